Source: an optimization exercise on an open RTL-to-GDS flow (aim: small area, a short achievable clock period and few clock cycles per item). Production flows keep margins and buffers that such runs may drop. In this exercise RTL edits were held to simulation tests only and were not proved equivalent to the original. Runs are listed by start time; runs that overlapped did not see each other's results, and the first one shown may already differ from the original design. Some runs may be left out. An edit can pass the tests and still lose a function that they never use.

## flow/config.mk

```make
export PLATFORM = sky130hd
export DESIGN_NAME = systolic_matmul
export DESIGN_NICKNAME = systolic_matmul
export VERILOG_FILES = /design/flow/design.v
export SDC_FILE = /design/flow/constraint.sdc
export NUM_CORES = 4
export LEC_CHECK = 0
export CAP_MARGIN = 20
export CORE_MARGIN = 2
export CORE_UTILIZATION = 40
export PLACE_DENSITY = 0.6
export SLEW_MARGIN = 20
```

## flow/constraint.sdc

```tcl
create_clock -name core_clock -period 8.0 [get_ports {clk}]
set_input_delay 1.6000 -clock core_clock [delete_from_list [all_inputs] [get_ports {clk}]]
set_output_delay 1.6000 -clock core_clock [all_outputs]
set_load 0.01 [all_outputs]
```

## flow/design.v

```verilog
`timescale 1ns / 1ps
module block #(parameter DATA_WIDTH = 32) (inp_north, inp_west, clk, rst, outp_south, outp_east, result);
    input [DATA_WIDTH-1:0] inp_north, inp_west;
    input clk, rst;
    output reg [DATA_WIDTH-1:0] outp_south, outp_east;
    output reg [2*DATA_WIDTH-1:0] result;
    wire [2*DATA_WIDTH-1:0] multi;
    always @(posedge clk or posedge rst) begin
        if(rst) begin
            result <= 0;
            outp_east <= 0;
            outp_south <= 0;
        end
        else begin
            result <= result + multi;
            outp_east <= inp_west;
            outp_south <= inp_north;
        end
    end
    assign multi = inp_north * inp_west;
endmodule
`timescale 1ns / 1ps
module systolic_array #(parameter DATA_WIDTH = 32) (inp_west0, inp_west4, inp_west8, inp_west12, inp_north0, inp_north1, inp_north2, inp_north3,
                      clk, rst, done,
                      result0, result1, result2, result3, result4, result5, result6, result7,
                      result8, result9, result10, result11, result12, result13, result14, result15);
    input [DATA_WIDTH-1:0] inp_west0, inp_west4, inp_west8, inp_west12, inp_north0, inp_north1, inp_north2, inp_north3;
    output reg done;
    input clk, rst;
    reg [31:0] count;   
    wire [DATA_WIDTH-1:0] outp_south0, outp_south1, outp_south2, outp_south3, outp_south4, outp_south5, outp_south6, outp_south7, outp_south8, outp_south9, outp_south10, outp_south11, outp_south12, outp_south13, outp_south14, outp_south15;
    wire [DATA_WIDTH-1:0] outp_east0, outp_east1, outp_east2, outp_east3, outp_east4, outp_east5, outp_east6, outp_east7, outp_east8, outp_east9, outp_east10, outp_east11, outp_east12, outp_east13, outp_east14, outp_east15;
    output [2*DATA_WIDTH-1:0] result0, result1, result2, result3, result4, result5, result6, result7, result8, result9, result10, result11, result12, result13, result14, result15;
    block #(DATA_WIDTH) P0 (inp_north0, inp_west0, clk, rst, outp_south0, outp_east0, result0);
    block #(DATA_WIDTH) P1 (inp_north1, outp_east0, clk, rst, outp_south1, outp_east1, result1);
    block #(DATA_WIDTH) P2 (inp_north2, outp_east1, clk, rst, outp_south2, outp_east2, result2);
    block #(DATA_WIDTH) P3 (inp_north3, outp_east2, clk, rst, outp_south3, outp_east3, result3);
    block #(DATA_WIDTH) P4 (outp_south0, inp_west4, clk, rst, outp_south4, outp_east4, result4);
    block #(DATA_WIDTH) P5 (outp_south1, outp_east4, clk, rst, outp_south5, outp_east5, result5);
    block #(DATA_WIDTH) P6 (outp_south2, outp_east5, clk, rst, outp_south6, outp_east6, result6);
    block #(DATA_WIDTH) P7 (outp_south3, outp_east6, clk, rst, outp_south7, outp_east7, result7);
    block #(DATA_WIDTH) P8 (outp_south4, inp_west8, clk, rst, outp_south8, outp_east8, result8);
    block #(DATA_WIDTH) P9 (outp_south5, outp_east8, clk, rst, outp_south9, outp_east9, result9);
    block #(DATA_WIDTH) P10 (outp_south6, outp_east9, clk, rst, outp_south10, outp_east10, result10);
    block #(DATA_WIDTH) P11 (outp_south7, outp_east10, clk, rst, outp_south11, outp_east11, result11);
    block #(DATA_WIDTH) P12 (outp_south8, inp_west12, clk, rst, outp_south12, outp_east12, result12);
    block #(DATA_WIDTH) P13 (outp_south9, outp_east12, clk, rst, outp_south13, outp_east13, result13);
    block #(DATA_WIDTH) P14 (outp_south10, outp_east13, clk, rst, outp_south14, outp_east14, result14);
    block #(DATA_WIDTH) P15 (outp_south11, outp_east14, clk, rst, outp_south15, outp_east15, result15);
    always @(posedge clk or posedge rst) begin
        if(rst) begin
            done <= 0;
            count <= 0;
        end
        else begin
            if(count == 11) begin
                done <= 1;
                count <= 0;
            end
            else begin
                done <= 0;
                count <= count + 1;
            end
        end    
    end
endmodule
module systolic_scheduler#(
  parameter DELAY = 10,
  parameter DATA_WIDTH = 32
) (
  input clk,
  input rst,
  input start,
  input [DATA_WIDTH-1:0] mat_a_00, mat_a_01, mat_a_02, mat_a_03,
  input [DATA_WIDTH-1:0] mat_a_10, mat_a_11, mat_a_12, mat_a_13,
  input [DATA_WIDTH-1:0] mat_a_20, mat_a_21, mat_a_22, mat_a_23,
  input [DATA_WIDTH-1:0] mat_a_30, mat_a_31, mat_a_32, mat_a_33,
  input [DATA_WIDTH-1:0] mat_b_00, mat_b_01, mat_b_02, mat_b_03,
  input [DATA_WIDTH-1:0] mat_b_10, mat_b_11, mat_b_12, mat_b_13,
  input [DATA_WIDTH-1:0] mat_b_20, mat_b_21, mat_b_22, mat_b_23,
  input [DATA_WIDTH-1:0] mat_b_30, mat_b_31, mat_b_32, mat_b_33,
  output reg [DATA_WIDTH-1:0] a_out0, a_out1, a_out2, a_out3,
  output reg [DATA_WIDTH-1:0] b_out0, b_out1, b_out2, b_out3,
  output reg valid,
  output reg done
);
  reg [3:0] step;  
  reg [$clog2(DELAY+1)-1:0] delay_counter;  
  reg feeding;  
  wire [DATA_WIDTH-1:0] mat_a [0:3][0:3];
  wire [DATA_WIDTH-1:0] mat_b [0:3][0:3];
  assign mat_a[0][0] = mat_a_00; assign mat_a[0][1] = mat_a_01; assign mat_a[0][2] = mat_a_02; assign mat_a[0][3] = mat_a_03;
  assign mat_a[1][0] = mat_a_10; assign mat_a[1][1] = mat_a_11; assign mat_a[1][2] = mat_a_12; assign mat_a[1][3] = mat_a_13;
  assign mat_a[2][0] = mat_a_20; assign mat_a[2][1] = mat_a_21; assign mat_a[2][2] = mat_a_22; assign mat_a[2][3] = mat_a_23;
  assign mat_a[3][0] = mat_a_30; assign mat_a[3][1] = mat_a_31; assign mat_a[3][2] = mat_a_32; assign mat_a[3][3] = mat_a_33;
  assign mat_b[0][0] = mat_b_00; assign mat_b[0][1] = mat_b_01; assign mat_b[0][2] = mat_b_02; assign mat_b[0][3] = mat_b_03;
  assign mat_b[1][0] = mat_b_10; assign mat_b[1][1] = mat_b_11; assign mat_b[1][2] = mat_b_12; assign mat_b[1][3] = mat_b_13;
  assign mat_b[2][0] = mat_b_20; assign mat_b[2][1] = mat_b_21; assign mat_b[2][2] = mat_b_22; assign mat_b[2][3] = mat_b_23;
  assign mat_b[3][0] = mat_b_30; assign mat_b[3][1] = mat_b_31; assign mat_b[3][2] = mat_b_32; assign mat_b[3][3] = mat_b_33;
  always @(posedge clk or posedge rst) begin
    if (rst) begin
      step <= 0;
      delay_counter <= 0;
      valid <= 0;
      done <= 0;
      feeding <= 0;
      a_out0 <= 0; a_out1 <= 0; a_out2 <= 0; a_out3 <= 0;
      b_out0 <= 0; b_out1 <= 0; b_out2 <= 0; b_out3 <= 0;
    end else begin
    if (start && !feeding) begin
        feeding <= 1;
        step <= 0;
        delay_counter <= 0;
        done <= 0;
        valid <= 0;
      end
      if (feeding) begin
        if (delay_counter == DELAY-1) begin
            delay_counter <= 0;
            valid <= 1;
            if (step <= 3) begin
              a_out0 <= mat_a[0][step];
              b_out0 <= mat_b[step][0];
            end else begin
              a_out0 <= 0;
              b_out0 <= 0;
            end
            if (step >= 1 && step <= 4) begin
              a_out1 <= mat_a[1][step-1];
              b_out1 <= mat_b[step-1][1];
            end else begin
              a_out1 <= 0;
              b_out1 <= 0;
            end
            if (step >= 2 && step <= 5) begin
              a_out2 <= mat_a[2][step-2];
              b_out2 <= mat_b[step-2][2];
            end else begin
              a_out2 <= 0;  
              b_out2 <= 0;
            end
            if (step >= 3 && step <= 6) begin
              a_out3 <= mat_a[3][step-3];
              b_out3 <= mat_b[step-3][3];
            end else begin
              a_out3 <= 0;
              b_out3 <= 0;
            end
            if (step == 7) begin
              feeding <= 0;
              done <= 1;
              valid <= 0;
            end else begin
              step <= step + 1;
            end
        end else begin
          delay_counter <= delay_counter + 1;
          valid <= 0;
        end
      end else if (done) begin
          valid <= 0;
          if (start) begin
              done <= 0;  
          end
      end else begin
        valid <= 0;
      end
    end
  end
endmodule
module systolic_matmul #(
  parameter DATA_WIDTH = 16
) (
  input clk,
  input rst,
  input start,
  input [DATA_WIDTH-1:0] mat_a_00, mat_a_01, mat_a_02, mat_a_03, mat_a_10, mat_a_11, mat_a_12, mat_a_13, mat_a_20, mat_a_21, mat_a_22, mat_a_23, mat_a_30, mat_a_31, mat_a_32, mat_a_33,
  input [DATA_WIDTH-1:0] mat_b_00, mat_b_01, mat_b_02, mat_b_03, mat_b_10, mat_b_11, mat_b_12, mat_b_13, mat_b_20, mat_b_21, mat_b_22, mat_b_23, mat_b_30, mat_b_31, mat_b_32, mat_b_33,
  output [2*DATA_WIDTH-1:0] c_00, c_01, c_02, c_03, c_10, c_11, c_12, c_13, c_20, c_21, c_22, c_23, c_30, c_31, c_32, c_33,
  output reg busy,
  output reg done
);
  localparam LAST = 11;
  wire [DATA_WIDTH-1:0] a_out0, a_out1, a_out2, a_out3;
  wire [DATA_WIDTH-1:0] b_out0, b_out1, b_out2, b_out3;
  wire sched_valid, sched_done, array_done;
  reg [3:0] cnt;
  wire go = start && !busy;
  always @(posedge clk or posedge rst) begin
    if (rst) begin
      busy <= 0;
      done <= 0;
      cnt <= 0;
    end else begin
      done <= 0;
      if (go) begin
        busy <= 1;
        cnt <= 1;
      end else if (busy) begin
        if (cnt == LAST) begin
          busy <= 0;
          done <= 1;
          cnt <= 0;
        end else begin
          cnt <= cnt + 1;
        end
      end
    end
  end
  systolic_scheduler #(
    .DELAY(1),
    .DATA_WIDTH(DATA_WIDTH)
  ) scheduler (
    .clk(clk),
    .rst(rst),
    .start(go),
    .mat_a_00(mat_a_00),
    .mat_a_01(mat_a_01),
    .mat_a_02(mat_a_02),
    .mat_a_03(mat_a_03),
    .mat_a_10(mat_a_10),
    .mat_a_11(mat_a_11),
    .mat_a_12(mat_a_12),
    .mat_a_13(mat_a_13),
    .mat_a_20(mat_a_20),
    .mat_a_21(mat_a_21),
    .mat_a_22(mat_a_22),
    .mat_a_23(mat_a_23),
    .mat_a_30(mat_a_30),
    .mat_a_31(mat_a_31),
    .mat_a_32(mat_a_32),
    .mat_a_33(mat_a_33),
    .mat_b_00(mat_b_00),
    .mat_b_01(mat_b_01),
    .mat_b_02(mat_b_02),
    .mat_b_03(mat_b_03),
    .mat_b_10(mat_b_10),
    .mat_b_11(mat_b_11),
    .mat_b_12(mat_b_12),
    .mat_b_13(mat_b_13),
    .mat_b_20(mat_b_20),
    .mat_b_21(mat_b_21),
    .mat_b_22(mat_b_22),
    .mat_b_23(mat_b_23),
    .mat_b_30(mat_b_30),
    .mat_b_31(mat_b_31),
    .mat_b_32(mat_b_32),
    .mat_b_33(mat_b_33),
    .a_out0(a_out0), .a_out1(a_out1), .a_out2(a_out2), .a_out3(a_out3),
    .b_out0(b_out0), .b_out1(b_out1), .b_out2(b_out2), .b_out3(b_out3),
    .valid(sched_valid),
    .done(sched_done)
  );
  systolic_array #(
    .DATA_WIDTH(DATA_WIDTH)
  ) array (
    .inp_west0(a_out0), .inp_west4(a_out1), .inp_west8(a_out2), .inp_west12(a_out3),
    .inp_north0(b_out0), .inp_north1(b_out1), .inp_north2(b_out2), .inp_north3(b_out3),
    .clk(clk),
    .rst(rst),
    .done(array_done),
    .result0(c_00),
    .result1(c_01),
    .result2(c_02),
    .result3(c_03),
    .result4(c_10),
    .result5(c_11),
    .result6(c_12),
    .result7(c_13),
    .result8(c_20),
    .result9(c_21),
    .result10(c_22),
    .result11(c_23),
    .result12(c_30),
    .result13(c_31),
    .result14(c_32),
    .result15(c_33)
  );
endmodule
```

## flow/run.sh

```bash
#!/bin/bash
# synth_recipe.tcl (not shown) runs the flow's synth.tcl, then flattens the netlist and writes it again
# the make line also repeats each setting of config.mk as NAME=value (left out here)
make -C /OpenROAD-flow-scripts/flow DESIGN_CONFIG=/design/flow/config.mk WORK_HOME=/design/flow/orfs CLKGATE_MAP_FILE= SYNTH_SCRIPT=/design/flow/synth_recipe.tcl finish
```

==> impl_metrics.ini, run 1 <==
[run_status]
status = timing/DRC/antenna clean

[timing]
fmax_mhz = 137
hold_viol_final = 0
maxSlewHeadroom_pct = 13.4
slew_viol_final = 0
rsz0062_at_grt = false
finalSetupViolations = 0
min_period_ns = 7.31
skew_ns = 0.0697
worst_slack_ns = 0.690
worstMarginPinSlew_ns = 1.29
period_share_pct = 91.4

[floorplan]
die-area_mm2 = 0.466
die_w_um = 683
row_count = 249
io_pins = 1029
die_h_um = 683
initial_core_util_pct = 40.1
core_area_mm2 = 0.459

[clocking]
cts_max_level = 4
cts_setup_buffers = 0
clk_path_buf_depth = 4
cts-root-buf = clkbuf_16
clock_latency_ns = 0.94
cts_tree = yes
numCtsBuffers = 156
cts.sinks = 1035
post_cts_resized = 0
path_clk_slew_ns = 0.06
cts_hold_buffers = 0

[worst_setup_path]
crit_buf_inv = 5
crit_start = array.P9.outp_east[7]
endpoint = array.P10.result[28]
path_common_cell = fa_1
critPathKind = register to register
reg2reg_from = array.P9.outp_east[7]
start_kind = register
slowest_delay_ns = 1.02
critPathMaxFanout = 17
crit_chain = nand2_1 > fa_1 > inv_1 > fa_1 > inv_1 > fa_1 > inv_1 > fa_1 > fa_1 > inv_1 > fa_1 > inv_1 > ha_1 > a21oi_1 > o21ai_0 > a21oi_1 > o21ai_0 > o41ai_1 > o21ai_1 > o41a_1 > a21o_1 > a21oi_1 > xnor2_1
worstPathRequired_ns = 8.81
rr_endpoint = array.P10.result[28]
cpMaxStageDelayCell = dfrtp_1
cp.arrival_ns = 8.12
path_depth = 23
rrSetupSlack_ns = 0.69
cpLargestDelayFamily = adder cells
reg2regPathDepth = 23
cp-end-kind = register

[layout]
area_delta_synth_final_pct = 13.1
final_common_cell = inv_1
finish.utilization_pct = 45.4
layout-drive-gt1-share_pct = 3.63
mostFrequentLayoutCells = 5509 x inv_1, 3600 x fa_1, 2565 x nand2_1, 1829 x and2_1, 1588 x ha_1
final_nets = 26673

[grt]
grt_pass1_wl_um = 1010000
grt_util_all_layers_pct = 29.7
antenna_found_initial = 213
grt_start_max_net_pins = 132
grt_overflow = 0
grt_pass1_vias = 151846

[synth]
synth_cells = 20125
synth_cell_types = 94
synthesis.nets = 25836
synthTopCellsByArea = fa_1 39%, dfrtp_1 14%, inv_1 11%
synth_seq_area_share_pct = 14.1
synth-edff-count = 0
synth-async-reset-ratio_pct = 100
postSynthAreaPerCell_um2 = 9.16
synth_top_cell_area_share_pct = 39.1
synthesis.area_mm2 = 0.184
yosys_register_bits = 1035
synth_top_area_cell = fa_1
synthFlopType = dfrtp_1
ys_warn_count = 4

[route]
top_layer = met5
final_antenna_net_count = 0
wl_um = 681000
met1Wirelength_um = 250000
route.detailed.drc = 0
wl_per_cell_um = 24.9
dr.first_iter.drc_count = 10775
vias_per_cell = 5.18
drtPass1Iterations = 9
num_vias = 141713
routed-wl-met2_um = 317000
met3_length_um = 54400

[placed_design]
io_buffers = 1028
gp_congestion = 1.02
dp_slack_ns = 0.640
dpl.hpwl_um = 557000

[hold_path]
whs_path_depth = 0
min-delay-start = scheduler.a_out0[4]
hp-class = register to register

[run]
drv_cap = 0
==> per-stage QoR <==
stage / TNS (ns) / instances / hold slack [ns] / instance area (µm²)
CTS: 0 / 27233 / 0.436 / 208000
floorplan: -8143.17 / 20125 / 0.352 / 184000
global route: 0 / 27298 / 0.455 / 208000
detailed placement: 0 / 26953 / 0.428 / 203000
finish: 0 / 27339 / 0.435 / 208000
global placement: 0 / 26950 / 0.399 / 203000
==> cells in the mapped netlist, types with 18 or more instances <==
cell	number
nand2_1	2566
a211o_1	18
xor2_1	110
ha_1	1596
a21oi_1	492
fa_1	3600
inv_1	5510
nor2b_1	74
and3_1	44
a222oi_1	56
or3_1	19
o31ai_1	20
nand4_1	57
o21a_1	61
a211oi_1	46
xnor2_1	355
clkbuf_1	696
a22oi_1	129
nor2_1	357
o21bai_1	54
o21ai_1	22
buf_1	40
a21o_1	158
o21ai_0	208
mux2i_1	19
a31oi_1	47
nor3_1	59
a221oi_1	148
a22o_1	111
dfrtp_1	1035
o22ai_1	123
nand3_1	142
nand2b_1	58
and2_1	1829
==> layout make-up <==
class	instances	area, µm²
antenna	106	265
inverter	5518	20700
fill	44776	251000
clock inverter	84	972
tap	6149	7690
multi-input combinational	12835	135000
sequential	1035	25900
clock buffer	196	4320
timing repair buffer	1416	13400
==> worst reg2reg max path: stages, from the launching register on <==
cell and delay (ns):
dfrtp_1 1.02, nand2_1 0.20, fa_1 0.59, inv_1 0.06, fa_1 0.51, inv_1 0.06, fa_1 0.52, inv_1 0.05
fa_1 0.39, fa_1 0.51, inv_1 0.05, fa_1 0.47, inv_1 0.04, ha_1 0.35, a21oi_1 0.19, o21ai_0 0.12
a21oi_1 0.22, o21ai_0 0.23, o41ai_1 0.60, o21ai_1 0.22, o41a_1 0.37, a21o_1 0.19, a21oi_1 0.17, xnor2_1 0.13
==> worst min path at each step <==
stage | to | slack (ns)
2_1_floorplan | array.P0.outp_east[1] | 0.35
3_3_place_gp | array.P0.outp_east[4] | 0.40
3_5_place_dp | array.P0.outp_east[4] | 0.43
4_1_cts | array.P0.outp_east[4] | 0.44
5_1_grt | array.P0.outp_east[4] | 0.46
6_report | array.P0.outp_east[4] | 0.44
==> routing by layer <==
layer | vias to the layer above | track usage [%]
li1 | 61605 | -
met1 | 72722 | 34.7
met2 | 5579 | 48.5
met3 | 1677 | 6.88
met4 | 130 | 20.5
met5 | - | 0
==> cells by family after synthesis <==
family	synth area share, %
adder cells (fa/ha/maj)	49.9
XOR/XNOR	2.21
AO/OA/AOI/OAI	6.94
buffers and inverters	12.7
AND/OR/NAND/NOR	13.8
multiplexers	0.274
flip-flops	14.1
Testbench counts, summed over its fixed seeds: cycles 4,608, items 384.
Power of run 1 is not shown: the default activity estimate is doubtful for this run.
==> run 2, diff against run 1 <==
==> flow/design.v (replaced) <==
module systolic_matmul #(
  parameter DATA_WIDTH = 16
) (
  input clk,
  input rst,
  input start,
  input [DATA_WIDTH-1:0] mat_a_00, mat_a_01, mat_a_02, mat_a_03, mat_a_10, mat_a_11, mat_a_12, mat_a_13, mat_a_20, mat_a_21, mat_a_22, mat_a_23, mat_a_30, mat_a_31, mat_a_32, mat_a_33,
  input [DATA_WIDTH-1:0] mat_b_00, mat_b_01, mat_b_02, mat_b_03, mat_b_10, mat_b_11, mat_b_12, mat_b_13, mat_b_20, mat_b_21, mat_b_22, mat_b_23, mat_b_30, mat_b_31, mat_b_32, mat_b_33,
  output [2*DATA_WIDTH-1:0] c_00, c_01, c_02, c_03, c_10, c_11, c_12, c_13, c_20, c_21, c_22, c_23, c_30, c_31, c_32, c_33,
  output reg busy,
  output reg done
);
  wire [15:0] a [0:3][0:3];
  wire [15:0] b [0:3][0:3];
  assign a[0][0] = mat_a_00; assign a[0][1] = mat_a_01; assign a[0][2] = mat_a_02; assign a[0][3] = mat_a_03;
  assign a[1][0] = mat_a_10; assign a[1][1] = mat_a_11; assign a[1][2] = mat_a_12; assign a[1][3] = mat_a_13;
  assign a[2][0] = mat_a_20; assign a[2][1] = mat_a_21; assign a[2][2] = mat_a_22; assign a[2][3] = mat_a_23;
  assign a[3][0] = mat_a_30; assign a[3][1] = mat_a_31; assign a[3][2] = mat_a_32; assign a[3][3] = mat_a_33;
  assign b[0][0] = mat_b_00; assign b[0][1] = mat_b_01; assign b[0][2] = mat_b_02; assign b[0][3] = mat_b_03;
  assign b[1][0] = mat_b_10; assign b[1][1] = mat_b_11; assign b[1][2] = mat_b_12; assign b[1][3] = mat_b_13;
  assign b[2][0] = mat_b_20; assign b[2][1] = mat_b_21; assign b[2][2] = mat_b_22; assign b[2][3] = mat_b_23;
  assign b[3][0] = mat_b_30; assign b[3][1] = mat_b_31; assign b[3][2] = mat_b_32; assign b[3][3] = mat_b_33;
  reg [0:0] k;
  wire go = start && !busy;
  always @(posedge clk or posedge rst)
    if (rst) begin
      busy <= 1'b0; done <= 1'b0; k <= 0;
    end else begin
      done <= 1'b0;
      if (go) begin
        busy <= 1'b1; k <= 1;
      end else if (busy) begin
        if (k == 1) begin
          busy <= 1'b0; done <= 1'b1; k <= 0;
        end else
          k <= k + 1'b1;
      end
    end
  wire en = go || busy;
  wire [15:0] na_0_0 = ~((k ? a[0][2] : a[0][0]) & {16{en}});
  wire [15:0] nb_0_0 = ~(k ? b[2][0] : b[0][0]);
  wire [15:0] na_0_1 = ~((k ? a[0][3] : a[0][1]) & {16{en}});
  wire [15:0] nb_1_0 = ~(k ? b[3][0] : b[1][0]);
  wire [15:0] na_1_0 = ~((k ? a[1][2] : a[1][0]) & {16{en}});
  wire [15:0] nb_0_1 = ~(k ? b[2][1] : b[0][1]);
  wire [15:0] na_1_1 = ~((k ? a[1][3] : a[1][1]) & {16{en}});
  wire [15:0] nb_1_1 = ~(k ? b[3][1] : b[1][1]);
  wire [15:0] na_2_0 = ~((k ? a[2][2] : a[2][0]) & {16{en}});
  wire [15:0] nb_0_2 = ~(k ? b[2][2] : b[0][2]);
  wire [15:0] na_2_1 = ~((k ? a[2][3] : a[2][1]) & {16{en}});
  wire [15:0] nb_1_2 = ~(k ? b[3][2] : b[1][2]);
  wire [15:0] na_3_0 = ~((k ? a[3][2] : a[3][0]) & {16{en}});
  wire [15:0] nb_0_3 = ~(k ? b[2][3] : b[0][3]);
  wire [15:0] na_3_1 = ~((k ? a[3][3] : a[3][1]) & {16{en}});
  wire [15:0] nb_1_3 = ~(k ? b[3][3] : b[1][3]);
  reg [31:0] cs [0:3][0:3];
  reg [31:0] cc [0:3][0:3];
  wire [31:0] ns [0:3][0:3];
  wire [31:0] nc [0:3][0:3];
  mac m00 (na_0_0, nb_0_0, na_0_1, nb_1_0, cs[0][0], cc[0][0], ns[0][0], nc[0][0]);
  assign c_00 = cs[0][0] + cc[0][0];
  mac m01 (na_0_0, nb_0_1, na_0_1, nb_1_1, cs[0][1], cc[0][1], ns[0][1], nc[0][1]);
  assign c_01 = cs[0][1] + cc[0][1];
  mac m02 (na_0_0, nb_0_2, na_0_1, nb_1_2, cs[0][2], cc[0][2], ns[0][2], nc[0][2]);
  assign c_02 = cs[0][2] + cc[0][2];
  mac m03 (na_0_0, nb_0_3, na_0_1, nb_1_3, cs[0][3], cc[0][3], ns[0][3], nc[0][3]);
  assign c_03 = cs[0][3] + cc[0][3];
  mac m10 (na_1_0, nb_0_0, na_1_1, nb_1_0, cs[1][0], cc[1][0], ns[1][0], nc[1][0]);
  assign c_10 = cs[1][0] + cc[1][0];
  mac m11 (na_1_0, nb_0_1, na_1_1, nb_1_1, cs[1][1], cc[1][1], ns[1][1], nc[1][1]);
  assign c_11 = cs[1][1] + cc[1][1];
  mac m12 (na_1_0, nb_0_2, na_1_1, nb_1_2, cs[1][2], cc[1][2], ns[1][2], nc[1][2]);
  assign c_12 = cs[1][2] + cc[1][2];
  mac m13 (na_1_0, nb_0_3, na_1_1, nb_1_3, cs[1][3], cc[1][3], ns[1][3], nc[1][3]);
  assign c_13 = cs[1][3] + cc[1][3];
  mac m20 (na_2_0, nb_0_0, na_2_1, nb_1_0, cs[2][0], cc[2][0], ns[2][0], nc[2][0]);
  assign c_20 = cs[2][0] + cc[2][0];
  mac m21 (na_2_0, nb_0_1, na_2_1, nb_1_1, cs[2][1], cc[2][1], ns[2][1], nc[2][1]);
  assign c_21 = cs[2][1] + cc[2][1];
  mac m22 (na_2_0, nb_0_2, na_2_1, nb_1_2, cs[2][2], cc[2][2], ns[2][2], nc[2][2]);
  assign c_22 = cs[2][2] + cc[2][2];
  mac m23 (na_2_0, nb_0_3, na_2_1, nb_1_3, cs[2][3], cc[2][3], ns[2][3], nc[2][3]);
  assign c_23 = cs[2][3] + cc[2][3];
  mac m30 (na_3_0, nb_0_0, na_3_1, nb_1_0, cs[3][0], cc[3][0], ns[3][0], nc[3][0]);
  assign c_30 = cs[3][0] + cc[3][0];
  mac m31 (na_3_0, nb_0_1, na_3_1, nb_1_1, cs[3][1], cc[3][1], ns[3][1], nc[3][1]);
  assign c_31 = cs[3][1] + cc[3][1];
  mac m32 (na_3_0, nb_0_2, na_3_1, nb_1_2, cs[3][2], cc[3][2], ns[3][2], nc[3][2]);
  assign c_32 = cs[3][2] + cc[3][2];
  mac m33 (na_3_0, nb_0_3, na_3_1, nb_1_3, cs[3][3], cc[3][3], ns[3][3], nc[3][3]);
  assign c_33 = cs[3][3] + cc[3][3];
  always @(posedge clk or posedge rst)
    if (rst) begin
      cs[0][0] <= 32'd0; cc[0][0] <= 32'd0;
      cs[0][1] <= 32'd0; cc[0][1] <= 32'd0;
      cs[0][2] <= 32'd0; cc[0][2] <= 32'd0;
      cs[0][3] <= 32'd0; cc[0][3] <= 32'd0;
      cs[1][0] <= 32'd0; cc[1][0] <= 32'd0;
      cs[1][1] <= 32'd0; cc[1][1] <= 32'd0;
      cs[1][2] <= 32'd0; cc[1][2] <= 32'd0;
      cs[1][3] <= 32'd0; cc[1][3] <= 32'd0;
      cs[2][0] <= 32'd0; cc[2][0] <= 32'd0;
      cs[2][1] <= 32'd0; cc[2][1] <= 32'd0;
      cs[2][2] <= 32'd0; cc[2][2] <= 32'd0;
      cs[2][3] <= 32'd0; cc[2][3] <= 32'd0;
      cs[3][0] <= 32'd0; cc[3][0] <= 32'd0;
      cs[3][1] <= 32'd0; cc[3][1] <= 32'd0;
      cs[3][2] <= 32'd0; cc[3][2] <= 32'd0;
      cs[3][3] <= 32'd0; cc[3][3] <= 32'd0;
    end else begin
      cs[0][0] <= ns[0][0]; cc[0][0] <= nc[0][0];
      cs[0][1] <= ns[0][1]; cc[0][1] <= nc[0][1];
      cs[0][2] <= ns[0][2]; cc[0][2] <= nc[0][2];
      cs[0][3] <= ns[0][3]; cc[0][3] <= nc[0][3];
      cs[1][0] <= ns[1][0]; cc[1][0] <= nc[1][0];
      cs[1][1] <= ns[1][1]; cc[1][1] <= nc[1][1];
      cs[1][2] <= ns[1][2]; cc[1][2] <= nc[1][2];
      cs[1][3] <= ns[1][3]; cc[1][3] <= nc[1][3];
      cs[2][0] <= ns[2][0]; cc[2][0] <= nc[2][0];
      cs[2][1] <= ns[2][1]; cc[2][1] <= nc[2][1];
      cs[2][2] <= ns[2][2]; cc[2][2] <= nc[2][2];
      cs[2][3] <= ns[2][3]; cc[2][3] <= nc[2][3];
      cs[3][0] <= ns[3][0]; cc[3][0] <= nc[3][0];
      cs[3][1] <= ns[3][1]; cc[3][1] <= nc[3][1];
      cs[3][2] <= ns[3][2]; cc[3][2] <= nc[3][2];
      cs[3][3] <= ns[3][3]; cc[3][3] <= nc[3][3];
    end
endmodule
module mac (input [15:0] na0, input [15:0] nb0, input [15:0] na1, input [15:0] nb1, input [31:0] r0, input [31:0] r1, output [31:0] s, output [31:0] c);
  wire [255:0] pp0;
  pp_cell p0_0_0 (na0[0], nb0[0], pp0[0]);
  pp_cell p0_0_1 (na0[1], nb0[0], pp0[1]);
  pp_cell p0_0_2 (na0[2], nb0[0], pp0[2]);
  pp_cell p0_0_3 (na0[3], nb0[0], pp0[3]);
  pp_cell p0_0_4 (na0[4], nb0[0], pp0[4]);
  pp_cell p0_0_5 (na0[5], nb0[0], pp0[5]);
  pp_cell p0_0_6 (na0[6], nb0[0], pp0[6]);
  pp_cell p0_0_7 (na0[7], nb0[0], pp0[7]);
  pp_cell p0_0_8 (na0[8], nb0[0], pp0[8]);
  pp_cell p0_0_9 (na0[9], nb0[0], pp0[9]);
  pp_cell p0_0_10 (na0[10], nb0[0], pp0[10]);
  pp_cell p0_0_11 (na0[11], nb0[0], pp0[11]);
  pp_cell p0_0_12 (na0[12], nb0[0], pp0[12]);
  pp_cell p0_0_13 (na0[13], nb0[0], pp0[13]);
  pp_cell p0_0_14 (na0[14], nb0[0], pp0[14]);
  pp_cell p0_0_15 (na0[15], nb0[0], pp0[15]);
  pp_cell p0_1_0 (na0[0], nb0[1], pp0[16]);
  pp_cell p0_1_1 (na0[1], nb0[1], pp0[17]);
  pp_cell p0_1_2 (na0[2], nb0[1], pp0[18]);
  pp_cell p0_1_3 (na0[3], nb0[1], pp0[19]);
  pp_cell p0_1_4 (na0[4], nb0[1], pp0[20]);
  pp_cell p0_1_5 (na0[5], nb0[1], pp0[21]);
  pp_cell p0_1_6 (na0[6], nb0[1], pp0[22]);
  pp_cell p0_1_7 (na0[7], nb0[1], pp0[23]);
  pp_cell p0_1_8 (na0[8], nb0[1], pp0[24]);
  pp_cell p0_1_9 (na0[9], nb0[1], pp0[25]);
  pp_cell p0_1_10 (na0[10], nb0[1], pp0[26]);
  pp_cell p0_1_11 (na0[11], nb0[1], pp0[27]);
  pp_cell p0_1_12 (na0[12], nb0[1], pp0[28]);
  pp_cell p0_1_13 (na0[13], nb0[1], pp0[29]);
  pp_cell p0_1_14 (na0[14], nb0[1], pp0[30]);
  pp_cell p0_1_15 (na0[15], nb0[1], pp0[31]);
  pp_cell p0_2_0 (na0[0], nb0[2], pp0[32]);
  pp_cell p0_2_1 (na0[1], nb0[2], pp0[33]);
  pp_cell p0_2_2 (na0[2], nb0[2], pp0[34]);
  pp_cell p0_2_3 (na0[3], nb0[2], pp0[35]);
  pp_cell p0_2_4 (na0[4], nb0[2], pp0[36]);
  pp_cell p0_2_5 (na0[5], nb0[2], pp0[37]);
  pp_cell p0_2_6 (na0[6], nb0[2], pp0[38]);
  pp_cell p0_2_7 (na0[7], nb0[2], pp0[39]);
  pp_cell p0_2_8 (na0[8], nb0[2], pp0[40]);
  pp_cell p0_2_9 (na0[9], nb0[2], pp0[41]);
  pp_cell p0_2_10 (na0[10], nb0[2], pp0[42]);
  pp_cell p0_2_11 (na0[11], nb0[2], pp0[43]);
  pp_cell p0_2_12 (na0[12], nb0[2], pp0[44]);
  pp_cell p0_2_13 (na0[13], nb0[2], pp0[45]);
  pp_cell p0_2_14 (na0[14], nb0[2], pp0[46]);
  pp_cell p0_2_15 (na0[15], nb0[2], pp0[47]);
  pp_cell p0_3_0 (na0[0], nb0[3], pp0[48]);
  pp_cell p0_3_1 (na0[1], nb0[3], pp0[49]);
  pp_cell p0_3_2 (na0[2], nb0[3], pp0[50]);
  pp_cell p0_3_3 (na0[3], nb0[3], pp0[51]);
  pp_cell p0_3_4 (na0[4], nb0[3], pp0[52]);
  pp_cell p0_3_5 (na0[5], nb0[3], pp0[53]);
  pp_cell p0_3_6 (na0[6], nb0[3], pp0[54]);
  pp_cell p0_3_7 (na0[7], nb0[3], pp0[55]);
  pp_cell p0_3_8 (na0[8], nb0[3], pp0[56]);
  pp_cell p0_3_9 (na0[9], nb0[3], pp0[57]);
  pp_cell p0_3_10 (na0[10], nb0[3], pp0[58]);
  pp_cell p0_3_11 (na0[11], nb0[3], pp0[59]);
  pp_cell p0_3_12 (na0[12], nb0[3], pp0[60]);
  pp_cell p0_3_13 (na0[13], nb0[3], pp0[61]);
  pp_cell p0_3_14 (na0[14], nb0[3], pp0[62]);
  pp_cell p0_3_15 (na0[15], nb0[3], pp0[63]);
  pp_cell p0_4_0 (na0[0], nb0[4], pp0[64]);
  pp_cell p0_4_1 (na0[1], nb0[4], pp0[65]);
  pp_cell p0_4_2 (na0[2], nb0[4], pp0[66]);
  pp_cell p0_4_3 (na0[3], nb0[4], pp0[67]);
  pp_cell p0_4_4 (na0[4], nb0[4], pp0[68]);
  pp_cell p0_4_5 (na0[5], nb0[4], pp0[69]);
  pp_cell p0_4_6 (na0[6], nb0[4], pp0[70]);
  pp_cell p0_4_7 (na0[7], nb0[4], pp0[71]);
  pp_cell p0_4_8 (na0[8], nb0[4], pp0[72]);
  pp_cell p0_4_9 (na0[9], nb0[4], pp0[73]);
  pp_cell p0_4_10 (na0[10], nb0[4], pp0[74]);
  pp_cell p0_4_11 (na0[11], nb0[4], pp0[75]);
  pp_cell p0_4_12 (na0[12], nb0[4], pp0[76]);
  pp_cell p0_4_13 (na0[13], nb0[4], pp0[77]);
  pp_cell p0_4_14 (na0[14], nb0[4], pp0[78]);
  pp_cell p0_4_15 (na0[15], nb0[4], pp0[79]);
  pp_cell p0_5_0 (na0[0], nb0[5], pp0[80]);
  pp_cell p0_5_1 (na0[1], nb0[5], pp0[81]);
  pp_cell p0_5_2 (na0[2], nb0[5], pp0[82]);
  pp_cell p0_5_3 (na0[3], nb0[5], pp0[83]);
  pp_cell p0_5_4 (na0[4], nb0[5], pp0[84]);
  pp_cell p0_5_5 (na0[5], nb0[5], pp0[85]);
  pp_cell p0_5_6 (na0[6], nb0[5], pp0[86]);
  pp_cell p0_5_7 (na0[7], nb0[5], pp0[87]);
  pp_cell p0_5_8 (na0[8], nb0[5], pp0[88]);
  pp_cell p0_5_9 (na0[9], nb0[5], pp0[89]);
  pp_cell p0_5_10 (na0[10], nb0[5], pp0[90]);
  pp_cell p0_5_11 (na0[11], nb0[5], pp0[91]);
  pp_cell p0_5_12 (na0[12], nb0[5], pp0[92]);
  pp_cell p0_5_13 (na0[13], nb0[5], pp0[93]);
  pp_cell p0_5_14 (na0[14], nb0[5], pp0[94]);
  pp_cell p0_5_15 (na0[15], nb0[5], pp0[95]);
  pp_cell p0_6_0 (na0[0], nb0[6], pp0[96]);
  pp_cell p0_6_1 (na0[1], nb0[6], pp0[97]);
  pp_cell p0_6_2 (na0[2], nb0[6], pp0[98]);
  pp_cell p0_6_3 (na0[3], nb0[6], pp0[99]);
  pp_cell p0_6_4 (na0[4], nb0[6], pp0[100]);
  pp_cell p0_6_5 (na0[5], nb0[6], pp0[101]);
  pp_cell p0_6_6 (na0[6], nb0[6], pp0[102]);
  pp_cell p0_6_7 (na0[7], nb0[6], pp0[103]);
  pp_cell p0_6_8 (na0[8], nb0[6], pp0[104]);
  pp_cell p0_6_9 (na0[9], nb0[6], pp0[105]);
  pp_cell p0_6_10 (na0[10], nb0[6], pp0[106]);
  pp_cell p0_6_11 (na0[11], nb0[6], pp0[107]);
  pp_cell p0_6_12 (na0[12], nb0[6], pp0[108]);
  pp_cell p0_6_13 (na0[13], nb0[6], pp0[109]);
  pp_cell p0_6_14 (na0[14], nb0[6], pp0[110]);
  pp_cell p0_6_15 (na0[15], nb0[6], pp0[111]);
  pp_cell p0_7_0 (na0[0], nb0[7], pp0[112]);
  pp_cell p0_7_1 (na0[1], nb0[7], pp0[113]);
  pp_cell p0_7_2 (na0[2], nb0[7], pp0[114]);
  pp_cell p0_7_3 (na0[3], nb0[7], pp0[115]);
  pp_cell p0_7_4 (na0[4], nb0[7], pp0[116]);
  pp_cell p0_7_5 (na0[5], nb0[7], pp0[117]);
  pp_cell p0_7_6 (na0[6], nb0[7], pp0[118]);
  pp_cell p0_7_7 (na0[7], nb0[7], pp0[119]);
  pp_cell p0_7_8 (na0[8], nb0[7], pp0[120]);
  pp_cell p0_7_9 (na0[9], nb0[7], pp0[121]);
  pp_cell p0_7_10 (na0[10], nb0[7], pp0[122]);
  pp_cell p0_7_11 (na0[11], nb0[7], pp0[123]);
  pp_cell p0_7_12 (na0[12], nb0[7], pp0[124]);
  pp_cell p0_7_13 (na0[13], nb0[7], pp0[125]);
  pp_cell p0_7_14 (na0[14], nb0[7], pp0[126]);
  pp_cell p0_7_15 (na0[15], nb0[7], pp0[127]);
  pp_cell p0_8_0 (na0[0], nb0[8], pp0[128]);
  pp_cell p0_8_1 (na0[1], nb0[8], pp0[129]);
  pp_cell p0_8_2 (na0[2], nb0[8], pp0[130]);
  pp_cell p0_8_3 (na0[3], nb0[8], pp0[131]);
  pp_cell p0_8_4 (na0[4], nb0[8], pp0[132]);
  pp_cell p0_8_5 (na0[5], nb0[8], pp0[133]);
  pp_cell p0_8_6 (na0[6], nb0[8], pp0[134]);
  pp_cell p0_8_7 (na0[7], nb0[8], pp0[135]);
  pp_cell p0_8_8 (na0[8], nb0[8], pp0[136]);
  pp_cell p0_8_9 (na0[9], nb0[8], pp0[137]);
  pp_cell p0_8_10 (na0[10], nb0[8], pp0[138]);
  pp_cell p0_8_11 (na0[11], nb0[8], pp0[139]);
  pp_cell p0_8_12 (na0[12], nb0[8], pp0[140]);
  pp_cell p0_8_13 (na0[13], nb0[8], pp0[141]);
  pp_cell p0_8_14 (na0[14], nb0[8], pp0[142]);
  pp_cell p0_8_15 (na0[15], nb0[8], pp0[143]);
  pp_cell p0_9_0 (na0[0], nb0[9], pp0[144]);
  pp_cell p0_9_1 (na0[1], nb0[9], pp0[145]);
  pp_cell p0_9_2 (na0[2], nb0[9], pp0[146]);
  pp_cell p0_9_3 (na0[3], nb0[9], pp0[147]);
  pp_cell p0_9_4 (na0[4], nb0[9], pp0[148]);
  pp_cell p0_9_5 (na0[5], nb0[9], pp0[149]);
  pp_cell p0_9_6 (na0[6], nb0[9], pp0[150]);
  pp_cell p0_9_7 (na0[7], nb0[9], pp0[151]);
  pp_cell p0_9_8 (na0[8], nb0[9], pp0[152]);
  pp_cell p0_9_9 (na0[9], nb0[9], pp0[153]);
  pp_cell p0_9_10 (na0[10], nb0[9], pp0[154]);
  pp_cell p0_9_11 (na0[11], nb0[9], pp0[155]);
  pp_cell p0_9_12 (na0[12], nb0[9], pp0[156]);
  pp_cell p0_9_13 (na0[13], nb0[9], pp0[157]);
  pp_cell p0_9_14 (na0[14], nb0[9], pp0[158]);
  pp_cell p0_9_15 (na0[15], nb0[9], pp0[159]);
  pp_cell p0_10_0 (na0[0], nb0[10], pp0[160]);
  pp_cell p0_10_1 (na0[1], nb0[10], pp0[161]);
  pp_cell p0_10_2 (na0[2], nb0[10], pp0[162]);
  pp_cell p0_10_3 (na0[3], nb0[10], pp0[163]);
  pp_cell p0_10_4 (na0[4], nb0[10], pp0[164]);
  pp_cell p0_10_5 (na0[5], nb0[10], pp0[165]);
  pp_cell p0_10_6 (na0[6], nb0[10], pp0[166]);
  pp_cell p0_10_7 (na0[7], nb0[10], pp0[167]);
  pp_cell p0_10_8 (na0[8], nb0[10], pp0[168]);
  pp_cell p0_10_9 (na0[9], nb0[10], pp0[169]);
  pp_cell p0_10_10 (na0[10], nb0[10], pp0[170]);
  pp_cell p0_10_11 (na0[11], nb0[10], pp0[171]);
  pp_cell p0_10_12 (na0[12], nb0[10], pp0[172]);
  pp_cell p0_10_13 (na0[13], nb0[10], pp0[173]);
  pp_cell p0_10_14 (na0[14], nb0[10], pp0[174]);
  pp_cell p0_10_15 (na0[15], nb0[10], pp0[175]);
  pp_cell p0_11_0 (na0[0], nb0[11], pp0[176]);
  pp_cell p0_11_1 (na0[1], nb0[11], pp0[177]);
  pp_cell p0_11_2 (na0[2], nb0[11], pp0[178]);
  pp_cell p0_11_3 (na0[3], nb0[11], pp0[179]);
  pp_cell p0_11_4 (na0[4], nb0[11], pp0[180]);
  pp_cell p0_11_5 (na0[5], nb0[11], pp0[181]);
  pp_cell p0_11_6 (na0[6], nb0[11], pp0[182]);
  pp_cell p0_11_7 (na0[7], nb0[11], pp0[183]);
  pp_cell p0_11_8 (na0[8], nb0[11], pp0[184]);
  pp_cell p0_11_9 (na0[9], nb0[11], pp0[185]);
  pp_cell p0_11_10 (na0[10], nb0[11], pp0[186]);
  pp_cell p0_11_11 (na0[11], nb0[11], pp0[187]);
  pp_cell p0_11_12 (na0[12], nb0[11], pp0[188]);
  pp_cell p0_11_13 (na0[13], nb0[11], pp0[189]);
  pp_cell p0_11_14 (na0[14], nb0[11], pp0[190]);
  pp_cell p0_11_15 (na0[15], nb0[11], pp0[191]);
  pp_cell p0_12_0 (na0[0], nb0[12], pp0[192]);
  pp_cell p0_12_1 (na0[1], nb0[12], pp0[193]);
  pp_cell p0_12_2 (na0[2], nb0[12], pp0[194]);
  pp_cell p0_12_3 (na0[3], nb0[12], pp0[195]);
  pp_cell p0_12_4 (na0[4], nb0[12], pp0[196]);
  pp_cell p0_12_5 (na0[5], nb0[12], pp0[197]);
  pp_cell p0_12_6 (na0[6], nb0[12], pp0[198]);
  pp_cell p0_12_7 (na0[7], nb0[12], pp0[199]);
  pp_cell p0_12_8 (na0[8], nb0[12], pp0[200]);
  pp_cell p0_12_9 (na0[9], nb0[12], pp0[201]);
  pp_cell p0_12_10 (na0[10], nb0[12], pp0[202]);
  pp_cell p0_12_11 (na0[11], nb0[12], pp0[203]);
  pp_cell p0_12_12 (na0[12], nb0[12], pp0[204]);
  pp_cell p0_12_13 (na0[13], nb0[12], pp0[205]);
  pp_cell p0_12_14 (na0[14], nb0[12], pp0[206]);
  pp_cell p0_12_15 (na0[15], nb0[12], pp0[207]);
  pp_cell p0_13_0 (na0[0], nb0[13], pp0[208]);
  pp_cell p0_13_1 (na0[1], nb0[13], pp0[209]);
  pp_cell p0_13_2 (na0[2], nb0[13], pp0[210]);
  pp_cell p0_13_3 (na0[3], nb0[13], pp0[211]);
  pp_cell p0_13_4 (na0[4], nb0[13], pp0[212]);
  pp_cell p0_13_5 (na0[5], nb0[13], pp0[213]);
  pp_cell p0_13_6 (na0[6], nb0[13], pp0[214]);
  pp_cell p0_13_7 (na0[7], nb0[13], pp0[215]);
  pp_cell p0_13_8 (na0[8], nb0[13], pp0[216]);
  pp_cell p0_13_9 (na0[9], nb0[13], pp0[217]);
  pp_cell p0_13_10 (na0[10], nb0[13], pp0[218]);
  pp_cell p0_13_11 (na0[11], nb0[13], pp0[219]);
  pp_cell p0_13_12 (na0[12], nb0[13], pp0[220]);
  pp_cell p0_13_13 (na0[13], nb0[13], pp0[221]);
  pp_cell p0_13_14 (na0[14], nb0[13], pp0[222]);
  pp_cell p0_13_15 (na0[15], nb0[13], pp0[223]);
  pp_cell p0_14_0 (na0[0], nb0[14], pp0[224]);
  pp_cell p0_14_1 (na0[1], nb0[14], pp0[225]);
  pp_cell p0_14_2 (na0[2], nb0[14], pp0[226]);
  pp_cell p0_14_3 (na0[3], nb0[14], pp0[227]);
  pp_cell p0_14_4 (na0[4], nb0[14], pp0[228]);
  pp_cell p0_14_5 (na0[5], nb0[14], pp0[229]);
  pp_cell p0_14_6 (na0[6], nb0[14], pp0[230]);
  pp_cell p0_14_7 (na0[7], nb0[14], pp0[231]);
  pp_cell p0_14_8 (na0[8], nb0[14], pp0[232]);
  pp_cell p0_14_9 (na0[9], nb0[14], pp0[233]);
  pp_cell p0_14_10 (na0[10], nb0[14], pp0[234]);
  pp_cell p0_14_11 (na0[11], nb0[14], pp0[235]);
  pp_cell p0_14_12 (na0[12], nb0[14], pp0[236]);
  pp_cell p0_14_13 (na0[13], nb0[14], pp0[237]);
  pp_cell p0_14_14 (na0[14], nb0[14], pp0[238]);
  pp_cell p0_14_15 (na0[15], nb0[14], pp0[239]);
  pp_cell p0_15_0 (na0[0], nb0[15], pp0[240]);
  pp_cell p0_15_1 (na0[1], nb0[15], pp0[241]);
  pp_cell p0_15_2 (na0[2], nb0[15], pp0[242]);
  pp_cell p0_15_3 (na0[3], nb0[15], pp0[243]);
  pp_cell p0_15_4 (na0[4], nb0[15], pp0[244]);
  pp_cell p0_15_5 (na0[5], nb0[15], pp0[245]);
  pp_cell p0_15_6 (na0[6], nb0[15], pp0[246]);
  pp_cell p0_15_7 (na0[7], nb0[15], pp0[247]);
  pp_cell p0_15_8 (na0[8], nb0[15], pp0[248]);
  pp_cell p0_15_9 (na0[9], nb0[15], pp0[249]);
  pp_cell p0_15_10 (na0[10], nb0[15], pp0[250]);
  pp_cell p0_15_11 (na0[11], nb0[15], pp0[251]);
  pp_cell p0_15_12 (na0[12], nb0[15], pp0[252]);
  pp_cell p0_15_13 (na0[13], nb0[15], pp0[253]);
  pp_cell p0_15_14 (na0[14], nb0[15], pp0[254]);
  pp_cell p0_15_15 (na0[15], nb0[15], pp0[255]);
  wire [255:0] pp1;
  pp_cell p1_0_0 (na1[0], nb1[0], pp1[0]);
  pp_cell p1_0_1 (na1[1], nb1[0], pp1[1]);
  pp_cell p1_0_2 (na1[2], nb1[0], pp1[2]);
  pp_cell p1_0_3 (na1[3], nb1[0], pp1[3]);
  pp_cell p1_0_4 (na1[4], nb1[0], pp1[4]);
  pp_cell p1_0_5 (na1[5], nb1[0], pp1[5]);
  pp_cell p1_0_6 (na1[6], nb1[0], pp1[6]);
  pp_cell p1_0_7 (na1[7], nb1[0], pp1[7]);
  pp_cell p1_0_8 (na1[8], nb1[0], pp1[8]);
  pp_cell p1_0_9 (na1[9], nb1[0], pp1[9]);
  pp_cell p1_0_10 (na1[10], nb1[0], pp1[10]);
  pp_cell p1_0_11 (na1[11], nb1[0], pp1[11]);
  pp_cell p1_0_12 (na1[12], nb1[0], pp1[12]);
  pp_cell p1_0_13 (na1[13], nb1[0], pp1[13]);
  pp_cell p1_0_14 (na1[14], nb1[0], pp1[14]);
  pp_cell p1_0_15 (na1[15], nb1[0], pp1[15]);
  pp_cell p1_1_0 (na1[0], nb1[1], pp1[16]);
  pp_cell p1_1_1 (na1[1], nb1[1], pp1[17]);
  pp_cell p1_1_2 (na1[2], nb1[1], pp1[18]);
  pp_cell p1_1_3 (na1[3], nb1[1], pp1[19]);
  pp_cell p1_1_4 (na1[4], nb1[1], pp1[20]);
  pp_cell p1_1_5 (na1[5], nb1[1], pp1[21]);
  pp_cell p1_1_6 (na1[6], nb1[1], pp1[22]);
  pp_cell p1_1_7 (na1[7], nb1[1], pp1[23]);
  pp_cell p1_1_8 (na1[8], nb1[1], pp1[24]);
  pp_cell p1_1_9 (na1[9], nb1[1], pp1[25]);
  pp_cell p1_1_10 (na1[10], nb1[1], pp1[26]);
  pp_cell p1_1_11 (na1[11], nb1[1], pp1[27]);
  pp_cell p1_1_12 (na1[12], nb1[1], pp1[28]);
  pp_cell p1_1_13 (na1[13], nb1[1], pp1[29]);
  pp_cell p1_1_14 (na1[14], nb1[1], pp1[30]);
  pp_cell p1_1_15 (na1[15], nb1[1], pp1[31]);
  pp_cell p1_2_0 (na1[0], nb1[2], pp1[32]);
  pp_cell p1_2_1 (na1[1], nb1[2], pp1[33]);
  pp_cell p1_2_2 (na1[2], nb1[2], pp1[34]);
  pp_cell p1_2_3 (na1[3], nb1[2], pp1[35]);
  pp_cell p1_2_4 (na1[4], nb1[2], pp1[36]);
  pp_cell p1_2_5 (na1[5], nb1[2], pp1[37]);
  pp_cell p1_2_6 (na1[6], nb1[2], pp1[38]);
  pp_cell p1_2_7 (na1[7], nb1[2], pp1[39]);
  pp_cell p1_2_8 (na1[8], nb1[2], pp1[40]);
  pp_cell p1_2_9 (na1[9], nb1[2], pp1[41]);
  pp_cell p1_2_10 (na1[10], nb1[2], pp1[42]);
  pp_cell p1_2_11 (na1[11], nb1[2], pp1[43]);
  pp_cell p1_2_12 (na1[12], nb1[2], pp1[44]);
  pp_cell p1_2_13 (na1[13], nb1[2], pp1[45]);
  pp_cell p1_2_14 (na1[14], nb1[2], pp1[46]);
  pp_cell p1_2_15 (na1[15], nb1[2], pp1[47]);
  pp_cell p1_3_0 (na1[0], nb1[3], pp1[48]);
  pp_cell p1_3_1 (na1[1], nb1[3], pp1[49]);
  pp_cell p1_3_2 (na1[2], nb1[3], pp1[50]);
  pp_cell p1_3_3 (na1[3], nb1[3], pp1[51]);
  pp_cell p1_3_4 (na1[4], nb1[3], pp1[52]);
  pp_cell p1_3_5 (na1[5], nb1[3], pp1[53]);
  pp_cell p1_3_6 (na1[6], nb1[3], pp1[54]);
  pp_cell p1_3_7 (na1[7], nb1[3], pp1[55]);
  pp_cell p1_3_8 (na1[8], nb1[3], pp1[56]);
  pp_cell p1_3_9 (na1[9], nb1[3], pp1[57]);
  pp_cell p1_3_10 (na1[10], nb1[3], pp1[58]);
  pp_cell p1_3_11 (na1[11], nb1[3], pp1[59]);
  pp_cell p1_3_12 (na1[12], nb1[3], pp1[60]);
  pp_cell p1_3_13 (na1[13], nb1[3], pp1[61]);
  pp_cell p1_3_14 (na1[14], nb1[3], pp1[62]);
  pp_cell p1_3_15 (na1[15], nb1[3], pp1[63]);
  pp_cell p1_4_0 (na1[0], nb1[4], pp1[64]);
  pp_cell p1_4_1 (na1[1], nb1[4], pp1[65]);
  pp_cell p1_4_2 (na1[2], nb1[4], pp1[66]);
  pp_cell p1_4_3 (na1[3], nb1[4], pp1[67]);
  pp_cell p1_4_4 (na1[4], nb1[4], pp1[68]);
  pp_cell p1_4_5 (na1[5], nb1[4], pp1[69]);
  pp_cell p1_4_6 (na1[6], nb1[4], pp1[70]);
  pp_cell p1_4_7 (na1[7], nb1[4], pp1[71]);
  pp_cell p1_4_8 (na1[8], nb1[4], pp1[72]);
  pp_cell p1_4_9 (na1[9], nb1[4], pp1[73]);
  pp_cell p1_4_10 (na1[10], nb1[4], pp1[74]);
  pp_cell p1_4_11 (na1[11], nb1[4], pp1[75]);
  pp_cell p1_4_12 (na1[12], nb1[4], pp1[76]);
  pp_cell p1_4_13 (na1[13], nb1[4], pp1[77]);
  pp_cell p1_4_14 (na1[14], nb1[4], pp1[78]);
  pp_cell p1_4_15 (na1[15], nb1[4], pp1[79]);
  pp_cell p1_5_0 (na1[0], nb1[5], pp1[80]);
  pp_cell p1_5_1 (na1[1], nb1[5], pp1[81]);
  pp_cell p1_5_2 (na1[2], nb1[5], pp1[82]);
  pp_cell p1_5_3 (na1[3], nb1[5], pp1[83]);
  pp_cell p1_5_4 (na1[4], nb1[5], pp1[84]);
  pp_cell p1_5_5 (na1[5], nb1[5], pp1[85]);
  pp_cell p1_5_6 (na1[6], nb1[5], pp1[86]);
  pp_cell p1_5_7 (na1[7], nb1[5], pp1[87]);
  pp_cell p1_5_8 (na1[8], nb1[5], pp1[88]);
  pp_cell p1_5_9 (na1[9], nb1[5], pp1[89]);
  pp_cell p1_5_10 (na1[10], nb1[5], pp1[90]);
  pp_cell p1_5_11 (na1[11], nb1[5], pp1[91]);
  pp_cell p1_5_12 (na1[12], nb1[5], pp1[92]);
  pp_cell p1_5_13 (na1[13], nb1[5], pp1[93]);
  pp_cell p1_5_14 (na1[14], nb1[5], pp1[94]);
  pp_cell p1_5_15 (na1[15], nb1[5], pp1[95]);
  pp_cell p1_6_0 (na1[0], nb1[6], pp1[96]);
  pp_cell p1_6_1 (na1[1], nb1[6], pp1[97]);
  pp_cell p1_6_2 (na1[2], nb1[6], pp1[98]);
  pp_cell p1_6_3 (na1[3], nb1[6], pp1[99]);
  pp_cell p1_6_4 (na1[4], nb1[6], pp1[100]);
  pp_cell p1_6_5 (na1[5], nb1[6], pp1[101]);
  pp_cell p1_6_6 (na1[6], nb1[6], pp1[102]);
  pp_cell p1_6_7 (na1[7], nb1[6], pp1[103]);
  pp_cell p1_6_8 (na1[8], nb1[6], pp1[104]);
  pp_cell p1_6_9 (na1[9], nb1[6], pp1[105]);
  pp_cell p1_6_10 (na1[10], nb1[6], pp1[106]);
  pp_cell p1_6_11 (na1[11], nb1[6], pp1[107]);
  pp_cell p1_6_12 (na1[12], nb1[6], pp1[108]);
  pp_cell p1_6_13 (na1[13], nb1[6], pp1[109]);
  pp_cell p1_6_14 (na1[14], nb1[6], pp1[110]);
  pp_cell p1_6_15 (na1[15], nb1[6], pp1[111]);
  pp_cell p1_7_0 (na1[0], nb1[7], pp1[112]);
  pp_cell p1_7_1 (na1[1], nb1[7], pp1[113]);
  pp_cell p1_7_2 (na1[2], nb1[7], pp1[114]);
  pp_cell p1_7_3 (na1[3], nb1[7], pp1[115]);
  pp_cell p1_7_4 (na1[4], nb1[7], pp1[116]);
  pp_cell p1_7_5 (na1[5], nb1[7], pp1[117]);
  pp_cell p1_7_6 (na1[6], nb1[7], pp1[118]);
  pp_cell p1_7_7 (na1[7], nb1[7], pp1[119]);
  pp_cell p1_7_8 (na1[8], nb1[7], pp1[120]);
  pp_cell p1_7_9 (na1[9], nb1[7], pp1[121]);
  pp_cell p1_7_10 (na1[10], nb1[7], pp1[122]);
  pp_cell p1_7_11 (na1[11], nb1[7], pp1[123]);
  pp_cell p1_7_12 (na1[12], nb1[7], pp1[124]);
  pp_cell p1_7_13 (na1[13], nb1[7], pp1[125]);
  pp_cell p1_7_14 (na1[14], nb1[7], pp1[126]);
  pp_cell p1_7_15 (na1[15], nb1[7], pp1[127]);
  pp_cell p1_8_0 (na1[0], nb1[8], pp1[128]);
  pp_cell p1_8_1 (na1[1], nb1[8], pp1[129]);
  pp_cell p1_8_2 (na1[2], nb1[8], pp1[130]);
  pp_cell p1_8_3 (na1[3], nb1[8], pp1[131]);
  pp_cell p1_8_4 (na1[4], nb1[8], pp1[132]);
  pp_cell p1_8_5 (na1[5], nb1[8], pp1[133]);
  pp_cell p1_8_6 (na1[6], nb1[8], pp1[134]);
  pp_cell p1_8_7 (na1[7], nb1[8], pp1[135]);
  pp_cell p1_8_8 (na1[8], nb1[8], pp1[136]);
  pp_cell p1_8_9 (na1[9], nb1[8], pp1[137]);
  pp_cell p1_8_10 (na1[10], nb1[8], pp1[138]);
  pp_cell p1_8_11 (na1[11], nb1[8], pp1[139]);
  pp_cell p1_8_12 (na1[12], nb1[8], pp1[140]);
  pp_cell p1_8_13 (na1[13], nb1[8], pp1[141]);
  pp_cell p1_8_14 (na1[14], nb1[8], pp1[142]);
  pp_cell p1_8_15 (na1[15], nb1[8], pp1[143]);
  pp_cell p1_9_0 (na1[0], nb1[9], pp1[144]);
  pp_cell p1_9_1 (na1[1], nb1[9], pp1[145]);
  pp_cell p1_9_2 (na1[2], nb1[9], pp1[146]);
  pp_cell p1_9_3 (na1[3], nb1[9], pp1[147]);
  pp_cell p1_9_4 (na1[4], nb1[9], pp1[148]);
  pp_cell p1_9_5 (na1[5], nb1[9], pp1[149]);
  pp_cell p1_9_6 (na1[6], nb1[9], pp1[150]);
  pp_cell p1_9_7 (na1[7], nb1[9], pp1[151]);
  pp_cell p1_9_8 (na1[8], nb1[9], pp1[152]);
  pp_cell p1_9_9 (na1[9], nb1[9], pp1[153]);
  pp_cell p1_9_10 (na1[10], nb1[9], pp1[154]);
  pp_cell p1_9_11 (na1[11], nb1[9], pp1[155]);
  pp_cell p1_9_12 (na1[12], nb1[9], pp1[156]);
  pp_cell p1_9_13 (na1[13], nb1[9], pp1[157]);
  pp_cell p1_9_14 (na1[14], nb1[9], pp1[158]);
  pp_cell p1_9_15 (na1[15], nb1[9], pp1[159]);
  pp_cell p1_10_0 (na1[0], nb1[10], pp1[160]);
  pp_cell p1_10_1 (na1[1], nb1[10], pp1[161]);
  pp_cell p1_10_2 (na1[2], nb1[10], pp1[162]);
  pp_cell p1_10_3 (na1[3], nb1[10], pp1[163]);
  pp_cell p1_10_4 (na1[4], nb1[10], pp1[164]);
  pp_cell p1_10_5 (na1[5], nb1[10], pp1[165]);
  pp_cell p1_10_6 (na1[6], nb1[10], pp1[166]);
  pp_cell p1_10_7 (na1[7], nb1[10], pp1[167]);
  pp_cell p1_10_8 (na1[8], nb1[10], pp1[168]);
  pp_cell p1_10_9 (na1[9], nb1[10], pp1[169]);
  pp_cell p1_10_10 (na1[10], nb1[10], pp1[170]);
  pp_cell p1_10_11 (na1[11], nb1[10], pp1[171]);
  pp_cell p1_10_12 (na1[12], nb1[10], pp1[172]);
  pp_cell p1_10_13 (na1[13], nb1[10], pp1[173]);
  pp_cell p1_10_14 (na1[14], nb1[10], pp1[174]);
  pp_cell p1_10_15 (na1[15], nb1[10], pp1[175]);
  pp_cell p1_11_0 (na1[0], nb1[11], pp1[176]);
  pp_cell p1_11_1 (na1[1], nb1[11], pp1[177]);
  pp_cell p1_11_2 (na1[2], nb1[11], pp1[178]);
  pp_cell p1_11_3 (na1[3], nb1[11], pp1[179]);
  pp_cell p1_11_4 (na1[4], nb1[11], pp1[180]);
  pp_cell p1_11_5 (na1[5], nb1[11], pp1[181]);
  pp_cell p1_11_6 (na1[6], nb1[11], pp1[182]);
  pp_cell p1_11_7 (na1[7], nb1[11], pp1[183]);
  pp_cell p1_11_8 (na1[8], nb1[11], pp1[184]);
  pp_cell p1_11_9 (na1[9], nb1[11], pp1[185]);
  pp_cell p1_11_10 (na1[10], nb1[11], pp1[186]);
  pp_cell p1_11_11 (na1[11], nb1[11], pp1[187]);
  pp_cell p1_11_12 (na1[12], nb1[11], pp1[188]);
  pp_cell p1_11_13 (na1[13], nb1[11], pp1[189]);
  pp_cell p1_11_14 (na1[14], nb1[11], pp1[190]);
  pp_cell p1_11_15 (na1[15], nb1[11], pp1[191]);
  pp_cell p1_12_0 (na1[0], nb1[12], pp1[192]);
  pp_cell p1_12_1 (na1[1], nb1[12], pp1[193]);
  pp_cell p1_12_2 (na1[2], nb1[12], pp1[194]);
  pp_cell p1_12_3 (na1[3], nb1[12], pp1[195]);
  pp_cell p1_12_4 (na1[4], nb1[12], pp1[196]);
  pp_cell p1_12_5 (na1[5], nb1[12], pp1[197]);
  pp_cell p1_12_6 (na1[6], nb1[12], pp1[198]);
  pp_cell p1_12_7 (na1[7], nb1[12], pp1[199]);
  pp_cell p1_12_8 (na1[8], nb1[12], pp1[200]);
  pp_cell p1_12_9 (na1[9], nb1[12], pp1[201]);
  pp_cell p1_12_10 (na1[10], nb1[12], pp1[202]);
  pp_cell p1_12_11 (na1[11], nb1[12], pp1[203]);
  pp_cell p1_12_12 (na1[12], nb1[12], pp1[204]);
  pp_cell p1_12_13 (na1[13], nb1[12], pp1[205]);
  pp_cell p1_12_14 (na1[14], nb1[12], pp1[206]);
  pp_cell p1_12_15 (na1[15], nb1[12], pp1[207]);
  pp_cell p1_13_0 (na1[0], nb1[13], pp1[208]);
  pp_cell p1_13_1 (na1[1], nb1[13], pp1[209]);
  pp_cell p1_13_2 (na1[2], nb1[13], pp1[210]);
  pp_cell p1_13_3 (na1[3], nb1[13], pp1[211]);
  pp_cell p1_13_4 (na1[4], nb1[13], pp1[212]);
  pp_cell p1_13_5 (na1[5], nb1[13], pp1[213]);
  pp_cell p1_13_6 (na1[6], nb1[13], pp1[214]);
  pp_cell p1_13_7 (na1[7], nb1[13], pp1[215]);
  pp_cell p1_13_8 (na1[8], nb1[13], pp1[216]);
  pp_cell p1_13_9 (na1[9], nb1[13], pp1[217]);
  pp_cell p1_13_10 (na1[10], nb1[13], pp1[218]);
  pp_cell p1_13_11 (na1[11], nb1[13], pp1[219]);
  pp_cell p1_13_12 (na1[12], nb1[13], pp1[220]);
  pp_cell p1_13_13 (na1[13], nb1[13], pp1[221]);
  pp_cell p1_13_14 (na1[14], nb1[13], pp1[222]);
  pp_cell p1_13_15 (na1[15], nb1[13], pp1[223]);
  pp_cell p1_14_0 (na1[0], nb1[14], pp1[224]);
  pp_cell p1_14_1 (na1[1], nb1[14], pp1[225]);
  pp_cell p1_14_2 (na1[2], nb1[14], pp1[226]);
  pp_cell p1_14_3 (na1[3], nb1[14], pp1[227]);
  pp_cell p1_14_4 (na1[4], nb1[14], pp1[228]);
  pp_cell p1_14_5 (na1[5], nb1[14], pp1[229]);
  pp_cell p1_14_6 (na1[6], nb1[14], pp1[230]);
  pp_cell p1_14_7 (na1[7], nb1[14], pp1[231]);
  pp_cell p1_14_8 (na1[8], nb1[14], pp1[232]);
  pp_cell p1_14_9 (na1[9], nb1[14], pp1[233]);
  pp_cell p1_14_10 (na1[10], nb1[14], pp1[234]);
  pp_cell p1_14_11 (na1[11], nb1[14], pp1[235]);
  pp_cell p1_14_12 (na1[12], nb1[14], pp1[236]);
  pp_cell p1_14_13 (na1[13], nb1[14], pp1[237]);
  pp_cell p1_14_14 (na1[14], nb1[14], pp1[238]);
  pp_cell p1_14_15 (na1[15], nb1[14], pp1[239]);
  pp_cell p1_15_0 (na1[0], nb1[15], pp1[240]);
  pp_cell p1_15_1 (na1[1], nb1[15], pp1[241]);
  pp_cell p1_15_2 (na1[2], nb1[15], pp1[242]);
  pp_cell p1_15_3 (na1[3], nb1[15], pp1[243]);
  pp_cell p1_15_4 (na1[4], nb1[15], pp1[244]);
  pp_cell p1_15_5 (na1[5], nb1[15], pp1[245]);
  pp_cell p1_15_6 (na1[6], nb1[15], pp1[246]);
  pp_cell p1_15_7 (na1[7], nb1[15], pp1[247]);
  pp_cell p1_15_8 (na1[8], nb1[15], pp1[248]);
  pp_cell p1_15_9 (na1[9], nb1[15], pp1[249]);
  pp_cell p1_15_10 (na1[10], nb1[15], pp1[250]);
  pp_cell p1_15_11 (na1[11], nb1[15], pp1[251]);
  pp_cell p1_15_12 (na1[12], nb1[15], pp1[252]);
  pp_cell p1_15_13 (na1[13], nb1[15], pp1[253]);
  pp_cell p1_15_14 (na1[14], nb1[15], pp1[254]);
  pp_cell p1_15_15 (na1[15], nb1[15], pp1[255]);
  wire s1, c1;
  fa_cell f1 (r0[13], r1[13], pp0[13], s1, c1);
  wire s2, c2;
  fa_cell f2 (r0[14], r1[14], pp0[14], s2, c2);
  wire s3, c3;
  fa_cell f3 (pp0[29], pp0[44], pp0[59], s3, c3);
  wire s4, c4;
  ha_cell h4 (pp0[74], pp0[89], s4, c4);
  wire s5, c5;
  fa_cell f5 (r0[15], r1[15], pp0[15], s5, c5);
  wire s6, c6;
  fa_cell f6 (pp0[30], pp0[45], pp0[60], s6, c6);
  wire s7, c7;
  fa_cell f7 (pp0[75], pp0[90], pp0[105], s7, c7);
  wire s8, c8;
  fa_cell f8 (pp0[120], pp0[135], pp0[150], s8, c8);
  wire s9, c9;
  ha_cell h9 (pp0[165], pp0[180], s9, c9);
  wire s10, c10;
  fa_cell f10 (r0[16], r1[16], pp0[31], s10, c10);
  wire s11, c11;
  fa_cell f11 (pp0[46], pp0[61], pp0[76], s11, c11);
  wire s12, c12;
  fa_cell f12 (pp0[91], pp0[106], pp0[121], s12, c12);
  wire s13, c13;
  fa_cell f13 (pp0[136], pp0[151], pp0[166], s13, c13);
  wire s14, c14;
  ha_cell h14 (pp0[181], pp0[196], s14, c14);
  wire s15, c15;
  fa_cell f15 (r0[17], r1[17], pp0[47], s15, c15);
  wire s16, c16;
  fa_cell f16 (pp0[62], pp0[77], pp0[92], s16, c16);
  wire s17, c17;
  fa_cell f17 (pp0[107], pp0[122], pp0[137], s17, c17);
  wire s18, c18;
  ha_cell h18 (pp0[152], pp0[167], s18, c18);
  wire s19, c19;
  fa_cell f19 (r0[18], r1[18], pp0[63], s19, c19);
  wire s20, c20;
  fa_cell f20 (pp0[78], pp0[93], pp0[108], s20, c20);
  wire s21, c21;
  ha_cell h21 (r0[8], r1[8], s21, c21);
  wire s22, c22;
  fa_cell f22 (r0[9], r1[9], pp0[9], s22, c22);
  wire s23, c23;
  fa_cell f23 (pp0[24], pp0[39], pp0[54], s23, c23);
  wire s24, c24;
  fa_cell f24 (r0[10], r1[10], pp0[10], s24, c24);
  wire s25, c25;
  fa_cell f25 (pp0[25], pp0[40], pp0[55], s25, c25);
  wire s26, c26;
  fa_cell f26 (pp0[70], pp0[85], pp0[100], s26, c26);
  wire s27, c27;
  ha_cell h27 (pp0[115], pp0[130], s27, c27);
  wire s28, c28;
  fa_cell f28 (r0[11], r1[11], pp0[11], s28, c28);
  wire s29, c29;
  fa_cell f29 (pp0[26], pp0[41], pp0[56], s29, c29);
  wire s30, c30;
  fa_cell f30 (pp0[71], pp0[86], pp0[101], s30, c30);
  wire s31, c31;
  fa_cell f31 (pp0[116], pp0[131], pp0[146], s31, c31);
  wire s32, c32;
  fa_cell f32 (pp0[161], pp0[176], pp1[11], s32, c32);
  wire s33, c33;
  ha_cell h33 (pp1[26], pp1[41], s33, c33);
  wire s34, c34;
  fa_cell f34 (r0[12], r1[12], pp0[12], s34, c34);
  wire s35, c35;
  fa_cell f35 (pp0[27], pp0[42], pp0[57], s35, c35);
  wire s36, c36;
  fa_cell f36 (pp0[72], pp0[87], pp0[102], s36, c36);
  wire s37, c37;
  fa_cell f37 (pp0[117], pp0[132], pp0[147], s37, c37);
  wire s38, c38;
  fa_cell f38 (pp0[162], pp0[177], pp0[192], s38, c38);
  wire s39, c39;
  fa_cell f39 (pp1[12], pp1[27], pp1[42], s39, c39);
  wire s40, c40;
  fa_cell f40 (pp1[57], pp1[72], pp1[87], s40, c40);
  wire s41, c41;
  ha_cell h41 (pp1[102], pp1[117], s41, c41);
  wire s42, c42;
  fa_cell f42 (pp0[28], pp0[43], pp0[58], s42, c42);
  wire s43, c43;
  fa_cell f43 (pp0[73], pp0[88], pp0[103], s43, c43);
  wire s44, c44;
  fa_cell f44 (pp0[118], pp0[133], pp0[148], s44, c44);
  wire s45, c45;
  fa_cell f45 (pp0[163], pp0[178], pp0[193], s45, c45);
  wire s46, c46;
  fa_cell f46 (pp0[208], pp1[13], pp1[28], s46, c46);
  wire s47, c47;
  fa_cell f47 (pp1[43], pp1[58], pp1[73], s47, c47);
  wire s48, c48;
  fa_cell f48 (pp1[88], pp1[103], pp1[118], s48, c48);
  wire s49, c49;
  fa_cell f49 (pp1[133], pp1[148], pp1[163], s49, c49);
  wire s50, c50;
  ha_cell h50 (pp1[178], pp1[193], s50, c50);
  wire s51, c51;
  fa_cell f51 (pp0[104], pp0[119], pp0[134], s51, c51);
  wire s52, c52;
  fa_cell f52 (pp0[149], pp0[164], pp0[179], s52, c52);
  wire s53, c53;
  fa_cell f53 (pp0[194], pp0[209], pp0[224], s53, c53);
  wire s54, c54;
  fa_cell f54 (pp1[14], pp1[29], pp1[44], s54, c54);
  wire s55, c55;
  fa_cell f55 (pp1[59], pp1[74], pp1[89], s55, c55);
  wire s56, c56;
  fa_cell f56 (pp1[104], pp1[119], pp1[134], s56, c56);
  wire s57, c57;
  fa_cell f57 (pp1[149], pp1[164], pp1[179], s57, c57);
  wire s58, c58;
  fa_cell f58 (pp1[194], pp1[209], pp1[224], s58, c58);
  wire s59, c59;
  fa_cell f59 (c1, s2, s3, s59, c59);
  wire s60, c60;
  fa_cell f60 (pp0[195], pp0[210], pp0[225], s60, c60);
  wire s61, c61;
  fa_cell f61 (pp0[240], pp1[15], pp1[30], s61, c61);
  wire s62, c62;
  fa_cell f62 (pp1[45], pp1[60], pp1[75], s62, c62);
  wire s63, c63;
  fa_cell f63 (pp1[90], pp1[105], pp1[120], s63, c63);
  wire s64, c64;
  fa_cell f64 (pp1[135], pp1[150], pp1[165], s64, c64);
  wire s65, c65;
  fa_cell f65 (pp1[180], pp1[195], pp1[210], s65, c65);
  wire s66, c66;
  fa_cell f66 (pp1[225], pp1[240], c2, s66, c66);
  wire s67, c67;
  fa_cell f67 (c3, c4, s5, s67, c67);
  wire s68, c68;
  fa_cell f68 (s6, s7, s8, s68, c68);
  wire s69, c69;
  fa_cell f69 (pp0[211], pp0[226], pp0[241], s69, c69);
  wire s70, c70;
  fa_cell f70 (pp1[31], pp1[46], pp1[61], s70, c70);
  wire s71, c71;
  fa_cell f71 (pp1[76], pp1[91], pp1[106], s71, c71);
  wire s72, c72;
  fa_cell f72 (pp1[121], pp1[136], pp1[151], s72, c72);
  wire s73, c73;
  fa_cell f73 (pp1[166], pp1[181], pp1[196], s73, c73);
  wire s74, c74;
  fa_cell f74 (pp1[211], pp1[226], pp1[241], s74, c74);
  wire s75, c75;
  fa_cell f75 (c5, c6, c7, s75, c75);
  wire s76, c76;
  fa_cell f76 (c8, c9, s10, s76, c76);
  wire s77, c77;
  fa_cell f77 (s11, s12, s13, s77, c77);
  wire s78, c78;
  fa_cell f78 (pp0[182], pp0[197], pp0[212], s78, c78);
  wire s79, c79;
  fa_cell f79 (pp0[227], pp0[242], pp1[47], s79, c79);
  wire s80, c80;
  fa_cell f80 (pp1[62], pp1[77], pp1[92], s80, c80);
  wire s81, c81;
  fa_cell f81 (pp1[107], pp1[122], pp1[137], s81, c81);
  wire s82, c82;
  fa_cell f82 (pp1[152], pp1[167], pp1[182], s82, c82);
  wire s83, c83;
  fa_cell f83 (pp1[197], pp1[212], pp1[227], s83, c83);
  wire s84, c84;
  fa_cell f84 (pp1[242], c10, c11, s84, c84);
  wire s85, c85;
  fa_cell f85 (c12, c13, c14, s85, c85);
  wire s86, c86;
  fa_cell f86 (s15, s16, s17, s86, c86);
  wire s87, c87;
  fa_cell f87 (pp0[123], pp0[138], pp0[153], s87, c87);
  wire s88, c88;
  fa_cell f88 (pp0[168], pp0[183], pp0[198], s88, c88);
  wire s89, c89;
  fa_cell f89 (pp0[213], pp0[228], pp0[243], s89, c89);
  wire s90, c90;
  fa_cell f90 (pp1[63], pp1[78], pp1[93], s90, c90);
  wire s91, c91;
  fa_cell f91 (pp1[108], pp1[123], pp1[138], s91, c91);
  wire s92, c92;
  fa_cell f92 (pp1[153], pp1[168], pp1[183], s92, c92);
  wire s93, c93;
  fa_cell f93 (pp1[198], pp1[213], pp1[228], s93, c93);
  wire s94, c94;
  fa_cell f94 (pp1[243], c15, c16, s94, c94);
  wire s95, c95;
  fa_cell f95 (c17, c18, s19, s95, c95);
  wire s96, c96;
  fa_cell f96 (r0[19], r1[19], pp0[79], s96, c96);
  wire s97, c97;
  fa_cell f97 (pp0[94], pp0[109], pp0[124], s97, c97);
  wire s98, c98;
  fa_cell f98 (pp0[139], pp0[154], pp0[169], s98, c98);
  wire s99, c99;
  fa_cell f99 (pp0[184], pp0[199], pp0[214], s99, c99);
  wire s100, c100;
  fa_cell f100 (pp0[229], pp0[244], pp1[79], s100, c100);
  wire s101, c101;
  fa_cell f101 (pp1[94], pp1[109], pp1[124], s101, c101);
  wire s102, c102;
  fa_cell f102 (pp1[139], pp1[154], pp1[169], s102, c102);
  wire s103, c103;
  fa_cell f103 (pp1[184], pp1[199], pp1[214], s103, c103);
  wire s104, c104;
  fa_cell f104 (pp1[229], pp1[244], c19, s104, c104);
  wire s105, c105;
  fa_cell f105 (r0[20], r1[20], pp0[95], s105, c105);
  wire s106, c106;
  fa_cell f106 (pp0[110], pp0[125], pp0[140], s106, c106);
  wire s107, c107;
  fa_cell f107 (pp0[155], pp0[170], pp0[185], s107, c107);
  wire s108, c108;
  fa_cell f108 (pp0[200], pp0[215], pp0[230], s108, c108);
  wire s109, c109;
  fa_cell f109 (pp0[245], pp1[95], pp1[110], s109, c109);
  wire s110, c110;
  fa_cell f110 (pp1[125], pp1[140], pp1[155], s110, c110);
  wire s111, c111;
  fa_cell f111 (pp1[170], pp1[185], pp1[200], s111, c111);
  wire s112, c112;
  fa_cell f112 (r0[21], r1[21], pp0[111], s112, c112);
  wire s113, c113;
  fa_cell f113 (pp0[126], pp0[141], pp0[156], s113, c113);
  wire s114, c114;
  fa_cell f114 (pp0[171], pp0[186], pp0[201], s114, c114);
  wire s115, c115;
  fa_cell f115 (pp0[216], pp0[231], pp0[246], s115, c115);
  wire s116, c116;
  fa_cell f116 (pp1[111], pp1[126], pp1[141], s116, c116);
  wire s117, c117;
  fa_cell f117 (r0[22], r1[22], pp0[127], s117, c117);
  wire s118, c118;
  fa_cell f118 (pp0[142], pp0[157], pp0[172], s118, c118);
  wire s119, c119;
  fa_cell f119 (pp0[187], pp0[202], pp0[217], s119, c119);
  wire s120, c120;
  fa_cell f120 (r0[23], r1[23], pp0[143], s120, c120);
  wire s121, c121;
  ha_cell h121 (r0[5], r1[5], s121, c121);
  wire s122, c122;
  fa_cell f122 (r0[6], r1[6], pp0[6], s122, c122);
  wire s123, c123;
  fa_cell f123 (pp0[21], pp0[36], pp0[51], s123, c123);
  wire s124, c124;
  fa_cell f124 (r0[7], r1[7], pp0[7], s124, c124);
  wire s125, c125;
  fa_cell f125 (pp0[22], pp0[37], pp0[52], s125, c125);
  wire s126, c126;
  fa_cell f126 (pp0[67], pp0[82], pp0[97], s126, c126);
  wire s127, c127;
  ha_cell h127 (pp0[112], pp1[7], s127, c127);
  wire s128, c128;
  fa_cell f128 (pp0[8], pp0[23], pp0[38], s128, c128);
  wire s129, c129;
  fa_cell f129 (pp0[53], pp0[68], pp0[83], s129, c129);
  wire s130, c130;
  fa_cell f130 (pp0[98], pp0[113], pp0[128], s130, c130);
  wire s131, c131;
  fa_cell f131 (pp1[8], pp1[23], pp1[38], s131, c131);
  wire s132, c132;
  fa_cell f132 (pp1[53], pp1[68], pp1[83], s132, c132);
  wire s133, c133;
  fa_cell f133 (pp0[69], pp0[84], pp0[99], s133, c133);
  wire s134, c134;
  fa_cell f134 (pp0[114], pp0[129], pp0[144], s134, c134);
  wire s135, c135;
  fa_cell f135 (pp1[9], pp1[24], pp1[39], s135, c135);
  wire s136, c136;
  fa_cell f136 (pp1[54], pp1[69], pp1[84], s136, c136);
  wire s137, c137;
  fa_cell f137 (pp1[99], pp1[114], pp1[129], s137, c137);
  wire s138, c138;
  ha_cell h138 (pp1[144], c21, s138, c138);
  wire s139, c139;
  fa_cell f139 (pp0[145], pp0[160], pp1[10], s139, c139);
  wire s140, c140;
  fa_cell f140 (pp1[25], pp1[40], pp1[55], s140, c140);
  wire s141, c141;
  fa_cell f141 (pp1[70], pp1[85], pp1[100], s141, c141);
  wire s142, c142;
  fa_cell f142 (pp1[115], pp1[130], pp1[145], s142, c142);
  wire s143, c143;
  fa_cell f143 (pp1[160], c22, c23, s143, c143);
  wire s144, c144;
  fa_cell f144 (s24, s25, s26, s144, c144);
  wire s145, c145;
  fa_cell f145 (pp1[56], pp1[71], pp1[86], s145, c145);
  wire s146, c146;
  fa_cell f146 (pp1[101], pp1[116], pp1[131], s146, c146);
  wire s147, c147;
  fa_cell f147 (pp1[146], pp1[161], pp1[176], s147, c147);
  wire s148, c148;
  fa_cell f148 (c24, c25, c26, s148, c148);
  wire s149, c149;
  fa_cell f149 (c27, s28, s29, s149, c149);
  wire s150, c150;
  fa_cell f150 (s30, s31, s32, s150, c150);
  wire s151, c151;
  fa_cell f151 (pp1[132], pp1[147], pp1[162], s151, c151);
  wire s152, c152;
  fa_cell f152 (pp1[177], pp1[192], c28, s152, c152);
  wire s153, c153;
  fa_cell f153 (c29, c30, c31, s153, c153);
  wire s154, c154;
  fa_cell f154 (c32, c33, s34, s154, c154);
  wire s155, c155;
  fa_cell f155 (s35, s36, s37, s155, c155);
  wire s156, c156;
  fa_cell f156 (s38, s39, s40, s156, c156);
  wire s157, c157;
  fa_cell f157 (pp1[208], s1, c34, s157, c157);
  wire s158, c158;
  fa_cell f158 (c35, c36, c37, s158, c158);
  wire s159, c159;
  fa_cell f159 (c38, c39, c40, s159, c159);
  wire s160, c160;
  fa_cell f160 (c41, s42, s43, s160, c160);
  wire s161, c161;
  fa_cell f161 (s44, s45, s46, s161, c161);
  wire s162, c162;
  fa_cell f162 (s47, s48, s49, s162, c162);
  wire s163, c163;
  fa_cell f163 (s4, c42, c43, s163, c163);
  wire s164, c164;
  fa_cell f164 (c44, c45, c46, s164, c164);
  wire s165, c165;
  fa_cell f165 (c47, c48, c49, s165, c165);
  wire s166, c166;
  fa_cell f166 (c50, s51, s52, s166, c166);
  wire s167, c167;
  fa_cell f167 (s53, s54, s55, s167, c167);
  wire s168, c168;
  fa_cell f168 (s56, s57, s58, s168, c168);
  wire s169, c169;
  fa_cell f169 (s9, c51, c52, s169, c169);
  wire s170, c170;
  fa_cell f170 (c53, c54, c55, s170, c170);
  wire s171, c171;
  fa_cell f171 (c56, c57, c58, s171, c171);
  wire s172, c172;
  fa_cell f172 (c59, s60, s61, s172, c172);
  wire s173, c173;
  fa_cell f173 (s62, s63, s64, s173, c173);
  wire s174, c174;
  fa_cell f174 (s65, s66, s67, s174, c174);
  wire s175, c175;
  fa_cell f175 (s14, c60, c61, s175, c175);
  wire s176, c176;
  fa_cell f176 (c62, c63, c64, s176, c176);
  wire s177, c177;
  fa_cell f177 (c65, c66, c67, s177, c177);
  wire s178, c178;
  fa_cell f178 (c68, s69, s70, s178, c178);
  wire s179, c179;
  fa_cell f179 (s71, s72, s73, s179, c179);
  wire s180, c180;
  fa_cell f180 (s74, s75, s76, s180, c180);
  wire s181, c181;
  fa_cell f181 (s18, c69, c70, s181, c181);
  wire s182, c182;
  fa_cell f182 (c71, c72, c73, s182, c182);
  wire s183, c183;
  fa_cell f183 (c74, c75, c76, s183, c183);
  wire s184, c184;
  fa_cell f184 (c77, s78, s79, s184, c184);
  wire s185, c185;
  fa_cell f185 (s80, s81, s82, s185, c185);
  wire s186, c186;
  fa_cell f186 (s83, s84, s85, s186, c186);
  wire s187, c187;
  fa_cell f187 (s20, c78, c79, s187, c187);
  wire s188, c188;
  fa_cell f188 (c80, c81, c82, s188, c188);
  wire s189, c189;
  fa_cell f189 (c83, c84, c85, s189, c189);
  wire s190, c190;
  fa_cell f190 (c86, s87, s88, s190, c190);
  wire s191, c191;
  fa_cell f191 (s89, s90, s91, s191, c191);
  wire s192, c192;
  fa_cell f192 (s92, s93, s94, s192, c192);
  wire s193, c193;
  fa_cell f193 (c20, c87, c88, s193, c193);
  wire s194, c194;
  fa_cell f194 (c89, c90, c91, s194, c194);
  wire s195, c195;
  fa_cell f195 (c92, c93, c94, s195, c195);
  wire s196, c196;
  fa_cell f196 (c95, s96, s97, s196, c196);
  wire s197, c197;
  fa_cell f197 (s98, s99, s100, s197, c197);
  wire s198, c198;
  fa_cell f198 (s101, s102, s103, s198, c198);
  wire s199, c199;
  fa_cell f199 (pp1[215], pp1[230], pp1[245], s199, c199);
  wire s200, c200;
  fa_cell f200 (c96, c97, c98, s200, c200);
  wire s201, c201;
  fa_cell f201 (c99, c100, c101, s201, c201);
  wire s202, c202;
  fa_cell f202 (c102, c103, c104, s202, c202);
  wire s203, c203;
  fa_cell f203 (s105, s106, s107, s203, c203);
  wire s204, c204;
  fa_cell f204 (s108, s109, s110, s204, c204);
  wire s205, c205;
  fa_cell f205 (pp1[156], pp1[171], pp1[186], s205, c205);
  wire s206, c206;
  fa_cell f206 (pp1[201], pp1[216], pp1[231], s206, c206);
  wire s207, c207;
  fa_cell f207 (pp1[246], c105, c106, s207, c207);
  wire s208, c208;
  fa_cell f208 (c107, c108, c109, s208, c208);
  wire s209, c209;
  fa_cell f209 (c110, c111, s112, s209, c209);
  wire s210, c210;
  fa_cell f210 (s113, s114, s115, s210, c210);
  wire s211, c211;
  fa_cell f211 (pp0[232], pp0[247], pp1[127], s211, c211);
  wire s212, c212;
  fa_cell f212 (pp1[142], pp1[157], pp1[172], s212, c212);
  wire s213, c213;
  fa_cell f213 (pp1[187], pp1[202], pp1[217], s213, c213);
  wire s214, c214;
  fa_cell f214 (pp1[232], pp1[247], c112, s214, c214);
  wire s215, c215;
  fa_cell f215 (c113, c114, c115, s215, c215);
  wire s216, c216;
  fa_cell f216 (c116, s117, s118, s216, c216);
  wire s217, c217;
  fa_cell f217 (pp0[158], pp0[173], pp0[188], s217, c217);
  wire s218, c218;
  fa_cell f218 (pp0[203], pp0[218], pp0[233], s218, c218);
  wire s219, c219;
  fa_cell f219 (pp0[248], pp1[143], pp1[158], s219, c219);
  wire s220, c220;
  fa_cell f220 (pp1[173], pp1[188], pp1[203], s220, c220);
  wire s221, c221;
  fa_cell f221 (pp1[218], pp1[233], pp1[248], s221, c221);
  wire s222, c222;
  fa_cell f222 (c117, c118, c119, s222, c222);
  wire s223, c223;
  fa_cell f223 (r0[24], r1[24], pp0[159], s223, c223);
  wire s224, c224;
  fa_cell f224 (pp0[174], pp0[189], pp0[204], s224, c224);
  wire s225, c225;
  fa_cell f225 (pp0[219], pp0[234], pp0[249], s225, c225);
  wire s226, c226;
  fa_cell f226 (pp1[159], pp1[174], pp1[189], s226, c226);
  wire s227, c227;
  fa_cell f227 (pp1[204], pp1[219], pp1[234], s227, c227);
  wire s228, c228;
  fa_cell f228 (r0[25], r1[25], pp0[175], s228, c228);
  wire s229, c229;
  fa_cell f229 (pp0[190], pp0[205], pp0[220], s229, c229);
  wire s230, c230;
  fa_cell f230 (pp0[235], pp0[250], pp1[175], s230, c230);
  wire s231, c231;
  fa_cell f231 (r0[26], r1[26], pp0[191], s231, c231);
  wire s232, c232;
  ha_cell h232 (r0[3], r1[3], s232, c232);
  wire s233, c233;
  fa_cell f233 (r0[4], r1[4], pp0[4], s233, c233);
  wire s234, c234;
  fa_cell f234 (pp0[19], pp0[34], pp0[49], s234, c234);
  wire s235, c235;
  fa_cell f235 (pp0[5], pp0[20], pp0[35], s235, c235);
  wire s236, c236;
  fa_cell f236 (pp0[50], pp0[65], pp0[80], s236, c236);
  wire s237, c237;
  fa_cell f237 (pp1[5], pp1[20], pp1[35], s237, c237);
  wire s238, c238;
  fa_cell f238 (pp0[66], pp0[81], pp0[96], s238, c238);
  wire s239, c239;
  fa_cell f239 (pp1[6], pp1[21], pp1[36], s239, c239);
  wire s240, c240;
  fa_cell f240 (pp1[51], pp1[66], pp1[81], s240, c240);
  wire s241, c241;
  ha_cell h241 (pp1[96], c121, s241, c241);
  wire s242, c242;
  fa_cell f242 (pp1[22], pp1[37], pp1[52], s242, c242);
  wire s243, c243;
  fa_cell f243 (pp1[67], pp1[82], pp1[97], s243, c243);
  wire s244, c244;
  fa_cell f244 (pp1[112], c122, c123, s244, c244);
  wire s245, c245;
  fa_cell f245 (s124, s125, s126, s245, c245);
  wire s246, c246;
  fa_cell f246 (pp1[98], pp1[113], pp1[128], s246, c246);
  wire s247, c247;
  fa_cell f247 (s21, c124, c125, s247, c247);
  wire s248, c248;
  fa_cell f248 (c126, c127, s128, s248, c248);
  wire s249, c249;
  fa_cell f249 (s129, s130, s131, s249, c249);
  wire s250, c250;
  fa_cell f250 (s22, s23, c128, s250, c250);
  wire s251, c251;
  fa_cell f251 (c129, c130, c131, s251, c251);
  wire s252, c252;
  fa_cell f252 (c132, s133, s134, s252, c252);
  wire s253, c253;
  fa_cell f253 (s135, s136, s137, s253, c253);
  wire s254, c254;
  fa_cell f254 (s27, c133, c134, s254, c254);
  wire s255, c255;
  fa_cell f255 (c135, c136, c137, s255, c255);
  wire s256, c256;
  fa_cell f256 (c138, s139, s140, s256, c256);
  wire s257, c257;
  fa_cell f257 (s141, s142, s143, s257, c257);
  wire s258, c258;
  fa_cell f258 (s33, c139, c140, s258, c258);
  wire s259, c259;
  fa_cell f259 (c141, c142, c143, s259, c259);
  wire s260, c260;
  fa_cell f260 (c144, s145, s146, s260, c260);
  wire s261, c261;
  fa_cell f261 (s147, s148, s149, s261, c261);
  wire s262, c262;
  fa_cell f262 (s41, c145, c146, s262, c262);
  wire s263, c263;
  fa_cell f263 (c147, c148, c149, s263, c263);
  wire s264, c264;
  fa_cell f264 (c150, s151, s152, s264, c264);
  wire s265, c265;
  fa_cell f265 (s153, s154, s155, s265, c265);
  wire s266, c266;
  fa_cell f266 (s50, c151, c152, s266, c266);
  wire s267, c267;
  fa_cell f267 (c153, c154, c155, s267, c267);
  wire s268, c268;
  fa_cell f268 (c156, s157, s158, s268, c268);
  wire s269, c269;
  fa_cell f269 (s159, s160, s161, s269, c269);
  wire s270, c270;
  fa_cell f270 (s59, c157, c158, s270, c270);
  wire s271, c271;
  fa_cell f271 (c159, c160, c161, s271, c271);
  wire s272, c272;
  fa_cell f272 (c162, s163, s164, s272, c272);
  wire s273, c273;
  fa_cell f273 (s165, s166, s167, s273, c273);
  wire s274, c274;
  fa_cell f274 (s68, c163, c164, s274, c274);
  wire s275, c275;
  fa_cell f275 (c165, c166, c167, s275, c275);
  wire s276, c276;
  fa_cell f276 (c168, s169, s170, s276, c276);
  wire s277, c277;
  fa_cell f277 (s171, s172, s173, s277, c277);
  wire s278, c278;
  fa_cell f278 (s77, c169, c170, s278, c278);
  wire s279, c279;
  fa_cell f279 (c171, c172, c173, s279, c279);
  wire s280, c280;
  fa_cell f280 (c174, s175, s176, s280, c280);
  wire s281, c281;
  fa_cell f281 (s177, s178, s179, s281, c281);
  wire s282, c282;
  fa_cell f282 (s86, c175, c176, s282, c282);
  wire s283, c283;
  fa_cell f283 (c177, c178, c179, s283, c283);
  wire s284, c284;
  fa_cell f284 (c180, s181, s182, s284, c284);
  wire s285, c285;
  fa_cell f285 (s183, s184, s185, s285, c285);
  wire s286, c286;
  fa_cell f286 (s95, c181, c182, s286, c286);
  wire s287, c287;
  fa_cell f287 (c183, c184, c185, s287, c287);
  wire s288, c288;
  fa_cell f288 (c186, s187, s188, s288, c288);
  wire s289, c289;
  fa_cell f289 (s189, s190, s191, s289, c289);
  wire s290, c290;
  fa_cell f290 (s104, c187, c188, s290, c290);
  wire s291, c291;
  fa_cell f291 (c189, c190, c191, s291, c291);
  wire s292, c292;
  fa_cell f292 (c192, s193, s194, s292, c292);
  wire s293, c293;
  fa_cell f293 (s195, s196, s197, s293, c293);
  wire s294, c294;
  fa_cell f294 (s111, c193, c194, s294, c294);
  wire s295, c295;
  fa_cell f295 (c195, c196, c197, s295, c295);
  wire s296, c296;
  fa_cell f296 (c198, s199, s200, s296, c296);
  wire s297, c297;
  fa_cell f297 (s201, s202, s203, s297, c297);
  wire s298, c298;
  fa_cell f298 (s116, c199, c200, s298, c298);
  wire s299, c299;
  fa_cell f299 (c201, c202, c203, s299, c299);
  wire s300, c300;
  fa_cell f300 (c204, s205, s206, s300, c300);
  wire s301, c301;
  fa_cell f301 (s207, s208, s209, s301, c301);
  wire s302, c302;
  fa_cell f302 (s119, c205, c206, s302, c302);
  wire s303, c303;
  fa_cell f303 (c207, c208, c209, s303, c303);
  wire s304, c304;
  fa_cell f304 (c210, s211, s212, s304, c304);
  wire s305, c305;
  fa_cell f305 (s213, s214, s215, s305, c305);
  wire s306, c306;
  fa_cell f306 (s120, c211, c212, s306, c306);
  wire s307, c307;
  fa_cell f307 (c213, c214, c215, s307, c307);
  wire s308, c308;
  fa_cell f308 (c216, s217, s218, s308, c308);
  wire s309, c309;
  fa_cell f309 (s219, s220, s221, s309, c309);
  wire s310, c310;
  fa_cell f310 (pp1[249], c120, c217, s310, c310);
  wire s311, c311;
  fa_cell f311 (c218, c219, c220, s311, c311);
  wire s312, c312;
  fa_cell f312 (c221, c222, s223, s312, c312);
  wire s313, c313;
  fa_cell f313 (s224, s225, s226, s313, c313);
  wire s314, c314;
  fa_cell f314 (pp1[190], pp1[205], pp1[220], s314, c314);
  wire s315, c315;
  fa_cell f315 (pp1[235], pp1[250], c223, s315, c315);
  wire s316, c316;
  fa_cell f316 (c224, c225, c226, s316, c316);
  wire s317, c317;
  fa_cell f317 (c227, s228, s229, s317, c317);
  wire s318, c318;
  fa_cell f318 (pp0[206], pp0[221], pp0[236], s318, c318);
  wire s319, c319;
  fa_cell f319 (pp0[251], pp1[191], pp1[206], s319, c319);
  wire s320, c320;
  fa_cell f320 (pp1[221], pp1[236], pp1[251], s320, c320);
  wire s321, c321;
  fa_cell f321 (c228, c229, c230, s321, c321);
  wire s322, c322;
  fa_cell f322 (r0[27], r1[27], pp0[207], s322, c322);
  wire s323, c323;
  fa_cell f323 (pp0[222], pp0[237], pp0[252], s323, c323);
  wire s324, c324;
  fa_cell f324 (pp1[207], pp1[222], pp1[237], s324, c324);
  wire s325, c325;
  fa_cell f325 (r0[28], r1[28], pp0[223], s325, c325);
  wire s326, c326;
  fa_cell f326 (r0[2], r1[2], pp0[2], s326, c326);
  wire s327, c327;
  fa_cell f327 (pp0[3], pp0[18], pp0[33], s327, c327);
  wire s328, c328;
  fa_cell f328 (pp0[48], pp1[3], pp1[18], s328, c328);
  wire s329, c329;
  fa_cell f329 (pp0[64], pp1[4], pp1[19], s329, c329);
  wire s330, c330;
  fa_cell f330 (pp1[34], pp1[49], pp1[64], s330, c330);
  wire s331, c331;
  ha_cell h331 (c232, s233, s331, c331);
  wire s332, c332;
  fa_cell f332 (pp1[50], pp1[65], pp1[80], s332, c332);
  wire s333, c333;
  fa_cell f333 (s121, c233, c234, s333, c333);
  wire s334, c334;
  fa_cell f334 (s235, s236, s237, s334, c334);
  wire s335, c335;
  fa_cell f335 (s122, s123, c235, s335, c335);
  wire s336, c336;
  fa_cell f336 (c236, c237, s238, s336, c336);
  wire s337, c337;
  fa_cell f337 (s239, s240, s241, s337, c337);
  wire s338, c338;
  fa_cell f338 (s127, c238, c239, s338, c338);
  wire s339, c339;
  fa_cell f339 (c240, c241, s242, s339, c339);
  wire s340, c340;
  fa_cell f340 (s243, s244, s245, s340, c340);
  wire s341, c341;
  fa_cell f341 (s132, c242, c243, s341, c341);
  wire s342, c342;
  fa_cell f342 (c244, c245, s246, s342, c342);
  wire s343, c343;
  fa_cell f343 (s247, s248, s249, s343, c343);
  wire s344, c344;
  fa_cell f344 (s138, c246, c247, s344, c344);
  wire s345, c345;
  fa_cell f345 (c248, c249, s250, s345, c345);
  wire s346, c346;
  fa_cell f346 (s251, s252, s253, s346, c346);
  wire s347, c347;
  fa_cell f347 (s144, c250, c251, s347, c347);
  wire s348, c348;
  fa_cell f348 (c252, c253, s254, s348, c348);
  wire s349, c349;
  fa_cell f349 (s255, s256, s257, s349, c349);
  wire s350, c350;
  fa_cell f350 (s150, c254, c255, s350, c350);
  wire s351, c351;
  fa_cell f351 (c256, c257, s258, s351, c351);
  wire s352, c352;
  fa_cell f352 (s259, s260, s261, s352, c352);
  wire s353, c353;
  fa_cell f353 (s156, c258, c259, s353, c353);
  wire s354, c354;
  fa_cell f354 (c260, c261, s262, s354, c354);
  wire s355, c355;
  fa_cell f355 (s263, s264, s265, s355, c355);
  wire s356, c356;
  fa_cell f356 (s162, c262, c263, s356, c356);
  wire s357, c357;
  fa_cell f357 (c264, c265, s266, s357, c357);
  wire s358, c358;
  fa_cell f358 (s267, s268, s269, s358, c358);
  wire s359, c359;
  fa_cell f359 (s168, c266, c267, s359, c359);
  wire s360, c360;
  fa_cell f360 (c268, c269, s270, s360, c360);
  wire s361, c361;
  fa_cell f361 (s271, s272, s273, s361, c361);
  wire s362, c362;
  fa_cell f362 (s174, c270, c271, s362, c362);
  wire s363, c363;
  fa_cell f363 (c272, c273, s274, s363, c363);
  wire s364, c364;
  fa_cell f364 (s275, s276, s277, s364, c364);
  wire s365, c365;
  fa_cell f365 (s180, c274, c275, s365, c365);
  wire s366, c366;
  fa_cell f366 (c276, c277, s278, s366, c366);
  wire s367, c367;
  fa_cell f367 (s279, s280, s281, s367, c367);
  wire s368, c368;
  fa_cell f368 (s186, c278, c279, s368, c368);
  wire s369, c369;
  fa_cell f369 (c280, c281, s282, s369, c369);
  wire s370, c370;
  fa_cell f370 (s283, s284, s285, s370, c370);
  wire s371, c371;
  fa_cell f371 (s192, c282, c283, s371, c371);
  wire s372, c372;
  fa_cell f372 (c284, c285, s286, s372, c372);
  wire s373, c373;
  fa_cell f373 (s287, s288, s289, s373, c373);
  wire s374, c374;
  fa_cell f374 (s198, c286, c287, s374, c374);
  wire s375, c375;
  fa_cell f375 (c288, c289, s290, s375, c375);
  wire s376, c376;
  fa_cell f376 (s291, s292, s293, s376, c376);
  wire s377, c377;
  fa_cell f377 (s204, c290, c291, s377, c377);
  wire s378, c378;
  fa_cell f378 (c292, c293, s294, s378, c378);
  wire s379, c379;
  fa_cell f379 (s295, s296, s297, s379, c379);
  wire s380, c380;
  fa_cell f380 (s210, c294, c295, s380, c380);
  wire s381, c381;
  fa_cell f381 (c296, c297, s298, s381, c381);
  wire s382, c382;
  fa_cell f382 (s299, s300, s301, s382, c382);
  wire s383, c383;
  fa_cell f383 (s216, c298, c299, s383, c383);
  wire s384, c384;
  fa_cell f384 (c300, c301, s302, s384, c384);
  wire s385, c385;
  fa_cell f385 (s303, s304, s305, s385, c385);
  wire s386, c386;
  fa_cell f386 (s222, c302, c303, s386, c386);
  wire s387, c387;
  fa_cell f387 (c304, c305, s306, s387, c387);
  wire s388, c388;
  fa_cell f388 (s307, s308, s309, s388, c388);
  wire s389, c389;
  fa_cell f389 (s227, c306, c307, s389, c389);
  wire s390, c390;
  fa_cell f390 (c308, c309, s310, s390, c390);
  wire s391, c391;
  fa_cell f391 (s311, s312, s313, s391, c391);
  wire s392, c392;
  fa_cell f392 (s230, c310, c311, s392, c392);
  wire s393, c393;
  fa_cell f393 (c312, c313, s314, s393, c393);
  wire s394, c394;
  fa_cell f394 (s315, s316, s317, s394, c394);
  wire s395, c395;
  fa_cell f395 (s231, c314, c315, s395, c395);
  wire s396, c396;
  fa_cell f396 (c316, c317, s318, s396, c396);
  wire s397, c397;
  fa_cell f397 (s319, s320, s321, s397, c397);
  wire s398, c398;
  fa_cell f398 (pp1[252], c231, c318, s398, c398);
  wire s399, c399;
  fa_cell f399 (c319, c320, c321, s399, c399);
  wire s400, c400;
  fa_cell f400 (s322, s323, s324, s400, c400);
  wire s401, c401;
  fa_cell f401 (pp0[238], pp0[253], pp1[223], s401, c401);
  wire s402, c402;
  fa_cell f402 (pp1[238], pp1[253], c322, s402, c402);
  wire s403, c403;
  fa_cell f403 (c323, c324, s325, s403, c403);
  wire s404, c404;
  fa_cell f404 (r0[29], r1[29], pp0[239], s404, c404);
  wire s405, c405;
  fa_cell f405 (pp0[254], pp1[239], pp1[254], s405, c405);
  wire s406, c406;
  fa_cell f406 (r0[1], r1[1], pp0[1], s406, c406);
  wire s407, c407;
  fa_cell f407 (pp0[17], pp0[32], pp1[2], s407, c407);
  wire s408, c408;
  ha_cell h408 (pp1[17], pp1[32], s408, c408);
  wire s409, c409;
  fa_cell f409 (pp1[33], pp1[48], s232, s409, c409);
  wire s410, c410;
  fa_cell f410 (c326, s327, s328, s410, c410);
  wire s411, c411;
  fa_cell f411 (s234, c327, c328, s411, c411);
  wire s412, c412;
  fa_cell f412 (s329, s330, s331, s412, c412);
  wire s413, c413;
  fa_cell f413 (c329, c330, c331, s413, c413);
  wire s414, c414;
  fa_cell f414 (s332, s333, s334, s414, c414);
  wire s415, c415;
  fa_cell f415 (c332, c333, c334, s415, c415);
  wire s416, c416;
  fa_cell f416 (s335, s336, s337, s416, c416);
  wire s417, c417;
  fa_cell f417 (c335, c336, c337, s417, c417);
  wire s418, c418;
  fa_cell f418 (s338, s339, s340, s418, c418);
  wire s419, c419;
  fa_cell f419 (c338, c339, c340, s419, c419);
  wire s420, c420;
  fa_cell f420 (s341, s342, s343, s420, c420);
  wire s421, c421;
  fa_cell f421 (c341, c342, c343, s421, c421);
  wire s422, c422;
  fa_cell f422 (s344, s345, s346, s422, c422);
  wire s423, c423;
  fa_cell f423 (c344, c345, c346, s423, c423);
  wire s424, c424;
  fa_cell f424 (s347, s348, s349, s424, c424);
  wire s425, c425;
  fa_cell f425 (c347, c348, c349, s425, c425);
  wire s426, c426;
  fa_cell f426 (s350, s351, s352, s426, c426);
  wire s427, c427;
  fa_cell f427 (c350, c351, c352, s427, c427);
  wire s428, c428;
  fa_cell f428 (s353, s354, s355, s428, c428);
  wire s429, c429;
  fa_cell f429 (c353, c354, c355, s429, c429);
  wire s430, c430;
  fa_cell f430 (s356, s357, s358, s430, c430);
  wire s431, c431;
  fa_cell f431 (c356, c357, c358, s431, c431);
  wire s432, c432;
  fa_cell f432 (s359, s360, s361, s432, c432);
  wire s433, c433;
  fa_cell f433 (c359, c360, c361, s433, c433);
  wire s434, c434;
  fa_cell f434 (s362, s363, s364, s434, c434);
  wire s435, c435;
  fa_cell f435 (c362, c363, c364, s435, c435);
  wire s436, c436;
  fa_cell f436 (s365, s366, s367, s436, c436);
  wire s437, c437;
  fa_cell f437 (c365, c366, c367, s437, c437);
  wire s438, c438;
  fa_cell f438 (s368, s369, s370, s438, c438);
  wire s439, c439;
  fa_cell f439 (c368, c369, c370, s439, c439);
  wire s440, c440;
  fa_cell f440 (s371, s372, s373, s440, c440);
  wire s441, c441;
  fa_cell f441 (c371, c372, c373, s441, c441);
  wire s442, c442;
  fa_cell f442 (s374, s375, s376, s442, c442);
  wire s443, c443;
  fa_cell f443 (c374, c375, c376, s443, c443);
  wire s444, c444;
  fa_cell f444 (s377, s378, s379, s444, c444);
  wire s445, c445;
  fa_cell f445 (c377, c378, c379, s445, c445);
  wire s446, c446;
  fa_cell f446 (s380, s381, s382, s446, c446);
  wire s447, c447;
  fa_cell f447 (c380, c381, c382, s447, c447);
  wire s448, c448;
  fa_cell f448 (s383, s384, s385, s448, c448);
  wire s449, c449;
  fa_cell f449 (c383, c384, c385, s449, c449);
  wire s450, c450;
  fa_cell f450 (s386, s387, s388, s450, c450);
  wire s451, c451;
  fa_cell f451 (c386, c387, c388, s451, c451);
  wire s452, c452;
  fa_cell f452 (s389, s390, s391, s452, c452);
  wire s453, c453;
  fa_cell f453 (c389, c390, c391, s453, c453);
  wire s454, c454;
  fa_cell f454 (s392, s393, s394, s454, c454);
  wire s455, c455;
  fa_cell f455 (c392, c393, c394, s455, c455);
  wire s456, c456;
  fa_cell f456 (s395, s396, s397, s456, c456);
  wire s457, c457;
  fa_cell f457 (c395, c396, c397, s457, c457);
  wire s458, c458;
  fa_cell f458 (s398, s399, s400, s458, c458);
  wire s459, c459;
  fa_cell f459 (c398, c399, c400, s459, c459);
  wire s460, c460;
  fa_cell f460 (s401, s402, s403, s460, c460);
  wire s461, c461;
  fa_cell f461 (c325, c401, c402, s461, c461);
  wire s462, c462;
  fa_cell f462 (c403, s404, s405, s462, c462);
  wire s463, c463;
  fa_cell f463 (r0[30], r1[30], pp0[255], s463, c463);
  wire s464, c464;
  fa_cell f464 (pp1[255], c404, c405, s464, c464);
  wire s465, c465;
  ha_cell h465 (r0[0], r1[0], s465, c465);
  wire s466, c466;
  fa_cell f466 (pp0[16], pp1[1], pp1[16], s466, c466);
  wire s467, c467;
  fa_cell f467 (s326, c406, s407, s467, c467);
  wire s468, c468;
  fa_cell f468 (c407, c408, s409, s468, c468);
  wire s469, c469;
  fa_cell f469 (c409, c410, s411, s469, c469);
  wire s470, c470;
  fa_cell f470 (c411, c412, s413, s470, c470);
  wire s471, c471;
  fa_cell f471 (c413, c414, s415, s471, c471);
  wire s472, c472;
  fa_cell f472 (c415, c416, s417, s472, c472);
  wire s473, c473;
  fa_cell f473 (c417, c418, s419, s473, c473);
  wire s474, c474;
  fa_cell f474 (c419, c420, s421, s474, c474);
  wire s475, c475;
  fa_cell f475 (c421, c422, s423, s475, c475);
  wire s476, c476;
  fa_cell f476 (c423, c424, s425, s476, c476);
  wire s477, c477;
  fa_cell f477 (c425, c426, s427, s477, c477);
  wire s478, c478;
  fa_cell f478 (c427, c428, s429, s478, c478);
  wire s479, c479;
  fa_cell f479 (c429, c430, s431, s479, c479);
  wire s480, c480;
  fa_cell f480 (c431, c432, s433, s480, c480);
  wire s481, c481;
  fa_cell f481 (c433, c434, s435, s481, c481);
  wire s482, c482;
  fa_cell f482 (c435, c436, s437, s482, c482);
  wire s483, c483;
  fa_cell f483 (c437, c438, s439, s483, c483);
  wire s484, c484;
  fa_cell f484 (c439, c440, s441, s484, c484);
  wire s485, c485;
  fa_cell f485 (c441, c442, s443, s485, c485);
  wire s486, c486;
  fa_cell f486 (c443, c444, s445, s486, c486);
  wire s487, c487;
  fa_cell f487 (c445, c446, s447, s487, c487);
  wire s488, c488;
  fa_cell f488 (c447, c448, s449, s488, c488);
  wire s489, c489;
  fa_cell f489 (c449, c450, s451, s489, c489);
  wire s490, c490;
  fa_cell f490 (c451, c452, s453, s490, c490);
  wire s491, c491;
  fa_cell f491 (c453, c454, s455, s491, c491);
  wire s492, c492;
  fa_cell f492 (c455, c456, s457, s492, c492);
  wire s493, c493;
  fa_cell f493 (c457, c458, s459, s493, c493);
  wire s494, c494;
  fa_cell f494 (c459, c460, s461, s494, c494);
  wire s495, c495;
  fa_cell f495 (c461, c462, s463, s495, c495);
  wire s496, c496;
  fa_cell f496 (r0[31], r1[31], c463, s496, c496);
  wire s497, c497;
  ha_cell h497 (pp0[0], pp1[0], s497, c497);
  wire s498, c498;
  fa_cell f498 (s406, c465, s466, s498, c498);
  wire s499, c499;
  fa_cell f499 (s408, c466, s467, s499, c499);
  wire s500, c500;
  fa_cell f500 (s410, c467, s468, s500, c500);
  wire s501, c501;
  fa_cell f501 (s412, c468, s469, s501, c501);
  wire s502, c502;
  fa_cell f502 (s414, c469, s470, s502, c502);
  wire s503, c503;
  fa_cell f503 (s416, c470, s471, s503, c503);
  wire s504, c504;
  fa_cell f504 (s418, c471, s472, s504, c504);
  wire s505, c505;
  fa_cell f505 (s420, c472, s473, s505, c505);
  wire s506, c506;
  fa_cell f506 (s422, c473, s474, s506, c506);
  wire s507, c507;
  fa_cell f507 (s424, c474, s475, s507, c507);
  wire s508, c508;
  fa_cell f508 (s426, c475, s476, s508, c508);
  wire s509, c509;
  fa_cell f509 (s428, c476, s477, s509, c509);
  wire s510, c510;
  fa_cell f510 (s430, c477, s478, s510, c510);
  wire s511, c511;
  fa_cell f511 (s432, c478, s479, s511, c511);
  wire s512, c512;
  fa_cell f512 (s434, c479, s480, s512, c512);
  wire s513, c513;
  fa_cell f513 (s436, c480, s481, s513, c513);
  wire s514, c514;
  fa_cell f514 (s438, c481, s482, s514, c514);
  wire s515, c515;
  fa_cell f515 (s440, c482, s483, s515, c515);
  wire s516, c516;
  fa_cell f516 (s442, c483, s484, s516, c516);
  wire s517, c517;
  fa_cell f517 (s444, c484, s485, s517, c517);
  wire s518, c518;
  fa_cell f518 (s446, c485, s486, s518, c518);
  wire s519, c519;
  fa_cell f519 (s448, c486, s487, s519, c519);
  wire s520, c520;
  fa_cell f520 (s450, c487, s488, s520, c520);
  wire s521, c521;
  fa_cell f521 (s452, c488, s489, s521, c521);
  wire s522, c522;
  fa_cell f522 (s454, c489, s490, s522, c522);
  wire s523, c523;
  fa_cell f523 (s456, c490, s491, s523, c523);
  wire s524, c524;
  fa_cell f524 (s458, c491, s492, s524, c524);
  wire s525, c525;
  fa_cell f525 (s460, c492, s493, s525, c525);
  wire s526, c526;
  fa_cell f526 (s462, c493, s494, s526, c526);
  wire s527, c527;
  fa_cell f527 (s464, c494, s495, s527, c527);
  wire s528, c528;
  fa_cell f528 (c464, c495, s496, s528, c528);
  assign s = {c527, c526, c525, c524, c523, c522, c521, c520, c519, c518, c517, c516, c515, c514, c513, c512, c511, c510, c509, c508, c507, c506, c505, c504, c503, c502, c501, c500, c499, c498, c497, s465};
  assign c = {s528, s527, s526, s525, s524, s523, s522, s521, s520, s519, s518, s517, s516, s515, s514, s513, s512, s511, s510, s509, s508, s507, s506, s505, s504, s503, s502, s501, s500, s499, s498, s497};
endmodule
module fa_cell (input a, input b, input ci, output s, output co);
  assign s = a ^ b ^ ci;
  assign co = (a & b) | (ci & (a ^ b));
endmodule
module ha_cell (input a, input b, output s, output co);
  assign s = a ^ b;
  assign co = a & b;
endmodule
module pp_cell (input na, input nb, output p);
  assign p = ~(na | nb);
endmodule
--- a/flow/config.mk
+++ b/flow/config.mk
@@ -12 +12,2 @@
 export SLEW_MARGIN = 20
+export SYNTH_HIERARCHICAL = 1
==> run 2 against run 1 <==
The layout now fails its checks (setup timing); hold slack better by 0.055 ns; non-clock buffer count up 618; setup slack worse by 0.82 ns; sequential share of layout area down 3.6 points; register-to-register slack better by 0.55 ns; critical path depth down 13; first-iteration DRC count up 140%; synthesized cell count up 12%; die area up 40%; global-route usage up 7.7 points; fmax down 10%.
==> impl_metrics.ini, run 2 <==
[run_status]
status = finished with violations
check.faults = setup timing

[route]
wl_um = 1210000
num_vias = 200938
dr.first_iter.drc_count = 25603
drtPass1Iterations = 9
final_antenna_net_count = 0
vias_per_cell = 6.20
route.detailed.drc = 0
wl_per_cell_um = 37.2

[hold_path]
hp-class = register to register

[synth]
synthFlopType = dfrtp_1
yosysMostFrequentCell = nor2_1
synth_seq_area_share_pct = 9.92
synthTopCellsByCount = 8441 x nor2_1, 8176 x fa_1, 1027 x dfrtp_1
synth_cell_types = 103
ys_warn_count = 11
synth_cells = 22538
synthTopCellsByArea = fa_1 63%, nor2_1 12%, dfrtp_1 9.9%
synth_top_area_cell = fa_1
muxShareOfSynthArea_pct = 1.07
synth-compound-area-share_pct = 3.42
yosys_register_bits = 1027
synthesis.nets = 32013
synthesis.area_mm2 = 0.259
synth_fa_ha_area_share_pct = 67.0
synth-async-reset-ratio_pct = 100
synth_top_family_by_area = adder cells
synth_simple_gate_area_share_pct = 13.8
synth-xor-area-share_pct = 1.50
synth-edff-count = 0
synth_top_cell_area_share_pct = 63.2
postSynthAreaPerCell_um2 = 11.5

[placed_design]
gp_congestion = 1.02
dpl.hpwl_um = 901000
io_buffers = 1028
dp_cells = 32056

[layout]
layout-drive-gt1-share_pct = 7.41
reg.largest.list = cc x512, cs x512
final_nets = 33088
final_cells = 32435
final_common_cell = nor2_1
regArea_mm2 = 0.0257
fillers = 59305
multi_input_area_mm2 = 0.227
area_delta_synth_final_pct = 12.7
mostFrequentLayoutCells = 8441 x nor2_1, 8176 x fa_1, 1028 x clkdlybuf4s50_1, 1026 x dfrtp_1, 784 x ha_1

[worst_setup_path]
cp-end-kind = primary output
crit_chain = ha_1 > nand4_1 > a21oi_1 > a211o_1 > and2_1 > nor3b_1 > o31ai_1 > a21oi_1 > xnor2_1 > clkdlybuf4s50_1
path_common_cell = a21oi_1
cpMaxStageDelayCell = a21oi_1
start_kind = register
critPathMaxFanout = 14
slowest_delay_ns = 1.15
critPathKind = register to primary output
worstPathRequired_ns = 6.40
cp.arrival_ns = 6.53

[clocking]
clk_path_buf_depth = 4
cts_hold_buffers = 0
cts_max_level = 4
cts.sinks = 1027
cts_setup_buffers = 0
numCtsBuffers = 167
post_cts_resized = 0
clock_latency_ns = 1.03
path_clk_slew_ns = 0.05
cts_tree = yes
cts-root-buf = clkbuf_16

[floorplan]
die-area_mm2 = 0.654
row_count = 295
core_area_mm2 = 0.645
io_pins = 1029
die_h_um = 809
initial_core_util_pct = 40.2
die_w_um = 809

[run]
drv_cap = 0

[timing]
hold_viol_final = 0
skew_ns = 0.0658
finalSetupViolations = 4
worstMarginPinSlew_ns = 1.32
worst_slack_ns = -0.128
period_share_pct = 102
fmax_mhz = 123
slew_viol_final = 0
maxSlewHeadroom_pct = 11.0
min_period_ns = 8.13
rsz0062_at_grt = false

[grt]
grt_start_max_net_pins = 144
grt_pass1_vias = 219485
grt_util_all_layers_pct = 37.4
grt_pass1_wl_um = 1710000
antenna_found_initial = 50
grt_overflow = 0
run 2: worst paths after layout:
check	slack, ns	cells past startpoint	from	endpoint
worst max-delay path	-0.13	10	cs[11][15]	c_23[31]
max in group asynchronous	4.98	4	rst	cc[12][5]
min in group asynchronous	1.05	2	rst	cs[7][2]
worst min register to register	0.49	1	cc[4][0]	cs[4][0]
worst min-delay path	0.49	1	cc[4][0]	cs[4][0]
worst max register to register	1.24	13	k	cc[3][17]
run 2: worst max-delay path, delay by kind of cell, from the launching register on:
kind	cells	cell delay (ns)
compound gates	4	2.42
flops	1	0.53
buf+inv	1	0.64
fa+ha+maj	1	0.50
simple gates	3	0.97
xor+xnor	1	0.43
run 2: metrics by stage:
step	setup WS, ns	hold WS (ns)	setup TNS (ns)	instance area, µm²	utilization [%]
2_1_floorplan	-7.76	0.556	-7965.31	259000	-
3_3_place_gp	0.297	0.479	0	286000	44.3
3_5_place_dp	0.300	0.485	0	286000	44.3
4_1_cts	0.351	0.496	0	292000	45.2
5_1_grt	0.0548	0.511	0	292000	45.2
6_report	-0.128	0.490	-0.264	292000	45.2
run 2: cells by family (layout without fill, tap and decap cells):
family | Yosys count | count (layout)
XOR/XNOR | 444 | 444
adder cells (fa/ha/maj) | 8960 | 8960
multiplexers | 262 | 262
flip-flops | 1027 | 1027
AO/OA/AOI/OAI | 1338 | 1338
buffers and inverters | 1228 | 2434
AND/OR/NAND/NOR | 9279 | 9279
other | 0 | 78
run 2: per-module statistics from Yosys (local to each module, per instance):
| module | flops+latches | cell area, µm² |
|---|---|---|
| ha_cell | 0 | 12.5 |
| systolic_matmul | 1027 | 53700 |
| fa_cell | 0 | 20.0 |
| pp_cell | 0 | 3.75 |
| mac | 0 | 480 |
run 2: routing by layer:
| layer | share of wire, % | vias to the layer above | track usage (%) |
|---|---|---|---|
| li1 | - | 72258 | - |
| met2 | 36 | 19063 | 45.1 |
| met5 | 0.12 | - | 1.22 |
| met1 | 37 | 106069 | 50.0 |
| met4 | 9.4 | 56 | 25.8 |
| met3 | 18 | 3492 | 20.7 |
run 2: area by class of cell:
cell class	count	share of cell area, %
Inverter	100	0.130
Timing Repair Buffer	2034	7.39
Sequential cell	1027	8.80
Tap cell	8613	3.69
Clock buffer	232	1.66
Multi-Input combinational cell	20283	77.9
Clock inverter	68	0.354
Antenna cell	78	0.0669
Testbench counts for the RTL of run 2, summed over its fixed seeds: cycles 768, items 384.
Power of run 2 is not shown: default switching activity piles up to over one toggle a cycle in this logic, so the estimate is an artifact.
==> run 3, diff against run 2 <==
--- a/flow/design.v
+++ b/flow/design.v
@@ -60,33 +60,33 @@
   mac m00 (na_0_0, nb_0_0, na_0_1, nb_1_0, cs[0][0], cc[0][0], ns[0][0], nc[0][0]);
-  assign c_00 = cs[0][0] + cc[0][0];
+  cpa a00 (cs[0][0], cc[0][0], c_00);
   mac m01 (na_0_0, nb_0_1, na_0_1, nb_1_1, cs[0][1], cc[0][1], ns[0][1], nc[0][1]);
-  assign c_01 = cs[0][1] + cc[0][1];
+  cpa a01 (cs[0][1], cc[0][1], c_01);
   mac m02 (na_0_0, nb_0_2, na_0_1, nb_1_2, cs[0][2], cc[0][2], ns[0][2], nc[0][2]);
-  assign c_02 = cs[0][2] + cc[0][2];
+  cpa a02 (cs[0][2], cc[0][2], c_02);
   mac m03 (na_0_0, nb_0_3, na_0_1, nb_1_3, cs[0][3], cc[0][3], ns[0][3], nc[0][3]);
-  assign c_03 = cs[0][3] + cc[0][3];
+  cpa a03 (cs[0][3], cc[0][3], c_03);
   mac m10 (na_1_0, nb_0_0, na_1_1, nb_1_0, cs[1][0], cc[1][0], ns[1][0], nc[1][0]);
-  assign c_10 = cs[1][0] + cc[1][0];
+  cpa a10 (cs[1][0], cc[1][0], c_10);
   mac m11 (na_1_0, nb_0_1, na_1_1, nb_1_1, cs[1][1], cc[1][1], ns[1][1], nc[1][1]);
-  assign c_11 = cs[1][1] + cc[1][1];
+  cpa a11 (cs[1][1], cc[1][1], c_11);
   mac m12 (na_1_0, nb_0_2, na_1_1, nb_1_2, cs[1][2], cc[1][2], ns[1][2], nc[1][2]);
-  assign c_12 = cs[1][2] + cc[1][2];
+  cpa a12 (cs[1][2], cc[1][2], c_12);
   mac m13 (na_1_0, nb_0_3, na_1_1, nb_1_3, cs[1][3], cc[1][3], ns[1][3], nc[1][3]);
-  assign c_13 = cs[1][3] + cc[1][3];
+  cpa a13 (cs[1][3], cc[1][3], c_13);
   mac m20 (na_2_0, nb_0_0, na_2_1, nb_1_0, cs[2][0], cc[2][0], ns[2][0], nc[2][0]);
-  assign c_20 = cs[2][0] + cc[2][0];
+  cpa a20 (cs[2][0], cc[2][0], c_20);
   mac m21 (na_2_0, nb_0_1, na_2_1, nb_1_1, cs[2][1], cc[2][1], ns[2][1], nc[2][1]);
-  assign c_21 = cs[2][1] + cc[2][1];
+  cpa a21 (cs[2][1], cc[2][1], c_21);
   mac m22 (na_2_0, nb_0_2, na_2_1, nb_1_2, cs[2][2], cc[2][2], ns[2][2], nc[2][2]);
-  assign c_22 = cs[2][2] + cc[2][2];
+  cpa a22 (cs[2][2], cc[2][2], c_22);
   mac m23 (na_2_0, nb_0_3, na_2_1, nb_1_3, cs[2][3], cc[2][3], ns[2][3], nc[2][3]);
-  assign c_23 = cs[2][3] + cc[2][3];
+  cpa a23 (cs[2][3], cc[2][3], c_23);
   mac m30 (na_3_0, nb_0_0, na_3_1, nb_1_0, cs[3][0], cc[3][0], ns[3][0], nc[3][0]);
-  assign c_30 = cs[3][0] + cc[3][0];
+  cpa a30 (cs[3][0], cc[3][0], c_30);
   mac m31 (na_3_0, nb_0_1, na_3_1, nb_1_1, cs[3][1], cc[3][1], ns[3][1], nc[3][1]);
-  assign c_31 = cs[3][1] + cc[3][1];
+  cpa a31 (cs[3][1], cc[3][1], c_31);
   mac m32 (na_3_0, nb_0_2, na_3_1, nb_1_2, cs[3][2], cc[3][2], ns[3][2], nc[3][2]);
-  assign c_32 = cs[3][2] + cc[3][2];
+  cpa a32 (cs[3][2], cc[3][2], c_32);
   mac m33 (na_3_0, nb_0_3, na_3_1, nb_1_3, cs[3][3], cc[3][3], ns[3][3], nc[3][3]);
-  assign c_33 = cs[3][3] + cc[3][3];
+  cpa a33 (cs[3][3], cc[3][3], c_33);
   always @(posedge clk or posedge rst)
@@ -1702,2 +1702,309 @@
 endmodule
+module cpa (input [31:0] x, input [31:0] y, output [31:0] z);
+  wire [31:0] g0, p0;
+  ha_cell pg0 (x[0], y[0], p0[0], g0[0]);
+  ha_cell pg1 (x[1], y[1], p0[1], g0[1]);
+  ha_cell pg2 (x[2], y[2], p0[2], g0[2]);
+  ha_cell pg3 (x[3], y[3], p0[3], g0[3]);
+  ha_cell pg4 (x[4], y[4], p0[4], g0[4]);
+  ha_cell pg5 (x[5], y[5], p0[5], g0[5]);
+  ha_cell pg6 (x[6], y[6], p0[6], g0[6]);
+  ha_cell pg7 (x[7], y[7], p0[7], g0[7]);
+  ha_cell pg8 (x[8], y[8], p0[8], g0[8]);
+  ha_cell pg9 (x[9], y[9], p0[9], g0[9]);
+  ha_cell pg10 (x[10], y[10], p0[10], g0[10]);
+  ha_cell pg11 (x[11], y[11], p0[11], g0[11]);
+  ha_cell pg12 (x[12], y[12], p0[12], g0[12]);
+  ha_cell pg13 (x[13], y[13], p0[13], g0[13]);
+  ha_cell pg14 (x[14], y[14], p0[14], g0[14]);
+  ha_cell pg15 (x[15], y[15], p0[15], g0[15]);
+  ha_cell pg16 (x[16], y[16], p0[16], g0[16]);
+  ha_cell pg17 (x[17], y[17], p0[17], g0[17]);
+  ha_cell pg18 (x[18], y[18], p0[18], g0[18]);
+  ha_cell pg19 (x[19], y[19], p0[19], g0[19]);
+  ha_cell pg20 (x[20], y[20], p0[20], g0[20]);
+  ha_cell pg21 (x[21], y[21], p0[21], g0[21]);
+  ha_cell pg22 (x[22], y[22], p0[22], g0[22]);
+  ha_cell pg23 (x[23], y[23], p0[23], g0[23]);
+  ha_cell pg24 (x[24], y[24], p0[24], g0[24]);
+  ha_cell pg25 (x[25], y[25], p0[25], g0[25]);
+  ha_cell pg26 (x[26], y[26], p0[26], g0[26]);
+  ha_cell pg27 (x[27], y[27], p0[27], g0[27]);
+  ha_cell pg28 (x[28], y[28], p0[28], g0[28]);
+  ha_cell pg29 (x[29], y[29], p0[29], g0[29]);
+  ha_cell pg30 (x[30], y[30], p0[30], g0[30]);
+  ha_cell pg31 (x[31], y[31], p0[31], g0[31]);
+  wire g1_1;
+  ao_cell c1_1 (g0[1], p0[1], g0[0], g1_1);
+  wire g1_3;
+  ao_cell c1_3 (g0[3], p0[3], g0[2], g1_3);
+  wire p1_3;
+  and_cell d1_3 (p0[3], p0[2], p1_3);
+  wire g1_5;
+  ao_cell c1_5 (g0[5], p0[5], g0[4], g1_5);
+  wire p1_5;
+  and_cell d1_5 (p0[5], p0[4], p1_5);
+  wire g1_7;
+  ao_cell c1_7 (g0[7], p0[7], g0[6], g1_7);
+  wire p1_7;
+  and_cell d1_7 (p0[7], p0[6], p1_7);
+  wire g1_9;
+  ao_cell c1_9 (g0[9], p0[9], g0[8], g1_9);
+  wire p1_9;
+  and_cell d1_9 (p0[9], p0[8], p1_9);
+  wire g1_11;
+  ao_cell c1_11 (g0[11], p0[11], g0[10], g1_11);
+  wire p1_11;
+  and_cell d1_11 (p0[11], p0[10], p1_11);
+  wire g1_13;
+  ao_cell c1_13 (g0[13], p0[13], g0[12], g1_13);
+  wire p1_13;
+  and_cell d1_13 (p0[13], p0[12], p1_13);
+  wire g1_15;
+  ao_cell c1_15 (g0[15], p0[15], g0[14], g1_15);
+  wire p1_15;
+  and_cell d1_15 (p0[15], p0[14], p1_15);
+  wire g1_17;
+  ao_cell c1_17 (g0[17], p0[17], g0[16], g1_17);
+  wire p1_17;
+  and_cell d1_17 (p0[17], p0[16], p1_17);
+  wire g1_19;
+  ao_cell c1_19 (g0[19], p0[19], g0[18], g1_19);
+  wire p1_19;
+  and_cell d1_19 (p0[19], p0[18], p1_19);
+  wire g1_21;
+  ao_cell c1_21 (g0[21], p0[21], g0[20], g1_21);
+  wire p1_21;
+  and_cell d1_21 (p0[21], p0[20], p1_21);
+  wire g1_23;
+  ao_cell c1_23 (g0[23], p0[23], g0[22], g1_23);
+  wire p1_23;
+  and_cell d1_23 (p0[23], p0[22], p1_23);
+  wire g1_25;
+  ao_cell c1_25 (g0[25], p0[25], g0[24], g1_25);
+  wire p1_25;
+  and_cell d1_25 (p0[25], p0[24], p1_25);
+  wire g1_27;
+  ao_cell c1_27 (g0[27], p0[27], g0[26], g1_27);
+  wire p1_27;
+  and_cell d1_27 (p0[27], p0[26], p1_27);
+  wire g1_29;
+  ao_cell c1_29 (g0[29], p0[29], g0[28], g1_29);
+  wire p1_29;
+  and_cell d1_29 (p0[29], p0[28], p1_29);
+  wire g2_2;
+  ao_cell c2_2 (g0[2], p0[2], g1_1, g2_2);
+  wire g2_3;
+  ao_cell c2_3 (g1_3, p1_3, g1_1, g2_3);
+  wire g2_6;
+  ao_cell c2_6 (g0[6], p0[6], g1_5, g2_6);
+  wire p2_6;
+  and_cell d2_6 (p0[6], p1_5, p2_6);
+  wire g2_7;
+  ao_cell c2_7 (g1_7, p1_7, g1_5, g2_7);
+  wire p2_7;
+  and_cell d2_7 (p1_7, p1_5, p2_7);
+  wire g2_10;
+  ao_cell c2_10 (g0[10], p0[10], g1_9, g2_10);
+  wire p2_10;
+  and_cell d2_10 (p0[10], p1_9, p2_10);
+  wire g2_11;
+  ao_cell c2_11 (g1_11, p1_11, g1_9, g2_11);
+  wire p2_11;
+  and_cell d2_11 (p1_11, p1_9, p2_11);
+  wire g2_14;
+  ao_cell c2_14 (g0[14], p0[14], g1_13, g2_14);
+  wire p2_14;
+  and_cell d2_14 (p0[14], p1_13, p2_14);
+  wire g2_15;
+  ao_cell c2_15 (g1_15, p1_15, g1_13, g2_15);
+  wire p2_15;
+  and_cell d2_15 (p1_15, p1_13, p2_15);
+  wire g2_18;
+  ao_cell c2_18 (g0[18], p0[18], g1_17, g2_18);
+  wire p2_18;
+  and_cell d2_18 (p0[18], p1_17, p2_18);
+  wire g2_19;
+  ao_cell c2_19 (g1_19, p1_19, g1_17, g2_19);
+  wire p2_19;
+  and_cell d2_19 (p1_19, p1_17, p2_19);
+  wire g2_22;
+  ao_cell c2_22 (g0[22], p0[22], g1_21, g2_22);
+  wire p2_22;
+  and_cell d2_22 (p0[22], p1_21, p2_22);
+  wire g2_23;
+  ao_cell c2_23 (g1_23, p1_23, g1_21, g2_23);
+  wire p2_23;
+  and_cell d2_23 (p1_23, p1_21, p2_23);
+  wire g2_26;
+  ao_cell c2_26 (g0[26], p0[26], g1_25, g2_26);
+  wire p2_26;
+  and_cell d2_26 (p0[26], p1_25, p2_26);
+  wire g2_27;
+  ao_cell c2_27 (g1_27, p1_27, g1_25, g2_27);
+  wire p2_27;
+  and_cell d2_27 (p1_27, p1_25, p2_27);
+  wire g2_30;
+  ao_cell c2_30 (g0[30], p0[30], g1_29, g2_30);
+  wire p2_30;
+  and_cell d2_30 (p0[30], p1_29, p2_30);
+  wire g3_4;
+  ao_cell c3_4 (g0[4], p0[4], g2_3, g3_4);
+  wire g3_5;
+  ao_cell c3_5 (g1_5, p1_5, g2_3, g3_5);
+  wire g3_6;
+  ao_cell c3_6 (g2_6, p2_6, g2_3, g3_6);
+  wire g3_7;
+  ao_cell c3_7 (g2_7, p2_7, g2_3, g3_7);
+  wire g3_12;
+  ao_cell c3_12 (g0[12], p0[12], g2_11, g3_12);
+  wire p3_12;
+  and_cell d3_12 (p0[12], p2_11, p3_12);
+  wire g3_13;
+  ao_cell c3_13 (g1_13, p1_13, g2_11, g3_13);
+  wire p3_13;
+  and_cell d3_13 (p1_13, p2_11, p3_13);
+  wire g3_14;
+  ao_cell c3_14 (g2_14, p2_14, g2_11, g3_14);
+  wire p3_14;
+  and_cell d3_14 (p2_14, p2_11, p3_14);
+  wire g3_15;
+  ao_cell c3_15 (g2_15, p2_15, g2_11, g3_15);
+  wire p3_15;
+  and_cell d3_15 (p2_15, p2_11, p3_15);
+  wire g3_20;
+  ao_cell c3_20 (g0[20], p0[20], g2_19, g3_20);
+  wire p3_20;
+  and_cell d3_20 (p0[20], p2_19, p3_20);
+  wire g3_21;
+  ao_cell c3_21 (g1_21, p1_21, g2_19, g3_21);
+  wire p3_21;
+  and_cell d3_21 (p1_21, p2_19, p3_21);
+  wire g3_22;
+  ao_cell c3_22 (g2_22, p2_22, g2_19, g3_22);
+  wire p3_22;
+  and_cell d3_22 (p2_22, p2_19, p3_22);
+  wire g3_23;
+  ao_cell c3_23 (g2_23, p2_23, g2_19, g3_23);
+  wire p3_23;
+  and_cell d3_23 (p2_23, p2_19, p3_23);
+  wire g3_28;
+  ao_cell c3_28 (g0[28], p0[28], g2_27, g3_28);
+  wire p3_28;
+  and_cell d3_28 (p0[28], p2_27, p3_28);
+  wire g3_29;
+  ao_cell c3_29 (g1_29, p1_29, g2_27, g3_29);
+  wire p3_29;
+  and_cell d3_29 (p1_29, p2_27, p3_29);
+  wire g3_30;
+  ao_cell c3_30 (g2_30, p2_30, g2_27, g3_30);
+  wire p3_30;
+  and_cell d3_30 (p2_30, p2_27, p3_30);
+  wire g4_8;
+  ao_cell c4_8 (g0[8], p0[8], g3_7, g4_8);
+  wire g4_9;
+  ao_cell c4_9 (g1_9, p1_9, g3_7, g4_9);
+  wire g4_10;
+  ao_cell c4_10 (g2_10, p2_10, g3_7, g4_10);
+  wire g4_11;
+  ao_cell c4_11 (g2_11, p2_11, g3_7, g4_11);
+  wire g4_12;
+  ao_cell c4_12 (g3_12, p3_12, g3_7, g4_12);
+  wire g4_13;
+  ao_cell c4_13 (g3_13, p3_13, g3_7, g4_13);
+  wire g4_14;
+  ao_cell c4_14 (g3_14, p3_14, g3_7, g4_14);
+  wire g4_15;
+  ao_cell c4_15 (g3_15, p3_15, g3_7, g4_15);
+  wire g4_24;
+  ao_cell c4_24 (g0[24], p0[24], g3_23, g4_24);
+  wire p4_24;
+  and_cell d4_24 (p0[24], p3_23, p4_24);
+  wire g4_25;
+  ao_cell c4_25 (g1_25, p1_25, g3_23, g4_25);
+  wire p4_25;
+  and_cell d4_25 (p1_25, p3_23, p4_25);
+  wire g4_26;
+  ao_cell c4_26 (g2_26, p2_26, g3_23, g4_26);
+  wire p4_26;
+  and_cell d4_26 (p2_26, p3_23, p4_26);
+  wire g4_27;
+  ao_cell c4_27 (g2_27, p2_27, g3_23, g4_27);
+  wire p4_27;
+  and_cell d4_27 (p2_27, p3_23, p4_27);
+  wire g4_28;
+  ao_cell c4_28 (g3_28, p3_28, g3_23, g4_28);
+  wire p4_28;
+  and_cell d4_28 (p3_28, p3_23, p4_28);
+  wire g4_29;
+  ao_cell c4_29 (g3_29, p3_29, g3_23, g4_29);
+  wire p4_29;
+  and_cell d4_29 (p3_29, p3_23, p4_29);
+  wire g4_30;
+  ao_cell c4_30 (g3_30, p3_30, g3_23, g4_30);
+  wire p4_30;
+  and_cell d4_30 (p3_30, p3_23, p4_30);
+  wire g5_16;
+  ao_cell c5_16 (g0[16], p0[16], g4_15, g5_16);
+  wire g5_17;
+  ao_cell c5_17 (g1_17, p1_17, g4_15, g5_17);
+  wire g5_18;
+  ao_cell c5_18 (g2_18, p2_18, g4_15, g5_18);
+  wire g5_19;
+  ao_cell c5_19 (g2_19, p2_19, g4_15, g5_19);
+  wire g5_20;
+  ao_cell c5_20 (g3_20, p3_20, g4_15, g5_20);
+  wire g5_21;
+  ao_cell c5_21 (g3_21, p3_21, g4_15, g5_21);
+  wire g5_22;
+  ao_cell c5_22 (g3_22, p3_22, g4_15, g5_22);
+  wire g5_23;
+  ao_cell c5_23 (g3_23, p3_23, g4_15, g5_23);
+  wire g5_24;
+  ao_cell c5_24 (g4_24, p4_24, g4_15, g5_24);
+  wire g5_25;
+  ao_cell c5_25 (g4_25, p4_25, g4_15, g5_25);
+  wire g5_26;
+  ao_cell c5_26 (g4_26, p4_26, g4_15, g5_26);
+  wire g5_27;
+  ao_cell c5_27 (g4_27, p4_27, g4_15, g5_27);
+  wire g5_28;
+  ao_cell c5_28 (g4_28, p4_28, g4_15, g5_28);
+  wire g5_29;
+  ao_cell c5_29 (g4_29, p4_29, g4_15, g5_29);
+  wire g5_30;
+  ao_cell c5_30 (g4_30, p4_30, g4_15, g5_30);
+  assign z[0] = p0[0];
+  xor_cell s1 (p0[1], g0[0], z[1]);
+  xor_cell s2 (p0[2], g1_1, z[2]);
+  xor_cell s3 (p0[3], g2_2, z[3]);
+  xor_cell s4 (p0[4], g2_3, z[4]);
+  xor_cell s5 (p0[5], g3_4, z[5]);
+  xor_cell s6 (p0[6], g3_5, z[6]);
+  xor_cell s7 (p0[7], g3_6, z[7]);
+  xor_cell s8 (p0[8], g3_7, z[8]);
+  xor_cell s9 (p0[9], g4_8, z[9]);
+  xor_cell s10 (p0[10], g4_9, z[10]);
+  xor_cell s11 (p0[11], g4_10, z[11]);
+  xor_cell s12 (p0[12], g4_11, z[12]);
+  xor_cell s13 (p0[13], g4_12, z[13]);
+  xor_cell s14 (p0[14], g4_13, z[14]);
+  xor_cell s15 (p0[15], g4_14, z[15]);
+  xor_cell s16 (p0[16], g4_15, z[16]);
+  xor_cell s17 (p0[17], g5_16, z[17]);
+  xor_cell s18 (p0[18], g5_17, z[18]);
+  xor_cell s19 (p0[19], g5_18, z[19]);
+  xor_cell s20 (p0[20], g5_19, z[20]);
+  xor_cell s21 (p0[21], g5_20, z[21]);
+  xor_cell s22 (p0[22], g5_21, z[22]);
+  xor_cell s23 (p0[23], g5_22, z[23]);
+  xor_cell s24 (p0[24], g5_23, z[24]);
+  xor_cell s25 (p0[25], g5_24, z[25]);
+  xor_cell s26 (p0[26], g5_25, z[26]);
+  xor_cell s27 (p0[27], g5_26, z[27]);
+  xor_cell s28 (p0[28], g5_27, z[28]);
+  xor_cell s29 (p0[29], g5_28, z[29]);
+  xor_cell s30 (p0[30], g5_29, z[30]);
+  xor_cell s31 (p0[31], g5_30, z[31]);
+endmodule
 module fa_cell (input a, input b, input ci, output s, output co);
@@ -1710,2 +2017,11 @@
 endmodule
+module ao_cell (input g, input p, input gl, output go);
+  assign go = g | (p & gl);
+endmodule
+module and_cell (input a, input b, output y);
+  assign y = a & b;
+endmodule
+module xor_cell (input a, input b, output y);
+  assign y = a ^ b;
+endmodule
 module pp_cell (input na, input nb, output p);
--- a/flow/config.mk
+++ b/flow/config.mk
@@ -11,2 +11,3 @@
 export PLACE_DENSITY = 0.6
+export SETUP_SLACK_MARGIN = 0.1
 export SLEW_MARGIN = 20
==> run 3 against run 2 <==
The run now finishes clean; utilization fell by 0.28 points; largest cell class unchanged; die area is 0.11% higher; setup slack gained 1.1 ns; fmax increased by 15%; critical path type is now primary input to register.
==> impl_metrics.ini, run 3 <==
[clocking]
clk_path_buf_depth = 4
numCtsBuffers = 161
cts_tree = yes
cts_hold_buffers = 0
post_cts_resized = 0
cts_setup_buffers = 0
cts-root-buf = clkbuf_16
cts_max_level = 4
path_clk_slew_ns = 0.06
cts.sinks = 1027
clock_latency_ns = 1.01

[synth]
synth_cell_types = 18
synth_seq_area_share_pct = 9.91
synth-async-reset-ratio_pct = 100
postSynthAreaPerCell_um2 = 11.8
synth_top_area_cell = fa_1
synth_cells = 22069
synthesis.area_mm2 = 0.259
synthTopCellsByCount = 8193 x nor2_1, 8160 x fa_1, 1200 x a21o_1
synthesis.nets = 31544
synthFlopType = dfrtp_1
ys_warn_count = 11
yosys_register_bits = 1027
synth_top_cell_area_share_pct = 63.0
synth-edff-count = 0
yosysMostFrequentCell = nor2_1
synthTopCellsByArea = fa_1 63%, nor2_1 12%, dfrtp_1 9.9%

[worst_setup_path]
reg2regPathDepth = 12
critPathMaxFanout = 24
worstPathRequired_ns = 8.82
cp.arrival_ns = 7.88
cpLargestDelayFamily = adder cells
rr_endpoint = cc[8][22]
cpMaxStageDelayCell = fa_1
critPathKind = primary input to register
slowest_delay_ns = 0.66
path_common_cell = fa_1
start_kind = primary input
crit_chain = clkdlybuf4s50_1 > or2_4 > buf_12 > buf_12 > nand2_4 > buf_4 > nor2_1 > fa_1 > fa_1 > fa_1 > fa_1 > fa_1 > fa_1 > fa_1
rrSetupSlack_ns = 1.12
crit_buf_inv = 4
reg2reg_from = k
cp-end-kind = register

[timing]
slew_viol_final = 0
min_period_ns = 7.05
maxSlewHeadroom_pct = 17.7
fmax_mhz = 142
worstMarginPinSlew_ns = 1.21
finalSetupViolations = 0
skew_ns = 0.0693
hold_viol_final = 0
rsz0062_at_grt = false
period_share_pct = 88.1

[route]
final_antenna_net_count = 0
route.detailed.drc = 0
vias_per_cell = 6.08
wl_um = 1150000
dr.first_iter.drc_count = 25490
drtPass1Iterations = 9
wl_per_cell_um = 36.2
num_vias = 193625

[run_status]
status = timing/DRC/antenna clean

[layout]
layout-drive-gt1-share_pct = 6.61
area_delta_synth_final_pct = 11.9
final_nets = 32543
fillers = 58814
finish.utilization_pct = 45.0
mostFrequentLayoutCells = 8193 x nor2_1, 8160 x fa_1, 1199 x a21o_1, 1028 x clkdlybuf4s50_1, 1026 x dfrtp_1
final_common_cell = nor2_1
reg.largest.list = cc x512, cs x512

[placed_design]
io_buffers = 1028
dpl.hpwl_um = 846000
gp_congestion = 0.991

[grt]
grt_overflow = 0
grt_util_all_layers_pct = 35.8
antenna_found_initial = 61
grt_pass1_vias = 214696
grt_start_max_net_pins = 137
grt_pass1_wl_um = 1640000

[floorplan]
row_count = 295
core_area_mm2 = 0.646
die_h_um = 809
io_pins = 1029
die_w_um = 809
initial_core_util_pct = 40.2
die-area_mm2 = 0.655

[run]
drv_cap = 0

[hold_path]
whs_endpoint = cs[2][0]
whs_path_depth = 1
hp-class = register to register
min-delay-start = cc[2][0]
## run 3: cell count changes in the layout (fill, tap and decap cells not counted), moves of 250 or more
cell,delta
a21o_1,+973
a21oi_1,-422
nand2_1,-250
xnor2_1,-294
xor2_1,+346
and2_1,+693
## run 3: routing by layer
metal	wire, µm	global-route usage, %
met3	211000	20.2
met1	432000	48.7
met2	417000	43.4
met5	424	0.731
met4	92400	21.2
## run 3: worst max-delay path by stage
stage | start | slack [ns] | depth (start not counted) | end
after global routing | start | 0.90 | 15 | cc[7][20]
after floorplan | rst | -7.76 | 1 | busy
after detailed placement | start | 0.16 | 13 | cc[2][20]
after global placement | start | 0.20 | 14 | cc[4][16]
final | start | 0.95 | 14 | cc[11][24]
after CTS | cs[6][1] | 1.17 | 8 | c_12[17]
## run 3: stage by stage
stage | hold slack [ns] | instance area (µm²) | worst slack, ns | setup TNS [ns] | std cells
2_1_floorplan | 0.558 | 259000 | -7.76 | -7965.31 | 22069
3_3_place_gp | 0.481 | 285000 | 0.198 | 0 | 31516
3_5_place_dp | 0.487 | 285000 | 0.162 | 0 | 31518
4_1_cts | 0.498 | 290000 | 1.17 | 0 | 31801
5_1_grt | 0.520 | 290000 | 0.902 | 0 | 31805
6_report | 0.494 | 290000 | 0.950 | 0 | 31849
## run 3: cells by family (layout without fill, tap and decap cells)
kind of cell | Yosys count | count (layout) | share of synthesized area, %
compound gates | 1200 | 1200 | 3.47
xor+xnor | 496 | 496 | 1.68
fa+ha+maj | 8960 | 8960 | 66.9
buf+inv | 1085 | 2204 | 3.15
flops | 1027 | 1027 | 9.91
mux | 257 | 257 | 1.15
other cells | 0 | 48 | 0
simple gates | 9044 | 9044 | 13.8
## run 3: layout make-up
type	count	area, µm²	share of cell area, %
Antenna cell	48	120	0.0414
Clock buffer	226	4650	1.60
Clock inverter	57	842	0.290
Inverter	2	11.3	0.00388
Multi-Input combinational cell	19957	228000	78.5
Sequential cell	1027	25700	8.85
Tap cell	8613	10800	3.71
Timing Repair Buffer	1919	20200	6.95
## run 3: Yosys stat by module (local to each module, per instance)
module / cell area, µm² / copies in the design
pp_cell: 3.75 / 8192
xor_cell: 8.76 / 496
and_cell: 6.26 / 720
ha_cell: 12.5 / 800
mac: 480 / 16
systolic_matmul: 29500 / 1
fa_cell: 20.0 / 8160
cpa: 7.51 / 16
ao_cell: 7.51 / 1200
Testbench counts for the RTL of run 3, summed over its fixed seeds: cycles 768, items 384.
Power of run 3 is left out for the same reason.
==> run 4, diff against run 3 <==
==> flow/design.v (replaced) <==
module systolic_matmul #(
  parameter DATA_WIDTH = 16
) (
  input clk,
  input rst,
  input start,
  input [DATA_WIDTH-1:0] mat_a_00, mat_a_01, mat_a_02, mat_a_03, mat_a_10, mat_a_11, mat_a_12, mat_a_13, mat_a_20, mat_a_21, mat_a_22, mat_a_23, mat_a_30, mat_a_31, mat_a_32, mat_a_33,
  input [DATA_WIDTH-1:0] mat_b_00, mat_b_01, mat_b_02, mat_b_03, mat_b_10, mat_b_11, mat_b_12, mat_b_13, mat_b_20, mat_b_21, mat_b_22, mat_b_23, mat_b_30, mat_b_31, mat_b_32, mat_b_33,
  output [2*DATA_WIDTH-1:0] c_00, c_01, c_02, c_03, c_10, c_11, c_12, c_13, c_20, c_21, c_22, c_23, c_30, c_31, c_32, c_33,
  output reg busy,
  output reg done
);
  wire [15:0] a [0:3][0:3];
  wire [15:0] b [0:3][0:3];
  assign a[0][0] = mat_a_00; assign a[0][1] = mat_a_01; assign a[0][2] = mat_a_02; assign a[0][3] = mat_a_03;
  assign a[1][0] = mat_a_10; assign a[1][1] = mat_a_11; assign a[1][2] = mat_a_12; assign a[1][3] = mat_a_13;
  assign a[2][0] = mat_a_20; assign a[2][1] = mat_a_21; assign a[2][2] = mat_a_22; assign a[2][3] = mat_a_23;
  assign a[3][0] = mat_a_30; assign a[3][1] = mat_a_31; assign a[3][2] = mat_a_32; assign a[3][3] = mat_a_33;
  assign b[0][0] = mat_b_00; assign b[0][1] = mat_b_01; assign b[0][2] = mat_b_02; assign b[0][3] = mat_b_03;
  assign b[1][0] = mat_b_10; assign b[1][1] = mat_b_11; assign b[1][2] = mat_b_12; assign b[1][3] = mat_b_13;
  assign b[2][0] = mat_b_20; assign b[2][1] = mat_b_21; assign b[2][2] = mat_b_22; assign b[2][3] = mat_b_23;
  assign b[3][0] = mat_b_30; assign b[3][1] = mat_b_31; assign b[3][2] = mat_b_32; assign b[3][3] = mat_b_33;
  reg [0:0] k;
  wire go = start && !busy;
  always @(posedge clk or posedge rst)
    if (rst) begin
      busy <= 1'b0; done <= 1'b0; k <= 0;
    end else begin
      done <= 1'b0;
      if (go) begin
        busy <= 1'b1; k <= 1;
      end else if (busy) begin
        if (k == 1) begin
          busy <= 1'b0; done <= 1'b1; k <= 0;
        end else
          k <= k + 1'b1;
      end
    end
  wire en = go || busy;
  wire [15:0] na_0_0 = ~((k ? a[0][2] : a[0][0]));
  wire [15:0] nb_0_0 = ~(k ? b[2][0] : b[0][0]);
  wire [15:0] na_0_1 = ~((k ? a[0][3] : a[0][1]));
  wire [15:0] nb_1_0 = ~(k ? b[3][0] : b[1][0]);
  wire [15:0] na_1_0 = ~((k ? a[1][2] : a[1][0]));
  wire [15:0] nb_0_1 = ~(k ? b[2][1] : b[0][1]);
  wire [15:0] na_1_1 = ~((k ? a[1][3] : a[1][1]));
  wire [15:0] nb_1_1 = ~(k ? b[3][1] : b[1][1]);
  wire [15:0] na_2_0 = ~((k ? a[2][2] : a[2][0]));
  wire [15:0] nb_0_2 = ~(k ? b[2][2] : b[0][2]);
  wire [15:0] na_2_1 = ~((k ? a[2][3] : a[2][1]));
  wire [15:0] nb_1_2 = ~(k ? b[3][2] : b[1][2]);
  wire [15:0] na_3_0 = ~((k ? a[3][2] : a[3][0]));
  wire [15:0] nb_0_3 = ~(k ? b[2][3] : b[0][3]);
  wire [15:0] na_3_1 = ~((k ? a[3][3] : a[3][1]));
  wire [15:0] nb_1_3 = ~(k ? b[3][3] : b[1][3]);
  reg [31:0] cs [0:3][0:3];
  reg [31:0] cc [0:3][0:3];
  wire [31:0] ns [0:3][0:3];
  wire [31:0] nc [0:3][0:3];
  mac m00 (na_0_0, nb_0_0, na_0_1, nb_1_0, cs[0][0], cc[0][0], ns[0][0], nc[0][0]);
  cpa a00 (cs[0][0], cc[0][0], c_00);
  mac m01 (na_0_0, nb_0_1, na_0_1, nb_1_1, cs[0][1], cc[0][1], ns[0][1], nc[0][1]);
  cpa a01 (cs[0][1], cc[0][1], c_01);
  mac m02 (na_0_0, nb_0_2, na_0_1, nb_1_2, cs[0][2], cc[0][2], ns[0][2], nc[0][2]);
  cpa a02 (cs[0][2], cc[0][2], c_02);
  mac m03 (na_0_0, nb_0_3, na_0_1, nb_1_3, cs[0][3], cc[0][3], ns[0][3], nc[0][3]);
  cpa a03 (cs[0][3], cc[0][3], c_03);
  mac m10 (na_1_0, nb_0_0, na_1_1, nb_1_0, cs[1][0], cc[1][0], ns[1][0], nc[1][0]);
  cpa a10 (cs[1][0], cc[1][0], c_10);
  mac m11 (na_1_0, nb_0_1, na_1_1, nb_1_1, cs[1][1], cc[1][1], ns[1][1], nc[1][1]);
  cpa a11 (cs[1][1], cc[1][1], c_11);
  mac m12 (na_1_0, nb_0_2, na_1_1, nb_1_2, cs[1][2], cc[1][2], ns[1][2], nc[1][2]);
  cpa a12 (cs[1][2], cc[1][2], c_12);
  mac m13 (na_1_0, nb_0_3, na_1_1, nb_1_3, cs[1][3], cc[1][3], ns[1][3], nc[1][3]);
  cpa a13 (cs[1][3], cc[1][3], c_13);
  mac m20 (na_2_0, nb_0_0, na_2_1, nb_1_0, cs[2][0], cc[2][0], ns[2][0], nc[2][0]);
  cpa a20 (cs[2][0], cc[2][0], c_20);
  mac m21 (na_2_0, nb_0_1, na_2_1, nb_1_1, cs[2][1], cc[2][1], ns[2][1], nc[2][1]);
  cpa a21 (cs[2][1], cc[2][1], c_21);
  mac m22 (na_2_0, nb_0_2, na_2_1, nb_1_2, cs[2][2], cc[2][2], ns[2][2], nc[2][2]);
  cpa a22 (cs[2][2], cc[2][2], c_22);
  mac m23 (na_2_0, nb_0_3, na_2_1, nb_1_3, cs[2][3], cc[2][3], ns[2][3], nc[2][3]);
  cpa a23 (cs[2][3], cc[2][3], c_23);
  mac m30 (na_3_0, nb_0_0, na_3_1, nb_1_0, cs[3][0], cc[3][0], ns[3][0], nc[3][0]);
  cpa a30 (cs[3][0], cc[3][0], c_30);
  mac m31 (na_3_0, nb_0_1, na_3_1, nb_1_1, cs[3][1], cc[3][1], ns[3][1], nc[3][1]);
  cpa a31 (cs[3][1], cc[3][1], c_31);
  mac m32 (na_3_0, nb_0_2, na_3_1, nb_1_2, cs[3][2], cc[3][2], ns[3][2], nc[3][2]);
  cpa a32 (cs[3][2], cc[3][2], c_32);
  mac m33 (na_3_0, nb_0_3, na_3_1, nb_1_3, cs[3][3], cc[3][3], ns[3][3], nc[3][3]);
  cpa a33 (cs[3][3], cc[3][3], c_33);
  always @(posedge clk or posedge rst)
    if (rst) begin
      cs[0][0] <= 32'd0; cc[0][0] <= 32'd0;
      cs[0][1] <= 32'd0; cc[0][1] <= 32'd0;
      cs[0][2] <= 32'd0; cc[0][2] <= 32'd0;
      cs[0][3] <= 32'd0; cc[0][3] <= 32'd0;
      cs[1][0] <= 32'd0; cc[1][0] <= 32'd0;
      cs[1][1] <= 32'd0; cc[1][1] <= 32'd0;
      cs[1][2] <= 32'd0; cc[1][2] <= 32'd0;
      cs[1][3] <= 32'd0; cc[1][3] <= 32'd0;
      cs[2][0] <= 32'd0; cc[2][0] <= 32'd0;
      cs[2][1] <= 32'd0; cc[2][1] <= 32'd0;
      cs[2][2] <= 32'd0; cc[2][2] <= 32'd0;
      cs[2][3] <= 32'd0; cc[2][3] <= 32'd0;
      cs[3][0] <= 32'd0; cc[3][0] <= 32'd0;
      cs[3][1] <= 32'd0; cc[3][1] <= 32'd0;
      cs[3][2] <= 32'd0; cc[3][2] <= 32'd0;
      cs[3][3] <= 32'd0; cc[3][3] <= 32'd0;
    end else if (en) begin
      cs[0][0] <= ns[0][0]; cc[0][0] <= nc[0][0];
      cs[0][1] <= ns[0][1]; cc[0][1] <= nc[0][1];
      cs[0][2] <= ns[0][2]; cc[0][2] <= nc[0][2];
      cs[0][3] <= ns[0][3]; cc[0][3] <= nc[0][3];
      cs[1][0] <= ns[1][0]; cc[1][0] <= nc[1][0];
      cs[1][1] <= ns[1][1]; cc[1][1] <= nc[1][1];
      cs[1][2] <= ns[1][2]; cc[1][2] <= nc[1][2];
      cs[1][3] <= ns[1][3]; cc[1][3] <= nc[1][3];
      cs[2][0] <= ns[2][0]; cc[2][0] <= nc[2][0];
      cs[2][1] <= ns[2][1]; cc[2][1] <= nc[2][1];
      cs[2][2] <= ns[2][2]; cc[2][2] <= nc[2][2];
      cs[2][3] <= ns[2][3]; cc[2][3] <= nc[2][3];
      cs[3][0] <= ns[3][0]; cc[3][0] <= nc[3][0];
      cs[3][1] <= ns[3][1]; cc[3][1] <= nc[3][1];
      cs[3][2] <= ns[3][2]; cc[3][2] <= nc[3][2];
      cs[3][3] <= ns[3][3]; cc[3][3] <= nc[3][3];
    end
endmodule
module mac (input [15:0] na0, input [15:0] nb0, input [15:0] na1, input [15:0] nb1, input [31:0] r0, input [31:0] r1, output [31:0] s, output [31:0] c);
  wire [255:0] pp0;
  assign pp0[15:0] = ~(na0 | {16{nb0[0]}});
  assign pp0[31:16] = ~(na0 | {16{nb0[1]}});
  assign pp0[47:32] = ~(na0 | {16{nb0[2]}});
  assign pp0[63:48] = ~(na0 | {16{nb0[3]}});
  assign pp0[79:64] = ~(na0 | {16{nb0[4]}});
  assign pp0[95:80] = ~(na0 | {16{nb0[5]}});
  assign pp0[111:96] = ~(na0 | {16{nb0[6]}});
  assign pp0[127:112] = ~(na0 | {16{nb0[7]}});
  assign pp0[143:128] = ~(na0 | {16{nb0[8]}});
  assign pp0[159:144] = ~(na0 | {16{nb0[9]}});
  assign pp0[175:160] = ~(na0 | {16{nb0[10]}});
  assign pp0[191:176] = ~(na0 | {16{nb0[11]}});
  assign pp0[207:192] = ~(na0 | {16{nb0[12]}});
  assign pp0[223:208] = ~(na0 | {16{nb0[13]}});
  assign pp0[239:224] = ~(na0 | {16{nb0[14]}});
  assign pp0[255:240] = ~(na0 | {16{nb0[15]}});
  wire [255:0] pp1;
  assign pp1[15:0] = ~(na1 | {16{nb1[0]}});
  assign pp1[31:16] = ~(na1 | {16{nb1[1]}});
  assign pp1[47:32] = ~(na1 | {16{nb1[2]}});
  assign pp1[63:48] = ~(na1 | {16{nb1[3]}});
  assign pp1[79:64] = ~(na1 | {16{nb1[4]}});
  assign pp1[95:80] = ~(na1 | {16{nb1[5]}});
  assign pp1[111:96] = ~(na1 | {16{nb1[6]}});
  assign pp1[127:112] = ~(na1 | {16{nb1[7]}});
  assign pp1[143:128] = ~(na1 | {16{nb1[8]}});
  assign pp1[159:144] = ~(na1 | {16{nb1[9]}});
  assign pp1[175:160] = ~(na1 | {16{nb1[10]}});
  assign pp1[191:176] = ~(na1 | {16{nb1[11]}});
  assign pp1[207:192] = ~(na1 | {16{nb1[12]}});
  assign pp1[223:208] = ~(na1 | {16{nb1[13]}});
  assign pp1[239:224] = ~(na1 | {16{nb1[14]}});
  assign pp1[255:240] = ~(na1 | {16{nb1[15]}});
  wire [15:0] fs0, fc0;
  fa_vec #(16) f0 ({pp0[78], r0[18], pp0[107], pp0[62], r0[17], pp0[136], pp0[91], pp0[46], r0[16], pp0[120], pp0[75], pp0[30], r0[15], pp0[29], r0[14], r0[13]}, {pp0[93], r1[18], pp0[122], pp0[77], r1[17], pp0[151], pp0[106], pp0[61], r1[16], pp0[135], pp0[90], pp0[45], r1[15], pp0[44], r1[14], r1[13]}, {pp0[108], pp0[63], pp0[137], pp0[92], pp0[47], pp0[166], pp0[121], pp0[76], pp0[31], pp0[150], pp0[105], pp0[60], pp0[15], pp0[59], pp0[14], pp0[13]}, fs0, fc0);
  wire [3:0] hs0, hc0;
  ha_vec #(4) h0 ({pp0[152], pp0[181], pp0[165], pp0[74]}, {pp0[167], pp0[196], pp0[180], pp0[89]}, hs0, hc0);
  wire [94:0] fs1, fc1;
  fa_vec #(95) f1 ({r0[23], pp0[187], pp0[142], r0[22], pp1[111], pp0[216], pp0[171], pp0[126], r0[21], pp1[170], pp1[125], pp0[245], pp0[200], pp0[155], pp0[110], r0[20], pp1[229], pp1[184], pp1[139], pp1[94], pp0[229], pp0[184], pp0[139], pp0[94], r0[19], fc0[13], pp1[243], pp1[198], pp1[153], pp1[108], pp1[63], pp0[213], pp0[168], pp0[123], fs0[11], fc0[9], pp1[242], pp1[197], pp1[152], pp1[107], pp1[62], pp0[227], pp0[182], fs0[8], fc0[6], fc0[3], pp1[211], pp1[166], pp1[121], pp1[76], pp1[31], pp0[211], fs0[4], fc0[2], pp1[225], pp1[180], pp1[135], pp1[90], pp1[45], pp0[240], pp0[195], fc0[0], pp1[194], pp1[149], pp1[104], pp1[59], pp1[14], pp0[194], pp0[149], pp0[104], pp1[133], pp1[88], pp1[43], pp0[208], pp0[163], pp0[118], pp0[73], pp0[28], pp1[57], pp1[12], pp0[162], pp0[117], pp0[72], pp0[27], r0[12], pp0[161], pp0[116], pp0[71], pp0[26], r0[11], pp0[70], pp0[25], r0[10], pp0[24], r0[9]}, {r1[23], pp0[202], pp0[157], r1[22], pp1[126], pp0[231], pp0[186], pp0[141], r1[21], pp1[185], pp1[140], pp1[95], pp0[215], pp0[170], pp0[125], r1[20], pp1[244], pp1[199], pp1[154], pp1[109], pp0[244], pp0[199], pp0[154], pp0[109], r1[19], hc0[3], fc0[11], pp1[213], pp1[168], pp1[123], pp1[78], pp0[228], pp0[183], pp0[138], fs0[12], fc0[10], fc0[7], pp1[212], pp1[167], pp1[122], pp1[77], pp0[242], pp0[197], fs0[9], hc0[1], fc0[4], pp1[226], pp1[181], pp1[136], pp1[91], pp1[46], pp0[226], fs0[5], hc0[0], pp1[240], pp1[195], pp1[150], pp1[105], pp1[60], pp1[15], pp0[210], fs0[1], pp1[209], pp1[164], pp1[119], pp1[74], pp1[29], pp0[209], pp0[164], pp0[119], pp1[148], pp1[103], pp1[58], pp1[13], pp0[178], pp0[133], pp0[88], pp0[43], pp1[72], pp1[27], pp0[177], pp0[132], pp0[87], pp0[42], r1[12], pp0[176], pp0[131], pp0[86], pp0[41], r1[11], pp0[85], pp0[40], r1[10], pp0[39], r1[9]}, {pp0[143], pp0[217], pp0[172], pp0[127], pp1[141], pp0[246], pp0[201], pp0[156], pp0[111], pp1[200], pp1[155], pp1[110], pp0[230], pp0[185], pp0[140], pp0[95], fc0[14], pp1[214], pp1[169], pp1[124], pp1[79], pp0[214], pp0[169], pp0[124], pp0[79], fs0[14], fc0[12], pp1[228], pp1[183], pp1[138], pp1[93], pp0[243], pp0[198], pp0[153], fs0[13], hc0[2], fc0[8], pp1[227], pp1[182], pp1[137], pp1[92], pp1[47], pp0[212], fs0[10], fs0[7], fc0[5], pp1[241], pp1[196], pp1[151], pp1[106], pp1[61], pp0[241], fs0[6], fs0[3], fc0[1], pp1[210], pp1[165], pp1[120], pp1[75], pp1[30], pp0[225], fs0[2], pp1[224], pp1[179], pp1[134], pp1[89], pp1[44], pp0[224], pp0[179], pp0[134], pp1[163], pp1[118], pp1[73], pp1[28], pp0[193], pp0[148], pp0[103], pp0[58], pp1[87], pp1[42], pp0[192], pp0[147], pp0[102], pp0[57], pp0[12], pp1[11], pp0[146], pp0[101], pp0[56], pp0[11], pp0[100], pp0[55], pp0[10], pp0[54], pp0[9]}, fs1, fc1);
  wire [4:0] hs1, hc1;
  ha_vec #(5) h1 ({pp1[178], pp1[102], pp1[26], pp0[115], r0[8]}, {pp1[193], pp1[117], pp1[41], pp0[130], r1[8]}, hs1, hc1);
  wire [107:0] fs2, fc2;
  fa_vec #(108) f2 ({r0[26], pp0[235], pp0[190], r0[25], pp1[204], pp1[159], pp0[219], pp0[174], r0[24], fc1[91], pp1[218], pp1[173], pp0[248], pp0[203], pp0[158], fc1[90], fc1[87], pp1[232], pp1[187], pp1[142], pp0[232], fs1[87], fc1[84], fc1[81], pp1[246], pp1[201], pp1[156], fs1[82], fs1[79], fc1[76], fc1[73], fc1[70], pp1[215], fs1[75], fs1[72], fc1[69], fc1[66], fc1[63], fc0[15], fs1[66], fs1[63], fc1[60], fc1[57], fc1[54], fs0[15], fs1[57], fs1[54], fc1[51], fc1[48], fc1[45], hs0[3], fs1[48], fs1[45], fc1[42], fc1[39], fc1[36], hs0[2], fs1[39], fs1[36], fc1[33], fc1[30], fc1[27], hs0[1], fs1[30], fs1[27], hc1[4], fc1[22], fc1[19], hs0[0], fs1[22], fs1[19], hc1[3], fc1[14], fc1[11], pp1[208], fs1[14], fs1[11], fc1[9], fc1[6], pp1[177], pp1[132], fs1[7], hc1[1], fc1[2], pp1[146], pp1[101], pp1[56], fs1[2], pp1[160], pp1[115], pp1[70], pp1[25], pp0[145], pp1[99], pp1[54], pp1[9], pp0[114], pp0[69], pp1[53], pp1[8], pp0[98], pp0[53], pp0[8], pp0[67], pp0[22], r0[7], pp0[21], r0[6]}, {r1[26], pp0[250], pp0[205], r1[25], pp1[219], pp1[174], pp0[234], pp0[189], r1[24], fc1[92], pp1[233], pp1[188], pp1[143], pp0[218], pp0[173], fs1[91], fc1[88], pp1[247], pp1[202], pp1[157], pp0[247], fs1[88], fc1[85], fc1[82], fc1[79], pp1[216], pp1[171], fs1[83], fs1[80], fc1[77], fc1[74], fc1[71], pp1[230], fs1[76], fs1[73], fs1[70], fc1[67], fc1[64], fc1[61], fs1[67], fs1[64], fs1[61], fc1[58], fc1[55], fc1[52], fs1[58], fs1[55], fs1[52], fc1[49], fc1[46], fc1[43], fs1[49], fs1[46], fs1[43], fc1[40], fc1[37], fc1[34], fs1[40], fs1[37], fs1[34], fc1[31], fc1[28], fc1[25], fs1[31], fs1[28], fs1[25], fc1[23], fc1[20], fc1[17], fs1[23], fs1[20], fs1[17], fc1[15], fc1[12], fs0[0], fs1[15], fs1[12], hc1[2], fc1[7], pp1[192], pp1[147], fs1[8], fs1[5], fc1[3], pp1[161], pp1[116], pp1[71], fs1[3], fc1[0], pp1[130], pp1[85], pp1[40], pp0[160], pp1[114], pp1[69], pp1[24], pp0[129], pp0[84], pp1[68], pp1[23], pp0[113], pp0[68], pp0[23], pp0[82], pp0[37], r1[7], pp0[36], r1[6]}, {pp0[191], pp1[175], pp0[220], pp0[175], pp1[234], pp1[189], pp0[249], pp0[204], pp0[159], fc1[93], pp1[248], pp1[203], pp1[158], pp0[233], pp0[188], fs1[92], fc1[89], fc1[86], pp1[217], pp1[172], pp1[127], fs1[89], fs1[86], fc1[83], fc1[80], pp1[231], pp1[186], fs1[84], fs1[81], fc1[78], fc1[75], fc1[72], pp1[245], fs1[77], fs1[74], fs1[71], fc1[68], fc1[65], fc1[62], fs1[68], fs1[65], fs1[62], fc1[59], fc1[56], fc1[53], fs1[59], fs1[56], fs1[53], fc1[50], fc1[47], fc1[44], fs1[50], fs1[47], fs1[44], fc1[41], fc1[38], fc1[35], fs1[41], fs1[38], fs1[35], fc1[32], fc1[29], fc1[26], fs1[32], fs1[29], fs1[26], fc1[24], fc1[21], fc1[18], fs1[24], fs1[21], fs1[18], fc1[16], fc1[13], fc1[10], fs1[16], fs1[13], fs1[10], fc1[8], fc1[5], pp1[162], fs1[9], fs1[6], fc1[4], pp1[176], pp1[131], pp1[86], fs1[4], fc1[1], pp1[145], pp1[100], pp1[55], pp1[10], pp1[129], pp1[84], pp1[39], pp0[144], pp0[99], pp1[83], pp1[38], pp0[128], pp0[83], pp0[38], pp0[97], pp0[52], pp0[7], pp0[51], pp0[6]}, fs2, fc2);
  wire [2:0] hs2, hc2;
  ha_vec #(3) h2 ({pp1[144], pp0[112], r0[5]}, {hc1[0], pp1[7], r1[5]}, hs2, hc2);
  wire [91:0] fs3, fc3;
  fa_vec #(92) f3 ({r0[28], pp1[207], pp0[222], r0[27], fc2[104], pp1[221], pp0[251], pp0[206], fc2[103], fc2[100], pp1[235], pp1[190], fs2[100], fc2[97], fc2[94], pp1[249], fs2[95], fc2[92], fc2[89], fs1[94], fs2[89], fc2[86], fc2[83], fs1[93], fs2[83], fc2[80], fc2[77], fs1[90], fs2[77], fc2[74], fc2[71], fs1[85], fs2[71], fc2[68], fc2[65], fs1[78], fs2[65], fc2[62], fc2[59], fs1[69], fs2[59], fc2[56], fc2[53], fs1[60], fs2[53], fc2[50], fc2[47], fs1[51], fs2[47], fc2[44], fc2[41], fs1[42], fs2[41], fc2[38], fc2[35], fs1[33], fs2[35], fc2[32], fc2[29], hs1[4], fs2[29], fc2[26], fc2[23], hs1[3], fs2[23], fc2[20], fc2[17], hs1[2], fs2[17], hc2[2], fc2[12], hs1[1], fs2[12], fc2[9], fc2[6], fs1[0], fs2[6], fc2[4], hs1[0], pp1[98], fs2[2], pp1[112], pp1[67], pp1[22], pp1[51], pp1[6], pp0[66], pp1[5], pp0[50], pp0[5], pp0[19], r0[4]}, {r1[28], pp1[222], pp0[237], r1[27], fc2[105], pp1[236], pp1[191], pp0[221], fs2[104], fc2[101], pp1[250], pp1[205], fs2[101], fc2[98], fc2[95], fc1[94], fs2[96], fs2[93], fc2[90], fc2[87], fs2[90], fs2[87], fc2[84], fc2[81], fs2[84], fs2[81], fc2[78], fc2[75], fs2[78], fs2[75], fc2[72], fc2[69], fs2[72], fs2[69], fc2[66], fc2[63], fs2[66], fs2[63], fc2[60], fc2[57], fs2[60], fs2[57], fc2[54], fc2[51], fs2[54], fs2[51], fc2[48], fc2[45], fs2[48], fs2[45], fc2[42], fc2[39], fs2[42], fs2[39], fc2[36], fc2[33], fs2[36], fs2[33], fc2[30], fc2[27], fs2[30], fs2[27], fc2[24], fc2[21], fs2[24], fs2[21], fc2[18], fc2[15], fs2[18], fs2[15], fc2[13], fc2[10], fs2[13], fs2[10], fc2[7], fs1[1], fs2[7], hc2[1], fc2[2], pp1[113], fs2[3], fc2[0], pp1[82], pp1[37], pp1[66], pp1[21], pp0[81], pp1[20], pp0[65], pp0[20], pp0[34], r1[4]}, {pp0[223], pp1[237], pp0[252], pp0[207], fc2[106], pp1[251], pp1[206], pp0[236], fs2[105], fc2[102], fc2[99], pp1[220], fs2[102], fs2[99], fc2[96], fc2[93], fs2[97], fs2[94], fc2[91], fc2[88], fs2[91], fs2[88], fc2[85], fc2[82], fs2[85], fs2[82], fc2[79], fc2[76], fs2[79], fs2[76], fc2[73], fc2[70], fs2[73], fs2[70], fc2[67], fc2[64], fs2[67], fs2[64], fc2[61], fc2[58], fs2[61], fs2[58], fc2[55], fc2[52], fs2[55], fs2[52], fc2[49], fc2[46], fs2[49], fs2[46], fc2[43], fc2[40], fs2[43], fs2[40], fc2[37], fc2[34], fs2[37], fs2[34], fc2[31], fc2[28], fs2[31], fs2[28], fc2[25], fc2[22], fs2[25], fs2[22], fc2[19], fc2[16], fs2[19], fs2[16], fc2[14], fc2[11], fs2[14], fs2[11], fc2[8], fc2[5], fs2[8], fs2[5], fc2[3], pp1[128], fs2[4], fc2[1], pp1[97], pp1[52], pp1[81], pp1[36], pp0[96], pp1[35], pp0[80], pp0[35], pp0[49], pp0[4]}, fs3, fc3);
  wire [1:0] hs3, hc3;
  ha_vec #(2) h3 ({pp1[96], r0[3]}, {hc2[0], r1[3]}, hs3, hc3);
  wire [78:0] fs4, fc4;
  fa_vec #(79) f4 ({pp0[254], r0[29], fc3[89], pp1[238], pp0[238], fs3[88], fc3[85], pp1[252], fs3[85], fc3[82], fs2[107], fs3[81], fc3[78], fs2[106], fs3[77], fc3[74], fs2[103], fs3[73], fc3[70], fs2[98], fs3[69], fc3[66], fs2[92], fs3[65], fc3[62], fs2[86], fs3[61], fc3[58], fs2[80], fs3[57], fc3[54], fs2[74], fs3[53], fc3[50], fs2[68], fs3[49], fc3[46], fs2[62], fs3[45], fc3[42], fs2[56], fs3[41], fc3[38], fs2[50], fs3[37], fc3[34], fs2[44], fs3[33], fc3[30], fs2[38], fs3[29], fc3[26], fs2[32], fs3[25], fc3[22], fs2[26], fs3[21], fc3[18], fs2[20], fs3[17], fc3[14], hs2[2], fs3[13], fc3[10], fs2[9], fs3[9], fc3[7], hs2[1], fs3[6], fc3[3], fs2[0], fs3[2], hs2[0], pp1[50], pp1[34], pp0[64], pp0[48], pp0[3], r0[2]}, {pp1[239], r1[29], fc3[90], pp1[253], pp0[253], fs3[89], fc3[86], fc2[107], fs3[86], fc3[83], fc3[80], fs3[82], fc3[79], fc3[76], fs3[78], fc3[75], fc3[72], fs3[74], fc3[71], fc3[68], fs3[70], fc3[67], fc3[64], fs3[66], fc3[63], fc3[60], fs3[62], fc3[59], fc3[56], fs3[58], fc3[55], fc3[52], fs3[54], fc3[51], fc3[48], fs3[50], fc3[47], fc3[44], fs3[46], fc3[43], fc3[40], fs3[42], fc3[39], fc3[36], fs3[38], fc3[35], fc3[32], fs3[34], fc3[31], fc3[28], fs3[30], fc3[27], fc3[24], fs3[26], fc3[23], fc3[20], fs3[22], fc3[19], fc3[16], fs3[18], fc3[15], fc3[12], fs3[14], fc3[11], fc3[8], fs3[10], hc3[1], fc3[5], fs3[7], fc3[4], fs2[1], fs3[3], fc3[0], pp1[65], pp1[49], pp1[4], pp1[3], pp0[18], r1[2]}, {pp1[254], pp0[239], fs3[91], fc3[88], pp1[223], fs3[90], fc3[87], fc3[84], fs3[87], fs3[84], fc3[81], fs3[83], fs3[80], fc3[77], fs3[79], fs3[76], fc3[73], fs3[75], fs3[72], fc3[69], fs3[71], fs3[68], fc3[65], fs3[67], fs3[64], fc3[61], fs3[63], fs3[60], fc3[57], fs3[59], fs3[56], fc3[53], fs3[55], fs3[52], fc3[49], fs3[51], fs3[48], fc3[45], fs3[47], fs3[44], fc3[41], fs3[43], fs3[40], fc3[37], fs3[39], fs3[36], fc3[33], fs3[35], fs3[32], fc3[29], fs3[31], fs3[28], fc3[25], fs3[27], fs3[24], fc3[21], fs3[23], fs3[20], fc3[17], fs3[19], fs3[16], fc3[13], fs3[15], fs3[12], fc3[9], fs3[11], fs3[8], fc3[6], hs3[1], fs3[5], fc3[2], fs3[4], fc3[1], pp1[80], pp1[64], pp1[19], pp1[18], pp0[33], pp0[2]}, fs4, fc4);
  wire [0:0] hs4, hc4;
  ha_vec #(1) h4 ({hc3[0]}, {fs3[0]}, hs4, hc4);
  wire [57:0] fs5, fc5;
  fa_vec #(58) f5 ({pp1[255], r0[30], fc4[76], fc3[91], fs4[74], fc4[71], fs4[71], fc4[68], fs4[68], fc4[65], fs4[65], fc4[62], fs4[62], fc4[59], fs4[59], fc4[56], fs4[56], fc4[53], fs4[53], fc4[50], fs4[50], fc4[47], fs4[47], fc4[44], fs4[44], fc4[41], fs4[41], fc4[38], fs4[38], fc4[35], fs4[35], fc4[32], fs4[32], fc4[29], fs4[29], fc4[26], fs4[26], fc4[23], fs4[23], fc4[20], fs4[20], fc4[17], fs4[17], fc4[14], fs4[14], fc4[11], fs4[11], fc4[8], fs4[8], fc4[5], fs4[5], fc4[3], fs4[3], fs3[1], fc4[0], pp1[33], pp0[17], r0[1]}, {fc4[77], r1[30], fs4[77], fc4[74], fs4[75], fc4[72], fs4[72], fc4[69], fs4[69], fc4[66], fs4[66], fc4[63], fs4[63], fc4[60], fs4[60], fc4[57], fs4[57], fc4[54], fs4[54], fc4[51], fs4[51], fc4[48], fs4[48], fc4[45], fs4[45], fc4[42], fs4[42], fc4[39], fs4[39], fc4[36], fs4[36], fc4[33], fs4[33], fc4[30], fs4[30], fc4[27], fs4[27], fc4[24], fs4[24], fc4[21], fs4[21], fc4[18], fs4[18], fc4[15], fs4[15], fc4[12], fs4[12], fc4[9], fs4[9], fc4[6], fs4[6], fc4[4], fs4[4], fc4[1], fs4[1], pp1[48], pp0[32], r1[1]}, {fc4[78], pp0[255], fs4[78], fc4[75], fs4[76], fc4[73], fs4[73], fc4[70], fs4[70], fc4[67], fs4[67], fc4[64], fs4[64], fc4[61], fs4[61], fc4[58], fs4[58], fc4[55], fs4[55], fc4[52], fs4[52], fc4[49], fs4[49], fc4[46], fs4[46], fc4[43], fs4[43], fc4[40], fs4[40], fc4[37], fs4[37], fc4[34], fs4[34], fc4[31], fs4[31], fc4[28], fs4[28], fc4[25], fs4[25], fc4[22], fs4[22], fc4[19], fs4[19], fc4[16], fs4[16], fc4[13], fs4[13], fc4[10], fs4[10], fc4[7], fs4[7], hc4[0], hs4[0], fc4[2], fs4[2], hs3[0], pp1[2], pp0[1]}, fs5, fc5);
  wire [0:0] hs5, hc5;
  ha_vec #(1) h5 ({pp1[17]}, {pp1[32]}, hs5, hc5);
  wire [30:0] fs6, fc6;
  fa_vec #(31) f6 ({r0[31], fc5[54], fc5[52], fc5[50], fc5[48], fc5[46], fc5[44], fc5[42], fc5[40], fc5[38], fc5[36], fc5[34], fc5[32], fc5[30], fc5[28], fc5[26], fc5[24], fc5[22], fc5[20], fc5[18], fc5[16], fc5[14], fc5[12], fc5[10], fc5[8], fc5[6], fc5[4], fc5[2], fc5[1], fs4[0], pp0[16]}, {r1[31], fc5[55], fc5[53], fc5[51], fc5[49], fc5[47], fc5[45], fc5[43], fc5[41], fc5[39], fc5[37], fc5[35], fc5[33], fc5[31], fc5[29], fc5[27], fc5[25], fc5[23], fc5[21], fc5[19], fc5[17], fc5[15], fc5[13], fc5[11], fc5[9], fc5[7], fc5[5], fc5[3], hc5[0], fc5[0], pp1[1]}, {fc5[56], fs5[56], fs5[54], fs5[52], fs5[50], fs5[48], fs5[46], fs5[44], fs5[42], fs5[40], fs5[38], fs5[36], fs5[34], fs5[32], fs5[30], fs5[28], fs5[26], fs5[24], fs5[22], fs5[20], fs5[18], fs5[16], fs5[14], fs5[12], fs5[10], fs5[8], fs5[6], fs5[4], fs5[2], fs5[1], pp1[16]}, fs6, fc6);
  wire [0:0] hs6, hc6;
  ha_vec #(1) h6 ({r0[0]}, {r1[0]}, hs6, hc6);
  wire [30:0] fs7, fc7;
  fa_vec #(31) f7 ({fc5[57], fs5[57], fs5[55], fs5[53], fs5[51], fs5[49], fs5[47], fs5[45], fs5[43], fs5[41], fs5[39], fs5[37], fs5[35], fs5[33], fs5[31], fs5[29], fs5[27], fs5[25], fs5[23], fs5[21], fs5[19], fs5[17], fs5[15], fs5[13], fs5[11], fs5[9], fs5[7], fs5[5], fs5[3], hs5[0], fs5[0]}, {fc6[29], fc6[28], fc6[27], fc6[26], fc6[25], fc6[24], fc6[23], fc6[22], fc6[21], fc6[20], fc6[19], fc6[18], fc6[17], fc6[16], fc6[15], fc6[14], fc6[13], fc6[12], fc6[11], fc6[10], fc6[9], fc6[8], fc6[7], fc6[6], fc6[5], fc6[4], fc6[3], fc6[2], fc6[1], fc6[0], hc6[0]}, {fs6[30], fs6[29], fs6[28], fs6[27], fs6[26], fs6[25], fs6[24], fs6[23], fs6[22], fs6[21], fs6[20], fs6[19], fs6[18], fs6[17], fs6[16], fs6[15], fs6[14], fs6[13], fs6[12], fs6[11], fs6[10], fs6[9], fs6[8], fs6[7], fs6[6], fs6[5], fs6[4], fs6[3], fs6[2], fs6[1], fs6[0]}, fs7, fc7);
  wire [0:0] hs7, hc7;
  ha_vec #(1) h7 ({pp0[0]}, {pp1[0]}, hs7, hc7);
  assign s = {fc7[29], fc7[28], fc7[27], fc7[26], fc7[25], fc7[24], fc7[23], fc7[22], fc7[21], fc7[20], fc7[19], fc7[18], fc7[17], fc7[16], fc7[15], fc7[14], fc7[13], fc7[12], fc7[11], fc7[10], fc7[9], fc7[8], fc7[7], fc7[6], fc7[5], fc7[4], fc7[3], fc7[2], fc7[1], fc7[0], hc7[0], hs6[0]};
  assign c = {fs7[30], fs7[29], fs7[28], fs7[27], fs7[26], fs7[25], fs7[24], fs7[23], fs7[22], fs7[21], fs7[20], fs7[19], fs7[18], fs7[17], fs7[16], fs7[15], fs7[14], fs7[13], fs7[12], fs7[11], fs7[10], fs7[9], fs7[8], fs7[7], fs7[6], fs7[5], fs7[4], fs7[3], fs7[2], fs7[1], fs7[0], hs7[0]};
endmodule
module cpa (input [31:0] x, input [31:0] y, output [31:0] z);
  wire [31:0] g0, p0;
  ha_cell pg0 (x[0], y[0], p0[0], g0[0]);
  ha_cell pg1 (x[1], y[1], p0[1], g0[1]);
  ha_cell pg2 (x[2], y[2], p0[2], g0[2]);
  ha_cell pg3 (x[3], y[3], p0[3], g0[3]);
  ha_cell pg4 (x[4], y[4], p0[4], g0[4]);
  ha_cell pg5 (x[5], y[5], p0[5], g0[5]);
  ha_cell pg6 (x[6], y[6], p0[6], g0[6]);
  ha_cell pg7 (x[7], y[7], p0[7], g0[7]);
  ha_cell pg8 (x[8], y[8], p0[8], g0[8]);
  ha_cell pg9 (x[9], y[9], p0[9], g0[9]);
  ha_cell pg10 (x[10], y[10], p0[10], g0[10]);
  ha_cell pg11 (x[11], y[11], p0[11], g0[11]);
  ha_cell pg12 (x[12], y[12], p0[12], g0[12]);
  ha_cell pg13 (x[13], y[13], p0[13], g0[13]);
  ha_cell pg14 (x[14], y[14], p0[14], g0[14]);
  ha_cell pg15 (x[15], y[15], p0[15], g0[15]);
  ha_cell pg16 (x[16], y[16], p0[16], g0[16]);
  ha_cell pg17 (x[17], y[17], p0[17], g0[17]);
  ha_cell pg18 (x[18], y[18], p0[18], g0[18]);
  ha_cell pg19 (x[19], y[19], p0[19], g0[19]);
  ha_cell pg20 (x[20], y[20], p0[20], g0[20]);
  ha_cell pg21 (x[21], y[21], p0[21], g0[21]);
  ha_cell pg22 (x[22], y[22], p0[22], g0[22]);
  ha_cell pg23 (x[23], y[23], p0[23], g0[23]);
  ha_cell pg24 (x[24], y[24], p0[24], g0[24]);
  ha_cell pg25 (x[25], y[25], p0[25], g0[25]);
  ha_cell pg26 (x[26], y[26], p0[26], g0[26]);
  ha_cell pg27 (x[27], y[27], p0[27], g0[27]);
  ha_cell pg28 (x[28], y[28], p0[28], g0[28]);
  ha_cell pg29 (x[29], y[29], p0[29], g0[29]);
  ha_cell pg30 (x[30], y[30], p0[30], g0[30]);
  ha_cell pg31 (x[31], y[31], p0[31], g0[31]);
  wire g1_1;
  ao_cell c1_1 (g0[1], p0[1], g0[0], g1_1);
  wire g1_3;
  ao_cell c1_3 (g0[3], p0[3], g0[2], g1_3);
  wire p1_3;
  and_cell d1_3 (p0[3], p0[2], p1_3);
  wire g1_5;
  ao_cell c1_5 (g0[5], p0[5], g0[4], g1_5);
  wire p1_5;
  and_cell d1_5 (p0[5], p0[4], p1_5);
  wire g1_7;
  ao_cell c1_7 (g0[7], p0[7], g0[6], g1_7);
  wire p1_7;
  and_cell d1_7 (p0[7], p0[6], p1_7);
  wire g1_9;
  ao_cell c1_9 (g0[9], p0[9], g0[8], g1_9);
  wire p1_9;
  and_cell d1_9 (p0[9], p0[8], p1_9);
  wire g1_11;
  ao_cell c1_11 (g0[11], p0[11], g0[10], g1_11);
  wire p1_11;
  and_cell d1_11 (p0[11], p0[10], p1_11);
  wire g1_13;
  ao_cell c1_13 (g0[13], p0[13], g0[12], g1_13);
  wire p1_13;
  and_cell d1_13 (p0[13], p0[12], p1_13);
  wire g1_15;
  ao_cell c1_15 (g0[15], p0[15], g0[14], g1_15);
  wire p1_15;
  and_cell d1_15 (p0[15], p0[14], p1_15);
  wire g1_17;
  ao_cell c1_17 (g0[17], p0[17], g0[16], g1_17);
  wire p1_17;
  and_cell d1_17 (p0[17], p0[16], p1_17);
  wire g1_19;
  ao_cell c1_19 (g0[19], p0[19], g0[18], g1_19);
  wire p1_19;
  and_cell d1_19 (p0[19], p0[18], p1_19);
  wire g1_21;
  ao_cell c1_21 (g0[21], p0[21], g0[20], g1_21);
  wire p1_21;
  and_cell d1_21 (p0[21], p0[20], p1_21);
  wire g1_23;
  ao_cell c1_23 (g0[23], p0[23], g0[22], g1_23);
  wire p1_23;
  and_cell d1_23 (p0[23], p0[22], p1_23);
  wire g1_25;
  ao_cell c1_25 (g0[25], p0[25], g0[24], g1_25);
  wire p1_25;
  and_cell d1_25 (p0[25], p0[24], p1_25);
  wire g1_27;
  ao_cell c1_27 (g0[27], p0[27], g0[26], g1_27);
  wire p1_27;
  and_cell d1_27 (p0[27], p0[26], p1_27);
  wire g1_29;
  ao_cell c1_29 (g0[29], p0[29], g0[28], g1_29);
  wire p1_29;
  and_cell d1_29 (p0[29], p0[28], p1_29);
  wire g2_2;
  ao_cell c2_2 (g0[2], p0[2], g1_1, g2_2);
  wire g2_3;
  ao_cell c2_3 (g1_3, p1_3, g1_1, g2_3);
  wire g2_6;
  ao_cell c2_6 (g0[6], p0[6], g1_5, g2_6);
  wire p2_6;
  and_cell d2_6 (p0[6], p1_5, p2_6);
  wire g2_7;
  ao_cell c2_7 (g1_7, p1_7, g1_5, g2_7);
  wire p2_7;
  and_cell d2_7 (p1_7, p1_5, p2_7);
  wire g2_10;
  ao_cell c2_10 (g0[10], p0[10], g1_9, g2_10);
  wire p2_10;
  and_cell d2_10 (p0[10], p1_9, p2_10);
  wire g2_11;
  ao_cell c2_11 (g1_11, p1_11, g1_9, g2_11);
  wire p2_11;
  and_cell d2_11 (p1_11, p1_9, p2_11);
  wire g2_14;
  ao_cell c2_14 (g0[14], p0[14], g1_13, g2_14);
  wire p2_14;
  and_cell d2_14 (p0[14], p1_13, p2_14);
  wire g2_15;
  ao_cell c2_15 (g1_15, p1_15, g1_13, g2_15);
  wire p2_15;
  and_cell d2_15 (p1_15, p1_13, p2_15);
  wire g2_18;
  ao_cell c2_18 (g0[18], p0[18], g1_17, g2_18);
  wire p2_18;
  and_cell d2_18 (p0[18], p1_17, p2_18);
  wire g2_19;
  ao_cell c2_19 (g1_19, p1_19, g1_17, g2_19);
  wire p2_19;
  and_cell d2_19 (p1_19, p1_17, p2_19);
  wire g2_22;
  ao_cell c2_22 (g0[22], p0[22], g1_21, g2_22);
  wire p2_22;
  and_cell d2_22 (p0[22], p1_21, p2_22);
  wire g2_23;
  ao_cell c2_23 (g1_23, p1_23, g1_21, g2_23);
  wire p2_23;
  and_cell d2_23 (p1_23, p1_21, p2_23);
  wire g2_26;
  ao_cell c2_26 (g0[26], p0[26], g1_25, g2_26);
  wire p2_26;
  and_cell d2_26 (p0[26], p1_25, p2_26);
  wire g2_27;
  ao_cell c2_27 (g1_27, p1_27, g1_25, g2_27);
  wire p2_27;
  and_cell d2_27 (p1_27, p1_25, p2_27);
  wire g2_30;
  ao_cell c2_30 (g0[30], p0[30], g1_29, g2_30);
  wire p2_30;
  and_cell d2_30 (p0[30], p1_29, p2_30);
  wire g3_4;
  ao_cell c3_4 (g0[4], p0[4], g2_3, g3_4);
  wire g3_5;
  ao_cell c3_5 (g1_5, p1_5, g2_3, g3_5);
  wire g3_6;
  ao_cell c3_6 (g2_6, p2_6, g2_3, g3_6);
  wire g3_7;
  ao_cell c3_7 (g2_7, p2_7, g2_3, g3_7);
  wire g3_12;
  ao_cell c3_12 (g0[12], p0[12], g2_11, g3_12);
  wire p3_12;
  and_cell d3_12 (p0[12], p2_11, p3_12);
  wire g3_13;
  ao_cell c3_13 (g1_13, p1_13, g2_11, g3_13);
  wire p3_13;
  and_cell d3_13 (p1_13, p2_11, p3_13);
  wire g3_14;
  ao_cell c3_14 (g2_14, p2_14, g2_11, g3_14);
  wire p3_14;
  and_cell d3_14 (p2_14, p2_11, p3_14);
  wire g3_15;
  ao_cell c3_15 (g2_15, p2_15, g2_11, g3_15);
  wire p3_15;
  and_cell d3_15 (p2_15, p2_11, p3_15);
  wire g3_20;
  ao_cell c3_20 (g0[20], p0[20], g2_19, g3_20);
  wire p3_20;
  and_cell d3_20 (p0[20], p2_19, p3_20);
  wire g3_21;
  ao_cell c3_21 (g1_21, p1_21, g2_19, g3_21);
  wire p3_21;
  and_cell d3_21 (p1_21, p2_19, p3_21);
  wire g3_22;
  ao_cell c3_22 (g2_22, p2_22, g2_19, g3_22);
  wire p3_22;
  and_cell d3_22 (p2_22, p2_19, p3_22);
  wire g3_23;
  ao_cell c3_23 (g2_23, p2_23, g2_19, g3_23);
  wire p3_23;
  and_cell d3_23 (p2_23, p2_19, p3_23);
  wire g3_28;
  ao_cell c3_28 (g0[28], p0[28], g2_27, g3_28);
  wire p3_28;
  and_cell d3_28 (p0[28], p2_27, p3_28);
  wire g3_29;
  ao_cell c3_29 (g1_29, p1_29, g2_27, g3_29);
  wire p3_29;
  and_cell d3_29 (p1_29, p2_27, p3_29);
  wire g3_30;
  ao_cell c3_30 (g2_30, p2_30, g2_27, g3_30);
  wire p3_30;
  and_cell d3_30 (p2_30, p2_27, p3_30);
  wire g4_8;
  ao_cell c4_8 (g0[8], p0[8], g3_7, g4_8);
  wire g4_9;
  ao_cell c4_9 (g1_9, p1_9, g3_7, g4_9);
  wire g4_10;
  ao_cell c4_10 (g2_10, p2_10, g3_7, g4_10);
  wire g4_11;
  ao_cell c4_11 (g2_11, p2_11, g3_7, g4_11);
  wire g4_12;
  ao_cell c4_12 (g3_12, p3_12, g3_7, g4_12);
  wire g4_13;
  ao_cell c4_13 (g3_13, p3_13, g3_7, g4_13);
  wire g4_14;
  ao_cell c4_14 (g3_14, p3_14, g3_7, g4_14);
  wire g4_15;
  ao_cell c4_15 (g3_15, p3_15, g3_7, g4_15);
  wire g4_24;
  ao_cell c4_24 (g0[24], p0[24], g3_23, g4_24);
  wire p4_24;
  and_cell d4_24 (p0[24], p3_23, p4_24);
  wire g4_25;
  ao_cell c4_25 (g1_25, p1_25, g3_23, g4_25);
  wire p4_25;
  and_cell d4_25 (p1_25, p3_23, p4_25);
  wire g4_26;
  ao_cell c4_26 (g2_26, p2_26, g3_23, g4_26);
  wire p4_26;
  and_cell d4_26 (p2_26, p3_23, p4_26);
  wire g4_27;
  ao_cell c4_27 (g2_27, p2_27, g3_23, g4_27);
  wire p4_27;
  and_cell d4_27 (p2_27, p3_23, p4_27);
  wire g4_28;
  ao_cell c4_28 (g3_28, p3_28, g3_23, g4_28);
  wire p4_28;
  and_cell d4_28 (p3_28, p3_23, p4_28);
  wire g4_29;
  ao_cell c4_29 (g3_29, p3_29, g3_23, g4_29);
  wire p4_29;
  and_cell d4_29 (p3_29, p3_23, p4_29);
  wire g4_30;
  ao_cell c4_30 (g3_30, p3_30, g3_23, g4_30);
  wire p4_30;
  and_cell d4_30 (p3_30, p3_23, p4_30);
  wire g5_16;
  ao_cell c5_16 (g0[16], p0[16], g4_15, g5_16);
  wire g5_17;
  ao_cell c5_17 (g1_17, p1_17, g4_15, g5_17);
  wire g5_18;
  ao_cell c5_18 (g2_18, p2_18, g4_15, g5_18);
  wire g5_19;
  ao_cell c5_19 (g2_19, p2_19, g4_15, g5_19);
  wire g5_20;
  ao_cell c5_20 (g3_20, p3_20, g4_15, g5_20);
  wire g5_21;
  ao_cell c5_21 (g3_21, p3_21, g4_15, g5_21);
  wire g5_22;
  ao_cell c5_22 (g3_22, p3_22, g4_15, g5_22);
  wire g5_23;
  ao_cell c5_23 (g3_23, p3_23, g4_15, g5_23);
  wire g5_24;
  ao_cell c5_24 (g4_24, p4_24, g4_15, g5_24);
  wire g5_25;
  ao_cell c5_25 (g4_25, p4_25, g4_15, g5_25);
  wire g5_26;
  ao_cell c5_26 (g4_26, p4_26, g4_15, g5_26);
  wire g5_27;
  ao_cell c5_27 (g4_27, p4_27, g4_15, g5_27);
  wire g5_28;
  ao_cell c5_28 (g4_28, p4_28, g4_15, g5_28);
  wire g5_29;
  ao_cell c5_29 (g4_29, p4_29, g4_15, g5_29);
  wire g5_30;
  ao_cell c5_30 (g4_30, p4_30, g4_15, g5_30);
  assign z[0] = p0[0];
  xor_cell s1 (p0[1], g0[0], z[1]);
  xor_cell s2 (p0[2], g1_1, z[2]);
  xor_cell s3 (p0[3], g2_2, z[3]);
  xor_cell s4 (p0[4], g2_3, z[4]);
  xor_cell s5 (p0[5], g3_4, z[5]);
  xor_cell s6 (p0[6], g3_5, z[6]);
  xor_cell s7 (p0[7], g3_6, z[7]);
  xor_cell s8 (p0[8], g3_7, z[8]);
  xor_cell s9 (p0[9], g4_8, z[9]);
  xor_cell s10 (p0[10], g4_9, z[10]);
  xor_cell s11 (p0[11], g4_10, z[11]);
  xor_cell s12 (p0[12], g4_11, z[12]);
  xor_cell s13 (p0[13], g4_12, z[13]);
  xor_cell s14 (p0[14], g4_13, z[14]);
  xor_cell s15 (p0[15], g4_14, z[15]);
  xor_cell s16 (p0[16], g4_15, z[16]);
  xor_cell s17 (p0[17], g5_16, z[17]);
  xor_cell s18 (p0[18], g5_17, z[18]);
  xor_cell s19 (p0[19], g5_18, z[19]);
  xor_cell s20 (p0[20], g5_19, z[20]);
  xor_cell s21 (p0[21], g5_20, z[21]);
  xor_cell s22 (p0[22], g5_21, z[22]);
  xor_cell s23 (p0[23], g5_22, z[23]);
  xor_cell s24 (p0[24], g5_23, z[24]);
  xor_cell s25 (p0[25], g5_24, z[25]);
  xor_cell s26 (p0[26], g5_25, z[26]);
  xor_cell s27 (p0[27], g5_26, z[27]);
  xor_cell s28 (p0[28], g5_27, z[28]);
  xor_cell s29 (p0[29], g5_28, z[29]);
  xor_cell s30 (p0[30], g5_29, z[30]);
  xor_cell s31 (p0[31], g5_30, z[31]);
endmodule
module fa_cell (input a, input b, input ci, output s, output co);
  assign s = a ^ b ^ ci;
  assign co = (a & b) | (ci & (a ^ b));
endmodule
module ha_cell (input a, input b, output s, output co);
  assign s = a ^ b;
  assign co = a & b;
endmodule
module ao_cell (input g, input p, input gl, output go);
  assign go = g | (p & gl);
endmodule
module and_cell (input a, input b, output y);
  assign y = a & b;
endmodule
module xor_cell (input a, input b, output y);
  assign y = a ^ b;
endmodule
module fa_vec #(parameter N = 1) (input [N-1:0] a, input [N-1:0] b, input [N-1:0] ci, output [N-1:0] s, output [N-1:0] co);
  assign s = a ^ b ^ ci;
  assign co = (a & b) | (ci & (a ^ b));
endmodule
module ha_vec #(parameter N = 1) (input [N-1:0] a, input [N-1:0] b, output [N-1:0] s, output [N-1:0] co);
  assign s = a ^ b;
  assign co = a & b;
endmodule
==> run 4 against run 3 <==
Synthesized cell count is 9.4% higher; cell count rose by 5.8%; still clean on timing, DRC and antenna; die area up 10%; via count is 3.0% higher; hold slack better by 0.040 ns; clock-buffer cell count increased by 3; highest routed layer unchanged.
==> impl_metrics.ini, run 4 <==
[run_status]
status = timing/DRC/antenna clean

[timing]
rsz0062_at_grt = false
skew_ns = 0.0770
worstMarginPinSlew_ns = 1.36
fmax_mhz = 143
maxSlewHeadroom_pct = 9.11
finalSetupViolations = 0
min_period_ns = 6.98
hold_viol_final = 0
slew_viol_final = 0
period_share_pct = 87.3

[floorplan]
io_pins = 1029
die_w_um = 850
die_h_um = 850
row_count = 310
core_area_mm2 = 0.713
die-area_mm2 = 0.723
initial_core_util_pct = 40.2

[run]
drv_cap = 0

[worst_setup_path]
reg2regPathDepth = 13
worstPathRequired_ns = 6.40
critPathKind = register to primary output
crit_chain = ha_1 > a21o_1 > a21o_1 > a21o_1 > a21o_1 > a21o_1 > xor2_2 > clkdlybuf4s50_1
critPathMaxFanout = 16
start_kind = register
slowest_delay_ns = 0.88
cp.arrival_ns = 5.38
crit_buf_inv = 1
cpLargestDelayFamily = compound AO/OA/AOI/OAI gates
reg2reg_from = k
rrSetupSlack_ns = 1.19
cp-end-kind = primary output
rr_endpoint = cc[6][16]
path_common_cell = a21o_1
cpMaxStageDelayCell = xor2_2

[hold_path]
whs_path_depth = 1
hp-class = register to register
min-delay-start = cc[15][0]
whs_endpoint = cc[15][0]

[synth]
ys_warn_count = 11
synthesis.nets = 33610
synthesis.area_mm2 = 0.287
synth-compound-area-share_pct = 3.15
synth-async-reset-ratio_pct = 100
synth_seq_area_share_pct = 8.97
synth_top_cell_area_share_pct = 57.0
yosysMostFrequentCell = fa_1
synth_top_family_by_area = adder cells
yosys_register_bits = 1027
synthTopCellsByArea = fa_1 57%, nor2_1 9.8%, dfrtp_1 9.0%
synth-edff-count = 0
synth-xor-area-share_pct = 1.52
synth_fa_ha_area_share_pct = 60.5
synth_top_area_cell = fa_1
postSynthAreaPerCell_um2 = 11.9
synthTopCellsByCount = 8160 x fa_1, 7504 x nor2_1, 1745 x buf_6
synth_cells = 24135
muxShareOfSynthArea_pct = 4.92
synth_cell_types = 19
synth_simple_gate_area_share_pct = 12.9
synthFlopType = dfrtp_1

[placed_design]
io_buffers = 1028
gp_congestion = 0.949
dpl.hpwl_um = 828000
placed_area_mm2 = 0.300
dp_cells = 33366

[layout]
reg.largest.list = cc x512, cs x512
multi_input_area_mm2 = 0.241
area_delta_synth_final_pct = 7.04
layout-drive-gt1-share_pct = 12.4
final_nets = 33497
final_common_cell = fa_1
regArea_mm2 = 0.0257
fillers = 65938
mostFrequentLayoutCells = 8160 x fa_1, 7504 x nor2_1, 1200 x a21o_1, 1028 x clkdlybuf4s50_1, 1026 x dfrtp_1
final_cell_area_mm2 = 0.307
final_cells = 33706

[clocking]
clk_path_buf_depth = 4
cts_setup_buffers = 0
clock_latency_ns = 1.03
cts-root-buf = clkbuf_16
path_clk_slew_ns = 0.06
numCtsBuffers = 169
cts_tree = yes
cts.sinks = 1027
post_cts_resized = 0
cts_max_level = 4
cts_hold_buffers = 0

[grt]
grt_start_max_net_pins = 135
grt_util_all_layers_pct = 31.5
grt_pass1_wl_um = 1640000
grt_overflow = 0
grt_pass1_vias = 226436
antenna_found_initial = 67

[route]
vias_per_cell = 5.92
dr.first_iter.drc_count = 20563
num_vias = 199395
drtPass1Iterations = 8
wl_um = 1120000
route.detailed.drc = 0
wl_per_cell_um = 33.3
final_antenna_net_count = 0
## run 4: cell types whose count changed in the layout (fill, tap and decap cells not counted), moves of 15 or more
cell     previous run  this run
nor2_2              0       688
buf_4             636       583
diode_2            48        33
mux2_4             66         0
nand2_4           123         0
buf_12            254       358
mux2_2             62       820
nor2_1           8193      7504
mux2i_4           128       256
mux2_1              0       205
## run 4: per-module statistics from Yosys, one instance, submodules excluded, excerpt
| module | flops+latches | cell area, µm² |
|---|---|---|
| ha_cell | 0 | 12.5 |
| ao_cell | 0 | 7.51 |
| systolic_matmul | 1027 | 40600 |
| cpa | 0 | 7.51 |
| xor_cell | 0 | 8.76 |
| and_cell | 0 | 6.26 |
| mac | 0 | 3410 |
## run 4: layout make-up
class / instances / area share [%]
Antenna cell: 33 / 0.0269
Clock buffer: 229 / 1.59
Clock inverter: 77 / 0.364
Inverter: 2 / 0.00367
Multi-Input combinational cell: 20852 / 78.6
Sequential cell: 1027 / 8.38
Tap cell: 9516 / 3.88
Timing Repair Buffer: 1970 / 7.12
## run 4: metrics by stage
stage / setup WS (ns) / TNS, ns / hold slack [ns] / utilization, %
after global placement: 0.628 / 0 / 0.514 / 42.1
after floorplan: -7.76 / -7965.31 / 0.495 / -
after detailed placement: 0.604 / 0 / 0.526 / 42.1
after CTS: 1.06 / 0 / 0.538 / 43.0
final: 1.02 / 0 / 0.534 / 43.0
after global routing: 1.01 / 0 / 0.561 / 43.0
## run 4: cells by family (layout without fill, tap and decap cells)
family                     Yosys count  count (layout)
adders and majority gates         8960            8960
and+or+nand+nor                   8914            8914
DFF                               1027            1027
muxes                             1281            1281
buffers and inverters             2256            2278
xor gates and xnor gates           496             496
AOI/OAI and AO/OA                 1201            1201
other                                0              33
## run 4: worst max-delay path by stage
stage / start / to / slack (ns) / depth (start not counted)
after detailed placement: mat_a_10[15] / cc[4][21] / 0.60 / 13
after global placement: mat_a_10[15] / cc[6][19] / 0.63 / 13
after floorplan: rst / busy / -7.76 / 1
after global routing: cs[11][1] / c_23[25] / 1.01 / 8
after CTS: cs[11][1] / c_23[20] / 1.06 / 8
final: cs[11][1] / c_23[25] / 1.02 / 8
## run 4: metal layers
| layer | GRT usage (%) | part of all wire, % | vias to the layer above |
|---|---|---|---|
| li1 | - | - | 73719 |
| met1 | 38.7 | 35 | 106332 |
| met2 | 47.1 | 43 | 14932 |
| met3 | 11.1 | 13 | 4380 |
| met4 | 20.2 | 8.5 | 32 |
| met5 | 0.0393 | 0.018 | - |
Testbench counts for the RTL of run 4, summed over its fixed seeds: cycles 768, items 384.
Power of run 4 is left out for the same reason.
==> run 5, diff against run 4 <==
--- a/flow/config.mk
+++ b/flow/config.mk
@@ -9,4 +9,4 @@
 export CORE_MARGIN = 2
-export CORE_UTILIZATION = 40
-export PLACE_DENSITY = 0.6
+export CORE_UTILIZATION = 55
+export PLACE_DENSITY = 0.65
 export SETUP_SLACK_MARGIN = 0.1
==> run 5 against run 4 <==
Still clean; non-clock buffer count is 4 lower; cell count is 7.7% lower; register-to-register slack worse by 0.02 ns; setup slack worse by 0.16 ns; clock skew is 0.043 ns lower; die area is 27% lower; global-route usage is 9.7 points higher; hold slack hardly changed; synthesized area stayed put; synthesized cell count stayed put; sequential share of layout area is 0.10 points higher.
==> impl_metrics.ini, run 5 <==
[grt]
antenna_found_initial = 57
grt_pass1_wl_um = 1570000
grt_pass1_vias = 227390
grt_start_max_net_pins = 133
grt_util_all_layers_pct = 41.2
grt_overflow = 0

[run_status]
status = timing/DRC/antenna clean

[timing]
worstMarginPinSlew_ns = 1.26
finalSetupViolations = 0
period_share_pct = 89.3
maxSlewHeadroom_pct = 16.0
slew_viol_final = 0
hold_viol_final = 0
skew_ns = 0.0337
rsz0062_at_grt = false
min_period_ns = 7.14
fmax_mhz = 140

[layout]
layout-drive-gt1-share_pct = 12.3
reg.largest.list = cc x512, cs x512
mostFrequentLayoutCells = 8160 x fa_1, 7504 x nor2_1, 1200 x a21o_1, 1028 x clkdlybuf4s50_1, 1026 x dfrtp_1
final_common_cell = fa_1
regArea_mm2 = 0.0257
final_cells = 31117
final_nets = 33484
area_delta_synth_final_pct = 5.74
fillers = 42592
multi_input_area_mm2 = 0.241

[clocking]
clock_latency_ns = 0.97
clk_path_buf_depth = 4
path_clk_slew_ns = 0.05
post_cts_resized = 0
cts-root-buf = clkbuf_16
numCtsBuffers = 160
cts_tree = yes
cts_hold_buffers = 0
cts_setup_buffers = 0
cts.sinks = 1027
cts_max_level = 4

[placed_design]
gp_congestion = 0.980
dp_cells = 30789
dpl.hpwl_um = 766000
io_buffers = 1028

[synth]
synthTopCellsByCount = 8160 x fa_1, 7504 x nor2_1, 1745 x buf_6
synth_cell_types = 19
synth_top_cell_area_share_pct = 57.0
synth-edff-count = 0
synthesis.nets = 33610
ys_warn_count = 11
postSynthAreaPerCell_um2 = 11.9
yosys_register_bits = 1027
synthFlopType = dfrtp_1
yosysMostFrequentCell = fa_1
synth_cells = 24135
synth-async-reset-ratio_pct = 100
synthTopCellsByArea = fa_1 57%, nor2_1 9.8%, dfrtp_1 9.0%
synthesis.area_mm2 = 0.287
synth_seq_area_share_pct = 8.97
synth_top_area_cell = fa_1

[route]
final_antenna_net_count = 0
route.detailed.drc = 0
wl_um = 1050000
num_vias = 200105
dr.first_iter.drc_count = 21843
drtPass1Iterations = 8
vias_per_cell = 6.43
wl_per_cell_um = 33.8

[hold_path]
whs_endpoint = cs[7][0]
whs_path_depth = 1
hp-class = register to register
min-delay-start = cs[7][0]

[worst_setup_path]
critPathMaxFanout = 16
rrSetupSlack_ns = 1.17
reg2regPathDepth = 13
rr_endpoint = cc[6][16]
critPathKind = register to primary output
crit_start = cs[11][1]
worstPathRequired_ns = 6.40
start_kind = register
cp.arrival_ns = 5.54
reg2reg_from = k
cp-end-kind = primary output

[floorplan]
io_pins = 1029
die-area_mm2 = 0.527
die_h_um = 726
core_area_mm2 = 0.520
row_count = 265
die_w_um = 726
initial_core_util_pct = 55.1

[run]
drv_cap = 0
## run 5: cell count changes in the layout (fill, tap and decap cells not counted), moves of 2 or more
cell / previous run / this run
clkbuf_16: 174 / 162
xor2_1: 484 / 493
xor2_2: 12 / 3
clkbuf_1: 22 / 30
diode_2: 33 / 39
clkinvlp_4: 14 / 9
buf_4: 583 / 579
clkinv_2: 23 / 20
clkinv_4: 8 / 5
inv_6: 5 / 8
bufinv_16: 24 / 22
clkbuf_8: 33 / 31
## run 5: stage by stage
step | area (µm²) | setup WS, ns | utilization, % | hold slack (ns) | setup TNS (ns)
global route | 303000 | 0.879 | 58.3 | 0.549 | 0
floorplan | 287000 | -7.76 | - | 0.495 | -7965.31
detailed placement | 297000 | 0.552 | 57.2 | 0.521 | 0
finish | 303000 | 0.859 | 58.3 | 0.534 | 0
CTS | 303000 | 1.03 | 58.3 | 0.539 | 0
global placement | 297000 | 0.617 | 57.2 | 0.513 | 0
## run 5: cell type report
cell class              instances  share of cell area, %
diodes                         39                 0.0322
clock buffers                 223                   1.52
clock inverters                66                  0.329
inverters                       2                0.00372
multi-input cells           20852                   79.6
flip-flops and latches       1027                   8.48
well taps                    6942                   2.87
repair buffers               1966                   7.21
## run 5: kinds of logic (layout without fill, tap and decap cells)
kind of cell | Yosys count | count (layout) | share of synthesized area (%)
adders and majority gates | 8960 | 8960 | 60.5
and+or+nand+nor | 8914 | 8914 | 12.9
buffers and inverters | 2256 | 2257 | 8.02
muxes | 1281 | 1281 | 4.92
AOI/OAI and AO/OA | 1201 | 1201 | 3.15
DFF | 1027 | 1027 | 8.97
xor gates and xnor gates | 496 | 496 | 1.52
other | 0 | 39 | 0
## run 5: per-layer routing
| layer | share of wire, % | track usage, % | vias to the layer above | wire length, µm |
|---|---|---|---|---|
| met1 | 34 | 51.3 | 105152 | 355000 |
| met2 | 42 | 59.4 | 16299 | 445000 |
| met4 | 9.1 | 27.6 | 54 | 95200 |
| met3 | 15 | 16.3 | 4869 | 156000 |
| met5 | 0.067 | 0.472 | - | 708 |
| li1 | - | - | 73731 | - |
## run 5: worst max-delay path by stage
stage,to,slack (ns)
2_1_floorplan,busy,-7.76
3_3_place_gp,cc[10][18],0.62
3_5_place_dp,cc[6][18],0.55
4_1_cts,c_23[31],1.03
5_1_grt,c_23[17],0.88
6_report,c_23[17],0.86
## run 5: modules after synthesis (local to each module, per instance), excerpt
module	flops+latches	area [µm²]	times used
systolic_matmul	1027	40600	1
mac	0	3410	16
ha_cell	0	12.5	512
xor_cell	0	8.76	496
ao_cell	0	7.51	1200
cpa	0	7.51	16
and_cell	0	6.26	720
## run 5: worst max-delay path: stages, from the launching register on
cell             delay, ns
dfrtp_1               0.42
ha_1                  0.32
a21o_1                0.17
a21o_1                0.24
a21o_1                0.62
a21o_1                0.80
a21o_1                0.22
xor2_1                0.97
clkdlybuf4s50_1       0.80
Power of run 5 is left out for the same reason.
==> run 6, diff against run 5 <==
--- a/flow/design.v
+++ b/flow/design.v
@@ -39,17 +39,17 @@
   wire en = go || busy;
-  wire [15:0] na_0_0 = ~((k ? a[0][2] : a[0][0]));
+  wire [15:0] na_0_0 = ~((k ? a[0][2] : a[0][0]) & {16{en}});
   wire [15:0] nb_0_0 = ~(k ? b[2][0] : b[0][0]);
-  wire [15:0] na_0_1 = ~((k ? a[0][3] : a[0][1]));
+  wire [15:0] na_0_1 = ~((k ? a[0][3] : a[0][1]) & {16{en}});
   wire [15:0] nb_1_0 = ~(k ? b[3][0] : b[1][0]);
-  wire [15:0] na_1_0 = ~((k ? a[1][2] : a[1][0]));
+  wire [15:0] na_1_0 = ~((k ? a[1][2] : a[1][0]) & {16{en}});
   wire [15:0] nb_0_1 = ~(k ? b[2][1] : b[0][1]);
-  wire [15:0] na_1_1 = ~((k ? a[1][3] : a[1][1]));
+  wire [15:0] na_1_1 = ~((k ? a[1][3] : a[1][1]) & {16{en}});
   wire [15:0] nb_1_1 = ~(k ? b[3][1] : b[1][1]);
-  wire [15:0] na_2_0 = ~((k ? a[2][2] : a[2][0]));
+  wire [15:0] na_2_0 = ~((k ? a[2][2] : a[2][0]) & {16{en}});
   wire [15:0] nb_0_2 = ~(k ? b[2][2] : b[0][2]);
-  wire [15:0] na_2_1 = ~((k ? a[2][3] : a[2][1]));
+  wire [15:0] na_2_1 = ~((k ? a[2][3] : a[2][1]) & {16{en}});
   wire [15:0] nb_1_2 = ~(k ? b[3][2] : b[1][2]);
-  wire [15:0] na_3_0 = ~((k ? a[3][2] : a[3][0]));
+  wire [15:0] na_3_0 = ~((k ? a[3][2] : a[3][0]) & {16{en}});
   wire [15:0] nb_0_3 = ~(k ? b[2][3] : b[0][3]);
-  wire [15:0] na_3_1 = ~((k ? a[3][3] : a[3][1]));
+  wire [15:0] na_3_1 = ~((k ? a[3][3] : a[3][1]) & {16{en}});
   wire [15:0] nb_1_3 = ~(k ? b[3][3] : b[1][3]);
@@ -109,3 +109,3 @@
       cs[3][3] <= 32'd0; cc[3][3] <= 32'd0;
-    end else if (en) begin
+    end else begin
       cs[0][0] <= ns[0][0]; cc[0][0] <= nc[0][0];
--- a/flow/config.mk
+++ b/flow/config.mk
@@ -9,5 +9,5 @@
 export CORE_MARGIN = 2
-export CORE_UTILIZATION = 55
-export PLACE_DENSITY = 0.65
-export SETUP_SLACK_MARGIN = 0.1
+export CORE_UTILIZATION = 40
+export PLACE_DENSITY = 0.6
+export SETUP_SLACK_MARGIN = 1.3
 export SLEW_MARGIN = 20
==> run 6 against run 5 <==
Still clean on timing, DRC and antenna; register-to-register slack gained 0.32 ns; global-route usage is 10 points lower; final area fell by 2.6%; synthesized area decreased by 3.9%; setup slack improved by 0.53 ns; sequential share of layout area rose by 0.23 points; hold slack got worse by 0.038 ns; synthesized cell count down 4.1%; flip-flop and latch count did not move; critical path type is now primary input to register; critical endpoint is now cc[10][17]; highest routed layer unchanged.
==> impl_metrics.ini, run 6 <==
[synth]
yosysMostFrequentCell = fa_1
synth_seq_area_share_pct = 9.33
synth_cell_types = 21
synthTopCellsByArea = fa_1 59%, nor2_1 10%, dfrtp_1 9.3%
synth_top_area_cell = fa_1
synth-async-reset-ratio_pct = 100
synth-edff-count = 0
ys_warn_count = 11
synth_top_cell_area_share_pct = 59.3
synth_cells = 23141
yosys_register_bits = 1027
synthTopCellsByCount = 8160 x fa_1, 7505 x nor2_1, 1767 x buf_6
synthFlopType = dfrtp_1
synthesis.nets = 32616
synthesis.area_mm2 = 0.275
postSynthAreaPerCell_um2 = 11.9

[floorplan]
die-area_mm2 = 0.695
initial_core_util_pct = 40.2
io_pins = 1029
die_w_um = 834
core_area_mm2 = 0.686
row_count = 304
die_h_um = 834

[clocking]
cts_max_level = 4
cts.sinks = 1027
clock_latency_ns = 1.02
cts-root-buf = clkbuf_16
clk_path_buf_depth = 4
cts_tree = yes
path_clk_slew_ns = 0.06
numCtsBuffers = 164

[worst_setup_path]
path_common_cell = fa_1
rrSetupSlack_ns = 1.49
reg2reg_from = k
critPathKind = primary input to register
cpMaxStageDelayCell = fa_1
cp.arrival_ns = 7.42
endpoint = cc[10][17]
crit_buf_inv = 3
worstPathRequired_ns = 8.80
slowest_delay_ns = 0.57
path_depth = 14
start_kind = primary input
rr_endpoint = cc[10][17]
cp-end-kind = register
crit_start = start
cpLargestDelayFamily = adder cells
crit_chain = clkdlybuf4s50_1 > or2_4 > buf_16 > buf_12 > nand2_4 > nor2_1 > fa_1 > fa_1 > fa_1 > fa_1 > fa_1 > fa_1 > fa_1 > fa_1
critPathMaxFanout = 21
reg2regPathDepth = 14

[route]
wl_um = 1060000
vias_per_cell = 5.83
drtPass1Iterations = 7
dr.first_iter.drc_count = 19352
wl_per_cell_um = 32.7
final_antenna_net_count = 0
route.detailed.drc = 0
num_vias = 189462

[timing]
hold_slack_ns = 0.496
worstMarginPinSlew_ns = 1.20
slew_viol_final = 0
fin_tns_setup_ns = 0
hold_viol_final = 0
worst_slack_ns = 1.39
rsz0062_at_grt = true
skew_ns = 0.0946
finalSetupViolations = 0
min_period_ns = 6.61
period_share_pct = 82.7
fmax_mhz = 151
maxSlewHeadroom_pct = 18.1

[grt]
grt_start_max_net_pins = 123
grt_overflow = 0
grt_pass1_vias = 219023
grt_pass1_wl_um = 1560000
grt_util_all_layers_pct = 31.1
antenna_found_initial = 43

[layout]
final_nets = 32629
finish.utilization_pct = 43.0
layout-drive-gt1-share_pct = 10.1
fillers = 63041
mostFrequentLayoutCells = 8159 x fa_1, 7504 x nor2_1, 1198 x a21o_1, 1028 x clkdlybuf4s50_1, 1026 x dfrtp_1
reg.largest.list = cc x512, cs x512
area_delta_synth_final_pct = 7.09
final_common_cell = fa_1

[run]
drv_cap = 0

[placed_design]
dpl.hpwl_um = 777000
io_buffers = 1028
gp_congestion = 0.944
dp_slack_ns = 0.162

[run_status]
status = timing/DRC/antenna clean

[hold_path]
hp-class = register to register
[run 6: area by class of cell]
| class | count | area, µm² | share of cell area (%) |
|---|---|---|---|
| diodes | 25 | 62.6 | 0.0212 |
| clock buffers | 208 | 4590 | 1.56 |
| clock inverters | 78 | 1050 | 0.355 |
| inverters | 2 | 11.3 | 0.00382 |
| multi-input cells | 19957 | 230000 | 78.0 |
| flip-flops and latches | 1027 | 25700 | 8.71 |
| well taps | 9180 | 11500 | 3.89 |
| repair buffers | 2002 | 22100 | 7.49 |
[run 6: through the flow]
step	instances	cell area (µm²)
6_report	32479	295000
3_5_place_dp	32133	289000
5_1_grt	32457	295000
2_1_floorplan	23141	275000
3_3_place_gp	32130	289000
4_1_cts	32426	294000
[run 6: routing by layer]
metal | wire (µm) | global-route usage (%) | vias up
met5 | 268 | 0.0615 | -
met4 | 94500 | 20.9 | 30
met3 | 139000 | 11.0 | 4189
met2 | 464000 | 46.8 | 14196
met1 | 366000 | 37.8 | 101097
li1 | - | - | 69950
[run 6: repair_timing]
item                                    CTS  global route
cloned                                    1             2
gates resized for setup                   2            37
pin swaps                                 0             1
buffers inserted                          6            25
endpoints found under the setup margin  148           213
hold buffers                              0             0
[run 6: logic make-up after synthesis]
family | count (synthesis) | share of synthesized area, %
flip-flops | 1027 | 9.33
buffers and inverters | 2157 | 8.19
XOR/XNOR | 496 | 1.58
AO/OA/AOI/OAI | 1200 | 3.27
multiplexers | 257 | 1.08
adder cells (fa/ha/maj) | 8960 | 62.9
AND/OR/NAND/NOR | 9044 | 13.6
[run 6: worst min path at each step]
| stage | start | cells past startpoint | to |
|---|---|---|---|
| after floorplan | cc[0][0] | 2 | cs[0][0] |
| after global placement | cc[3][0] | 1 | cs[3][0] |
| after detailed placement | cc[3][0] | 1 | cs[3][0] |
| after CTS | cc[3][0] | 1 | cs[3][0] |
| after global routing | cc[4][0] | 1 | cs[4][0] |
| final | cc[3][0] | 1 | cs[3][0] |
[run 6: Yosys stat by module (local to each module, per instance), a selection]
module	cells inside	flops+latches
systolic_matmul	1461	1027
cpa	1	0
mac	643	0
xor_cell	1	0
and_cell	1	0
ao_cell	1	0
ha_cell	1	0
[run 6: worst register-to-register path: stages (launching register included)]
cell     delay, ns
dfrtp_4       0.42
buf_12        0.23
buf_12        0.21
buf_12        0.39
mux2i_4       0.44
buf_4         0.49
nor2_1        0.18
fa_1          0.52
fa_1          0.48
fa_1          0.53
fa_1          0.57
fa_1          0.46
fa_1          0.41
fa_1          0.54
fa_1          0.41
Testbench counts for the RTL of run 6, summed over its fixed seeds: cycles 768, items 384.
Power of run 6 is left out for the same reason.
==> run 7, diff against run 6 <==
--- a/flow/config.mk
+++ b/flow/config.mk
@@ -11,3 +11,3 @@
 export PLACE_DENSITY = 0.6
-export SETUP_SLACK_MARGIN = 1.3
+export SETUP_SLACK_MARGIN = 1.8
 export SLEW_MARGIN = 20
==> run 7 against run 6 <==
Wire length up 8.0%; synthesized cell count unchanged; clock skew down 0.019 ns; hold slack worse by 0.0074 ns; synthesized area unchanged; sequential share of layout area down 0.21 points; register-to-register slack better by 0.42 ns; first-iteration DRC count up 11%; fmax up 7.2%; cell count up 0.99%; largest cell class unchanged; highest routed layer unchanged.
==> impl_metrics.ini, run 7 <==
[grt]
grt_util_all_layers_pct = 32.6
grt_pass1_wl_um = 1610000
grt_overflow = 0
antenna_found_initial = 75
grt_pass1_vias = 219455
grt_start_max_net_pins = 134

[worst_setup_path]
reg2reg_from = k
rrSetupSlack_ns = 1.91
start_kind = primary input
reg2regPathDepth = 13
endpoint = cc[15][21]
critPathKind = primary input to register
cp.arrival_ns = 6.99
worstPathRequired_ns = 8.83
cp-end-kind = register
crit_start = mat_b_33[10]
critPathMaxFanout = 28
rr_endpoint = cc[10][17]

[synth]
yosys_register_bits = 1027
synth_cells = 23141
yosysMostFrequentCell = fa_1
synthFlopType = dfrtp_1
synthTopCellsByArea = fa_1 59%, nor2_1 10%, dfrtp_1 9.3%
synth_top_area_cell = fa_1
ys_warn_count = 11
synthTopCellsByCount = 8160 x fa_1, 7505 x nor2_1, 1767 x buf_6
synthesis.nets = 32616
synth-edff-count = 0
synth_cell_types = 21
synth_seq_area_share_pct = 9.33
postSynthAreaPerCell_um2 = 11.9
synth_top_cell_area_share_pct = 59.3
synthesis.area_mm2 = 0.275
synth-async-reset-ratio_pct = 100

[floorplan]
die_h_um = 834
initial_core_util_pct = 40.2
core_area_mm2 = 0.686
io_pins = 1029
row_count = 304
die_w_um = 834
die-area_mm2 = 0.695

[route]
dr.first_iter.drc_count = 21394
top_layer = met5
met1Wirelength_um = 383000
route.detailed.drc = 0
vias_per_cell = 5.94
met3_length_um = 174000
num_vias = 194712
wl_um = 1150000
drtPass1Iterations = 8
wl_per_cell_um = 35.0
final_antenna_net_count = 0
routed-wl-met2_um = 485000

[timing]
period_share_pct = 77.1
worstMarginPinSlew_ns = 1.27
min_period_ns = 6.17
maxSlewHeadroom_pct = 14.9
slew_viol_final = 0
finalSetupViolations = 0
skew_ns = 0.0756
hold_viol_final = 0
rsz0062_at_grt = false
worst_slack_ns = 1.83
hold_slack_ns = 0.488
fmax_mhz = 162

[clocking]
path_clk_slew_ns = 0.07
cts.sinks = 1027
clk_path_buf_depth = 4
numCtsBuffers = 163
cts_max_level = 4
cts-root-buf = clkbuf_16
cts_tree = yes
cts_hold_buffers = 0
clock_latency_ns = 1.01

[hold_path]
whs_path_depth = 1
hp-class = register to register

[run_status]
status = timing/DRC/antenna clean

[placed_design]
gp_congestion = 0.953
dp_slack_ns = 0.504
io_buffers = 1028
dpl.hpwl_um = 798000

[layout]
mostFrequentLayoutCells = 7932 x fa_1, 7490 x nor2_1, 1187 x a21o_1, 1026 x dfrtp_1, 1023 x clkdlybuf4s50_1
final_nets = 32917
regArea_mm2 = 0.0257
finish.utilization_pct = 44.1
multi_input_area_mm2 = 0.232
reg.largest.list = cc x512, cs x512
fillers = 62528
layout-drive-gt1-share_pct = 12.4
final_common_cell = fa_1
area_delta_synth_final_pct = 9.79

[run]
drv_cap = 0
run 7: cell counts after synthesis:
No cell type changed its count.
run 7: worst min-delay path by stage:
| stage | start | endpoint |
|---|---|---|
| 2_1_floorplan | cc[0][0] | cs[0][0] |
| 3_3_place_gp | cc[3][0] | cs[3][0] |
| 3_5_place_dp | cc[14][0] | cs[14][0] |
| 4_1_cts | cc[13][0] | cs[13][0] |
| 5_1_grt | cc[9][0] | cs[9][0] |
| 6_report | cc[13][0] | cs[13][0] |
run 7: repair_timing:
action / CTS / global route
setup endpoints to repair: 585 / 345
setup buffers: 81 / 122
pin swaps: 34 / 81
endpoints found under the hold margin: 0 / 0
gates cloned: 38 / 53
gates resized for setup: 211 / 278
run 7: cell type report:
| class | instances | area share, % |
|---|---|---|
| Antenna cell | 54 | 0.0447 |
| Clock buffer | 214 | 1.52 |
| Clock inverter | 75 | 0.323 |
| Inverter | 2 | 0.00372 |
| Multi-Input combinational cell | 19960 | 76.6 |
| Sequential cell | 1027 | 8.50 |
| Tap cell | 9180 | 3.80 |
| Timing Repair Buffer | 2288 | 9.22 |
run 7: per-stage QoR:
step / setup TNS, ns / cells / area [µm²]
6_report: 0 / 32800 / 302000
5_1_grt: 0 / 32750 / 302000
4_1_cts: 0 / 32570 / 298000
3_5_place_dp: 0 / 32162 / 290000
3_3_place_gp: 0 / 32160 / 290000
2_1_floorplan: -7965.31 / 23141 / 276000
run 7: routing by layer:
layer	global-route usage (%)	vias up
met1	39.7	103113
met3	13.3	4723
li1	-	70542
met5	0.0137	-
met2	47.7	16276
met4	21.6	58
run 7: Yosys stat by module, one instance, submodules excluded, a selection:
module / cell area (µm²) / flops+latches / cells / copies in the design
ao_cell: 7.51 / 0 / 1 / 1200
systolic_matmul: 29500 / 1027 / 1461 / 1
and_cell: 6.26 / 0 / 1 / 720
mac: 3410 / 0 / 643 / 16
cpa: 7.51 / 0 / 1 / 16
ha_cell: 12.5 / 0 / 1 / 512
xor_cell: 8.76 / 0 / 1 / 496
run 7: kinds of logic (layout without fill, tap and decap cells):
kind of cell,after synthesis,count (layout),share of synthesized area (%)
compound gates,1200,1200,3.27
xor+xnor,496,496,1.58
fa+ha+maj,8960,8960,62.9
buf+inv,2157,2579,8.19
flops,1027,1027,9.33
mux,257,257,1.08
other cells,0,54,0
simple gates,9044,9047,13.6
run 7: critical path, stage by stage:
cell	delay, ns
clkdlybuf4s50_1	0.80
mux2i_4	0.36
buf_4	0.65
nor2_1	0.14
fa_1	0.50
fa_1	0.50
fa_1	0.60
fa_1	0.44
fa_1	0.40
fa_1	0.53
fa_1	0.41
Power of run 7 is left out for the same reason.

## static timing again, ports no longer ideal
The flow's constraints put no driver on any port. The routed layouts listed below were extracted and timed again, unchanged, in two steps. Step 1 sets driving cells, clkbuf_16 on the clock port and buf_2 on the other inputs (assumed; they add their load-dependent delay and slew). Step 2 also shifts input and output timing later by t, the mid clock arrival at the registers, as if the neighbouring blocks saw the same clock. Slacks: ideal ports / drivers / drivers and shift; pairs: ideal ports / drivers.
run	t (ns)	slack for setup (ns)	worst setup path after step 2	worst data-port slew with drivers (ns)
run 1	1.031	0.690 / 0.690 / 0.690	register to register	0.35
run 2	1.137	-0.128 / -0.268 / 0.143	input to register	0.23
run 3	1.100	0.950 / 0.846 / -0.058	input to register	0.65
run 4	1.124	1.020 / 0.879 / 0.549	input to register	0.21
run 5	1.069	0.859 / 0.739 / 0.436	input to register	0.21
run 6	1.102	1.388 / 1.272 / 0.396	input to register	0.09
run 7	1.103	1.833 / 1.737 / 0.830	input to register	0.28
Met with ideal ports but missed after step 2: setup timing in run 3. The setup slack of run 3, which loses most, moves by -0.104 ns with the drivers and by -1.008 ns with both steps.
